From an optimization exercise on the open Yosys and OpenROAD flow, aimed at small area; shortcuts taken in it are not production practice. Function was checked by simulation only, so behaviour that the tests miss may differ from the original. The runs stand in the order in which they began. Some may have run side by side, so a run need not build on the results above it, and the first need not be the original design. Not every run is shown, and edits may drop behaviour that the tests do not exercise. Power is estimated from default activity; no workload was simulated.

===== flow/run.sh =====
#!/bin/bash
# synth_recipe.tcl (not shown) runs the flow's synth.tcl, then flattens the netlist and writes it again
# the make line also repeats each setting of config.mk as NAME=value (left out here)
make -C /OpenROAD-flow-scripts/flow DESIGN_CONFIG=/design/flow/config.mk WORK_HOME=/design/flow/orfs CLKGATE_MAP_FILE= SYNTH_SCRIPT=/design/flow/synth_recipe.tcl finish

===== flow/config.mk =====
export PLATFORM = sky130hd
export DESIGN_NAME = eth_icmp_top
export DESIGN_NICKNAME = eth_icmp_top
export VERILOG_FILES = /design/flow/design.v
export SDC_FILE = /design/flow/constraint.sdc
export NUM_CORES = 4
export LEC_CHECK = 0
export CAP_MARGIN = 20
export CORE_MARGIN = 2
export CORE_UTILIZATION = 40
export SLEW_MARGIN = 20

===== flow/design.v =====
module eth_icmp_top (
    input   wire            clk,
    input   wire            rst_n,
    input   wire    [4:0]   i_rx_5b,
    input   wire            i_sfp_los,
    output  reg     [4:0]   o_tx_5b
);
    localparam [47:0] MY_MAC = 48'h123456789ABC;
    localparam DLY = 75;             
    reg     [3:0]   r_prev;          
    reg     [2:0]   r_pos;           
    reg             r_in_frame;
    reg     [6:0]   r_rc;            
    reg             r_match;
    wire    [8:0]   w_bits = {r_prev, i_rx_5b};
    reg     [4:0]   w_grp;
    always @(*) begin
        case (r_pos)
            3'd0:    w_grp = w_bits[8:4];
            3'd1:    w_grp = w_bits[7:3];
            3'd2:    w_grp = w_bits[6:2];
            3'd3:    w_grp = w_bits[5:1];
            default: w_grp = w_bits[4:0];
        endcase
    end
    wire    [3:0]   w_nib;
    assign w_nib[0] = w_grp[0];
    assign w_nib[1] = w_grp[2] & ~(w_grp[4] & w_grp[3] & w_grp[1] & ~w_grp[0]);
    assign w_nib[2] = (~w_grp[4] & w_grp[3] & w_grp[2] & w_grp[1]) |
                      ( w_grp[4] & w_grp[3] & w_grp[2] & ~w_grp[1]) |
                      ( w_grp[3] & ~w_grp[2] & w_grp[1]);
    assign w_nib[3] = ( w_grp[4] & ~w_grp[3] & w_grp[2] & w_grp[1]) |
                      ( w_grp[4] & w_grp[3] & w_grp[2] & ~w_grp[1]) |
                      ( w_grp[4] & ~w_grp[2] & w_grp[1]);
    reg             w_chk;
    reg     [3:0]   w_exp;
    always @(*) begin
        w_chk = 1'b1;
        case (r_rc)
            7'd16: w_exp = MY_MAC[43:40];
            7'd17: w_exp = MY_MAC[47:44];
            7'd18: w_exp = MY_MAC[35:32];
            7'd19: w_exp = MY_MAC[39:36];
            7'd20: w_exp = MY_MAC[27:24];
            7'd21: w_exp = MY_MAC[31:28];
            7'd22: w_exp = MY_MAC[19:16];
            7'd23: w_exp = MY_MAC[23:20];
            7'd24: w_exp = MY_MAC[11: 8];
            7'd25: w_exp = MY_MAC[15:12];
            7'd26: w_exp = MY_MAC[ 3: 0];
            7'd27: w_exp = MY_MAC[ 7: 4];
            7'd40: w_exp = 4'h8;         
            7'd41: w_exp = 4'h0;
            7'd42: w_exp = 4'h0;
            7'd43: w_exp = 4'h0;
            7'd62: w_exp = 4'h1;         
            7'd63: w_exp = 4'h0;
            7'd84: w_exp = 4'h8;         
            default: begin w_exp = 4'h0; w_chk = 1'b0; end
        endcase
    end
    always @(posedge clk) begin
        r_prev <= i_rx_5b[3:0];
        if (~r_in_frame) begin
            r_pos   <= ~i_rx_5b[4] ? 3'd2 :
                       ~i_rx_5b[3] ? 3'd3 :
                       ~i_rx_5b[2] ? 3'd4 :
                       ~i_rx_5b[1] ? 3'd0 : 3'd1;
            r_rc    <= {6'd0, ~(i_rx_5b[4] & i_rx_5b[3] & i_rx_5b[2])};
            r_match <= 1'b1;
        end else begin
            if (r_rc != 7'd127) r_rc <= r_rc + 7'd1;
            if (w_chk & (w_nib != w_exp)) r_match <= 1'b0;
        end
    end
    always @(posedge clk or negedge rst_n) begin
        if (~rst_n) begin
            r_in_frame <= 1'b0;
        end else begin
            if (~r_in_frame) r_in_frame <= ~&i_rx_5b;
            else if (&w_grp) r_in_frame <= 1'b0;     
        end
    end
    wire w_accept = r_in_frame & (r_rc == 7'd85) & r_match & (w_grp == 5'b11110);
    reg     [3:0]   r_dl    [1:DLY];
    wire            w_hold;          
    integer i;
    always @(posedge clk) begin
        r_dl[1] <= w_nib;
        for (i = 2; i <= DLY - 8; i = i + 1)
            r_dl[i] <= r_dl[i - 1];
        for (i = DLY - 7; i <= DLY; i = i + 1)
            if (~w_hold) r_dl[i] <= r_dl[i - 1];
    end
    reg             r_tx;
    reg     [6:0]   r_tc;
    reg     [10:0]  r_bc;            
    reg             r_cy;
    reg             r_end;           
    reg             r_f;             
    reg     [3:0]   r_a;             
    reg     [31:0]  r_crc;
    assign w_hold = (r_tc >= 7'd57) & (r_tc <= 7'd64);
    wire    [3:0]   w_dl  = r_dl[DLY];
    wire    [3:0]   w_d62 = r_dl[DLY - 13];
    wire            w_tail = ((r_tc >= 7'd41) & (r_bc < 11'd5)) | r_end;
    wire            w_data = r_tx & (r_tc >= 7'd5) & ~w_tail;
    reg     [3:0]   w_tx_nib;
    always @(*) begin
        case (r_tc)
            7'd5, 7'd6, 7'd7, 7'd8, 7'd9, 7'd10,
            7'd11, 7'd12, 7'd13, 7'd14, 7'd15, 7'd16: w_tx_nib = r_dl[DLY - 12];
            7'd17: w_tx_nib = MY_MAC[43:40];
            7'd18: w_tx_nib = MY_MAC[47:44];
            7'd19: w_tx_nib = MY_MAC[35:32];
            7'd20: w_tx_nib = MY_MAC[39:36];
            7'd21: w_tx_nib = MY_MAC[27:24];
            7'd22: w_tx_nib = MY_MAC[31:28];
            7'd23: w_tx_nib = MY_MAC[19:16];
            7'd24: w_tx_nib = MY_MAC[23:20];
            7'd25: w_tx_nib = MY_MAC[11: 8];
            7'd26: w_tx_nib = MY_MAC[15:12];
            7'd27: w_tx_nib = MY_MAC[ 3: 0];
            7'd28: w_tx_nib = MY_MAC[ 7: 4];
            7'd57, 7'd58, 7'd59, 7'd60,
            7'd61, 7'd62, 7'd63, 7'd64: w_tx_nib = r_dl[DLY - 8];
            7'd73, 7'd74: w_tx_nib = 4'h0;                   
            7'd77: w_tx_nib = w_dl ^ 4'h8;                   
            7'd78: w_tx_nib = w_dl + {3'd0, r_cy};
            default: w_tx_nib = w_dl;
        endcase
    end
    wire            w_new_hi0 = (r_tc == 7'd24) ? (w_d62[2:0] == 3'd0) : (r_bc[10:8] == 3'd0);
    reg             w_glitch;
    reg     [3:0]   w_j;
    always @(*) begin
        w_glitch = 1'b0;
        w_j = 4'd0;
        case (r_tc)
            7'd24: begin w_glitch = (r_a <= 4'd3); w_j = 4'd7 - {r_a[2:0], 1'b0}; end
            7'd25: begin w_glitch = (r_a >= 4'd1) & (r_a <= 4'd4); w_j = 4'd8 - {r_a[2:0], 1'b0}; end
            7'd26: begin w_glitch = (w_d62 >= 4'd1) & (w_d62 <= 4'd4); w_j = 4'd9 - {w_d62[2:0], 1'b0}; end
            default: ;
        endcase
        w_glitch = w_glitch & r_f & w_new_hi0;
        if (~w_glitch) w_j = 4'd0;
    end
    reg     [31:0]  w_crc_nx;
    reg             w_fb;
    integer k;
    always @(*) begin
        w_crc_nx = r_crc;
        for (k = 0; k < 4; k = k + 1) begin
            w_fb = (w_crc_nx[31] ^ w_tx_nib[k] ^ (r_tc <= 7'd12)) & w_data;
            w_crc_nx = {w_crc_nx[30:0], 1'b0} ^ (32'h04C11DB7 & {32{w_fb}});
        end
    end
    reg     [3:0]   w_fcs;
    always @(*) begin
        case (w_j[2:0])
            3'd0: w_fcs = {r_crc[28], r_crc[29], r_crc[30], r_crc[31]};
            3'd1: w_fcs = {r_crc[24], r_crc[25], r_crc[26], r_crc[27]};
            3'd2: w_fcs = {r_crc[20], r_crc[21], r_crc[22], r_crc[23]};
            3'd3: w_fcs = {r_crc[16], r_crc[17], r_crc[18], r_crc[19]};
            3'd4: w_fcs = {r_crc[12], r_crc[13], r_crc[14], r_crc[15]};
            3'd5: w_fcs = {r_crc[ 8], r_crc[ 9], r_crc[10], r_crc[11]};
            3'd6: w_fcs = {r_crc[ 4], r_crc[ 5], r_crc[ 6], r_crc[ 7]};
            default: w_fcs = {r_crc[ 0], r_crc[ 1], r_crc[ 2], r_crc[ 3]};
        endcase
        w_fcs = ~w_fcs;
    end
    function [4:0] enc;
        input [3:0] n;
        case (n)
            4'h0: enc = 5'b11110;   4'h1: enc = 5'b01001;
            4'h2: enc = 5'b10100;   4'h3: enc = 5'b10101;
            4'h4: enc = 5'b01010;   4'h5: enc = 5'b01011;
            4'h6: enc = 5'b01110;   4'h7: enc = 5'b01111;
            4'h8: enc = 5'b10010;   4'h9: enc = 5'b10011;
            4'hA: enc = 5'b10110;   4'hB: enc = 5'b10111;
            4'hC: enc = 5'b11010;   4'hD: enc = 5'b11011;
            4'hE: enc = 5'b11100;   default: enc = 5'b11101;
        endcase
    endfunction
    wire            w_tr = r_end | (r_bc == 11'd0);
    always @(*) begin
        if (~r_tx)
            o_tx_5b = 5'b11111;                              
        else if (r_tc == 7'd0)
            o_tx_5b = 5'b11000;                              
        else if (r_tc == 7'd1)
            o_tx_5b = 5'b10001;                              
        else if (r_tc <= 7'd3)
            o_tx_5b = 5'b01011;                              
        else if (r_tc == 7'd4)
            o_tx_5b = 5'b11011;                              
        else if (~w_tail)
            o_tx_5b = enc(w_glitch ? w_fcs : w_tx_nib);
        else if (~w_tr)
            o_tx_5b = enc(w_fcs);
        else
            o_tx_5b = r_tc[0] ? 5'b01101 : 5'b00111;         
    end
    wire    [7:0]   w_len24 = r_bc[7:0] + 8'd24;
    always @(posedge clk) begin
        r_crc <= w_crc_nx;
        if (w_accept)
            r_tc[5:0] <= 6'd0;
        else
            r_tc[5:0] <= {r_tc[5:1] + {4'd0, r_tc[0] & ~&r_tc[6:1]}, ~r_tc[0]};
        if (r_tc == 7'd24) r_bc[10:8] <= w_d62[2:0];
        if (r_tc == 7'd26) r_bc[3:0]  <= w_d62;
        if (r_tc == 7'd27) r_bc[7:4]  <= w_d62;
        if (r_tc >= 7'd42 && ~r_tc[0]) r_bc <= r_bc - 11'd1;
        if (r_tc == 7'd28) r_a <= w_len24[3:0];
        if (r_tc == 7'd77) r_cy <= w_dl[3];
        if (w_accept)
            r_end <= 1'b0;
        else if (w_glitch & (w_j == 4'd7))
            r_end <= 1'b1;
    end
    always @(posedge clk or negedge rst_n) begin
        if (~rst_n) begin
            r_tc[6] <= 1'b1;
            r_f <= 1'b0;
        end else begin
            if (w_accept)
                r_tc[6] <= 1'b0;
            else
                r_tc[6] <= r_tc[6] | (&r_tc[5:0]);
            if (r_tc == 7'd28) r_f <= (w_len24[7:4] == 4'd1);
        end
    end
    always @(posedge clk or negedge rst_n) begin
        if (~rst_n)
            r_tx <= 1'b0;
        else if (w_accept)
            r_tx <= 1'b1;
        else if (w_tail & w_tr & ~r_tc[0])
            r_tx <= 1'b0;                                    
    end
endmodule

===== flow/constraint.sdc =====
create_clock -name core_clock -period 10.0 [get_ports {clk}]
set_input_delay 2.0000 -clock core_clock [delete_from_list [all_inputs] [get_ports {clk}]]
set_output_delay 2.0000 -clock core_clock [all_outputs]
set_load 0.01 [all_outputs]

==> flow_metrics.py, run 1 <==
metrics = {
    "floorplanning": {
        "pin_count": 13,
        "start_util_pct": 40.47,
        "num_rows": 62,
        "coreArea_sq_um": 28630,
        "die_area_sq_um": 30340,
        "dieHeight_microns": 174.2,
        "fp.dieW_microns": 174.2,
    },
    "worst_setup_path": {
        "required_ns": 8.00,
        "startpoint_type": "register",
        "worstPathArrival_ns": 5.60,
        "critical_path.max_stage_delay_ns": 0.78,
        "cp_cell_sequence": "nand2_1 > nor3_4 > nand2_1 > nor2_1 > mux2i_1 > ha_1 > nand2b_1 > and2_1 > o221ai_1 > o211a_1 > a211oi_2 > a211oi_2 > nor4b_1 > a211oi_1 > a211o_1 > clkdlybuf4s50_1",
        "cp_slowest_cell": "dfxtp_1",
        "setup.worst_path.end_class": "primary output",
        "r2r-start": "r_tc[2]$_SDFF_PP0_",
        "cp-startpoint": "r_tc[3]$_SDFF_PP0_",
        "crit_buf_inv": 1,
        "crit_family": "simple AND/OR/NAND/NOR gates",
        "cp_max_fo": 21,
        "worstSetupPathType": "reg -> out",
    },
    "logic_synthesis": {
        "seq_area_frac_synth_pct": 69.31,
        "synth-edff-count": 52,
        "netlist_instances": 892,
        "ys.flop_type": "dfxtp_1",
        "yosys_warnings": 2,
        "ys_ff_latch": 374,
        "async_flop_share_pct": 1.070,
        "synth_cell_types": 95,
        "synth_nets": 911,
        "avgSynthCellArea_sq_um": 12.99,
        "syn-cell-area_sq_um": 11580,
    },
    "sta": {
        "worst_slack_ns": 2.404,
        "finalMaxSlewViolations": 0,
        "setup_violations": 0,
        "tightest_slew_ns": 1.038,
        "skew_ns": 0.01123,
        "relSlewSlack_pct": 30.79,
        "fin_crit_sh_pct": 75.96,
        "fmax_mhz": 131.6,
        "fin_setup_tns_ns": 0,
        "hold_viol_final": 0,
        "rsz0062_at_grt": "false",
        "min_period_ns": 7.596,
    },
    "global_routing": {
        "grt_max_degree": 42,
        "grt_pass1_vias": 6114,
        "grt_overflow": 0,
        "antenna_found_initial": 0,
        "grt_usage_pct": 12.55,
        "grt_pass1_wl_microns": 31190,
    },
    "clock_tree": {
        "cts_tree": "done",
        "cts_buffer_depth": 3,
        "root_buffer": "clkbuf_16",
        "htreeDepth": 2,
        "clock_latency_ns": 0.52,
        "clk_pin_slew_ns": 0.06,
        "numCtsBuffers": 35,
        "post_cts_buffers": 0,
        "ctsHoldBuffers": 0,
        "cts_resized": 0,
        "cts_num_sinks": 374,
    },
    "finish": {
        "drive_gt1_share_pct": 11.15,
        "layout.nets": 928,
        "area_growth_pct": 13.92,
        "diodes": 0,
        "utilization_pct": 46.11,
        "fillers": 2584,
        "fin_cells": 1317,
    },
    "placement": {
        "place_worst_setup_slack_ns": 2.998,
        "numPortBuffers": 11,
        "gp_congestion": 0.8636,
        "dpl.cell_count": 1256,
        "hpwl_microns": 12000,
    },
    "power": {
        "total_power_mw": 3.420,
        "power.density_nw_per_um2": 259.1,
        "vdd.ir_drop.worst_v": 0.0001846,
        "p_leak_nw": 5.183,
    },
    "hold_path": {
        "min_from": "r_dl[50][2]$_DFF_P_",
        "min_path_type": "reg -> reg",
    },
    "routing": {
        "first_pass_iters": 4,
        "route.detailed.drc": 0,
        "antenna_left": 0,
        "vias_per_cell": 4.804,
        "drt_wl_total_microns": 18660,
        "routedWlPerCell_microns": 14.17,
        "first_iter_violations": 359,
        "via_count": 6327,
    },
    "outcome": {
        "status": "finished clean",
    },
    "flow_run": {
        "drv_cap": 0,
    },
}
[per-stage QoR]
step,hold slack [ns],area [sq um]
2_1_floorplan,0.3096,11580
3_3_place_gp,0.3109,12020
3_5_place_dp,0.3121,12020
4_1_cts,0.3250,13190
5_1_grt,0.3282,13200
6_report,0.3223,13200
[cells in the final DEF (no fill, tap or decap), drive strengths merged, types with 4 or more instances in the layout]
master / count
o21bai: 5
and2: 6
clkdlybuf4s50: 11
xor2: 19
nand2: 46
edfxtp: 52
a31oi: 10
xnor2: 40
inv: 21
nand3: 18
clkbuf: 45
o211ai: 4
nor3: 14
dfxtp: 318
a22oi: 4
mux2i: 12
or3: 4
and3: 11
a211oi: 8
or2: 12
mux2: 5
nor4: 5
nor2b: 7
nor3b: 5
nand2b: 7
clkinv: 9
nand4: 10
nor2: 63
nor4b: 4
o21ai: 34
mux4: 5
a221oi: 4
ha: 11
a21oi: 39
a2bb2oi: 6
[path summary, 6_finish.rpt]
| check | cells after the start | slack, ns | endpoint |
|---|---|---|---|
| setup reg to reg | 9 | 6.13 | r_crc[11]$_DFF_P_ |
| hold reg to reg | 0 | 0.32 | r_dl[51][2]$_DFF_P_ |
| setup / recovery | 16 | 2.40 | o_tx_5b[1] |
| min in group asynchronous | 1 | 1.75 | r_in_frame$_DFF_PN0_ |
| max in group asynchronous | 1 | 7.94 | r_tc[6]$_DFF_PN1_ |
| hold / removal | 0 | 0.32 | r_dl[51][2]$_DFF_P_ |
[cell usage after synthesis, drive strengths merged, types with 12 or more instances]
master    n  share of area (%)
buf      19                1.1
dfxtp   318                 55
a21oi    39                1.7
or2      12               0.65
mux2i    12                1.0
clkbuf   14               0.45
o21ai    34                1.5
nor2     63                2.1
nor3     14               0.75
inv      18               0.58
nand3    18               0.78
nand2    46                1.5
xnor2    40                3.2
edfxtp   52                 13
xor2     19                1.5
[logic make-up (layout without fill, tap and decap cells)]
kind of cell,Yosys count,after routing,share of synthesized area [%]
AND/OR/NAND/NOR,221,221,10.20
adder cells (fa/ha/maj),11,11,1.188
multiplexers,22,22,2.527
XOR/XNOR,61,61,5.044
buffers and inverters,51,92,2.117
flip-flops,374,374,69.31
AO/OA/AOI/OAI,152,152,9.623
[final cells by class]
| cell class | instances | area (sq um) | share of cell area (%) |
|---|---|---|---|
| Inverter | 18 | 67.56 | 0.5119 |
| Clock buffer | 45 | 983.4 | 7.452 |
| Sequential cell | 374 | 8029 | 60.84 |
| Multi-Input combinational cell | 467 | 3326 | 25.20 |
| Tap cell | 384 | 480.5 | 3.640 |
| Timing Repair Buffer | 13 | 125.1 | 0.9480 |
| Clock inverter | 16 | 186.4 | 1.413 |
[registers in the layout, summed over array words and instances, names as in the netlist]
signal	count
r_dl	300
r_bc	11
r_end	1
r_in_frame	1
r_tc	7
r_crc	32
r_f	1
r_match	1
r_tx	1
r_prev	4
r_a	4
r_rc	7
r_cy	1
r_pos	3
[per-layer routing]
metal  part of all wire (%)  up-vias  track usage [%]
met5                      0        -                0
met4                    2.2        0            4.832
met3                    5.0       37            2.997
met2                     42      116            18.75
met1                     51     3011            17.63
li1                       -     3163                -
[where the power goes]
group	leakage (nW)	switching (mW)	internal [mW]	total, mW
Combinational	1.37	0.205	0.143	0.348
Clock	0.571	0.547	0.757	1.30
Sequential	3.24	0.106	1.66	1.77
[worst register-to-register path, delay by kind of cell (launching register included)]
family / cells / cell delay [ns]
compound gates: 3 / 1.29
simple gates: 3 / 0.99
xor+xnor: 2 / 0.64
flops: 1 / 0.56
mux: 1 / 0.30
==> inputs of run 2 (changes only) <==
--- a/flow/config.mk
+++ b/flow/config.mk
@@ -5,7 +5,9 @@
 export SDC_FILE = /design/flow/constraint.sdc
 export NUM_CORES = 4
 export LEC_CHECK = 0
+export ABC_AREA = 1
 export CAP_MARGIN = 20
 export CORE_MARGIN = 2
 export CORE_UTILIZATION = 40
+export CTS_BUF_LIST = sky130_fd_sc_hd__clkbuf_4
 export SLEW_MARGIN = 20
==> flow_metrics.py, run 2 <==
metrics = {
    "outcome": {
        "status": "finished clean",
    },
    "worst_setup_path": {
        "r2r-start": "r_tc[3]$_SDFF_PP0_",
        "setup.worst_path.end_class": "primary output",
        "cp_max_fo": 12,
        "reg2reg_slack_ns": 6.48,
        "required_ns": 8.00,
        "rr_endpoint": "r_crc[10]$_DFF_P_",
        "worstSetupPathType": "reg -> out",
        "rr_worst_depth": 13,
        "startpoint_type": "register",
        "worstPathArrival_ns": 4.47,
    },
    "clock_tree": {
        "cts_num_sinks": 374,
        "clk_pin_slew_ns": 0.07,
        "root_buffer": "clkbuf_4",
        "clock_latency_ns": 0.68,
        "cts_resized": 0,
        "post_cts_buffers": 0,
        "cts_buffer_depth": 3,
        "ctsHoldBuffers": 0,
        "cts_tree": "done",
        "numCtsBuffers": 91,
        "htreeDepth": 3,
    },
    "routing": {
        "top_layer": "met4",
        "first_pass_iters": 5,
        "met1_length_microns": 9790,
        "route.detailed.drc": 0,
        "wl_met2_microns": 8770,
        "routedWlPerCell_microns": 12.29,
        "drt_wl_total_microns": 19880,
        "antenna_left": 0,
        "via_count": 7308,
        "vias_per_cell": 4.519,
        "wl_met3_microns": 896,
        "first_iter_violations": 405,
    },
    "finish": {
        "drive_gt1_share_pct": 17.86,
        "top_regs": "r_dl: 300 flops, r_crc: 32 flops, r_bc: 11 flops",
        "largest_register": "r_dl",
        "fillers": 2689,
        "area_growth_pct": 14.90,
        "utilization_pct": 46.92,
        "final_common_cell": "dfxtp_1",
        "largest_reg_flops": 300,
        "mostFrequentLayoutCells": "dfxtp_1, nand2_1, clkbuf_4, inv_1, nor2_1",
        "layout.nets": 1176,
    },
    "logic_synthesis": {
        "yosys-mux-area-fraction_pct": 0,
        "avgSynthCellArea_sq_um": 11.11,
        "synth_cell_types": 60,
        "yosys.area.top_type": "dfxtp_1",
        "synth_compound_area_share_pct": 5.195,
        "yosysMostFrequentCell": "dfxtp_1",
        "synth-edff-count": 52,
        "yosysTopAreaCellShare_pct": 54.17,
        "netlist_instances": 1058,
        "ys_ff_latch": 374,
        "synth_top_family_by_area": "simple AND/OR/NAND/NOR gates",
        "synthXorXnorAreaFrac_pct": 4.535,
        "ys.flop_type": "dfxtp_1",
        "async_flop_share_pct": 1.070,
        "synth-simple-area-share_pct": 16.83,
        "synth_nets": 1077,
        "syn-cell-area_sq_um": 11750,
        "yosys_warnings": 2,
        "synth_area_leaders": "dfxtp_1, edfxtp_1, nand2_1",
        "synth_fa_ha_area_share_pct": 1.171,
        "synth_commonest_cells": "dfxtp_1, nand2_1, inv_1, nor2_1, nand3_1",
        "seq_area_frac_synth_pct": 68.32,
    },
    "sta": {
        "rsz0062_at_grt": "false",
        "tightest_slew_ns": 1.094,
        "fin_crit_sh_pct": 64.67,
        "fin_setup_tns_ns": 0,
        "setup_violations": 0,
        "relSlewSlack_pct": 26.46,
        "fmax_mhz": 154.6,
        "hold_viol_final": 0,
        "min_period_ns": 6.467,
        "skew_ns": 0.03996,
        "finalMaxSlewViolations": 0,
    },
    "global_routing": {
        "antenna_found_initial": 1,
        "grt_max_degree": 16,
        "grt_overflow": 0,
        "grt_usage_pct": 13.47,
        "grt_pass1_wl_microns": 34170,
        "grt_pass1_vias": 7254,
    },
    "floorplanning": {
        "num_rows": 62,
        "coreArea_sq_um": 28780,
        "fp.dieW_microns": 175.4,
        "start_util_pct": 40.84,
        "pin_count": 13,
        "die_area_sq_um": 30770,
        "dieHeight_microns": 175.4,
    },
    "power": {
        "vdd.ir_drop.worst_v": 0.0001346,
        "power.density_nw_per_um2": 237.7,
        "p_leak_nw": 5.902,
    },
    "hold_path": {
        "min_from": "r_dl[8][2]$_DFF_P_",
        "whs_path_depth": 0,
        "min_path_type": "reg -> reg",
        "min_to": "r_dl[9][2]$_DFF_P_",
    },
    "flow_run": {
        "drv_cap": 0,
    },
    "placement": {
        "numPortBuffers": 11,
        "hpwl_microns": 13330,
        "gp_congestion": 0.8829,
    },
}
[run 2: cell types whose count changed after synthesis, sizes merged, moves of 11 or more]
| cell | delta |
|---|---|
| a21oi | -17 |
| inv | +89 |
| clkbuf | -13 |
| and3 | -11 |
| nor3 | +11 |
| xnor2 | -19 |
| nand3 | +44 |
| nor2 | +35 |
| mux2i | -12 |
| buf | -13 |
| o21ai | +11 |
| nand2 | +143 |
| xor2 | +17 |
[run 2: worst max-delay path by stage]
| stage | start | to | slack (ns) |
|---|---|---|---|
| global route | r_tc[3]$_SDFF_PP0_ | o_tx_5b[3] | 3.16 |
| CTS | r_tc[3]$_SDFF_PP0_ | o_tx_5b[3] | 3.47 |
| detailed placement | r_tc[3]$_SDFF_PP0_ | o_tx_5b[3] | 4.22 |
| finish | r_tc[3]$_SDFF_PP0_ | o_tx_5b[3] | 3.53 |
| floorplan | r_tc[2]$_SDFF_PP0_ | o_tx_5b[1] | 5.45 |
| global placement | r_tc[3]$_SDFF_PP0_ | o_tx_5b[3] | 4.24 |
[run 2: power by group]
part,switching (mW),internal (mW),total [mW]
Combinational,0.200,0.0968,0.296
Clock,0.575,0.640,1.22
Sequential,0.0657,1.63,1.70
Total,0.840,2.37,3.21
[run 2: logic make-up (layout without fill, tap and decap cells)]
kind of cell	count (synthesis)	count (layout)
adders and majority gates	11	11
and+or+nand+nor	405	405
AOI/OAI and AO/OA	96	96
xor gates and xnor gates	57	57
other	0	1
DFF	374	374
buffers and inverters	115	289
[run 2: metal layers]
metal,GRT usage (%),up-vias
li1,-,3718
met1,18.11,3399
met2,20.85,151
met3,3.680,40
met4,4.993,0
met5,0,-
[run 2: critical path, cell delays in order, from the launching register on]
cell             delay (ns)
dfxtp_1                0.56
nand2_4                0.13
nor2_4                 0.24
nand3_1                0.16
nand2_1                0.15
inv_1                  0.06
ha_1                   0.28
nand2_1                0.08
o21ai_4                0.17
inv_4                  0.14
nor2_2                 0.23
nand2_1                0.10
o21ai_0                0.18
nor2_1                 0.07
nand3_2                0.09
nand2_1                0.06
nand2_1                0.14
nand3_1                0.09
nand4_1                0.12
nand2_1                0.06
nand2_1                0.13
clkdlybuf4s50_1        0.57
[run 2: cell type report]
class | count | area [sq um] | area share [%]
Antenna cell | 1 | 2.502 | 0.01853
Clock buffer | 131 | 983.4 | 7.282
Clock inverter | 37 | 202.7 | 1.501
Inverter | 108 | 410.4 | 3.039
Multi-Input combinational cell | 569 | 3259 | 24.14
Sequential cell | 374 | 8029 | 59.46
Tap cell | 384 | 480.5 | 3.558
Timing Repair Buffer | 13 | 136.4 | 1.010
[run 2: per-stage QoR]
stage,hold WS [ns],instance area (sq um),setup slack (ns),power [mW],cells
CTS,0.2816,13500,3.474,3.264,1616
detailed placement,0.3121,12320,4.222,2.023,1448
floorplan,0.3096,11750,5.445,1.954,1058
global route,0.3035,13500,3.160,3.393,1617
finish,0.2982,13500,3.533,3.209,1617
global placement,0.3104,12290,4.239,2.018,1446
==> inputs of run 3 (changes only) <==
--- a/flow/config.mk
+++ b/flow/config.mk
@@ -9,5 +9,6 @@
 export CAP_MARGIN = 20
 export CORE_MARGIN = 2
 export CORE_UTILIZATION = 40
-export CTS_BUF_LIST = sky130_fd_sc_hd__clkbuf_4
+export CTS_BUF_LIST = sky130_fd_sc_hd__clkbuf_2 sky130_fd_sc_hd__clkbuf_4 sky130_fd_sc_hd__clkbuf_8
+export CTS_CLUSTER_SIZE = 30
 export SLEW_MARGIN = 20
==> flow_metrics.py, run 3 <==
metrics = {
    "global_routing": {
        "grt_max_degree": 16,
        "grt_usage_pct": 13.16,
        "grt_overflow": 0,
        "grt_pass1_vias": 6915,
        "grt_pass1_wl_microns": 33430,
        "antenna_found_initial": 0,
    },
    "hold_path": {
        "min_path_type": "reg -> reg",
        "whs_path_depth": 0,
    },
    "flow_run": {
        "drv_cap": 0,
    },
    "worst_setup_path": {
        "worstSetupPathType": "reg -> out",
        "worstPathArrival_ns": 4.36,
        "cp_cell_sequence": "nand2_4 > nor2_4 > nand3_1 > nand2_1 > inv_1 > ha_1 > nand2_1 > o21ai_4 > inv_4 > nor2_2 > nand2_1 > o21ai_0 > nor2_1 > nand3_2 > nand2_1 > nand2_1 > nand3_1 > nand4_1 > nand2_1 > nand2_1 > clkdlybuf4s50_1",
        "cp_max_fo": 12,
        "crit_buf_inv": 3,
        "cp_num_cells": 21,
        "rr_worst_depth": 13,
        "cp_slowest_cell": "dfxtp_1",
        "crit_family": "simple AND/OR/NAND/NOR gates",
        "crit_top_cell": "nand2_1",
        "critical_path.max_stage_delay_ns": 0.57,
        "required_ns": 8.00,
        "setup.worst_path.end_class": "primary output",
        "startpoint_type": "register",
    },
    "logic_synthesis": {
        "async_flop_share_pct": 1.070,
        "ys.flop_type": "dfxtp_1",
        "yosys_warnings": 2,
        "seq_area_frac_synth_pct": 68.32,
        "yosys.area.top_type": "dfxtp_1",
        "synth_area_leaders": "dfxtp_1, edfxtp_1, nand2_1",
        "syn-cell-area_sq_um": 11750,
        "yosysMostFrequentCell": "dfxtp_1",
        "netlist_instances": 1058,
        "synth_nets": 1077,
        "synth_commonest_cells": "dfxtp_1, nand2_1, inv_1, nor2_1, nand3_1",
        "yosysTopAreaCellShare_pct": 54.17,
        "synth_cell_types": 60,
        "ys_ff_latch": 374,
        "avgSynthCellArea_sq_um": 11.11,
        "synth-edff-count": 52,
    },
    "routing": {
        "first_pass_iters": 5,
        "antenna_left": 0,
        "via_count": 7083,
        "route.detailed.drc": 0,
        "drt_wl_total_microns": 19610,
        "vias_per_cell": 4.576,
        "first_iter_violations": 523,
        "routedWlPerCell_microns": 12.67,
    },
    "floorplanning": {
        "pin_count": 13,
        "num_rows": 62,
        "fp.dieW_microns": 175.4,
        "die_area_sq_um": 30770,
        "dieHeight_microns": 175.4,
        "start_util_pct": 40.84,
        "coreArea_sq_um": 28780,
    },
    "sta": {
        "setup_violations": 0,
        "hold_viol_final": 0,
        "fin_crit_sh_pct": 63.61,
        "skew_ns": 0.02443,
        "worst_slack_ns": 3.639,
        "tightest_slew_ns": 1.074,
        "fmax_mhz": 157.2,
        "min_period_ns": 6.361,
        "timing.hold.ws_ns": 0.3160,
        "relSlewSlack_pct": 27.82,
        "rsz0062_at_grt": "false",
        "finalMaxSlewViolations": 0,
        "fin_setup_tns_ns": 0,
    },
    "clock_tree": {
        "cts_num_sinks": 374,
        "ctsHoldBuffers": 0,
        "root_buffer": "clkbuf_8",
        "post_cts_buffers": 0,
        "cts_resized": 0,
        "cts_buffer_depth": 3,
        "htreeDepth": 2,
        "clock_latency_ns": 0.57,
        "clk_pin_slew_ns": 0.06,
        "cts_tree": "done",
        "numCtsBuffers": 55,
    },
    "finish": {
        "fin_cells": 1548,
        "ff_latch_area_sq_um": 8029,
        "layout.nets": 1140,
        "largest_reg_flops": 300,
        "mostFrequentLayoutCells": "dfxtp_1, nand2_1, inv_1, nor2_1, clkbuf_8",
        "multi_input_area_sq_um": 3259,
        "top_regs": "r_dl: 300 flops, r_crc: 32 flops, r_bc: 11 flops",
        "area_growth_pct": 15.47,
        "drive_gt1_share_pct": 15.29,
        "diodes": 0,
        "final_common_cell": "dfxtp_1",
        "largest_register": "r_dl",
        "fillers": 2635,
    },
    "power": {
        "power.density_nw_per_um2": 243.8,
        "vdd.ir_drop.worst_v": 0.0001096,
        "p_leak_nw": 5.870,
        "total_power_mw": 3.308,
    },
    "placement": {
        "place_worst_setup_slack_ns": 4.222,
        "numPortBuffers": 11,
        "hpwl_microns": 13330,
        "gp_congestion": 0.8829,
        "dpl.cell_count": 1448,
    },
    "outcome": {
        "status": "finished clean",
    },
}
==> run 3: cells by family (layout without fill, tap and decap cells) <==
logic type	Yosys count	in the layout	share of synthesized area (%)
AO/OA/AOI/OAI	96	96	5.196
adder cells (fa/ha/maj)	11	11	1.171
XOR/XNOR	57	57	4.535
buffers and inverters	115	221	3.950
AND/OR/NAND/NOR	405	405	16.83
flip-flops	374	374	68.32
==> run 3: worst paths after layout <==
path	startpoint	to	slack, ns
setup / recovery	r_tc[3]$_SDFF_PP0_	o_tx_5b[3]	3.64
hold / removal	r_dl[52][2]$_DFF_P_	r_dl[53][2]$_DFF_P_	0.32
setup reg to reg	r_tc[3]$_SDFF_PP0_	r_crc[10]$_DFF_P_	6.46
hold reg to reg	r_dl[52][2]$_DFF_P_	r_dl[53][2]$_DFF_P_	0.32
max in group asynchronous	rst_n	r_tc[6]$_DFF_PN1_	7.97
min in group asynchronous	rst_n	r_in_frame$_DFF_PN0_	1.72
==> run 3: metal layers <==
metal	GRT usage [%]	share of wire, %	up-vias
li1	-	-	3596
met1	18.49	50	3305
met2	20.14	43	145
met3	3.095	4.4	37
met4	4.167	1.8	0
met5	0	0	-
==> run 3: report_power, final <==
| part | switching (mW) | internal (mW) |
|---|---|---|
| clock network | 0.551 | 0.762 |
| registers | 0.0657 | 1.63 |
| logic | 0.200 | 0.0968 |
==> run 3: through the flow <==
step           util, %  cell area (sq um)
2_1_floorplan        -              11750
3_3_place_gp     42.70              12290
3_5_place_dp     42.79              12320
4_1_cts          47.15              13570
5_1_grt          47.15              13570
6_report         47.15              13570
==> run 3: cell type report <==
| cell class | instances | share of cell area [%] |
|---|---|---|
| inverter | 108 | 3.024 |
| sequential | 374 | 59.16 |
| multi-input combinational | 569 | 24.02 |
| tap | 384 | 3.540 |
| clock buffer | 81 | 7.800 |
| timing repair buffer | 13 | 1.005 |
| clock inverter | 19 | 1.448 |
==> inputs of run 4 (changes only) <==
==> flow/config.mk (replaced) <==
export PLATFORM = sky130hd
export DESIGN_NAME = eth_icmp_top
export DESIGN_NICKNAME = eth_icmp_top
export VERILOG_FILES = /design/flow/design.v
export SDC_FILE = /design/flow/constraint.sdc
export NUM_CORES = 4
export LEC_CHECK = 0
export CAP_MARGIN = 20
export CORE_MARGIN = 2
export CORE_UTILIZATION = 40
export CTS_BUF_LIST = sky130_fd_sc_hd__clkbuf_8
export CTS_CLUSTER_DIAMETER = 80
export CTS_CLUSTER_SIZE = 20
export SLEW_MARGIN = 20
==> flow_metrics.py, run 4 <==
metrics = {
    "outcome": {
        "status": "finished clean",
    },
    "hold_path": {
        "whs_path_depth": 0,
        "min_path_type": "reg -> reg",
    },
    "clock_tree": {
        "ctsHoldBuffers": 0,
        "clk_pin_slew_ns": 0.12,
        "clock_latency_ns": 0.56,
        "cts_num_sinks": 374,
        "cts_tree": "done",
        "numCtsBuffers": 22,
        "cts_resized": 0,
        "cts_buffer_depth": 3,
        "post_cts_buffers": 0,
        "htreeDepth": 1,
        "root_buffer": "clkbuf_8",
    },
    "worst_setup_path": {
        "cp_max_fo": 21,
        "startpoint_type": "register",
        "rr_worst_depth": 9,
        "worstPathArrival_ns": 5.64,
        "required_ns": 8.00,
        "worstSetupPathType": "reg -> out",
        "setup.worst_path.end_class": "primary output",
    },
    "sta": {
        "relSlewSlack_pct": 30.92,
        "setup_violations": 0,
        "min_period_ns": 7.639,
        "fmax_mhz": 130.9,
        "fin_setup_tns_ns": 0,
        "hold_viol_final": 0,
        "tightest_slew_ns": 1.036,
        "rsz0062_at_grt": "false",
        "fin_crit_sh_pct": 76.39,
        "skew_ns": 0.01763,
        "timing.hold.ws_ns": 0.3257,
        "finalMaxSlewViolations": 0,
    },
    "logic_synthesis": {
        "netlist_instances": 892,
        "yosys_warnings": 2,
        "yosysMostFrequentCell": "dfxtp_1",
        "ys_ff_latch": 374,
        "yosys.area.top_type": "dfxtp_1",
        "synth-edff-count": 52,
        "synth_commonest_cells": "dfxtp_1, nor2_1, edfxtp_1, nand2_1",
        "synth_area_leaders": "dfxtp_1, edfxtp_1, xnor2_1",
        "synth_nets": 911,
        "synth_cell_types": 95,
        "avgSynthCellArea_sq_um": 12.99,
        "async_flop_share_pct": 1.070,
        "seq_area_frac_synth_pct": 69.31,
        "yosysTopAreaCellShare_pct": 54.95,
        "ys.flop_type": "dfxtp_1",
        "syn-cell-area_sq_um": 11580,
    },
    "finish": {
        "largest_reg_flops": 300,
        "utilization_pct": 43.26,
        "top_regs": "r_dl: 300 flops, r_crc: 32 flops, r_bc: 11 flops",
        "final_common_cell": "dfxtp_1",
        "area_growth_pct": 6.880,
        "ff_latch_area_sq_um": 8029,
        "diodes": 0,
        "multi_input_area_sq_um": 3326,
        "layout.nets": 915,
        "fillers": 2657,
        "mostFrequentLayoutCells": "dfxtp_1, nor2_1, edfxtp_1, nand2_1",
        "drive_gt1_share_pct": 7.863,
        "largest_register": "r_dl",
    },
    "floorplanning": {
        "coreArea_sq_um": 28630,
        "pin_count": 13,
        "num_rows": 62,
        "die_area_sq_um": 30340,
        "dieHeight_microns": 174.2,
        "start_util_pct": 40.47,
        "fp.dieW_microns": 174.2,
    },
    "routing": {
        "wl_met2_microns": 7611,
        "top_layer": "met4",
        "first_pass_iters": 5,
        "vias_per_cell": 4.831,
        "antenna_left": 0,
        "wl_met3_microns": 724,
        "route.detailed.drc": 0,
        "first_iter_violations": 417,
        "met1_length_microns": 9401,
        "drt_wl_total_microns": 18110,
        "via_count": 6218,
        "routedWlPerCell_microns": 14.07,
    },
    "global_routing": {
        "grt_usage_pct": 12.19,
        "grt_overflow": 0,
        "grt_pass1_vias": 5891,
        "antenna_found_initial": 0,
        "grt_pass1_wl_microns": 30610,
        "grt_max_degree": 42,
    },
    "placement": {
        "numPortBuffers": 11,
        "gp_congestion": 0.8636,
        "hpwl_microns": 12000,
    },
    "power": {
        "p_leak_nw": 4.818,
        "power.density_nw_per_um2": 221.3,
        "vdd.ir_drop.worst_v": 0.0001240,
    },
    "flow_run": {
        "drv_cap": 0,
    },
}
## run 4: cell types whose count changed after synthesis, moves of 15 or more
| cell | before | now |
|---|---|---|
| a21oi_1 | 20 | 38 |
| nor2_1 | 85 | 61 |
| nand3_1 | 58 | 18 |
| xor2_1 | 35 | 18 |
| nand2_2 | 16 | 1 |
| nand2_1 | 164 | 45 |
| inv_1 | 95 | 18 |
| xnor2_1 | 19 | 38 |
## run 4: worst paths after layout
check	start	to	slack, ns
min in group asynchronous	rst_n	r_in_frame$_DFF_PN0_	1.70
worst min-delay path	r_dl[52][2]$_DFF_P_	r_dl[53][2]$_DFF_P_	0.33
worst max-delay path	r_tc[3]$_SDFF_PP0_	o_tx_5b[2]	2.36
max in group asynchronous	rst_n	r_tc[6]$_DFF_PN1_	8.00
worst min register to register	r_dl[52][2]$_DFF_P_	r_dl[53][2]$_DFF_P_	0.33
worst max register to register	r_tc[2]$_SDFF_PP0_	r_crc[11]$_DFF_P_	6.09
## run 4: worst max-delay path, stage by stage (launching register included)
cell,delay (ns)
dfxtp_1,0.81
nand2_1,0.27
nor3_4,0.42
nand2_1,0.16
nor2_1,0.24
mux2i_1,0.23
ha_1,0.37
nand2b_1,0.29
and2_1,0.28
o221ai_1,0.16
o211a_1,0.16
a211oi_2,0.34
a21oi_1,0.11
o311a_1,0.38
o31ai_1,0.27
clkdlybuf4s50_1,0.58
## run 4: metrics by stage
stage               total power, mW  cell area, sq um  instances  setup slack (ns)
global placement              2.138             12020       1256             3.048
CTS                           2.774             12370       1287             2.327
global route                  2.899             12380       1287             1.874
detailed placement            2.144             12020       1256             2.998
finish                        2.740             12380       1287             2.361
floorplan                     2.075             11580        892             4.093
## run 4: logic make-up after synthesis
group,count (synthesis),share of synthesized area [%]
AOI/OAI and AO/OA,152,9.623
xor gates and xnor gates,61,5.044
adders and majority gates,11,1.188
buffers and inverters,51,2.117
DFF,374,69.31
muxes,22,2.527
and+or+nand+nor,221,10.20
## run 4: metal layers
layer  up-vias  track usage, %
met1      2980           18.08
met2       110           18.17
met4         0           3.046
li1       3099               -
met5         -               0
met3        29           2.493
## run 4: where the power goes
part           leakage [nW]  internal [mW]  switching (mW)  total (mW)
Combinational          1.37          0.143           0.205       0.349
Clock                 0.206          0.208           0.418       0.626
Sequential             3.24           1.66           0.106        1.77
Total                  4.82           2.01           0.730        2.74
## run 4: layout make-up
class	count	area share, %
flip-flops and latches	374	64.84
multi-input cells	467	26.86
well taps	384	3.880
clock buffers	22	2.445
repair buffers	13	1.011
inverters	18	0.5457
clock inverters	9	0.4143
==> inputs of run 5 (changes only) <==
--- a/flow/config.mk
+++ b/flow/config.mk
@@ -8,7 +8,7 @@
 export CAP_MARGIN = 20
 export CORE_MARGIN = 2
 export CORE_UTILIZATION = 40
-export CTS_BUF_LIST = sky130_fd_sc_hd__clkbuf_8
-export CTS_CLUSTER_DIAMETER = 80
-export CTS_CLUSTER_SIZE = 20
+export CTS_BUF_LIST = sky130_fd_sc_hd__clkbuf_16
+export CTS_CLUSTER_DIAMETER = 100
+export CTS_CLUSTER_SIZE = 30
 export SLEW_MARGIN = 20
==> flow_metrics.py, run 5 <==
metrics = {
    "outcome": {
        "status": "finished clean",
    },
    "finish": {
        "layout.nets": 909,
        "fillers": 2643,
        "fin_cells": 1282,
        "final_common_cell": "dfxtp_1",
        "top_regs": "r_dl: 300 flops, r_crc: 32 flops, r_bc: 11 flops",
        "mostFrequentLayoutCells": "dfxtp_1, nor2_1, edfxtp_1, nand2_1",
        "drive_gt1_share_pct": 7.350,
        "largest_reg_flops": 300,
        "area_growth_pct": 7.852,
        "diodes": 0,
        "largest_register": "r_dl",
    },
    "hold_path": {
        "min_from": "r_dl[58][1]$_DFF_P_",
        "min_path_type": "reg -> reg",
        "min_to": "r_dl[59][1]$_DFF_P_",
        "whs_path_depth": 0,
    },
    "worst_setup_path": {
        "crit_buf_inv": 1,
        "cp_max_fo": 21,
        "required_ns": 8.00,
        "r2r-start": "r_tc[2]$_SDFF_PP0_",
        "reg2reg_slack_ns": 6.10,
        "setup.worst_path.end_class": "primary output",
        "crit_family": "simple AND/OR/NAND/NOR gates",
        "cp_cell_sequence": "nand2_1 > nor3_4 > nand2_1 > nor2_1 > mux2i_1 > ha_1 > nand2b_1 > and2_1 > o221ai_1 > o211a_1 > a211oi_2 > a21oi_1 > o311a_1 > o31ai_1 > clkdlybuf4s50_1",
        "rr_worst_depth": 9,
        "cp_slowest_cell": "dfxtp_1",
        "cp_num_cells": 15,
        "crit_top_cell": "nand2_1",
        "rr_endpoint": "r_crc[11]$_DFF_P_",
        "worstPathArrival_ns": 5.59,
        "worstSetupPathType": "reg -> out",
        "startpoint_type": "register",
        "critical_path.max_stage_delay_ns": 0.81,
    },
    "floorplanning": {
        "coreArea_sq_um": 28630,
        "fp.dieW_microns": 174.2,
        "dieHeight_microns": 174.2,
        "pin_count": 13,
        "num_rows": 62,
        "start_util_pct": 40.47,
        "die_area_sq_um": 30340,
    },
    "logic_synthesis": {
        "synth_fa_ha_area_share_pct": 1.188,
        "synth-simple-area-share_pct": 10.20,
        "avgSynthCellArea_sq_um": 12.99,
        "yosysTopAreaCellShare_pct": 54.95,
        "synth_nets": 911,
        "synth_compound_area_share_pct": 9.623,
        "netlist_instances": 892,
        "syn-cell-area_sq_um": 11580,
        "seq_area_frac_synth_pct": 69.31,
        "yosysMostFrequentCell": "dfxtp_1",
        "ys.flop_type": "dfxtp_1",
        "synth-edff-count": 52,
        "synth_area_leaders": "dfxtp_1, edfxtp_1, xnor2_1",
        "async_flop_share_pct": 1.070,
        "synth_commonest_cells": "dfxtp_1, nor2_1, edfxtp_1, nand2_1",
        "synth_top_family_by_area": "simple AND/OR/NAND/NOR gates",
        "ys_ff_latch": 374,
        "yosys.area.top_type": "dfxtp_1",
        "yosys_warnings": 2,
        "synthXorXnorAreaFrac_pct": 5.044,
        "yosys-mux-area-fraction_pct": 2.527,
        "synth_cell_types": 95,
    },
    "global_routing": {
        "grt_overflow": 0,
        "grt_max_degree": 42,
        "grt_pass1_vias": 5846,
        "grt_usage_pct": 12.11,
        "grt_pass1_wl_microns": 30440,
        "antenna_found_initial": 0,
    },
    "power": {
        "netSwitchingFraction_pct": 26.13,
        "p_int_mw": 2.105,
        "combPwrFrac_pct": 12.3,
        "power.density_nw_per_um2": 228.0,
        "vdd.ir_drop.worst_v": 0.0001623,
        "p_sw_uw": 744.4,
        "sequentialPowerShare_pct": 62.0,
        "power.clock.fraction_pct": 25.8,
        "p_leak_nw": 4.860,
        "total_power_mw": 2.849,
    },
    "placement": {
        "dpl.cell_count": 1256,
        "gp_congestion": 0.8636,
        "numPortBuffers": 11,
        "hpwl_microns": 12000,
    },
    "clock_tree": {
        "clk_pin_slew_ns": 0.11,
        "ctsHoldBuffers": 0,
        "post_cts_buffers": 0,
        "htreeDepth": 1,
        "cts_tree": "done",
        "cts_resized": 0,
        "cts_buffer_depth": 3,
        "numCtsBuffers": 16,
        "clock_latency_ns": 0.51,
        "root_buffer": "clkbuf_16",
        "cts_num_sinks": 374,
    },
    "sta": {
        "finalMaxSlewViolations": 0,
        "tightest_slew_ns": 1.043,
        "fin_crit_sh_pct": 75.87,
        "hold_viol_final": 0,
        "skew_ns": 0.009868,
        "fin_setup_tns_ns": 0,
        "relSlewSlack_pct": 30.49,
        "fmax_mhz": 131.8,
        "min_period_ns": 7.587,
        "setup_violations": 0,
        "rsz0062_at_grt": "false",
    },
    "routing": {
        "first_pass_iters": 6,
        "vias_per_cell": 4.810,
        "routedWlPerCell_microns": 14.13,
        "route.detailed.drc": 0,
        "antenna_left": 0,
        "via_count": 6166,
        "first_iter_violations": 410,
        "drt_wl_total_microns": 18120,
    },
    "flow_run": {
        "drv_cap": 0,
    },
}
run 5: cell counts after synthesis:
No cell type changed its count.
run 5: worst max-delay path by stage:
stage               slack (ns)          to                from
floorplan                 4.09  o_tx_5b[1]  r_tc[1]$_SDFF_PP0_
global placement          3.05  o_tx_5b[2]  r_tc[3]$_SDFF_PP0_
detailed placement        3.00  o_tx_5b[2]  r_tc[3]$_SDFF_PP0_
CTS                       2.39  o_tx_5b[2]  r_tc[3]$_SDFF_PP0_
global route              1.92  o_tx_5b[1]  r_tc[3]$_SDFF_PP0_
finish                    2.41  o_tx_5b[2]  r_tc[3]$_SDFF_PP0_
run 5: layout make-up:
cell class,count,area (sq um),share of cell area (%)
Multi-Input combinational cell,467,3326,26.62
Sequential cell,374,8029,64.26
Clock inverter,10,66.31,0.5307
Clock buffer,16,400.4,3.204
Inverter,18,67.56,0.5408
Timing Repair Buffer,13,125.1,1.001
Tap cell,384,480.5,3.845
run 5: cells by family after synthesis:
family / Yosys count
compound gates: 152
xor+xnor: 61
fa+ha+maj: 11
buf+inv: 51
flops: 374
mux: 22
simple gates: 221
run 5: metal layers:
layer	vias to the layer above	part of all wire, %	track usage, %
met3	29	4.2	2.318
met1	2940	52	17.85
li1	3091	-	-
met4	0	2.3	3.256
met2	106	42	18.19
met5	-	0	0
run 5: power groups by stage:
stage | Combinational (mW) | Sequential [mW] | Clock, mW
floorplan | 0.349 | 1.73 | 0
global placement | 0.342 | 1.80 | 0
detailed placement | 0.346 | 1.80 | 0
CTS | 0.348 | 1.77 | 0.763
global route | 0.393 | 1.79 | 0.818
finish | 0.349 | 1.77 | 0.734
run 5: stage by stage:
| step | setup WS, ns | cell area, sq um | hold slack (ns) | util (%) |
|---|---|---|---|---|
| after floorplan | 4.093 | 11580 | 0.3096 | - |
| after global placement | 3.048 | 12020 | 0.3109 | 41.99 |
| after detailed placement | 2.998 | 12020 | 0.3121 | 41.99 |
| after CTS | 2.393 | 12490 | 0.3315 | 43.62 |
| after global routing | 1.925 | 12490 | 0.3394 | 43.65 |
| final | 2.413 | 12490 | 0.3277 | 43.65 |
==> inputs of run 6 (changes only) <==
--- a/flow/config.mk
+++ b/flow/config.mk
@@ -8,7 +8,7 @@
 export CAP_MARGIN = 20
 export CORE_MARGIN = 2
 export CORE_UTILIZATION = 40
-export CTS_BUF_LIST = sky130_fd_sc_hd__clkbuf_16
-export CTS_CLUSTER_DIAMETER = 100
-export CTS_CLUSTER_SIZE = 30
+export CTS_BUF_LIST = sky130_fd_sc_hd__clkbuf_8
+export CTS_CLUSTER_DIAMETER = 64
+export CTS_CLUSTER_SIZE = 16
 export SLEW_MARGIN = 20
==> flow_metrics.py, run 6 <==
metrics = {
    "finish": {
        "area_growth_pct": 7.603,
        "drive_gt1_share_pct": 8.434,
        "largest_reg_flops": 300,
        "largest_register": "r_dl",
        "diodes": 0,
        "fin_cells": 1297,
        "utilization_pct": 43.55,
        "mostFrequentLayoutCells": "dfxtp_1, nor2_1, edfxtp_1, nand2_1",
        "final_common_cell": "dfxtp_1",
        "top_regs": "r_dl: 300 flops, r_crc: 32 flops, r_bc: 11 flops",
        "final_cell_area_sq_um": 12470,
        "layout.nets": 920,
    },
    "logic_synthesis": {
        "synth_commonest_cells": "dfxtp_1, nor2_1, edfxtp_1, nand2_1",
        "yosys.area.top_type": "dfxtp_1",
        "syn-cell-area_sq_um": 11580,
        "ys_ff_latch": 374,
        "ys.flop_type": "dfxtp_1",
        "synth_area_leaders": "dfxtp_1, edfxtp_1, xnor2_1",
        "yosysMostFrequentCell": "dfxtp_1",
        "async_flop_share_pct": 1.070,
        "netlist_instances": 892,
        "yosys_warnings": 2,
        "yosysTopAreaCellShare_pct": 54.95,
        "avgSynthCellArea_sq_um": 12.99,
        "seq_area_frac_synth_pct": 69.31,
        "synth_cell_types": 95,
        "synth_nets": 911,
        "synth-edff-count": 52,
    },
    "clock_tree": {
        "cts_tree": "done",
        "clock_latency_ns": 0.58,
        "root_buffer": "clkbuf_8",
        "ctsHoldBuffers": 0,
        "cts_resized": 0,
        "htreeDepth": 1,
        "clk_pin_slew_ns": 0.11,
        "cts_num_sinks": 374,
        "numCtsBuffers": 27,
        "cts_buffer_depth": 3,
        "post_cts_buffers": 0,
    },
    "sta": {
        "finalMaxSlewViolations": 0,
        "fmax_mhz": 130.5,
        "timing.hold.ws_ns": 0.3224,
        "relSlewSlack_pct": 29.32,
        "setup_violations": 0,
        "tightest_slew_ns": 1.060,
        "fin_setup_tns_ns": 0,
        "hold_viol_final": 0,
        "rsz0062_at_grt": "false",
        "worst_slack_ns": 2.335,
        "fin_crit_sh_pct": 76.65,
        "skew_ns": 0.01310,
        "min_period_ns": 7.665,
    },
    "power": {
        "netSwitchingFraction_pct": 26.63,
        "power.density_nw_per_um2": 224.7,
        "vdd.ir_drop.worst_v": 0.0001385,
        "power.clock.fraction_pct": 24.5,
        "combPwrFrac_pct": 12.5,
        "sequentialPowerShare_pct": 63.0,
        "p_leak_nw": 4.878,
        "p_int_mw": 2.055,
        "p_sw_uw": 746.0,
        "total_power_mw": 2.801,
    },
    "floorplanning": {
        "start_util_pct": 40.47,
        "pin_count": 13,
        "num_rows": 62,
        "die_area_sq_um": 30340,
        "dieHeight_microns": 174.2,
        "fp.dieW_microns": 174.2,
        "coreArea_sq_um": 28630,
    },
    "worst_setup_path": {
        "setup.worst_path.end_class": "primary output",
        "startpoint_type": "register",
        "crit_buf_inv": 1,
        "required_ns": 8.00,
        "worstSetupPathType": "reg -> out",
        "worstPathArrival_ns": 5.67,
        "crit_family": "simple AND/OR/NAND/NOR gates",
        "cp_cell_sequence": "nand2_1 > nor3_4 > nand2_1 > nor2_1 > mux2i_1 > ha_1 > nand2b_1 > and2_1 > o221ai_1 > o211a_1 > a211oi_2 > a21oi_1 > o311a_1 > o31ai_1 > clkdlybuf4s50_1",
        "critical_path.max_stage_delay_ns": 0.81,
        "cp_slowest_cell": "dfxtp_1",
        "cp_max_fo": 21,
        "crit_top_cell": "nand2_1",
        "reg2reg_slack_ns": 6.10,
    },
    "global_routing": {
        "grt_usage_pct": 12.28,
        "antenna_found_initial": 0,
        "grt-busiest-layer": "met2",
        "grt_pass1_wl_microns": 30850,
        "grt_max_degree": 42,
        "grt_overflow": 0,
        "grt_use_met2_pct": 18.24,
        "grtUsageMet3_pct": 2.559,
        "met1_usage_pct": 18.13,
        "grt_pass1_vias": 5965,
    },
    "routing": {
        "vias_per_cell": 4.812,
        "antenna_left": 0,
        "first_pass_iters": 5,
        "drt_wl_total_microns": 18330,
        "routedWlPerCell_microns": 14.14,
        "first_iter_violations": 410,
        "route.detailed.drc": 0,
        "via_count": 6241,
    },
    "outcome": {
        "status": "finished clean",
    },
    "placement": {
        "gp_congestion": 0.8636,
        "hpwl_microns": 12000,
        "dpl.cell_count": 1256,
        "place_worst_setup_slack_ns": 2.998,
        "numPortBuffers": 11,
        "placed_cell_area_sq_um": 12020,
    },
    "flow_run": {
        "drv_cap": 0,
    },
    "hold_path": {
        "min_path_type": "reg -> reg",
    },
}
[run 6: final timing paths]
kind / cells after the start / end / start
setup / recovery: 15 / o_tx_5b[2] / r_tc[3]$_SDFF_PP0_
hold / removal: 0 / r_dl[65][2]$_DFF_P_ / r_dl[64][2]$_DFF_P_
setup reg to reg: 9 / r_crc[11]$_DFF_P_ / r_tc[2]$_SDFF_PP0_
hold reg to reg: 0 / r_dl[65][2]$_DFF_P_ / r_dl[64][2]$_DFF_P_
max in group asynchronous: 1 / r_tc[6]$_DFF_PN1_ / rst_n
min in group asynchronous: 1 / r_f$_DFFE_PN0P_ / rst_n
[run 6: layout make-up]
class	count	area, sq um
clock buffers	27	371.6
clock inverters	14	66.31
fillers	2651	16160
inverters	18	67.56
multi-input cells	467	3326
flip-flops and latches	374	8029
well taps	384	480.5
repair buffers	13	125.1
[run 6: power groups by stage]
stage / registers [mW] / clock network, mW / logic, mW
3_3_place_gp: 1.80 / 0 / 0.342
5_1_grt: 1.79 / 0.785 / 0.392
6_report: 1.77 / 0.687 / 0.349
2_1_floorplan: 1.73 / 0 / 0.349
3_5_place_dp: 1.80 / 0 / 0.346
4_1_cts: 1.77 / 0.725 / 0.348
[run 6: cell families after synthesis]
family	Yosys count	synth area share, %
xor gates and xnor gates	61	5.044
AOI/OAI and AO/OA	152	9.623
adders and majority gates	11	1.188
DFF	374	69.31
muxes	22	2.527
and+or+nand+nor	221	10.20
buffers and inverters	51	2.117
[run 6: metal layers]
layer  up-vias  part of all wire (%)
li1       3114                     -
met1      2954                    51
met2       143                    42
met3        30                   4.9
met4         0                   2.3
met5         -                     0
==> inputs of run 7 (changes only) <==
--- a/flow/config.mk
+++ b/flow/config.mk
@@ -8,7 +8,7 @@
 export CAP_MARGIN = 20
 export CORE_MARGIN = 2
 export CORE_UTILIZATION = 40
-export CTS_BUF_LIST = sky130_fd_sc_hd__clkbuf_8
-export CTS_CLUSTER_DIAMETER = 64
-export CTS_CLUSTER_SIZE = 16
+export CTS_BUF_LIST = sky130_fd_sc_hd__clkbuf_16
+export CTS_CLUSTER_DIAMETER = 110
+export CTS_CLUSTER_SIZE = 36
 export SLEW_MARGIN = 20
==> flow_metrics.py, run 7 <==
metrics = {
    "floorplanning": {
        "coreArea_sq_um": 28630,
        "fp.dieW_microns": 174.2,
        "start_util_pct": 40.47,
        "num_rows": 62,
        "dieHeight_microns": 174.2,
        "pin_count": 13,
        "die_area_sq_um": 30340,
    },
    "finish": {
        "layout.nets": 907,
        "largest_register": "r_dl",
        "multi_input_area_sq_um": 3326,
        "final_common_cell": "dfxtp_1",
        "mostFrequentLayoutCells": "dfxtp_1, nor2_1, edfxtp_1, nand2_1",
        "fillers": 2651,
        "drive_gt1_share_pct": 7.271,
        "area_growth_pct": 7.441,
        "diodes": 0,
        "fin_cells": 1278,
        "largest_reg_flops": 300,
        "ff_latch_area_sq_um": 8029,
        "top_regs": "r_dl: 300 flops, r_crc: 32 flops, r_bc: 11 flops",
        "utilization_pct": 43.48,
    },
    "routing": {
        "antenna_left": 0,
        "vias_per_cell": 4.822,
        "first_pass_iters": 5,
        "via_count": 6163,
        "first_iter_violations": 370,
        "drt_wl_total_microns": 18070,
        "route.detailed.drc": 0,
        "routedWlPerCell_microns": 14.14,
    },
    "worst_setup_path": {
        "rr_endpoint": "r_crc[11]$_DFF_P_",
        "startpoint_type": "register",
        "crit_top_cell": "nand2_1",
        "cp_max_fo": 21,
        "crit_buf_inv": 1,
        "worstSetupPathType": "reg -> out",
        "worstPathArrival_ns": 5.59,
        "reg2reg_slack_ns": 6.11,
        "crit_family": "simple AND/OR/NAND/NOR gates",
        "critical_path.max_stage_delay_ns": 0.81,
        "required_ns": 8.00,
        "cp-startpoint": "r_tc[3]$_SDFF_PP0_",
        "r2r-start": "r_tc[2]$_SDFF_PP0_",
        "rr_worst_depth": 9,
        "cp_cell_sequence": "nand2_1 > nor3_4 > nand2_1 > nor2_1 > mux2i_1 > ha_1 > nand2b_1 > and2_1 > o221ai_1 > o211a_1 > a211oi_2 > a21oi_1 > o311a_1 > o31ai_1 > clkdlybuf4s50_1",
        "cp_slowest_cell": "dfxtp_1",
        "setup.worst_path.end_class": "primary output",
    },
    "placement": {
        "hpwl_microns": 12000,
        "numPortBuffers": 11,
        "gp_congestion": 0.8636,
        "dpl.cell_count": 1256,
    },
    "clock_tree": {
        "cts_buffer_depth": 3,
        "post_cts_buffers": 0,
        "root_buffer": "clkbuf_16",
        "cts_num_sinks": 374,
        "clock_latency_ns": 0.51,
        "ctsHoldBuffers": 0,
        "cts_tree": "done",
        "cts_resized": 0,
        "numCtsBuffers": 14,
        "htreeDepth": 1,
        "clk_pin_slew_ns": 0.12,
    },
    "sta": {
        "hold_viol_final": 0,
        "relSlewSlack_pct": 30.34,
        "fin_crit_sh_pct": 75.87,
        "fmax_mhz": 131.8,
        "finalMaxSlewViolations": 0,
        "rsz0062_at_grt": "false",
        "tightest_slew_ns": 1.045,
        "skew_ns": 0.02137,
        "setup_violations": 0,
        "min_period_ns": 7.587,
        "fin_setup_tns_ns": 0,
    },
    "hold_path": {
        "min_path_type": "reg -> reg",
        "min_to": "r_dl[32][1]$_DFF_P_",
        "min_from": "r_dl[31][1]$_DFF_P_",
        "whs_path_depth": 0,
    },
    "logic_synthesis": {
        "synth_commonest_cells": "dfxtp_1, nor2_1, edfxtp_1, nand2_1",
        "yosysMostFrequentCell": "dfxtp_1",
        "ys_ff_latch": 374,
        "yosys_warnings": 2,
        "ys.flop_type": "dfxtp_1",
        "yosys.area.top_type": "dfxtp_1",
        "netlist_instances": 892,
        "synth_nets": 911,
        "yosysTopAreaCellShare_pct": 54.95,
        "synth_cell_types": 95,
        "synth-edff-count": 52,
        "syn-cell-area_sq_um": 11580,
        "synth_area_leaders": "dfxtp_1, edfxtp_1, xnor2_1",
        "async_flop_share_pct": 1.070,
        "seq_area_frac_synth_pct": 69.31,
        "avgSynthCellArea_sq_um": 12.99,
    },
    "global_routing": {
        "antenna_found_initial": 0,
        "grt_pass1_wl_microns": 30290,
        "grt_pass1_vias": 5838,
        "grt_usage_pct": 12.09,
        "grt_max_degree": 42,
        "grt_overflow": 0,
    },
    "power": {
        "vdd.ir_drop.worst_v": 0.0001550,
        "p_leak_nw": 4.829,
        "total_power_mw": 2.815,
        "power.density_nw_per_um2": 226.1,
    },
    "flow_run": {
        "drv_cap": 0,
    },
    "outcome": {
        "status": "finished clean",
    },
}
==> run 7: cell count changes in the layout (fill, tap and decap cells not counted), sizes merged <==
cell	previous run	this run
clkbuf	27	15
inv	30	23
clkinv	2	1
clkinvlp	0	1
==> run 7: final cells by class <==
class | count | area share, %
sequential | 374 | 64.51
multi-input combinational | 467 | 26.72
tap | 384 | 3.860
clock buffer | 15 | 3.016
timing repair buffer | 13 | 1.005
inverter | 18 | 0.5428
clock inverter | 7 | 0.3518
==> run 7: power by group <==
group | total [mW] | switching [mW] | internal, mW
Sequential | 1.76 | 0.105 | 1.66
Clock | 0.701 | 0.420 | 0.281
Combinational | 0.348 | 0.205 | 0.143
==> run 7: per-stage QoR <==
step           cell area, sq um  hold WS, ns  setup WS, ns
2_1_floorplan             11580       0.3096         4.093
3_3_place_gp              12020       0.3109         3.048
3_5_place_dp              12020       0.3121         2.998
4_1_cts                   12440       0.3305         2.386
5_1_grt                   12450       0.3412         1.933
6_report                  12450       0.3213         2.413
==> run 7: per-layer routing <==
layer | up-vias | routed length [microns] | GRT usage [%]
met3 | 27 | 655 | 2.187
met2 | 87 | 7612 | 18.07
li1 | 3088 | - | -
met5 | - | 0 | 0
met1 | 2961 | 9358 | 17.78
met4 | 0 | 448 | 3.746
==> run 7: kinds of logic after synthesis <==
| kind of cell | share of synthesized area, % |
|---|---|
| simple gates | 10.20 |
| compound gates | 9.623 |
| mux | 2.527 |
| xor+xnor | 5.044 |
| fa+ha+maj | 1.188 |
| flops | 69.31 |
| buf+inv | 2.117 |
==> run 7: worst max-delay path by stage <==
stage / end / slack, ns / depth (start not counted)
2_1_floorplan: o_tx_5b[1] / 4.09 / 18
3_3_place_gp: o_tx_5b[2] / 3.05 / 15
3_5_place_dp: o_tx_5b[2] / 3.00 / 15
4_1_cts: o_tx_5b[2] / 2.39 / 15
5_1_grt: o_tx_5b[1] / 1.93 / 16
6_report: o_tx_5b[2] / 2.41 / 15
==> inputs of run 8 (changes only) <==
--- a/flow/design.v
+++ b/flow/design.v
@@ -83,26 +83,23 @@
     end
     wire w_accept = r_in_frame & (r_rc == 7'd85) & r_match & (w_grp == 5'b11110);
     reg     [3:0]   r_dl    [1:DLY];
-    wire            w_hold;          
+    wire            w_rot;           
     integer i;
     always @(posedge clk) begin
         r_dl[1] <= w_nib;
-        for (i = 2; i <= DLY - 8; i = i + 1)
+        for (i = 2; i <= DLY; i = i + 1)
             r_dl[i] <= r_dl[i - 1];
-        for (i = DLY - 7; i <= DLY; i = i + 1)
-            if (~w_hold) r_dl[i] <= r_dl[i - 1];
+        if (w_rot) r_dl[DLY - 7] <= r_dl[DLY];
     end
     reg             r_tx;
     reg     [6:0]   r_tc;
     reg     [10:0]  r_bc;            
     reg             r_cy;
     reg             r_end;           
-    reg             r_f;             
-    reg     [3:0]   r_a;             
+    reg     [2:0]   r_pl;            
     reg     [31:0]  r_crc;
-    assign w_hold = (r_tc >= 7'd57) & (r_tc <= 7'd64);
+    assign w_rot = (r_tc >= 7'd57) & (r_tc <= 7'd64);
     wire    [3:0]   w_dl  = r_dl[DLY];
-    wire    [3:0]   w_d62 = r_dl[DLY - 13];
     wire            w_tail = ((r_tc >= 7'd41) & (r_bc < 11'd5)) | r_end;
     wire            w_data = r_tx & (r_tc >= 7'd5) & ~w_tail;
     reg     [3:0]   w_tx_nib;
@@ -130,21 +127,18 @@
             default: w_tx_nib = w_dl;
         endcase
     end
-    wire            w_new_hi0 = (r_tc == 7'd24) ? (w_d62[2:0] == 3'd0) : (r_bc[10:8] == 3'd0);
-    reg             w_glitch;
-    reg     [3:0]   w_j;
-    always @(*) begin
-        w_glitch = 1'b0;
-        w_j = 4'd0;
-        case (r_tc)
-            7'd24: begin w_glitch = (r_a <= 4'd3); w_j = 4'd7 - {r_a[2:0], 1'b0}; end
-            7'd25: begin w_glitch = (r_a >= 4'd1) & (r_a <= 4'd4); w_j = 4'd8 - {r_a[2:0], 1'b0}; end
-            7'd26: begin w_glitch = (w_d62 >= 4'd1) & (w_d62 <= 4'd4); w_j = 4'd9 - {w_d62[2:0], 1'b0}; end
-            default: ;
-        endcase
-        w_glitch = w_glitch & r_f & w_new_hi0;
-        if (~w_glitch) w_j = 4'd0;
-    end
+    reg     [3:0]   w_x;
+    always @(*) begin
+        case (r_tc[1:0])
+            2'd0:    w_x = {1'b0, r_pl};             
+            2'd1:    w_x = {1'b0, r_pl} - 4'd1;      
+            default: w_x = r_bc[3:0];                
+        endcase
+    end
+    wire            w_glitch = (r_tc >= 7'd24) & (r_tc <= 7'd26) & (r_pl != 3'd0) &
+                               (w_x != 4'd0) & (w_x <= 4'd4) & (r_bc[10:8] == 3'd0);
+    wire    [1:0]   w_jh = 2'd0 - w_x[1:0];
+    wire    [2:0]   w_j = w_glitch ? {w_jh, ~r_tc[0]} : 3'd0;
     reg     [31:0]  w_crc_nx;
     reg             w_fb;
     integer k;
@@ -157,7 +151,7 @@
     end
     reg     [3:0]   w_fcs;
     always @(*) begin
-        case (w_j[2:0])
+        case (w_j)
             3'd0: w_fcs = {r_crc[28], r_crc[29], r_crc[30], r_crc[31]};
             3'd1: w_fcs = {r_crc[24], r_crc[25], r_crc[26], r_crc[27]};
             3'd2: w_fcs = {r_crc[20], r_crc[21], r_crc[22], r_crc[23]};
@@ -194,12 +188,10 @@
             o_tx_5b = 5'b01011;                              
         else if (r_tc == 7'd4)
             o_tx_5b = 5'b11011;                              
-        else if (~w_tail)
-            o_tx_5b = enc(w_glitch ? w_fcs : w_tx_nib);
-        else if (~w_tr)
-            o_tx_5b = enc(w_fcs);
+        else if (w_tail & w_tr)
+            o_tx_5b = r_tc[0] ? 5'b01101 : 5'b00111;         
         else
-            o_tx_5b = r_tc[0] ? 5'b01101 : 5'b00111;         
+            o_tx_5b = enc((w_tail | w_glitch) ? w_fcs : w_tx_nib);
     end
     wire    [7:0]   w_len24 = r_bc[7:0] + 8'd24;
     always @(posedge clk) begin
@@ -208,27 +200,28 @@
             r_tc[5:0] <= 6'd0;
         else
             r_tc[5:0] <= {r_tc[5:1] + {4'd0, r_tc[0] & ~&r_tc[6:1]}, ~r_tc[0]};
-        if (r_tc == 7'd24) r_bc[10:8] <= w_d62[2:0];
-        if (r_tc == 7'd26) r_bc[3:0]  <= w_d62;
-        if (r_tc == 7'd27) r_bc[7:4]  <= w_d62;
-        if (r_tc >= 7'd42 && ~r_tc[0]) r_bc <= r_bc - 11'd1;
-        if (r_tc == 7'd28) r_a <= w_len24[3:0];
-        if (r_tc == 7'd77) r_cy <= w_dl[3];
+        if (r_tc == 7'd23)
+            r_bc <= {r_dl[DLY - 14][2:0], r_dl[DLY - 17], r_dl[DLY - 16]};
+        else
+            r_bc <= r_bc - {10'd0, r_tc >= 7'd42 && ~r_tc[0]};
+        r_cy <= w_dl[3];
         if (w_accept)
             r_end <= 1'b0;
-        else if (w_glitch & (w_j == 4'd7))
+        else if (w_glitch & (w_j == 3'd7))
             r_end <= 1'b1;
     end
     always @(posedge clk or negedge rst_n) begin
         if (~rst_n) begin
             r_tc[6] <= 1'b1;
-            r_f <= 1'b0;
+            r_pl <= 3'd0;
         end else begin
             if (w_accept)
                 r_tc[6] <= 1'b0;
             else
                 r_tc[6] <= r_tc[6] | (&r_tc[5:0]);
-            if (r_tc == 7'd28) r_f <= (w_len24[7:4] == 4'd1);
+            if (r_tc == 7'd28)
+                r_pl <= (w_len24[7:4] != 4'd1) ? 3'd0 :
+                        (w_len24[3:0] <= 4'd4) ? w_len24[2:0] + 3'd1 : 3'd6;
         end
     end
     always @(posedge clk or negedge rst_n) begin
--- a/flow/config.mk
+++ b/flow/config.mk
@@ -8,7 +8,7 @@
 export CAP_MARGIN = 20
 export CORE_MARGIN = 2
 export CORE_UTILIZATION = 40
-export CTS_BUF_LIST = sky130_fd_sc_hd__clkbuf_16
-export CTS_CLUSTER_DIAMETER = 110
-export CTS_CLUSTER_SIZE = 36
+export CTS_BUF_LIST = sky130_fd_sc_hd__clkbuf_8
+export CTS_CLUSTER_DIAMETER = 70
+export CTS_CLUSTER_SIZE = 18
 export SLEW_MARGIN = 20
==> flow_metrics.py, run 8 <==
metrics = {
    "clock_tree": {
        "cts_tree": "done",
        "cts_num_sinks": 372,
        "post_cts_buffers": 0,
        "cts_resized": 0,
        "htreeDepth": 1,
        "root_buffer": "clkbuf_8",
        "clk_pin_slew_ns": 0.12,
        "ctsHoldBuffers": 0,
        "clock_latency_ns": 0.56,
        "cts_buffer_depth": 3,
        "numCtsBuffers": 24,
    },
    "worst_setup_path": {
        "cp-startpoint": "r_pl[0]$_DFFE_PN0P_",
        "r2r-start": "r_tc[0]$_SDFF_PP0_",
        "critical_path.max_stage_delay_ns": 0.68,
        "crit_buf_inv": 2,
        "crit_family": "compound AO/OA/AOI/OAI gates",
        "required_ns": 8.00,
        "cp_cell_sequence": "inv_1 > ha_1 > mux2_2 > nor2_1 > a21oi_1 > ha_1 > mux2_2 > a22oi_1 > o22ai_1 > o22a_1 > a21oi_1 > o2bb2ai_1 > nor2b_1 > a221o_1 > o21a_1 > clkdlybuf4s50_1",
        "setup.worst_path.end_class": "primary output",
        "startpoint_type": "register",
        "cp_slowest_cell": "ha_1",
        "worstSetupPathType": "reg -> out",
        "cp_max_fo": 17,
        "worstPathArrival_ns": 4.81,
    },
    "finish": {
        "final_cell_area_sq_um": 11530,
        "top_regs": "r_dl: 300 flops, r_crc: 32 flops, r_bc: 11 flops",
        "layout.nets": 872,
        "largest_register": "r_dl",
        "diodes": 0,
        "area_growth_pct": 8.016,
        "fillers": 2475,
        "largest_reg_flops": 300,
        "mostFrequentLayoutCells": "dfxtp_1, nand2_1, xnor2_1, nor2_1, o21ai_0",
        "drive_gt1_share_pct": 7.629,
        "final_common_cell": "dfxtp_1",
    },
    "hold_path": {
        "min_from": "r_dl[8][0]$_DFF_P_",
        "min_path_type": "reg -> reg",
    },
    "logic_synthesis": {
        "synth_nets": 856,
        "synth_commonest_cells": "dfxtp_1, nand2_1, xnor2_1, nor2_1, o21ai_0",
        "yosys_warnings": 2,
        "yosysMostFrequentCell": "dfxtp_1",
        "synth-edff-count": 4,
        "synth_cell_types": 74,
        "synth_area_leaders": "dfxtp_1, xnor2_1, ha_1",
        "ys_ff_latch": 372,
        "seq_area_frac_synth_pct": 70.42,
        "async_flop_share_pct": 1.613,
        "yosysTopAreaCellShare_pct": 67.88,
        "avgSynthCellArea_sq_um": 12.83,
        "ys.flop_type": "dfxtp_1",
        "syn-cell-area_sq_um": 10680,
        "netlist_instances": 832,
        "yosys.area.top_type": "dfxtp_1",
    },
    "global_routing": {
        "grt_pass1_vias": 5422,
        "antenna_found_initial": 0,
        "grt_usage_pct": 11.45,
        "grt_max_degree": 34,
        "grt_overflow": 0,
        "grt_pass1_wl_microns": 26820,
    },
    "floorplanning": {
        "dieHeight_microns": 167.4,
        "coreArea_sq_um": 26130,
        "num_rows": 59,
        "pin_count": 13,
        "start_util_pct": 40.86,
        "fp.dieW_microns": 167.4,
        "die_area_sq_um": 28010,
    },
    "placement": {
        "hpwl_microns": 10150,
        "place_worst_setup_slack_ns": 3.816,
        "placed_cell_area_sq_um": 11120,
        "gp_congestion": 0.8449,
        "numPortBuffers": 11,
    },
    "power": {
        "p_sw_uw": 594.3,
        "p_leak_nw": 4.496,
        "p_int_mw": 1.924,
        "combPwrFrac_pct": 8.1,
        "netSwitchingFraction_pct": 23.60,
        "vdd.ir_drop.worst_v": 0.0001593,
        "sequentialPowerShare_pct": 65.3,
        "power.density_nw_per_um2": 218.4,
        "power.clock.fraction_pct": 26.6,
    },
    "sta": {
        "fin_crit_sh_pct": 68.11,
        "skew_ns": 0.01703,
        "relSlewSlack_pct": 45.30,
        "fmax_mhz": 146.8,
        "finalMaxSlewViolations": 0,
        "fin_setup_tns_ns": 0,
        "rsz0062_at_grt": "false",
        "setup_violations": 0,
        "worst_slack_ns": 3.189,
        "hold_viol_final": 0,
        "min_period_ns": 6.811,
        "tightest_slew_ns": 0.8091,
    },
    "routing": {
        "first_iter_violations": 375,
        "drt_wl_total_microns": 15680,
        "via_count": 5621,
        "antenna_left": 0,
        "first_pass_iters": 15,
        "routedWlPerCell_microns": 13.21,
        "route.detailed.drc": 0,
        "vias_per_cell": 4.735,
    },
    "outcome": {
        "status": "finished clean",
    },
    "flow_run": {
        "drv_cap": 0,
    },
}
run 8: final timing paths:
path,cells past startpoint,slack [ns],endpoint
max,16,3.19,o_tx_5b[4]
min,0,0.32,r_dl[9][0]$_DFF_P_
max reg2reg,9,6.41,r_crc[25]$_DFF_P_
min reg2reg,0,0.32,r_dl[9][0]$_DFF_P_
max in group asynchronous,1,7.94,r_tc[6]$_DFF_PN1_
min in group asynchronous,1,1.73,r_in_frame$_DFF_PN0_
run 8: cells by family (layout without fill, tap and decap cells):
kind of cell             Yosys count  in the layout  synth area share, %
multiplexers                      27             27                3.457
AO/OA/AOI/OAI                    123            123                8.086
AND/OR/NAND/NOR                  185            185                9.083
XOR/XNOR                          64             64                5.320
buffers and inverters             45             65                1.758
adder cells (fa/ha/maj)           16             16                1.875
flip-flops                       372            372                70.42
run 8: routing by layer:
metal	global-route usage, %	vias to the layer above	part of all wire, %
met2	17.73	88	43
met3	2.411	22	4.7
met5	0	-	0
li1	-	2839	-
met4	2.760	0	1.6
met1	16.47	2672	51
run 8: worst register-to-register path: stages, from the launching register on:
cell and delay [ns]:
dfxtp_1 0.43, buf_4 0.30, or3_1 0.42, mux2i_4 0.29, nor4b_4 0.58, mux2i_1 0.51, xnor2_1 0.21, and2_1 0.26
xnor2_1 0.33, xor2_1 0.20
run 8: area by class of cell:
cell class | instances | area, sq um | share of cell area, %
well taps | 335 | 419.2 | 3.635
multi-input cells | 415 | 2982 | 25.85
flip-flops and latches | 372 | 7518 | 65.19
clock buffers | 25 | 344.1 | 2.984
repair buffers | 14 | 132.6 | 1.150
clock inverters | 5 | 57.56 | 0.4991
inverters | 21 | 78.83 | 0.6835
run 8: through the flow:
step	hold WS [ns]	std cells	util (%)	total power [mW]
6_report	0.3241	1187	44.13	2.518
5_1_grt	0.3339	1187	44.13	2.649
4_1_cts	0.3289	1187	44.11	2.553
3_5_place_dp	0.3121	1157	42.57	1.879
3_3_place_gp	0.3101	1157	42.57	1.876
2_1_floorplan	0.3096	832	-	1.829
run 8: power groups by stage:
stage,Combinational (mW),Clock [mW],Sequential (mW)
detailed placement,0.204,0,1.68
global placement,0.201,0,1.67
global route,0.232,0.759,1.66
CTS,0.204,0.705,1.64
finish,0.205,0.670,1.64
floorplan,0.192,0,1.64
==> inputs of run 9 (changes only) <==
==> flow/design.v (replaced) <==
module eth_icmp_top (
    input   wire            clk,
    input   wire            rst_n,
    input   wire    [4:0]   i_rx_5b,
    input   wire            i_sfp_los,
    output  reg     [4:0]   o_tx_5b
);
    localparam [47:0] MY_MAC = 48'h123456789ABC;
    localparam DLY = 75;             
    reg     [3:0]   r_prev;          
    reg     [2:0]   r_pos;           
    reg             r_in_frame;
    reg     [7:0]   r_cnt;           
    reg             r_match;
    wire    [8:0]   w_bits = {r_prev, i_rx_5b};
    reg     [4:0]   w_grp;
    always @(*) begin
        case (r_pos)
            3'd0:    w_grp = w_bits[8:4];
            3'd1:    w_grp = w_bits[7:3];
            3'd2:    w_grp = w_bits[6:2];
            3'd3:    w_grp = w_bits[5:1];
            default: w_grp = w_bits[4:0];
        endcase
    end
    wire    [3:0]   w_nib;
    assign w_nib[0] = w_grp[0];
    assign w_nib[1] = w_grp[2] & ~(w_grp[4] & w_grp[3] & w_grp[1] & ~w_grp[0]);
    assign w_nib[2] = (~w_grp[4] & w_grp[3] & w_grp[2] & w_grp[1]) |
                      ( w_grp[4] & w_grp[3] & w_grp[2] & ~w_grp[1]) |
                      ( w_grp[3] & ~w_grp[2] & w_grp[1]);
    assign w_nib[3] = ( w_grp[4] & ~w_grp[3] & w_grp[2] & w_grp[1]) |
                      ( w_grp[4] & w_grp[3] & w_grp[2] & ~w_grp[1]) |
                      ( w_grp[4] & ~w_grp[2] & w_grp[1]);
    reg             w_chk;
    reg     [3:0]   w_exp;
    always @(*) begin
        w_chk = 1'b1;
        case (r_cnt)
            8'd16: w_exp = MY_MAC[43:40];
            8'd17: w_exp = MY_MAC[47:44];
            8'd18: w_exp = MY_MAC[35:32];
            8'd19: w_exp = MY_MAC[39:36];
            8'd20: w_exp = MY_MAC[27:24];
            8'd21: w_exp = MY_MAC[31:28];
            8'd22: w_exp = MY_MAC[19:16];
            8'd23: w_exp = MY_MAC[23:20];
            8'd24: w_exp = MY_MAC[11: 8];
            8'd25: w_exp = MY_MAC[15:12];
            8'd26: w_exp = MY_MAC[ 3: 0];
            8'd27: w_exp = MY_MAC[ 7: 4];
            8'd40: w_exp = 4'h8;         
            8'd41: w_exp = 4'h0;
            8'd42: w_exp = 4'h0;
            8'd43: w_exp = 4'h0;
            8'd62: w_exp = 4'h1;         
            8'd63: w_exp = 4'h0;
            8'd84: w_exp = 4'h8;         
            8'd85: w_exp = 4'h0;
            default: begin w_exp = 4'h0; w_chk = 1'b0; end
        endcase
    end
    wire w_sof = ~r_in_frame & ~&i_rx_5b;
    always @(posedge clk) begin
        r_prev <= i_rx_5b[3:0];
        if (w_sof)
            r_cnt <= {7'd0, ~(i_rx_5b[4] & i_rx_5b[3] & i_rx_5b[2])};
        else if (r_cnt != 8'd255)
            r_cnt <= r_cnt + 8'd1;
        if (~r_in_frame) begin
            r_pos   <= ~i_rx_5b[4] ? 3'd2 :
                       ~i_rx_5b[3] ? 3'd3 :
                       ~i_rx_5b[2] ? 3'd4 :
                       ~i_rx_5b[1] ? 3'd0 : 3'd1;
            r_match <= 1'b1;
        end else if (w_chk & (w_nib != w_exp)) begin
            r_match <= 1'b0;         
        end
    end
    always @(posedge clk or negedge rst_n) begin
        if (~rst_n) begin
            r_in_frame <= 1'b0;
        end else begin
            if (~r_in_frame) r_in_frame <= ~&i_rx_5b;
            else if (&w_grp) r_in_frame <= 1'b0;     
        end
    end
    wire w_accept = r_in_frame & (r_cnt == 8'd85) & r_match & (w_grp == 5'b11110);
    reg     [3:0]   r_dl    [1:DLY];
    wire            w_rot;           
    integer i;
    always @(posedge clk) begin
        r_dl[1] <= w_nib;
        for (i = 2; i <= DLY; i = i + 1)
            r_dl[i] <= r_dl[i - 1];
        if (w_rot) r_dl[DLY - 7] <= r_dl[DLY];
    end
    reg             r_tx;
    reg             r_odd;           
    reg     [10:0]  r_bc;            
    reg             r_cy;
    reg             r_end;           
    reg     [2:0]   r_pl;            
    reg     [31:0]  r_crc;
    assign w_rot = (r_cnt >= 8'd143) & (r_cnt <= 8'd150);
    wire    [3:0]   w_dl  = r_dl[DLY];
    wire            w_hdr = (r_cnt >= 8'd86) & (r_cnt <= 8'd126);       
    wire            w_tail = (~w_hdr & (r_bc < 11'd5)) | r_end;
    wire            w_data = r_tx & (r_cnt >= 8'd91 | r_cnt < 8'd86) & ~w_tail;
    reg     [3:0]   w_tx_nib;
    always @(*) begin
        case (r_cnt)
            8'd91, 8'd92, 8'd93, 8'd94, 8'd95, 8'd96,
            8'd97, 8'd98, 8'd99, 8'd100, 8'd101, 8'd102: w_tx_nib = r_dl[DLY - 12];
            8'd103: w_tx_nib = MY_MAC[43:40];
            8'd104: w_tx_nib = MY_MAC[47:44];
            8'd105: w_tx_nib = MY_MAC[35:32];
            8'd106: w_tx_nib = MY_MAC[39:36];
            8'd107: w_tx_nib = MY_MAC[27:24];
            8'd108: w_tx_nib = MY_MAC[31:28];
            8'd109: w_tx_nib = MY_MAC[19:16];
            8'd110: w_tx_nib = MY_MAC[23:20];
            8'd111: w_tx_nib = MY_MAC[11: 8];
            8'd112: w_tx_nib = MY_MAC[15:12];
            8'd113: w_tx_nib = MY_MAC[ 3: 0];
            8'd114: w_tx_nib = MY_MAC[ 7: 4];
            8'd143, 8'd144, 8'd145, 8'd146,
            8'd147, 8'd148, 8'd149, 8'd150: w_tx_nib = r_dl[DLY - 8];
            8'd159, 8'd160: w_tx_nib = 4'h0;                 
            8'd163: w_tx_nib = w_dl ^ 4'h8;                  
            8'd164: w_tx_nib = w_dl + {3'd0, r_cy};
            default: w_tx_nib = w_dl;
        endcase
    end
    reg     [3:0]   w_x;
    always @(*) begin
        case (r_cnt[1:0])
            2'd2:    w_x = {1'b0, r_pl};             
            2'd3:    w_x = {1'b0, r_pl} - 4'd1;      
            default: w_x = r_bc[3:0];                
        endcase
    end
    wire            w_glitch = (r_cnt >= 8'd110) & (r_cnt <= 8'd112) & (r_pl != 3'd0) &
                               (w_x != 4'd0) & (w_x <= 4'd4) & (r_bc[10:8] == 3'd0);
    wire    [1:0]   w_jh = 2'd0 - w_x[1:0];
    wire    [2:0]   w_j = w_glitch ? {w_jh, ~r_cnt[0]} : 3'd0;
    wire            w_inv = (r_cnt >= 8'd91) & (r_cnt <= 8'd98);
    reg     [31:0]  w_crc_nx;
    reg             w_fb;
    integer k;
    always @(*) begin
        w_crc_nx = r_crc;
        for (k = 0; k < 4; k = k + 1) begin
            w_fb = (w_crc_nx[31] ^ w_tx_nib[k] ^ w_inv) & w_data;
            w_crc_nx = {w_crc_nx[30:0], 1'b0} ^ (32'h04C11DB7 & {32{w_fb}});
        end
    end
    reg     [3:0]   w_fcs;
    always @(*) begin
        case (w_j)
            3'd0: w_fcs = {r_crc[28], r_crc[29], r_crc[30], r_crc[31]};
            3'd1: w_fcs = {r_crc[24], r_crc[25], r_crc[26], r_crc[27]};
            3'd2: w_fcs = {r_crc[20], r_crc[21], r_crc[22], r_crc[23]};
            3'd3: w_fcs = {r_crc[16], r_crc[17], r_crc[18], r_crc[19]};
            3'd4: w_fcs = {r_crc[12], r_crc[13], r_crc[14], r_crc[15]};
            3'd5: w_fcs = {r_crc[ 8], r_crc[ 9], r_crc[10], r_crc[11]};
            3'd6: w_fcs = {r_crc[ 4], r_crc[ 5], r_crc[ 6], r_crc[ 7]};
            default: w_fcs = {r_crc[ 0], r_crc[ 1], r_crc[ 2], r_crc[ 3]};
        endcase
        w_fcs = ~w_fcs;
    end
    function [4:0] enc;
        input [3:0] n;
        case (n)
            4'h0: enc = 5'b11110;   4'h1: enc = 5'b01001;
            4'h2: enc = 5'b10100;   4'h3: enc = 5'b10101;
            4'h4: enc = 5'b01010;   4'h5: enc = 5'b01011;
            4'h6: enc = 5'b01110;   4'h7: enc = 5'b01111;
            4'h8: enc = 5'b10010;   4'h9: enc = 5'b10011;
            4'hA: enc = 5'b10110;   4'hB: enc = 5'b10111;
            4'hC: enc = 5'b11010;   4'hD: enc = 5'b11011;
            4'hE: enc = 5'b11100;   default: enc = 5'b11101;
        endcase
    endfunction
    wire            w_tr = r_end | (r_bc == 11'd0);
    always @(*) begin
        if (~r_tx)
            o_tx_5b = 5'b11111;                              
        else if (r_cnt == 8'd86)
            o_tx_5b = 5'b11000;                              
        else if (r_cnt == 8'd87)
            o_tx_5b = 5'b10001;                              
        else if (r_cnt == 8'd88 || r_cnt == 8'd89)
            o_tx_5b = 5'b01011;                              
        else if (r_cnt == 8'd90)
            o_tx_5b = 5'b11011;                              
        else if (w_tail & w_tr)
            o_tx_5b = r_odd ? 5'b00111 : 5'b01101;           
        else
            o_tx_5b = enc((w_tail | w_glitch) ? w_fcs : w_tx_nib);
    end
    always @(posedge clk) begin
        r_crc <= w_crc_nx;
        r_odd <= w_accept | ~r_odd;
        if (r_cnt == 8'd109)
            r_bc <= {r_dl[DLY - 14][2:0], r_dl[DLY - 17], r_dl[DLY - 16]};
        else
            r_bc <= r_bc - {10'd0, ~w_hdr & r_odd};
        r_cy <= w_dl[3];
        if (w_sof)
            r_end <= 1'b0;
        else if (r_tx & w_glitch & (w_j == 3'd7))
            r_end <= 1'b1;
    end
    wire            w_f = (r_bc[7:3] == 5'd0) | (r_bc[7:3] == 5'd31);
    wire            w_h = (r_bc[7:3] == 5'd31) & (r_bc[2:0] <= 3'd4);
    always @(posedge clk or negedge rst_n) begin
        if (~rst_n)
            r_pl <= 3'd0;
        else if (r_in_frame & r_match & (r_cnt == 8'd113))
            r_pl <= ~w_f ? 3'd0 : w_h ? r_bc[2:0] + 3'd1 : 3'd6;
    end
    always @(posedge clk or negedge rst_n) begin
        if (~rst_n)
            r_tx <= 1'b0;
        else if (w_accept)
            r_tx <= 1'b1;
        else if (w_tail & w_tr & r_odd)
            r_tx <= 1'b0;                                    
    end
endmodule
==> flow_metrics.py, run 9 <==
metrics = {
    "outcome": {
        "status": "finished clean",
    },
    "placement": {
        "gp_congestion": 0.8913,
        "dpl.cell_count": 1165,
        "place_worst_setup_slack_ns": 2.392,
        "hpwl_microns": 11550,
        "numPortBuffers": 11,
    },
    "logic_synthesis": {
        "yosysMostFrequentCell": "dfxtp_1",
        "syn-cell-area_sq_um": 10760,
        "yosysTopAreaCellShare_pct": 66.63,
        "yosys_warnings": 2,
        "netlist_instances": 841,
        "synth-simple-area-share_pct": 9.480,
        "seq_area_frac_synth_pct": 68.91,
        "synth_area_leaders": "dfxtp_1, xnor2_1, nor2_1",
        "synth-edff-count": 4,
        "ys_ff_latch": 367,
        "synth_fa_ha_area_share_pct": 1.512,
        "yosys.area.top_type": "dfxtp_1",
        "async_flop_share_pct": 1.362,
        "synth_cell_types": 84,
        "synth_nets": 862,
        "yosys-mux-area-fraction_pct": 3.048,
        "ys.flop_type": "dfxtp_1",
        "synthXorXnorAreaFrac_pct": 5.956,
        "synth_compound_area_share_pct": 8.666,
        "avgSynthCellArea_sq_um": 12.79,
        "synth_top_family_by_area": "simple AND/OR/NAND/NOR gates",
        "synth_commonest_cells": "dfxtp_1, nor2_1, nand2_1, xnor2_1",
    },
    "hold_path": {
        "min_path_type": "reg -> reg",
        "whs_path_depth": 0,
        "min_from": "r_dl[5][3]$_DFF_P_",
        "min_to": "r_dl[6][3]$_DFF_P_",
    },
    "sta": {
        "worst_slack_ns": 1.700,
        "skew_ns": 0.03031,
        "fin_crit_sh_pct": 83.00,
        "fmax_mhz": 120.5,
        "relSlewSlack_pct": 36.22,
        "rsz0062_at_grt": "false",
        "setup_violations": 0,
        "fin_setup_tns_ns": 0,
        "finalMaxSlewViolations": 0,
        "tightest_slew_ns": 0.9554,
        "hold_viol_final": 0,
        "min_period_ns": 8.300,
    },
    "finish": {
        "fin_cells": 1199,
        "drive_gt1_share_pct": 7.692,
        "diodes": 0,
        "layout.nets": 872,
        "largest_register": "r_dl",
        "final_common_cell": "dfxtp_1",
        "top_regs": "r_dl: 300 flops, r_crc: 32 flops, r_bc: 11 flops",
        "mostFrequentLayoutCells": "dfxtp_1, nor2_1, nand2_1, clkbuf_8",
        "largest_reg_flops": 300,
        "utilization_pct": 43.30,
        "area_growth_pct": 7.270,
    },
    "power": {
        "p_leak_nw": 4.632,
        "combPwrFrac_pct": 15.1,
        "sequentialPowerShare_pct": 62.5,
        "power.density_nw_per_um2": 258.3,
        "vdd.ir_drop.worst_v": 0.0001944,
        "netSwitchingFraction_pct": 28.17,
        "p_sw_uw": 839.7,
        "total_power_mw": 2.981,
        "power.clock.fraction_pct": 22.4,
        "p_int_mw": 2.141,
    },
    "routing": {
        "vias_per_cell": 4.773,
        "routedWlPerCell_microns": 14.45,
        "route.detailed.drc": 0,
        "first_pass_iters": 5,
        "antenna_left": 0,
        "via_count": 5723,
        "drt_wl_total_microns": 17330,
        "first_iter_violations": 347,
    },
    "global_routing": {
        "grt_usage_pct": 12.30,
        "grt_overflow": 0,
        "grt_max_degree": 25,
        "antenna_found_initial": 0,
        "grt_pass1_wl_microns": 28480,
        "grt_pass1_vias": 5465,
    },
    "worst_setup_path": {
        "worstPathArrival_ns": 6.30,
        "r2r-start": "r_cnt[0]$_DFFE_PP_",
        "startpoint_type": "register",
        "setup.worst_path.end_class": "primary output",
        "rr_endpoint": "r_crc[13]$_DFF_P_",
        "cp_max_fo": 18,
        "required_ns": 8.00,
        "worstSetupPathType": "reg -> out",
        "reg2reg_slack_ns": 5.32,
        "rr_worst_depth": 10,
    },
    "floorplanning": {
        "num_rows": 60,
        "pin_count": 13,
        "start_util_pct": 40.36,
        "die_area_sq_um": 28220,
        "fp.dieW_microns": 168.0,
        "dieHeight_microns": 168.0,
        "coreArea_sq_um": 26650,
    },
    "clock_tree": {
        "post_cts_buffers": 0,
        "clk_pin_slew_ns": 0.10,
        "cts_buffer_depth": 3,
        "ctsHoldBuffers": 0,
        "cts_resized": 0,
        "cts_num_sinks": 367,
        "root_buffer": "clkbuf_8",
        "htreeDepth": 1,
        "numCtsBuffers": 25,
        "cts_tree": "done",
        "clock_latency_ns": 0.58,
    },
    "flow_run": {
        "drv_cap": 0,
    },
}
## run 9: changes by cell type after synthesis, moves of 5 or more
cell      previous run  this run
xnor2_1             47        25
a22oi_1              6         0
nor3_1              10        15
o21ai_0             35        24
a31oi_1              5        11
a211oi_1             2         8
nand3_1             14        21
xnor3_1              0         6
o22ai_1              1         9
nor2_1              44        50
buf_2               12         7
## run 9: metal layers
layer	global-route usage (%)	wire length, microns
met1	18.57	9123
met2	17.82	7033
met3	2.139	763
met4	4.045	407
met5	0	0
## run 9: per-stage QoR
stage          hold WS (ns)  cell area [sq um]
5_1_grt              0.3324              11540
3_3_place_gp         0.3104              11120
6_report             0.3192              11540
4_1_cts              0.3303              11540
3_5_place_dp         0.3121              11120
2_1_floorplan        0.3096              10760
## run 9: worst max path at each step
stage / cells after the start / slack [ns] / from / endpoint
2_1_floorplan: 17 / 4.42 / r_cnt[0]$_DFFE_PP_ / o_tx_5b[1]
3_3_place_gp: 15 / 2.36 / r_cnt[0]$_DFFE_PP_ / o_tx_5b[1]
3_5_place_dp: 14 / 2.39 / r_cnt[0]$_DFFE_PP_ / o_tx_5b[1]
4_1_cts: 15 / 1.70 / r_cnt[0]$_DFFE_PP_ / o_tx_5b[1]
5_1_grt: 15 / 1.14 / r_cnt[0]$_DFFE_PP_ / o_tx_5b[1]
6_report: 15 / 1.70 / r_cnt[0]$_DFFE_PP_ / o_tx_5b[1]
## run 9: power by group through the flow
stage	combinational (mW)	sequential [mW]	clock [mW]
CTS	0.444	1.87	0.702
detailed placement	0.442	1.90	0
global route	0.496	1.89	0.758
finish	0.451	1.86	0.667
floorplan	0.407	1.82	0
global placement	0.440	1.89	0
## run 9: layout make-up
type	instances	area (sq um)
Inverter	22	82.58
Clock inverter	8	58.81
Sequential cell	367	7412
Fill cell	2473	15110
Multi-Input combinational cell	423	3083
Timing Repair Buffer	12	117.6
Tap cell	341	426.7
Clock buffer	26	357.8
## run 9: logic make-up (layout without fill, tap and decap cells)
| family | after synthesis | after routing |
|---|---|---|
| flip-flops | 367 | 367 |
| AND/OR/NAND/NOR | 201 | 201 |
| AO/OA/AOI/OAI | 129 | 129 |
| XOR/XNOR | 56 | 56 |
| buffers and inverters | 51 | 68 |
| multiplexers | 24 | 24 |
| adder cells (fa/ha/maj) | 13 | 13 |
## run 9: critical path, stage by stage (launching register included)
cell and delay [ns]:
edfxtp_1 0.83, inv_1 0.36, ha_1 0.54, nor2_1 0.36, a221o_1 0.48, inv_1 0.36, ha_1 0.32, xnor2_1 0.13
or3_1 0.52, a2111oi_0 0.46, a211o_1 0.20, a22oi_2 0.12, nand3_1 0.11, o31ai_1 0.07, o311ai_1 0.25, clkdlybuf4s50_1 0.60
==> inputs of run 10 (changes only) <==
--- a/flow/design.v
+++ b/flow/design.v
@@ -104,8 +104,8 @@
     reg     [31:0]  r_crc;
     assign w_rot = (r_cnt >= 8'd143) & (r_cnt <= 8'd150);
     wire    [3:0]   w_dl  = r_dl[DLY];
-    wire            w_hdr = (r_cnt >= 8'd86) & (r_cnt <= 8'd126);       
-    wire            w_tail = (~w_hdr & (r_bc < 11'd5)) | r_end;
+    wire            w_hdr = (r_cnt >= 8'd86) & (r_cnt <= 8'd132);       
+    wire            w_tail = (~w_hdr & (r_bc[10:3] == 8'd0)) | r_end;
     wire            w_data = r_tx & (r_cnt >= 8'd91 | r_cnt < 8'd86) & ~w_tail;
     reg     [3:0]   w_tx_nib;
     always @(*) begin
@@ -144,15 +144,14 @@
                                (w_x != 4'd0) & (w_x <= 4'd4) & (r_bc[10:8] == 3'd0);
     wire    [1:0]   w_jh = 2'd0 - w_x[1:0];
     wire    [2:0]   w_j = w_glitch ? {w_jh, ~r_cnt[0]} : 3'd0;
-    wire            w_inv = (r_cnt >= 8'd91) & (r_cnt <= 8'd98);
     reg     [31:0]  w_crc_nx;
     reg             w_fb;
     integer k;
     always @(*) begin
         w_crc_nx = r_crc;
         for (k = 0; k < 4; k = k + 1) begin
-            w_fb = (w_crc_nx[31] ^ w_tx_nib[k] ^ w_inv) & w_data;
-            w_crc_nx = {w_crc_nx[30:0], 1'b0} ^ (32'h04C11DB7 & {32{w_fb}});
+            w_fb = (w_crc_nx[31] ^ w_tx_nib[k]) & w_data;
+            w_crc_nx = {w_crc_nx[30:0], ~w_data} ^ (32'h04C11DB7 & {32{w_fb}});
         end
     end
     reg     [3:0]   w_fcs;
@@ -182,7 +181,7 @@
             4'hE: enc = 5'b11100;   default: enc = 5'b11101;
         endcase
     endfunction
-    wire            w_tr = r_end | (r_bc == 11'd0);
+    wire            w_tr = r_end | ~r_bc[2];     
     always @(*) begin
         if (~r_tx)
             o_tx_5b = 5'b11111;                              
==> flow_metrics.py, run 10 <==
metrics = {
    "outcome": {
        "status": "finished clean",
    },
    "routing": {
        "first_iter_violations": 430,
        "vias_per_cell": 4.855,
        "route.detailed.drc": 0,
        "drt_wl_total_microns": 17220,
        "routedWlPerCell_microns": 14.46,
        "antenna_left": 0,
        "via_count": 5782,
        "first_pass_iters": 5,
    },
    "clock_tree": {
        "post_cts_buffers": 0,
        "cts_buffer_depth": 3,
        "root_buffer": "clkbuf_8",
        "cts_resized": 0,
        "numCtsBuffers": 24,
        "ctsHoldBuffers": 0,
        "cts_tree": "done",
        "cts_num_sinks": 367,
        "clock_latency_ns": 0.58,
        "clk_pin_slew_ns": 0.12,
        "htreeDepth": 1,
    },
    "worst_setup_path": {
        "cp_max_fo": 25,
        "startpoint_type": "register",
        "worstPathArrival_ns": 6.02,
        "setup.worst_path.end_class": "primary output",
        "required_ns": 8.00,
        "worstSetupPathType": "reg -> out",
    },
    "logic_synthesis": {
        "seq_area_frac_synth_pct": 70.01,
        "syn-cell-area_sq_um": 10590,
        "avgSynthCellArea_sq_um": 12.56,
        "yosys.area.top_type": "dfxtp_1",
        "synth_area_leaders": "dfxtp_1, xnor2_1, xor2_1",
        "netlist_instances": 843,
        "async_flop_share_pct": 1.362,
        "synth-edff-count": 4,
        "yosys_warnings": 2,
        "yosysTopAreaCellShare_pct": 67.69,
        "ys_ff_latch": 367,
        "yosysMostFrequentCell": "dfxtp_1",
        "synth_cell_types": 74,
        "ys.flop_type": "dfxtp_1",
        "synth_nets": 864,
        "synth_commonest_cells": "dfxtp_1, nand2_1, nor2_1, o21ai_0, xnor2_1",
    },
    "floorplanning": {
        "coreArea_sq_um": 26060,
        "dieHeight_microns": 166.7,
        "pin_count": 13,
        "die_area_sq_um": 27790,
        "num_rows": 59,
        "fp.dieW_microns": 166.7,
        "start_util_pct": 40.63,
    },
    "sta": {
        "skew_ns": 0.01671,
        "min_period_ns": 8.023,
        "finalMaxSlewViolations": 0,
        "rsz0062_at_grt": "false",
        "relSlewSlack_pct": 31.25,
        "fmax_mhz": 124.6,
        "fin_crit_sh_pct": 80.23,
        "hold_viol_final": 0,
        "fin_setup_tns_ns": 0,
        "setup_violations": 0,
        "tightest_slew_ns": 1.030,
    },
    "finish": {
        "drive_gt1_share_pct": 6.075,
        "diodes": 0,
        "largest_reg_flops": 300,
        "top_regs": "r_dl: 300 flops, r_crc: 32 flops, r_bc: 11 flops",
        "mostFrequentLayoutCells": "dfxtp_1, nand2_1, nor2_1, o21ai_0, xnor2_1",
        "area_growth_pct": 7.457,
        "final_cell_area_sq_um": 11380,
        "largest_register": "r_dl",
        "final_common_cell": "dfxtp_1",
        "layout.nets": 872,
    },
    "global_routing": {
        "antenna_found_initial": 0,
        "grt_pass1_wl_microns": 28570,
        "grt_overflow": 0,
        "grt_usage_pct": 12.40,
        "grt_max_degree": 35,
        "grt_pass1_vias": 5505,
    },
    "placement": {
        "numPortBuffers": 11,
        "placed_cell_area_sq_um": 11000,
        "gp_congestion": 0.8506,
        "hpwl_microns": 11080,
    },
    "power": {
        "power.density_nw_per_um2": 296.1,
        "p_leak_nw": 4.498,
        "total_power_mw": 3.369,
        "vdd.ir_drop.worst_v": 0.0001372,
    },
    "hold_path": {
        "min_path_type": "reg -> reg",
    },
    "flow_run": {
        "drv_cap": 0,
    },
}
## run 10: cell types whose count changed after synthesis, sizes merged, moves of 5 or more
cell,previous run,this run
nor2,52,38
o21ai,25,38
a21oi,26,20
a221o,7,1
nand2b,5,11
o22ai,10,4
xnor3,6,0
a31oi,11,6
clkbuf,13,18
mux2i,12,17
nand4,4,9
xnor2,27,32
## run 10: critical path, cell delays in order (launching register included)
cell and delay (ns):
edfxtp_1 0.91, inv_1 0.24, ha_1 0.47, nor2_1 0.44, a221oi_2 0.10, buf_4 0.23, ha_1 0.78, inv_1 0.18
a311oi_1 0.49, o22a_1 0.20, a2bb2oi_1 0.39, nor3_1 0.11, o21a_1 0.13, o211ai_1 0.17, clkdlybuf4s50_1 0.56
## run 10: final timing paths
path | start | to | slack (ns) | depth (start not counted)
setup / recovery | r_cnt[0]$_DFFE_PP_ | o_tx_5b[3] | 1.98 | 14
setup reg to reg | r_cnt[0]$_DFFE_PP_ | r_crc[4]$_DFF_P_ | 4.72 | 11
hold / removal | r_dl[2][0]$_DFF_P_ | r_dl[3][0]$_DFF_P_ | 0.32 | 0
min in group asynchronous | rst_n | r_in_frame$_DFF_PN0_ | 1.69 | 1
hold reg to reg | r_dl[2][0]$_DFF_P_ | r_dl[3][0]$_DFF_P_ | 0.32 | 0
max in group asynchronous | rst_n | r_tx$_DFFE_PN0P_ | 8.02 | 1
## run 10: stage by stage
step	util (%)	std cells	setup WS, ns	hold slack, ns
final	43.66	1191	1.977	0.3228
after global routing	43.66	1191	1.522	0.3285
after CTS	43.66	1191	1.934	0.3183
after floorplan	-	843	3.633	0.3096
after detailed placement	42.22	1160	2.643	0.3121
after global placement	42.22	1160	2.626	0.3105
## run 10: layer usage
layer  share of wire (%)  vias up  global-route usage [%]
li1                    -     2897                       -
met1                  51     2743                   18.30
met2                  41      107                   17.71
met3                 5.0       35                   2.971
met4                 3.2        0                   4.348
met5                   0        -                       0
## run 10: cell type report
class	count	area [sq um]
clock buffer	24	330.3
clock inverter	7	45.04
fill	2417	14680
inverter	23	86.33
multi-input combinational	421	2952
sequential	367	7412
tap	335	419.2
timing repair buffer	14	132.6
## run 10: kinds of logic (layout without fill, tap and decap cells)
| group | after synthesis | count (layout) | share of synthesized area (%) |
|---|---|---|---|
| mux | 28 | 28 | 3.309 |
| fa+ha+maj | 13 | 13 | 1.536 |
| simple gates | 191 | 191 | 9.407 |
| xor+xnor | 56 | 56 | 4.857 |
| flops | 367 | 367 | 70.01 |
| compound gates | 133 | 133 | 8.721 |
| buf+inv | 55 | 68 | 2.163 |
## run 10: where the power goes
part / internal, mW / total [mW] / switching, mW / leakage, nW
Combinational: 0.309 / 0.727 / 0.417 / 1.22
Clock: 0.224 / 0.646 / 0.422 / 0.209
Sequential: 1.81 / 2.00 / 0.190 / 3.07
==> inputs of run 11 (changes only) <==
==> flow/flow/run.sh (new file) <==
#!/bin/bash
# Standard layout, with two changes: the port buffers are buf_1 cells, and
# clock tree synthesis uses clkbuf_8 clusters without dummy loads.
set -euo pipefail
export BUFFER_PORTS_ARGS="-buffer_cell sky130_fd_sc_hd__buf_1"
export CTS_ARGS="-sink_clustering_enable -repair_clock_nets -sink_clustering_size 18 -sink_clustering_max_diameter 70 -buf_list sky130_fd_sc_hd__clkbuf_8 -dont_use_dummy_load"
bash standard.sh > standard.log 2>&1
==> flow/standard.sh (new file) <==
#!/bin/bash
# synth_recipe.tcl (not shown) runs the flow's synth.tcl, then flattens the netlist and writes it again
# the make line also repeats each setting of config.mk as NAME=value (left out here)
make -C /OpenROAD-flow-scripts/flow DESIGN_CONFIG=/design/flow/config.mk WORK_HOME=/design/flow/orfs CLKGATE_MAP_FILE= SYNTH_SCRIPT=/design/flow/synth_recipe.tcl "${@:-finish}"
removed: flow/run.sh
==> flow_metrics.py, run 11 <==
metrics = {
    "worst_setup_path": {
        "worstSetupPathType": "reg -> out",
        "required_ns": 8.00,
        "r2r-start": "r_cnt[0]$_DFFE_PP_",
        "critical_path.max_stage_delay_ns": 0.93,
        "startpoint_type": "register",
        "worstPathArrival_ns": 5.84,
        "cp_slowest_cell": "edfxtp_1",
        "rr_worst_depth": 11,
        "crit_top_cell": "ha_1",
        "setup.worst_path.end_class": "primary output",
        "cp_cell_sequence": "ha_1 > nor2_1 > a221oi_2 > buf_4 > ha_1 > inv_1 > a311oi_1 > o22a_1 > a2bb2oi_1 > nor3_1 > o21a_1 > o211ai_1 > buf_1",
        "cp_max_fo": 26,
        "cp-startpoint": "r_cnt[0]$_DFFE_PP_",
    },
    "sta": {
        "timing.hold.ws_ns": 0.3105,
        "setup_violations": 0,
        "min_period_ns": 7.839,
        "tightest_slew_ns": 1.039,
        "worst_slack_ns": 2.161,
        "fin_setup_tns_ns": 0,
        "skew_ns": 0.04753,
        "fmax_mhz": 127.6,
        "hold_viol_final": 0,
        "rsz0062_at_grt": "false",
        "relSlewSlack_pct": 30.66,
        "finalMaxSlewViolations": 0,
        "fin_crit_sh_pct": 78.39,
    },
    "logic_synthesis": {
        "yosysMostFrequentCell": "dfxtp_1",
        "yosys.area.top_type": "dfxtp_1",
        "yosys_warnings": 2,
        "synth_cell_types": 74,
        "synth_nets": 864,
        "async_flop_share_pct": 1.362,
        "synth_commonest_cells": "dfxtp_1, nand2_1, nor2_1, o21ai_0, xnor2_1",
        "syn-cell-area_sq_um": 10590,
        "ys_ff_latch": 367,
        "seq_area_frac_synth_pct": 70.01,
        "ys.flop_type": "dfxtp_1",
        "avgSynthCellArea_sq_um": 12.56,
        "synth-edff-count": 4,
        "netlist_instances": 843,
        "yosysTopAreaCellShare_pct": 67.69,
        "synth_area_leaders": "dfxtp_1, xnor2_1, xor2_1",
    },
    "clock_tree": {
        "cts_buffer_depth": 3,
        "numCtsBuffers": 24,
        "cts_num_sinks": 367,
        "root_buffer": "clkbuf_8",
        "cts_resized": 0,
        "post_cts_buffers": 0,
        "htreeDepth": 1,
        "clk_pin_slew_ns": 0.11,
        "ctsHoldBuffers": 0,
        "cts_tree": "done",
        "clock_latency_ns": 0.56,
    },
    "finish": {
        "largest_reg_flops": 300,
        "drive_gt1_share_pct": 5.660,
        "final_common_cell": "dfxtp_1",
        "diodes": 0,
        "top_regs": "r_dl: 300 flops, r_crc: 32 flops, r_bc: 11 flops",
        "area_growth_pct": 6.311,
        "mostFrequentLayoutCells": "dfxtp_1, nand2_1, nor2_1, o21ai_0, xnor2_1",
        "largest_register": "r_dl",
        "multi_input_area_sq_um": 2952,
        "layout.nets": 871,
        "fillers": 2421,
        "ff_latch_area_sq_um": 7412,
        "fin_cells": 1183,
    },
    "power": {
        "p_leak_nw": 4.424,
        "vdd.ir_drop.worst_v": 0.0001427,
        "total_power_mw": 3.342,
        "power.density_nw_per_um2": 296.9,
    },
    "floorplanning": {
        "coreArea_sq_um": 26060,
        "pin_count": 13,
        "start_util_pct": 40.63,
        "num_rows": 59,
        "fp.dieW_microns": 166.7,
        "die_area_sq_um": 27790,
        "dieHeight_microns": 166.7,
    },
    "routing": {
        "drt_wl_total_microns": 17410,
        "antenna_left": 0,
        "vias_per_cell": 4.885,
        "first_pass_iters": 5,
        "route.detailed.drc": 0,
        "routedWlPerCell_microns": 14.71,
        "via_count": 5779,
        "first_iter_violations": 429,
    },
    "placement": {
        "dpl.cell_count": 1159,
        "place_worst_setup_slack_ns": 2.758,
        "hpwl_microns": 11340,
        "gp_congestion": 0.8763,
        "numPortBuffers": 11,
    },
    "hold_path": {
        "min_from": "r_dl[51][2]$_DFF_P_",
        "whs_path_depth": 0,
        "min_path_type": "reg -> reg",
    },
    "flow_run": {
        "drv_cap": 0,
    },
    "global_routing": {
        "grt_max_degree": 35,
        "grt_pass1_vias": 5508,
        "antenna_found_initial": 0,
        "grt_pass1_wl_microns": 29040,
        "grt_usage_pct": 12.61,
        "grt_overflow": 0,
    },
    "outcome": {
        "status": "finished clean",
    },
}
-- run 11: cell count changes in the layout (fill, tap and decap cells not counted) --
cell / change
buf_1: +11
buf_4: -1
clkdlybuf4s50_1: -11
clkinv_2: -1
clkinv_8: -1
inv_1: -4
inv_6: -1
-- run 11: cell families (layout without fill, tap and decap cells) --
logic type,Yosys count,in the layout,synth area share (%)
AOI/OAI and AO/OA,133,133,8.721
xor gates and xnor gates,56,56,4.857
adders and majority gates,13,13,1.536
buffers and inverters,55,60,2.163
DFF,367,367,70.01
muxes,28,28,3.309
and+or+nand+nor,191,191,9.407
-- run 11: path summary, 6_finish.rpt --
check | endpoint | slack [ns]
min in group asynchronous | r_in_frame$_DFF_PN0_ | 1.34
max | o_tx_5b[3] | 2.16
max in group asynchronous | r_tx$_DFFE_PN0P_ | 8.33
min | r_dl[52][2]$_DFF_P_ | 0.31
min reg2reg | r_dl[52][2]$_DFF_P_ | 0.31
max reg2reg | r_crc[4]$_DFF_P_ | 4.81
-- run 11: worst max-delay path, delay by kind of cell (launching register included) --
family,cells,cell delay [ns]
compound gates,6,1.79
buf+inv,3,0.63
flops,1,0.93
simple gates,2,0.42
fa+ha+maj,2,1.52
-- run 11: cell type report --
type | count | area share (%)
flip-flops and latches | 367 | 65.85
multi-input cells | 421 | 26.22
well taps | 335 | 3.724
clock buffers | 24 | 2.935
inverters | 23 | 0.7670
repair buffers | 13 | 0.5002
-- run 11: report_power, final --
| part | switching (mW) | internal [mW] | total (mW) |
|---|---|---|---|
| Clock | 0.405 | 0.216 | 0.621 |
| Sequential | 0.189 | 1.81 | 2.00 |
| Combinational | 0.420 | 0.306 | 0.725 |
-- run 11: through the flow --
stage	util (%)	cell area [sq um]
after floorplan	-	10590
after global placement	41.93	10930
after detailed placement	41.93	10930
after CTS	43.19	11260
after global routing	43.19	11260
final	43.19	11260
-- run 11: routing by layer --
metal | share of wire (%) | global-route usage (%)
met2 | 40 | 17.73
met3 | 5.8 | 2.733
met1 | 52 | 19.09
met4 | 2.6 | 4.273
met5 | 0 | 0
==> inputs of run 12 (changes only) <==
==> flow/flow/run.sh (replaced) <==
#!/bin/bash
# Own layout flow: the standard flow with three changes.
#  1. After the standard synthesis, the combinational logic between the
#     registers is mapped again by ABC with an area-oriented script
#     (deepsyn + area mapping).  The registers, their names and their cells
#     are left exactly as the standard synthesis made them.
#  2. The port buffers are buf_1 cells.
#  3. Clock tree synthesis uses clkbuf_8 clusters without dummy loads.
# Each tool's output goes to a log file of its own in this folder.
set -euo pipefail
RES=orfs/results/${FLOW_PLATFORM}/eth_icmp_top/base
LIB=${FLOW_HOME}/platforms/${FLOW_PLATFORM}/lib/sky130_fd_sc_hd__tt_025C_1v80.lib
YOSYS=${FLOW_HOME}/../tools/install/yosys/bin/yosys

bash standard.sh synth > standard_synth.log 2>&1
cp $RES/1_2_yosys.v standard_1_2_yosys.v

cat > remap.ys <<EOY
read_liberty -ignore_miss_func $LIB
read_verilog standard_1_2_yosys.v
hierarchy -top $FLOW_TOP
blackbox sky130_fd_sc_hd__df* sky130_fd_sc_hd__edf* sky130_fd_sc_hd__sdf*
flatten
opt_clean -purge
tee -o remap_stat_before.txt stat -liberty $LIB
abc -liberty $LIB -dont_use sky130_fd_sc_hd__lpflow_bleeder_1 -dont_use sky130_fd_sc_hd__lpflow_clkbufkapwr_1 -dont_use sky130_fd_sc_hd__lpflow_clkbufkapwr_16 -dont_use sky130_fd_sc_hd__lpflow_clkbufkapwr_2 -dont_use sky130_fd_sc_hd__lpflow_clkbufkapwr_4 -dont_use sky130_fd_sc_hd__lpflow_clkbufkapwr_8 -dont_use sky130_fd_sc_hd__lpflow_clkinvkapwr_1 -dont_use sky130_fd_sc_hd__lpflow_clkinvkapwr_16 -dont_use sky130_fd_sc_hd__lpflow_clkinvkapwr_2 -dont_use sky130_fd_sc_hd__lpflow_clkinvkapwr_4 -dont_use sky130_fd_sc_hd__lpflow_clkinvkapwr_8 -dont_use sky130_fd_sc_hd__lpflow_decapkapwr_12 -dont_use sky130_fd_sc_hd__lpflow_decapkapwr_3 -dont_use sky130_fd_sc_hd__lpflow_decapkapwr_4 -dont_use sky130_fd_sc_hd__lpflow_decapkapwr_6 -dont_use sky130_fd_sc_hd__lpflow_decapkapwr_8 -dont_use sky130_fd_sc_hd__lpflow_inputiso0n_1 -dont_use sky130_fd_sc_hd__lpflow_inputiso0p_1 -dont_use sky130_fd_sc_hd__lpflow_inputiso1n_1 -dont_use sky130_fd_sc_hd__lpflow_inputiso1p_1 -dont_use sky130_fd_sc_hd__lpflow_inputisolatch_1 -dont_use sky130_fd_sc_hd__lpflow_isobufsrc_1 -dont_use sky130_fd_sc_hd__lpflow_isobufsrc_16 -dont_use sky130_fd_sc_hd__lpflow_isobufsrc_2 -dont_use sky130_fd_sc_hd__lpflow_isobufsrc_4 -dont_use sky130_fd_sc_hd__lpflow_isobufsrc_8 -dont_use sky130_fd_sc_hd__lpflow_isobufsrckapwr_16 -dont_use sky130_fd_sc_hd__lpflow_lsbuf_lh_hl_isowell_tap_1 -dont_use sky130_fd_sc_hd__lpflow_lsbuf_lh_hl_isowell_tap_2 -dont_use sky130_fd_sc_hd__lpflow_lsbuf_lh_hl_isowell_tap_4 -dont_use sky130_fd_sc_hd__lpflow_lsbuf_lh_isowell_4 -dont_use sky130_fd_sc_hd__lpflow_lsbuf_lh_isowell_tap_1 -dont_use sky130_fd_sc_hd__lpflow_lsbuf_lh_isowell_tap_2 -dont_use sky130_fd_sc_hd__lpflow_lsbuf_lh_isowell_tap_4 -dont_use sky130_fd_sc_hd__probe_p_8 -dont_use sky130_fd_sc_hd__probec_p_8  -dont_use sky130_fd_sc_hd__probe_p_8 -dont_use sky130_fd_sc_hd__probec_p_8 -script +strash;&get,-n;&deepsyn,-T,60;&put;dc2;&get,-n;&dch,-f;&nf,-a,-R,1000;&put
splitnets
opt_clean -purge
hilomap -singleton -hicell sky130_fd_sc_hd__conb_1 HI -locell sky130_fd_sc_hd__conb_1 LO
insbuf -buf sky130_fd_sc_hd__buf_4 A X
opt_clean -purge
rename -hide w:*\$func\$*
tee -o remap_check.txt check
tee -o remap_stat.txt stat -liberty $LIB
write_verilog -noattr -nohex -nodec remap.v
EOY
$YOSYS -s remap.ys > remap.log 2>&1
cp remap.v $RES/1_2_yosys.v
rm -f $RES/1_synth.odb $RES/1_synth.sdc

export BUFFER_PORTS_ARGS="-buffer_cell sky130_fd_sc_hd__buf_1"
export CTS_ARGS="-sink_clustering_enable -repair_clock_nets -sink_clustering_size 18 -sink_clustering_max_diameter 70 -buf_list sky130_fd_sc_hd__clkbuf_8 -dont_use_dummy_load"
bash standard.sh > standard.log 2>&1
==> flow_metrics.py, run 12 <==
metrics = {
    "worst_setup_path": {
        "rr_worst_depth": 14,
        "setup.worst_path.end_class": "primary output",
        "cp_cell_sequence": "and3_1 > and2_0 > nor2_1 > nor3b_1 > a31oi_1 > nor2_1 > a222oi_1 > o31ai_1 > a21oi_1 > o221ai_1 > xor2_1 > nand2_1 > a21oi_1 > and2_0 > o221ai_1 > buf_1",
        "worstSetupPathType": "reg -> out",
        "cp_max_fo": 19,
        "required_ns": 8.00,
        "cp_slowest_cell": "edfxtp_1",
        "startpoint_type": "register",
        "reg2reg_slack_ns": 5.58,
        "worstPathArrival_ns": 4.69,
        "critical_path.max_stage_delay_ns": 0.69,
    },
    "power": {
        "vdd.ir_drop.worst_v": 0.0001778,
        "power.density_nw_per_um2": 261.7,
        "p_leak_nw": 3.944,
    },
    "routing": {
        "first_pass_iters": 5,
        "route.detailed.drc": 0,
        "drt_wl_total_microns": 14510,
        "vias_per_cell": 4.608,
        "routedWlPerCell_microns": 13.25,
        "antenna_left": 0,
        "first_iter_violations": 355,
        "via_count": 5046,
    },
    "sta": {
        "relSlewSlack_pct": 40.66,
        "fin_crit_sh_pct": 66.86,
        "fin_setup_tns_ns": 0,
        "min_period_ns": 6.686,
        "skew_ns": 0.01784,
        "setup_violations": 0,
        "hold_viol_final": 0,
        "worst_slack_ns": 3.314,
        "timing.hold.ws_ns": 0.3160,
        "finalMaxSlewViolations": 0,
        "rsz0062_at_grt": "false",
        "tightest_slew_ns": 0.8809,
        "fmax_mhz": 149.6,
    },
    "floorplanning": {
        "num_rows": 56,
        "start_util_pct": 40.73,
        "dieHeight_microns": 158.4,
        "die_area_sq_um": 25080,
        "fp.dieW_microns": 158.4,
        "coreArea_sq_um": 23400,
        "pin_count": 13,
    },
    "finish": {
        "largest_reg_flops": 300,
        "fin_cells": 1095,
        "diodes": 0,
        "mostFrequentLayoutCells": "dfxtp_1, nand2_1, nor2_1, a21oi_1, o21ai_0",
        "drive_gt1_share_pct": 3.093,
        "top_regs": "r_dl: 300 flops, r_crc: 32 flops, r_bc: 11 flops",
        "area_growth_pct": 8.085,
        "utilization_pct": 44.03,
        "final_common_cell": "dfxtp_1",
        "largest_register": "r_dl",
        "layout.nets": 786,
    },
    "outcome": {
        "status": "finished clean",
    },
    "clock_tree": {
        "clock_latency_ns": 0.54,
        "cts_buffer_depth": 3,
        "cts_tree": "done",
        "cts_resized": 0,
        "post_cts_buffers": 0,
        "htreeDepth": 1,
        "ctsHoldBuffers": 0,
        "numCtsBuffers": 24,
        "clk_pin_slew_ns": 0.10,
        "root_buffer": "clkbuf_8",
        "cts_num_sinks": 367,
    },
    "placement": {
        "dpl.cell_count": 1071,
        "place_worst_setup_slack_ns": 3.998,
        "gp_congestion": 0.8871,
        "hpwl_microns": 9508,
        "numPortBuffers": 11,
    },
    "global_routing": {
        "grt_max_degree": 20,
        "grt_usage_pct": 11.71,
        "antenna_found_initial": 0,
        "grt_pass1_wl_microns": 23470,
        "grt_overflow": 0,
        "grt_pass1_vias": 4625,
    },
    "logic_synthesis": {
        "synth_nets": 749,
        "netlist_instances": 741,
        "yosys_warnings": 2,
        "syn-cell-area_sq_um": 9533,
        "avgSynthCellArea_sq_um": 12.86,
    },
    "hold_path": {
        "whs_path_depth": 0,
        "min_path_type": "reg -> reg",
    },
    "flow_run": {
        "drv_cap": 0,
    },
}
[run 12: final cells by class]
| type | instances | area, sq um |
|---|---|---|
| sequential | 367 | 7412 |
| timing repair buffer | 11 | 41.29 |
| clock buffer | 24 | 330.3 |
| inverter | 11 | 41.29 |
| multi-input combinational | 363 | 2079 |
| tap | 319 | 399.1 |
| fill | 2204 | 13100 |
[run 12: final timing paths]
| check | startpoint | end |
|---|---|---|
| min in group asynchronous | rst_n | r_pl[0]$_DFFE_PN0P_ |
| max in group asynchronous | rst_n | r_pl[1]$_DFFE_PN0P_ |
| min | r_dl[47][0]$_DFF_P_ | r_dl[48][0]$_DFF_P_ |
| max reg2reg | r_cnt[0]$_DFFE_PP_ | r_crc[8]$_DFF_P_ |
| min reg2reg | r_dl[47][0]$_DFF_P_ | r_dl[48][0]$_DFF_P_ |
| max | r_cnt[0]$_DFFE_PP_ | o_tx_5b[3] |
[run 12: routing by layer]
layer	part of all wire [%]	wire length, microns	global-route usage (%)	vias up
met5	0	0	0	-
met4	2.8	410	3.647	0
met3	4.6	666	2.123	27
met2	38	5570	16.17	100
met1	54	7861	18.36	2341
li1	-	-	-	2578
[run 12: metrics by stage]
step | area (sq um) | total power, mW
6_report | 10300 | 2.697
5_1_grt | 10300 | 2.837
4_1_cts | 10300 | 2.730
3_5_place_dp | 9973 | 2.111
3_3_place_gp | 9973 | 2.105
2_1_floorplan | 9533 | 2.012
[run 12: power breakdown]
group	internal (mW)	leakage (nW)	switching (mW)	total, mW
Sequential	1.75	3.06	0.131	1.88
Clock	0.216	0.173	0.399	0.616
Combinational	0.0745	0.710	0.130	0.205
Total	2.04	3.94	0.660	2.70
[run 12: worst max-delay path: cells and delay by family, from the launching register on]
kind                   cells  cell delay [ns]
flip-flops                 1             0.69
AND/OR/NAND/NOR            7             1.49
AO/OA/AOI/OAI              7             1.59
buffers and inverters      1             0.19
XOR/XNOR                   1             0.18
==> inputs of run 13 (changes only) <==
--- a/flow/design.v
+++ b/flow/design.v
@@ -11,7 +11,6 @@
     reg     [2:0]   r_pos;           
     reg             r_in_frame;
     reg     [7:0]   r_cnt;           
-    reg             r_match;
     wire    [8:0]   w_bits = {r_prev, i_rx_5b};
     reg     [4:0]   w_grp;
     always @(*) begin
@@ -32,34 +31,6 @@
     assign w_nib[3] = ( w_grp[4] & ~w_grp[3] & w_grp[2] & w_grp[1]) |
                       ( w_grp[4] & w_grp[3] & w_grp[2] & ~w_grp[1]) |
                       ( w_grp[4] & ~w_grp[2] & w_grp[1]);
-    reg             w_chk;
-    reg     [3:0]   w_exp;
-    always @(*) begin
-        w_chk = 1'b1;
-        case (r_cnt)
-            8'd16: w_exp = MY_MAC[43:40];
-            8'd17: w_exp = MY_MAC[47:44];
-            8'd18: w_exp = MY_MAC[35:32];
-            8'd19: w_exp = MY_MAC[39:36];
-            8'd20: w_exp = MY_MAC[27:24];
-            8'd21: w_exp = MY_MAC[31:28];
-            8'd22: w_exp = MY_MAC[19:16];
-            8'd23: w_exp = MY_MAC[23:20];
-            8'd24: w_exp = MY_MAC[11: 8];
-            8'd25: w_exp = MY_MAC[15:12];
-            8'd26: w_exp = MY_MAC[ 3: 0];
-            8'd27: w_exp = MY_MAC[ 7: 4];
-            8'd40: w_exp = 4'h8;         
-            8'd41: w_exp = 4'h0;
-            8'd42: w_exp = 4'h0;
-            8'd43: w_exp = 4'h0;
-            8'd62: w_exp = 4'h1;         
-            8'd63: w_exp = 4'h0;
-            8'd84: w_exp = 4'h8;         
-            8'd85: w_exp = 4'h0;
-            default: begin w_exp = 4'h0; w_chk = 1'b0; end
-        endcase
-    end
     wire w_sof = ~r_in_frame & ~&i_rx_5b;
     always @(posedge clk) begin
         r_prev <= i_rx_5b[3:0];
@@ -67,15 +38,11 @@
             r_cnt <= {7'd0, ~(i_rx_5b[4] & i_rx_5b[3] & i_rx_5b[2])};
         else if (r_cnt != 8'd255)
             r_cnt <= r_cnt + 8'd1;
-        if (~r_in_frame) begin
+        if (~r_in_frame)
             r_pos   <= ~i_rx_5b[4] ? 3'd2 :
                        ~i_rx_5b[3] ? 3'd3 :
                        ~i_rx_5b[2] ? 3'd4 :
                        ~i_rx_5b[1] ? 3'd0 : 3'd1;
-            r_match <= 1'b1;
-        end else if (w_chk & (w_nib != w_exp)) begin
-            r_match <= 1'b0;         
-        end
     end
     always @(posedge clk or negedge rst_n) begin
         if (~rst_n) begin
@@ -85,16 +52,33 @@
             else if (&w_grp) r_in_frame <= 1'b0;     
         end
     end
-    wire w_accept = r_in_frame & (r_cnt == 8'd85) & r_match & (w_grp == 5'b11110);
     reg     [3:0]   r_dl    [1:DLY];
-    wire            w_rot;           
+    wire            w_rot_mac;       
+    wire            w_rot_ip;        
     integer i;
     always @(posedge clk) begin
         r_dl[1] <= w_nib;
         for (i = 2; i <= DLY; i = i + 1)
             r_dl[i] <= r_dl[i - 1];
-        if (w_rot) r_dl[DLY - 7] <= r_dl[DLY];
-    end
+        if (w_rot_mac) r_dl[DLY - 11] <= r_dl[DLY];
+        if (w_rot_ip)  r_dl[DLY - 7]  <= r_dl[DLY];
+    end
+    function [3:0] mac_nib;              
+        input integer n;
+        mac_nib = MY_MAC[(47 - 8 * (n / 2) - 4 * (1 - n % 2)) -: 4];
+    endfunction
+    reg             w_match;
+    integer m;
+    always @(*) begin
+        w_match = 1'b1;
+        for (m = 0; m < 12; m = m + 1)
+            w_match = w_match & (r_dl[69 - m] == mac_nib(m));
+        w_match = w_match & (r_dl[45] == 4'h8) & (r_dl[44] == 4'h0) &   
+                  (r_dl[43] == 4'h0) & (r_dl[42] == 4'h0) &
+                  (r_dl[23] == 4'h1) & (r_dl[22] == 4'h0) &              
+                  (r_dl[1] == 4'h8) & (w_grp == 5'b11110);               
+    end
+    wire w_accept = r_in_frame & (r_cnt == 8'd85) & w_match;
     reg             r_tx;
     reg             r_odd;           
     reg     [10:0]  r_bc;            
@@ -102,7 +86,8 @@
     reg             r_end;           
     reg     [2:0]   r_pl;            
     reg     [31:0]  r_crc;
-    assign w_rot = (r_cnt >= 8'd143) & (r_cnt <= 8'd150);
+    assign w_rot_mac = (r_cnt >= 8'd91) & (r_cnt <= 8'd102);
+    assign w_rot_ip  = (r_cnt >= 8'd143) & (r_cnt <= 8'd150);
     wire    [3:0]   w_dl  = r_dl[DLY];
     wire            w_hdr = (r_cnt >= 8'd86) & (r_cnt <= 8'd132);       
     wire            w_tail = (~w_hdr & (r_bc[10:3] == 8'd0)) | r_end;
@@ -112,21 +97,9 @@
         case (r_cnt)
             8'd91, 8'd92, 8'd93, 8'd94, 8'd95, 8'd96,
             8'd97, 8'd98, 8'd99, 8'd100, 8'd101, 8'd102: w_tx_nib = r_dl[DLY - 12];
-            8'd103: w_tx_nib = MY_MAC[43:40];
-            8'd104: w_tx_nib = MY_MAC[47:44];
-            8'd105: w_tx_nib = MY_MAC[35:32];
-            8'd106: w_tx_nib = MY_MAC[39:36];
-            8'd107: w_tx_nib = MY_MAC[27:24];
-            8'd108: w_tx_nib = MY_MAC[31:28];
-            8'd109: w_tx_nib = MY_MAC[19:16];
-            8'd110: w_tx_nib = MY_MAC[23:20];
-            8'd111: w_tx_nib = MY_MAC[11: 8];
-            8'd112: w_tx_nib = MY_MAC[15:12];
-            8'd113: w_tx_nib = MY_MAC[ 3: 0];
-            8'd114: w_tx_nib = MY_MAC[ 7: 4];
             8'd143, 8'd144, 8'd145, 8'd146,
             8'd147, 8'd148, 8'd149, 8'd150: w_tx_nib = r_dl[DLY - 8];
-            8'd159, 8'd160: w_tx_nib = 4'h0;                 
+            8'd159: w_tx_nib = w_dl ^ 4'h8;                  
             8'd163: w_tx_nib = w_dl ^ 4'h8;                  
             8'd164: w_tx_nib = w_dl + {3'd0, r_cy};
             default: w_tx_nib = w_dl;
@@ -216,7 +189,7 @@
     always @(posedge clk or negedge rst_n) begin
         if (~rst_n)
             r_pl <= 3'd0;
-        else if (r_in_frame & r_match & (r_cnt == 8'd113))
+        else if (r_in_frame & (r_tx | r_end) & (r_cnt == 8'd113))
             r_pl <= ~w_f ? 3'd0 : w_h ? r_bc[2:0] + 3'd1 : 3'd6;
     end
     always @(posedge clk or negedge rst_n) begin
==> flow_metrics.py, run 13 <==
metrics = {
    "routing": {
        "drt_wl_total_microns": 15700,
        "vias_per_cell": 4.690,
        "routedWlPerCell_microns": 14.37,
        "antenna_left": 0,
        "first_iter_violations": 271,
        "route.detailed.drc": 0,
        "first_pass_iters": 5,
        "via_count": 5126,
    },
    "sta": {
        "finalMaxSlewViolations": 0,
        "hold_viol_final": 0,
        "fin_crit_sh_pct": 66.85,
        "setup_violations": 0,
        "fin_setup_tns_ns": 0,
        "tightest_slew_ns": 0.9976,
        "skew_ns": 0.07867,
        "rsz0062_at_grt": "false",
        "min_period_ns": 6.685,
        "relSlewSlack_pct": 32.79,
        "fmax_mhz": 149.6,
    },
    "finish": {
        "largest_register": "r_dl",
        "diodes": 0,
        "area_growth_pct": 8.037,
        "fin_cells": 1093,
        "drive_gt1_share_pct": 3.101,
        "mostFrequentLayoutCells": "dfxtp_1, nand2_1, nor2_1, o21ai_0, xnor2_1",
        "final_common_cell": "dfxtp_1",
        "largest_reg_flops": 300,
        "layout.nets": 784,
        "top_regs": "r_dl: 300 flops, r_crc: 32 flops, r_bc: 11 flops",
    },
    "floorplanning": {
        "dieHeight_microns": 158.8,
        "coreArea_sq_um": 23470,
        "die_area_sq_um": 25230,
        "num_rows": 56,
        "fp.dieW_microns": 158.8,
        "start_util_pct": 40.85,
        "pin_count": 13,
    },
    "clock_tree": {
        "cts_buffer_depth": 3,
        "cts_resized": 0,
        "cts_num_sinks": 366,
        "numCtsBuffers": 24,
        "post_cts_buffers": 0,
        "clock_latency_ns": 0.59,
        "root_buffer": "clkbuf_8",
        "clk_pin_slew_ns": 0.11,
        "cts_tree": "done",
        "ctsHoldBuffers": 0,
        "htreeDepth": 1,
    },
    "power": {
        "p_leak_nw": 3.967,
        "power.density_nw_per_um2": 252.6,
        "vdd.ir_drop.worst_v": 0.0001520,
    },
    "global_routing": {
        "grt_pass1_vias": 4860,
        "grt_max_degree": 19,
        "antenna_found_initial": 0,
        "grt_pass1_wl_microns": 25700,
        "grt_usage_pct": 12.61,
        "grt_overflow": 0,
    },
    "logic_synthesis": {
        "avgSynthCellArea_sq_um": 12.98,
        "netlist_instances": 739,
        "yosys_warnings": 2,
        "synth_nets": 747,
        "syn-cell-area_sq_um": 9589,
    },
    "placement": {
        "dpl.cell_count": 1069,
        "gp_congestion": 0.8340,
        "numPortBuffers": 11,
        "hpwl_microns": 10470,
    },
    "worst_setup_path": {
        "reg2reg_slack_ns": 5.23,
        "required_ns": 8.00,
        "rr_worst_depth": 15,
        "startpoint_type": "register",
        "worstSetupPathType": "reg -> out",
        "cp_max_fo": 16,
        "cp-endpoint": "o_tx_5b[3]",
        "cp-startpoint": "r_cnt[1]$_SDFFE_PP0P_",
        "worstPathArrival_ns": 4.68,
        "r2r-start": "r_cnt[1]$_SDFFE_PP0P_",
        "rr_endpoint": "r_crc[8]$_DFF_P_",
        "setup.worst_path.end_class": "primary output",
    },
    "flow_run": {
        "drv_cap": 0,
    },
    "hold_path": {
        "min_from": "r_dl[37][0]$_DFF_P_",
        "min_path_type": "reg -> reg",
    },
    "outcome": {
        "status": "finished clean",
    },
}
[run 13: power breakdown]
part | switching (mW) | internal (mW) | total (mW)
combinational | 0.0937 | 0.0666 | 0.160
sequential | 0.122 | 1.71 | 1.84
clock | 0.404 | 0.216 | 0.621
total | 0.620 | 2.00 | 2.62
[run 13: stage by stage]
step	power [mW]	setup WS, ns	instance area, sq um	utilization [%]	hold slack [ns]
global placement	2.022	3.981	10030	42.73	0.3101
detailed placement	2.028	3.982	10030	42.73	0.3121
CTS	2.648	3.293	10360	44.14	0.2720
finish	2.617	3.315	10360	44.14	0.2740
global route	2.750	2.855	10360	44.14	0.2835
floorplan	1.946	4.709	9589	-	0.3096
[run 13: area by class of cell]
| type | instances | area [sq um] |
|---|---|---|
| Timing Repair Buffer | 11 | 41.29 |
| Multi-Input combinational cell | 358 | 2141 |
| Tap cell | 319 | 399.1 |
| Sequential cell | 366 | 7392 |
| Inverter | 15 | 56.30 |
| Clock buffer | 24 | 330.3 |
| Fill cell | 2175 | 13110 |
[run 13: worst min path at each step]
stage | end | slack (ns) | cells past startpoint
after CTS | r_dl[38][0]$_DFF_P_ | 0.27 | 0
after detailed placement | r_dl[10][2]$_DFF_P_ | 0.31 | 0
after global placement | r_dl[71][3]$_DFF_P_ | 0.31 | 0
after global routing | r_dl[38][0]$_DFF_P_ | 0.28 | 0
after floorplan | r_dl[10][0]$_DFF_P_ | 0.31 | 0
final | r_dl[38][0]$_DFF_P_ | 0.27 | 0
[run 13: per-layer routing]
metal / wire [microns] / part of all wire (%) / global-route usage [%] / up-vias
met5: 0 / 0 / 0 / -
met4: 487 / 3.1 / 4.879 / 0
met3: 554 / 3.5 / 2.220 / 35
met2: 6543 / 42 / 18.54 / 70
met1: 8116 / 52 / 18.42 / 2443
li1: - / - / - / 2578
[run 13: critical path: stages, from the launching register on]
cell	delay, ns
dfxtp_1	0.68
and2_0	0.35
nand3_1	0.18
xnor2_1	0.17
and3_1	0.30
or2_0	0.29
a21o_1	0.20
nand3_1	0.10
a21oi_1	0.07
a221o_1	0.26
a31oi_1	0.32
o22ai_1	0.13
nor2_1	0.16
nand2_1	0.11
a21o_1	0.18
nand2_1	0.08
nand2_1	0.06
a211oi_1	0.24
a31oi_1	0.07
buf_1	0.14
==> inputs of run 14 (changes only) <==
==> flow/flow/run.sh (replaced) <==
#!/bin/bash
# Own layout flow: the standard flow with three changes.
#  1. After the standard synthesis, the combinational logic between the
#     registers is mapped again by ABC with an area-oriented script
#     (deepsyn + area mapping), best of three seeds.  The registers, their names and their cells
#     are left exactly as the standard synthesis made them.
#  2. The port buffers are buf_1 cells.
#  3. Clock tree synthesis uses clkbuf_8 clusters without dummy loads.
# Each tool's output goes to a log file of its own in this folder.
set -euo pipefail
RES=orfs/results/${FLOW_PLATFORM}/eth_icmp_top/base
LIB=${FLOW_HOME}/platforms/${FLOW_PLATFORM}/lib/sky130_fd_sc_hd__tt_025C_1v80.lib
YOSYS=${FLOW_HOME}/../tools/install/yosys/bin/yosys

bash standard.sh synth > standard_synth.log 2>&1
cp $RES/1_2_yosys.v standard_1_2_yosys.v

cat > remap_before.ys <<EOY
read_liberty -lib $LIB
read_verilog standard_1_2_yosys.v
hierarchy -top $FLOW_TOP
tee -o remap_stat_before.txt stat -liberty $LIB
EOY
$YOSYS -s remap_before.ys > remap_before.log 2>&1

# three remaps with different deepsyn seeds run side by side; the smallest
# netlist is kept
for S in 1 2 3; do
cat > remap_$S.ys <<EOY
read_liberty -ignore_miss_func $LIB
read_verilog standard_1_2_yosys.v
hierarchy -top $FLOW_TOP
blackbox sky130_fd_sc_hd__df* sky130_fd_sc_hd__edf* sky130_fd_sc_hd__sdf*
flatten
opt_clean -purge
abc -liberty $LIB -dont_use sky130_fd_sc_hd__lpflow_bleeder_1 -dont_use sky130_fd_sc_hd__lpflow_clkbufkapwr_1 -dont_use sky130_fd_sc_hd__lpflow_clkbufkapwr_16 -dont_use sky130_fd_sc_hd__lpflow_clkbufkapwr_2 -dont_use sky130_fd_sc_hd__lpflow_clkbufkapwr_4 -dont_use sky130_fd_sc_hd__lpflow_clkbufkapwr_8 -dont_use sky130_fd_sc_hd__lpflow_clkinvkapwr_1 -dont_use sky130_fd_sc_hd__lpflow_clkinvkapwr_16 -dont_use sky130_fd_sc_hd__lpflow_clkinvkapwr_2 -dont_use sky130_fd_sc_hd__lpflow_clkinvkapwr_4 -dont_use sky130_fd_sc_hd__lpflow_clkinvkapwr_8 -dont_use sky130_fd_sc_hd__lpflow_decapkapwr_12 -dont_use sky130_fd_sc_hd__lpflow_decapkapwr_3 -dont_use sky130_fd_sc_hd__lpflow_decapkapwr_4 -dont_use sky130_fd_sc_hd__lpflow_decapkapwr_6 -dont_use sky130_fd_sc_hd__lpflow_decapkapwr_8 -dont_use sky130_fd_sc_hd__lpflow_inputiso0n_1 -dont_use sky130_fd_sc_hd__lpflow_inputiso0p_1 -dont_use sky130_fd_sc_hd__lpflow_inputiso1n_1 -dont_use sky130_fd_sc_hd__lpflow_inputiso1p_1 -dont_use sky130_fd_sc_hd__lpflow_inputisolatch_1 -dont_use sky130_fd_sc_hd__lpflow_isobufsrc_1 -dont_use sky130_fd_sc_hd__lpflow_isobufsrc_16 -dont_use sky130_fd_sc_hd__lpflow_isobufsrc_2 -dont_use sky130_fd_sc_hd__lpflow_isobufsrc_4 -dont_use sky130_fd_sc_hd__lpflow_isobufsrc_8 -dont_use sky130_fd_sc_hd__lpflow_isobufsrckapwr_16 -dont_use sky130_fd_sc_hd__lpflow_lsbuf_lh_hl_isowell_tap_1 -dont_use sky130_fd_sc_hd__lpflow_lsbuf_lh_hl_isowell_tap_2 -dont_use sky130_fd_sc_hd__lpflow_lsbuf_lh_hl_isowell_tap_4 -dont_use sky130_fd_sc_hd__lpflow_lsbuf_lh_isowell_4 -dont_use sky130_fd_sc_hd__lpflow_lsbuf_lh_isowell_tap_1 -dont_use sky130_fd_sc_hd__lpflow_lsbuf_lh_isowell_tap_2 -dont_use sky130_fd_sc_hd__lpflow_lsbuf_lh_isowell_tap_4 -dont_use sky130_fd_sc_hd__probe_p_8 -dont_use sky130_fd_sc_hd__probec_p_8  -dont_use sky130_fd_sc_hd__probe_p_8 -dont_use sky130_fd_sc_hd__probec_p_8 -script +strash;&get,-n;&deepsyn,-T,60,-S,$S;&put;dc2;&get,-n;&dch,-f;&nf,-a,-R,1000;&put
splitnets
opt_clean -purge
hilomap -singleton -hicell sky130_fd_sc_hd__conb_1 HI -locell sky130_fd_sc_hd__conb_1 LO
insbuf -buf sky130_fd_sc_hd__buf_4 A X
opt_clean -purge
rename -hide w:*\$func\$*
tee -o remap_check_$S.txt check
tee -o remap_stat_$S.txt stat -liberty $LIB
write_verilog -noattr -nohex -nodec remap_$S.v
EOY
$YOSYS -s remap_$S.ys > remap_$S.log 2>&1 &
done
wait
# a remap that lost logic (far smaller than the standard netlist) is not used
STD=$(grep 'Chip area' remap_stat_before.txt | awk '{print $NF}')
BEST=$(for S in 1 2 3; do
         A=$(grep 'Chip area' remap_stat_$S.txt 2>/dev/null | awk '{print $NF}')
         if [[ -n "$A" && -s remap_$S.v ]] && awk -v a="$A" -v s="$STD" 'BEGIN{exit !(a > 0.85*s)}'; then echo "$A $S"; fi
       done | sort -g | head -1 | awk '{print $2}')
[[ -n "$BEST" ]]
echo "remap seed $BEST kept (standard $STD)" > remap_choice.txt
cp remap_$BEST.v remap.v
cp remap.v $RES/1_2_yosys.v
rm -f $RES/1_synth.odb $RES/1_synth.sdc

export BUFFER_PORTS_ARGS="-buffer_cell sky130_fd_sc_hd__buf_1"
export CTS_ARGS="-sink_clustering_enable -repair_clock_nets -sink_clustering_size 18 -sink_clustering_max_diameter 70 -buf_list sky130_fd_sc_hd__clkbuf_8 -dont_use_dummy_load"
bash standard.sh > standard.log 2>&1
==> flow_metrics.py, run 14 <==
metrics = {
    "flow_run": {
        "drv_cap": 0,
    },
    "worst_setup_path": {
        "cp_cell_sequence": "nand2_1 > o21ai_0 > nor2_1 > and3_1 > a31oi_1 > nand3_1 > xor2_1 > nor2_1 > nor2_1 > a21oi_1 > a21oi_1 > a221o_1 > nor2_1 > a221oi_1 > nor2_1 > a21oi_1 > nor2b_1 > o32a_1 > buf_1",
        "cp_num_cells": 19,
        "rr_worst_depth": 15,
        "startpoint_type": "register",
        "setup.worst_path.end_class": "primary output",
        "cp_slowest_cell": "dfxtp_1",
        "worstPathArrival_ns": 5.18,
        "worstSetupPathType": "reg -> out",
        "critical_path.max_stage_delay_ns": 0.64,
        "crit_top_cell": "nor2_1",
        "crit_buf_inv": 1,
        "cp_max_fo": 14,
        "crit_family": "simple AND/OR/NAND/NOR gates",
        "required_ns": 8.00,
    },
    "global_routing": {
        "grt_pass1_wl_microns": 25340,
        "grt_pass1_vias": 4761,
        "grt_overflow": 0,
        "grt_max_degree": 19,
        "antenna_found_initial": 1,
        "grt_usage_pct": 12.93,
    },
    "finish": {
        "drive_gt1_share_pct": 3.303,
        "top_regs": "r_dl: 300 flops, r_crc: 32 flops, r_bc: 11 flops",
        "utilization_pct": 44.00,
        "largest_reg_flops": 300,
        "final_common_cell": "dfxtp_1",
        "diodes": 0,
        "largest_register": "r_dl",
        "mostFrequentLayoutCells": "dfxtp_1, nor2_1, nand2_1, a21oi_1, o21ai_0",
        "fillers": 2181,
        "area_growth_pct": 8.176,
        "layout.nets": 767,
    },
    "floorplanning": {
        "fp.dieW_microns": 158.3,
        "die_area_sq_um": 25050,
        "coreArea_sq_um": 23400,
        "dieHeight_microns": 158.3,
        "start_util_pct": 40.68,
        "num_rows": 56,
        "pin_count": 13,
    },
    "power": {
        "vdd.ir_drop.worst_v": 0.0001679,
        "power.density_nw_per_um2": 257.1,
        "p_leak_nw": 3.935,
    },
    "routing": {
        "antenna_left": 0,
        "first_pass_iters": 5,
        "first_iter_violations": 283,
        "route.detailed.drc": 0,
        "drt_wl_total_microns": 15550,
        "vias_per_cell": 4.667,
        "via_count": 5022,
        "routedWlPerCell_microns": 14.45,
    },
    "clock_tree": {
        "cts_buffer_depth": 3,
        "cts_num_sinks": 366,
        "numCtsBuffers": 24,
        "clock_latency_ns": 0.58,
        "cts_tree": "done",
        "clk_pin_slew_ns": 0.11,
        "cts_resized": 0,
        "ctsHoldBuffers": 0,
        "root_buffer": "clkbuf_8",
        "htreeDepth": 1,
        "post_cts_buffers": 0,
    },
    "placement": {
        "gp_congestion": 0.8368,
        "hpwl_microns": 10690,
        "numPortBuffers": 11,
    },
    "sta": {
        "rsz0062_at_grt": "false",
        "fin_crit_sh_pct": 71.79,
        "skew_ns": 0.07312,
        "fin_setup_tns_ns": 0,
        "tightest_slew_ns": 0.7243,
        "relSlewSlack_pct": 51.20,
        "hold_viol_final": 0,
        "setup_violations": 0,
        "fmax_mhz": 139.3,
        "min_period_ns": 7.179,
        "finalMaxSlewViolations": 0,
    },
    "logic_synthesis": {
        "avgSynthCellArea_sq_um": 13.18,
        "netlist_instances": 722,
        "yosys_warnings": 2,
        "syn-cell-area_sq_um": 9519,
        "synth_nets": 730,
    },
    "outcome": {
        "status": "finished clean",
    },
    "hold_path": {
        "min_path_type": "reg -> reg",
        "whs_path_depth": 0,
    },
}
run 14: changes by cell type in the layout (fill, tap and decap cells not counted), sizes merged, moves of 5 or more:
cell,before,now
nand2,57,44
o22ai,9,3
a21oi,16,27
a31oi,5,10
xnor2,28,21
mux2,5,10
xor2,8,19
nand3,15,9
run 14: final timing paths:
| path | slack [ns] | startpoint | end |
|---|---|---|---|
| setup / recovery | 2.82 | r_cnt[1]$_SDFFE_PP0P_ | o_tx_5b[4] |
| hold / removal | 0.29 | r_dl[40][2]$_DFF_P_ | r_dl[41][2]$_DFF_P_ |
| setup reg to reg | 5.15 | r_cnt[1]$_SDFFE_PP0P_ | r_crc[11]$_DFF_P_ |
| hold reg to reg | 0.29 | r_dl[40][2]$_DFF_P_ | r_dl[41][2]$_DFF_P_ |
| max in group asynchronous | 8.38 | rst_n | r_tx$_DFFE_PN0P_ |
| min in group asynchronous | 1.29 | rst_n | r_in_frame$_DFF_PN0_ |
run 14: routing by layer:
metal	part of all wire (%)	GRT usage [%]	vias up
met5	0	0	-
met4	2.3	3.818	0
met3	5.3	2.967	28
met2	42	19.03	101
met1	51	19.00	2373
li1	-	-	2520
run 14: through the flow:
step / worst slack [ns] / total power [mW] / hold slack (ns) / cells / cell area [sq um]
after global placement: 3.597 / 2.058 / 0.3096 / 1052 / 9960
after detailed placement: 3.528 / 2.066 / 0.3121 / 1052 / 9960
final: 2.821 / 2.647 / 0.2892 / 1076 / 10300
after global routing: 2.320 / 2.792 / 0.2947 / 1076 / 10300
after floorplan: 4.401 / 1.975 / 0.3096 / 722 / 9519
after CTS: 2.840 / 2.682 / 0.2822 / 1076 / 10290
run 14: cell type report:
cell class                      instances  area (sq um)  area share, %
Sequential cell                       366          7392          71.79
Multi-Input combinational cell        341          2078          20.18
Tap cell                              319         399.1          3.876
Clock buffer                           24         330.3          3.208
Inverter                               15         56.30         0.5468
Timing Repair Buffer                   11         41.29         0.4010
run 14: report_power, final:
part           total (mW)  leakage (nW)  switching (mW)  internal (mW)
Sequential           1.87          3.05           0.133           1.74
Clock               0.612         0.173           0.396          0.216
Combinational       0.166         0.708          0.0989         0.0674
Total                2.65          3.94           0.628           2.02
==> inputs of run 15 (changes only) <==
--- a/flow/flow/run.sh
+++ b/flow/flow/run.sh
@@ -60,5 +60,5 @@
 rm -f $RES/1_synth.odb $RES/1_synth.sdc
 
 export BUFFER_PORTS_ARGS="-buffer_cell sky130_fd_sc_hd__buf_1"
-export CTS_ARGS="-sink_clustering_enable -repair_clock_nets -sink_clustering_size 18 -sink_clustering_max_diameter 70 -buf_list sky130_fd_sc_hd__clkbuf_8 -dont_use_dummy_load"
+export CTS_ARGS="-sink_clustering_enable -repair_clock_nets -sink_clustering_size 22 -sink_clustering_max_diameter 60 -buf_list sky130_fd_sc_hd__clkbuf_8 -dont_use_dummy_load"
 bash standard.sh > standard.log 2>&1
==> flow_metrics.py, run 15 <==
metrics = {
    "sta": {
        "fmax_mhz": 156.6,
        "tightest_slew_ns": 0.8277,
        "min_period_ns": 6.386,
        "fin_crit_sh_pct": 63.86,
        "timing.hold.ws_ns": 0.3092,
        "fin_setup_tns_ns": 0,
        "hold_viol_final": 0,
        "skew_ns": 0.03997,
        "relSlewSlack_pct": 44.62,
        "setup_violations": 0,
        "finalMaxSlewViolations": 0,
        "rsz0062_at_grt": "false",
    },
    "routing": {
        "via_count": 5029,
        "first_iter_violations": 345,
        "antenna_left": 0,
        "routedWlPerCell_microns": 14.36,
        "route.detailed.drc": 0,
        "first_pass_iters": 4,
        "drt_wl_total_microns": 15490,
        "vias_per_cell": 4.661,
    },
    "worst_setup_path": {
        "worstPathArrival_ns": 4.39,
        "setup.worst_path.end_class": "primary output",
        "cp_cell_sequence": "and2_0 > nand2_1 > xnor2_1 > nand2_1 > nor2_1 > a22oi_1 > o21ai_0 > a21oi_1 > a222oi_1 > o211ai_1 > o22ai_1 > nor2_1 > o21ai_0 > nand2_1 > nor3_1 > nor2_1 > buf_1",
        "r2r-start": "r_cnt[1]$_SDFFE_PP0P_",
        "cp_max_fo": 14,
        "startpoint_type": "register",
        "cp_slowest_cell": "dfxtp_1",
        "rr_worst_depth": 13,
        "critical_path.max_stage_delay_ns": 0.63,
        "worstSetupPathType": "reg -> out",
        "rr_endpoint": "r_crc[7]$_DFF_P_",
        "crit_family": "simple AND/OR/NAND/NOR gates",
        "crit_buf_inv": 1,
        "required_ns": 8.00,
        "reg2reg_slack_ns": 5.74,
    },
    "logic_synthesis": {
        "avgSynthCellArea_sq_um": 13.12,
        "yosys_warnings": 2,
        "syn-cell-area_sq_um": 9538,
        "synth_nets": 735,
        "netlist_instances": 727,
    },
    "global_routing": {
        "grt_max_degree": 23,
        "grt_overflow": 0,
        "grt_pass1_vias": 4834,
        "grt_pass1_wl_microns": 24870,
        "grt_usage_pct": 12.65,
        "antenna_found_initial": 0,
    },
    "placement": {
        "numPortBuffers": 11,
        "hpwl_microns": 10830,
        "gp_congestion": 0.8052,
    },
    "clock_tree": {
        "numCtsBuffers": 21,
        "clk_pin_slew_ns": 0.12,
        "cts_resized": 0,
        "cts_buffer_depth": 3,
        "ctsHoldBuffers": 0,
        "htreeDepth": 1,
        "post_cts_buffers": 0,
        "root_buffer": "clkbuf_8",
        "clock_latency_ns": 0.53,
        "cts_num_sinks": 366,
        "cts_tree": "done",
    },
    "finish": {
        "diodes": 0,
        "area_growth_pct": 7.727,
        "ff_latch_area_sq_um": 7392,
        "multi_input_area_sq_um": 2093,
        "largest_reg_flops": 300,
        "largest_register": "r_dl",
        "layout.nets": 770,
        "final_common_cell": "dfxtp_1",
        "mostFrequentLayoutCells": "dfxtp_1, nor2_1, nand2_1, o21ai_0, a21oi_1",
        "fillers": 2179,
        "top_regs": "r_dl: 300 flops, r_crc: 32 flops, r_bc: 11 flops",
        "drive_gt1_share_pct": 2.895,
    },
    "floorplanning": {
        "dieHeight_microns": 158.4,
        "coreArea_sq_um": 23470,
        "start_util_pct": 40.63,
        "fp.dieW_microns": 158.4,
        "pin_count": 13,
        "die_area_sq_um": 25100,
        "num_rows": 56,
    },
    "power": {
        "power.density_nw_per_um2": 249.9,
        "p_leak_nw": 3.894,
        "vdd.ir_drop.worst_v": 0.0001380,
    },
    "hold_path": {
        "min_from": "r_dl[55][1]$_DFF_P_",
        "min_path_type": "reg -> reg",
        "min_to": "r_dl[56][1]$_DFF_P_",
        "whs_path_depth": 0,
    },
    "flow_run": {
        "drv_cap": 0,
    },
    "outcome": {
        "status": "finished clean",
    },
}
==> run 15: metal layers <==
layer	global-route usage [%]	wire length, microns
met1	17.19	7663
met2	20.41	6875
met3	2.395	516
met4	4.161	437
met5	0	0
==> run 15: worst max-delay path by stage <==
stage                             to                  start  cells past startpoint
after global routing      o_tx_5b[4]  r_cnt[1]$_SDFFE_PP0P_                     17
after floorplan           o_tx_5b[1]  r_cnt[1]$_SDFFE_PP0P_                     15
after CTS                 o_tx_5b[4]  r_cnt[1]$_SDFFE_PP0P_                     17
after detailed placement  o_tx_5b[4]  r_cnt[1]$_SDFFE_PP0P_                     17
final                     o_tx_5b[4]  r_cnt[1]$_SDFFE_PP0P_                     17
after global placement    o_tx_5b[4]  r_cnt[1]$_SDFFE_PP0P_                     17
==> run 15: worst reg2reg max path, cell delays in order, from the launching register on <==
cell and delay [ns]:
dfxtp_1 0.63, and2_0 0.32, nand2_1 0.13, xnor2_1 0.22
nand2_1 0.07, nor2_1 0.57, or2_0 0.26, a21oi_1 0.08
o21a_1 0.12, a221oi_1 0.50, xnor2_1 0.27, xor2_1 0.24
mux2i_1 0.55, xnor2_1 0.19
==> run 15: layout make-up <==
class | instances | area share (%)
clock buffers | 21 | 2.813
multi-input cells | 347 | 20.37
inverters | 14 | 0.5114
well taps | 319 | 3.885
flip-flops and latches | 366 | 71.94
repair buffers | 12 | 0.4749
==> run 15: power by group <==
part,total [mW],leakage (nW),internal [mW],switching [mW]
Clock,0.585,0.151,0.191,0.394
Combinational,0.163,0.695,0.0646,0.0988
Sequential,1.82,3.05,1.69,0.124
Total,2.57,3.89,1.95,0.617
==> run 15: through the flow <==
step	std cells	worst slack (ns)	util, %	total power, mW	instance area (sq um)
after floorplan	727	4.971	-	1.927	9538
after global placement	1058	4.199	42.54	2.009	9986
after detailed placement	1058	4.196	42.54	2.016	9986
after CTS	1079	3.603	43.77	2.595	10270
after global routing	1079	2.971	43.77	2.692	10270
final	1079	3.614	43.77	2.568	10270
==> inputs of run 16 (changes only) <==
--- a/flow/design.v
+++ b/flow/design.v
@@ -63,21 +63,29 @@
         if (w_rot_mac) r_dl[DLY - 11] <= r_dl[DLY];
         if (w_rot_ip)  r_dl[DLY - 7]  <= r_dl[DLY];
     end
-    function [3:0] mac_nib;              
-        input integer n;
-        mac_nib = MY_MAC[(47 - 8 * (n / 2) - 4 * (1 - n % 2)) -: 4];
-    endfunction
-    reg             w_match;
-    integer m;
-    always @(*) begin
-        w_match = 1'b1;
-        for (m = 0; m < 12; m = m + 1)
-            w_match = w_match & (r_dl[69 - m] == mac_nib(m));
-        w_match = w_match & (r_dl[45] == 4'h8) & (r_dl[44] == 4'h0) &   
-                  (r_dl[43] == 4'h0) & (r_dl[42] == 4'h0) &
-                  (r_dl[23] == 4'h1) & (r_dl[22] == 4'h0) &              
-                  (r_dl[1] == 4'h8) & (w_grp == 5'b11110);               
-    end
+    reg             w_chk;
+    reg     [3:0]   w_exp;
+    always @(*) begin
+        w_chk = 1'b1;
+        w_exp = 4'h0;
+        if (r_cnt[7:4] == 4'd1 && r_cnt[3:0] <= 4'd11)
+            w_exp = {r_cnt[3:1] + {2'd0, ~r_cnt[0]}, r_cnt[0]};
+        else case (r_cnt)
+            8'd40: w_exp = 4'h8;         
+            8'd41, 8'd42, 8'd43: ;
+            8'd62: w_exp = 4'h1;         
+            8'd63: ;
+            8'd84: w_exp = 4'h8;         
+            default: w_chk = 1'b0;
+        endcase
+    end
+    reg             r_match;
+    always @(posedge clk)
+        if (~r_in_frame)
+            r_match <= 1'b1;
+        else if (w_chk & (w_nib != w_exp))
+            r_match <= 1'b0;
+    wire            w_match = r_match & (w_grp == 5'b11110);
     wire w_accept = r_in_frame & (r_cnt == 8'd85) & w_match;
     reg             r_tx;
     reg             r_odd;           
@@ -105,18 +113,20 @@
             default: w_tx_nib = w_dl;
         endcase
     end
-    reg     [3:0]   w_x;
-    always @(*) begin
-        case (r_cnt[1:0])
-            2'd2:    w_x = {1'b0, r_pl};             
-            2'd3:    w_x = {1'b0, r_pl} - 4'd1;      
-            default: w_x = r_bc[3:0];                
-        endcase
-    end
-    wire            w_glitch = (r_cnt >= 8'd110) & (r_cnt <= 8'd112) & (r_pl != 3'd0) &
-                               (w_x != 4'd0) & (w_x <= 4'd4) & (r_bc[10:8] == 3'd0);
-    wire    [1:0]   w_jh = 2'd0 - w_x[1:0];
-    wire    [2:0]   w_j = w_glitch ? {w_jh, ~r_cnt[0]} : 3'd0;
+    wire            w_n19 = (r_cnt == 8'd110);
+    wire            w_n20 = (r_cnt == 8'd111);
+    wire            w_n21 = (r_cnt == 8'd112) & (r_pl != 3'd0);
+    wire    [7:0]   w_sel;               
+    assign w_sel[7] = (w_n19 & (r_pl == 3'd1)) | (w_n21 & (r_bc[3:0] == 4'd1));
+    assign w_sel[5] = (w_n19 & (r_pl == 3'd2)) | (w_n21 & (r_bc[3:0] == 4'd2));
+    assign w_sel[3] = (w_n19 & (r_pl == 3'd3)) | (w_n21 & (r_bc[3:0] == 4'd3));
+    assign w_sel[1] = (w_n19 & (r_pl == 3'd4)) | (w_n21 & (r_bc[3:0] == 4'd4));
+    assign w_sel[6] = w_n20 & (r_pl == 3'd2);
+    assign w_sel[4] = w_n20 & (r_pl == 3'd3);
+    assign w_sel[2] = w_n20 & (r_pl == 3'd4);
+    assign w_sel[0] = w_n20 & (r_pl == 3'd5);
+    wire            w_glitch = (|w_sel) & (r_bc[10:8] == 3'd0);
+    wire            w_cut = w_sel[7] & (r_bc[10:8] == 3'd0);
     reg     [31:0]  w_crc_nx;
     reg             w_fb;
     integer k;
@@ -128,17 +138,12 @@
         end
     end
     reg     [3:0]   w_fcs;
-    always @(*) begin
-        case (w_j)
-            3'd0: w_fcs = {r_crc[28], r_crc[29], r_crc[30], r_crc[31]};
-            3'd1: w_fcs = {r_crc[24], r_crc[25], r_crc[26], r_crc[27]};
-            3'd2: w_fcs = {r_crc[20], r_crc[21], r_crc[22], r_crc[23]};
-            3'd3: w_fcs = {r_crc[16], r_crc[17], r_crc[18], r_crc[19]};
-            3'd4: w_fcs = {r_crc[12], r_crc[13], r_crc[14], r_crc[15]};
-            3'd5: w_fcs = {r_crc[ 8], r_crc[ 9], r_crc[10], r_crc[11]};
-            3'd6: w_fcs = {r_crc[ 4], r_crc[ 5], r_crc[ 6], r_crc[ 7]};
-            default: w_fcs = {r_crc[ 0], r_crc[ 1], r_crc[ 2], r_crc[ 3]};
-        endcase
+    integer q;
+    always @(*) begin
+        w_fcs = {r_crc[28], r_crc[29], r_crc[30], r_crc[31]} & {4{~w_glitch}};
+        for (q = 0; q < 8; q = q + 1)
+            if (w_sel[q] & w_glitch)
+                w_fcs = w_fcs | {r_crc[28 - 4*q], r_crc[29 - 4*q], r_crc[30 - 4*q], r_crc[31 - 4*q]};
         w_fcs = ~w_fcs;
     end
     function [4:0] enc;
@@ -181,7 +186,7 @@
         r_cy <= w_dl[3];
         if (w_sof)
             r_end <= 1'b0;
-        else if (r_tx & w_glitch & (w_j == 3'd7))
+        else if (r_tx & w_cut)
             r_end <= 1'b1;
     end
     wire            w_f = (r_bc[7:3] == 5'd0) | (r_bc[7:3] == 5'd31);
--- a/flow/flow/run.sh
+++ b/flow/flow/run.sh
@@ -60,5 +60,5 @@
 rm -f $RES/1_synth.odb $RES/1_synth.sdc
 
 export BUFFER_PORTS_ARGS="-buffer_cell sky130_fd_sc_hd__buf_1"
-export CTS_ARGS="-sink_clustering_enable -repair_clock_nets -sink_clustering_size 22 -sink_clustering_max_diameter 60 -buf_list sky130_fd_sc_hd__clkbuf_8 -dont_use_dummy_load"
+export CTS_ARGS="-sink_clustering_enable -repair_clock_nets -sink_clustering_size 18 -sink_clustering_max_diameter 70 -buf_list sky130_fd_sc_hd__clkbuf_8 -dont_use_dummy_load"
 bash standard.sh > standard.log 2>&1
==> flow_metrics.py, run 16 <==
metrics = {
    "outcome": {
        "status": "finished clean",
    },
    "sta": {
        "tightest_slew_ns": 0.8670,
        "setup_violations": 0,
        "skew_ns": 0.06255,
        "fin_setup_tns_ns": 0,
        "finalMaxSlewViolations": 0,
        "fin_crit_sh_pct": 66.43,
        "min_period_ns": 6.643,
        "fmax_mhz": 150.5,
        "rsz0062_at_grt": "false",
        "relSlewSlack_pct": 42.02,
        "hold_viol_final": 0,
    },
    "clock_tree": {
        "clk_pin_slew_ns": 0.10,
        "htreeDepth": 1,
        "cts_num_sinks": 367,
        "clock_latency_ns": 0.55,
        "ctsHoldBuffers": 0,
        "cts_tree": "done",
        "cts_buffer_depth": 3,
        "post_cts_buffers": 0,
        "cts_resized": 0,
        "numCtsBuffers": 25,
        "root_buffer": "clkbuf_8",
    },
    "hold_path": {
        "min_path_type": "reg -> reg",
        "min_to": "r_dl[16][3]$_DFF_P_",
        "min_from": "r_dl[15][3]$_DFF_P_",
        "whs_path_depth": 0,
    },
    "worst_setup_path": {
        "setup.worst_path.end_class": "primary output",
        "rr_endpoint": "r_crc[8]$_DFF_P_",
        "rr_worst_depth": 15,
        "reg2reg_slack_ns": 5.50,
        "r2r-start": "r_cnt[0]$_DFFE_PP_",
        "worstPathArrival_ns": 4.64,
        "startpoint_type": "register",
        "worstSetupPathType": "reg -> out",
        "cp_max_fo": 8,
        "required_ns": 8.00,
    },
    "floorplanning": {
        "coreArea_sq_um": 23400,
        "start_util_pct": 40.52,
        "fp.dieW_microns": 158.0,
        "num_rows": 56,
        "die_area_sq_um": 24950,
        "dieHeight_microns": 158.0,
        "pin_count": 13,
    },
    "flow_run": {
        "drv_cap": 0,
    },
    "finish": {
        "area_growth_pct": 8.272,
        "diodes": 0,
        "final_common_cell": "dfxtp_1",
        "largest_register": "r_dl",
        "layout.nets": 760,
        "top_regs": "r_dl: 300 flops, r_crc: 32 flops, r_bc: 11 flops",
        "final_cell_area_sq_um": 10270,
        "utilization_pct": 43.87,
        "fin_cells": 1069,
        "drive_gt1_share_pct": 3.333,
        "largest_reg_flops": 300,
        "mostFrequentLayoutCells": "dfxtp_1, nor2_1, nand2_1, a21oi_1, clkbuf_8",
        "fillers": 2233,
    },
    "global_routing": {
        "grt_max_degree": 19,
        "grt_pass1_vias": 4717,
        "grt_usage_pct": 11.71,
        "grt_overflow": 0,
        "grt_pass1_wl_microns": 23380,
        "antenna_found_initial": 0,
    },
    "routing": {
        "first_pass_iters": 7,
        "via_count": 4970,
        "antenna_left": 0,
        "wl_met2_microns": 5471,
        "vias_per_cell": 4.649,
        "route.detailed.drc": 0,
        "first_iter_violations": 392,
        "routedWlPerCell_microns": 13.19,
        "top_layer": "met4",
        "met1_length_microns": 7630,
        "wl_met3_microns": 677,
        "drt_wl_total_microns": 14100,
    },
    "logic_synthesis": {
        "netlist_instances": 714,
        "syn-cell-area_sq_um": 9483,
        "yosys_warnings": 2,
        "synth_nets": 722,
        "avgSynthCellArea_sq_um": 13.28,
    },
    "placement": {
        "hpwl_microns": 9280,
        "gp_congestion": 0.8378,
        "placed_cell_area_sq_um": 9923,
        "dpl.cell_count": 1044,
        "numPortBuffers": 11,
    },
    "power": {
        "total_power_mw": 2.723,
        "p_leak_nw": 3.975,
        "vdd.ir_drop.worst_v": 0.0001957,
        "power.density_nw_per_um2": 265.2,
    },
}
## run 16: per-layer routing
metal	global-route usage, %	vias up
met4	3.689	0
met2	16.17	100
met5	0	-
met3	2.382	29
li1	-	2493
met1	18.20	2348
## run 16: worst max path at each step
| stage | start | endpoint | slack [ns] | cells past startpoint |
|---|---|---|---|---|
| floorplan | r_cnt[0]$_DFFE_PP_ | o_tx_5b[1] | 4.95 | 15 |
| global placement | r_cnt[0]$_DFFE_PP_ | o_tx_5b[1] | 4.05 | 17 |
| detailed placement | r_cnt[0]$_DFFE_PP_ | o_tx_5b[1] | 3.91 | 17 |
| CTS | r_cnt[0]$_DFFE_PP_ | o_tx_5b[1] | 3.30 | 17 |
| global route | r_cnt[0]$_DFFE_PP_ | o_tx_5b[1] | 3.01 | 17 |
| finish | r_cnt[0]$_DFFE_PP_ | o_tx_5b[1] | 3.36 | 17 |
## run 16: final cells by class
class,count,area [sq um],share of cell area [%]
clock buffers,25,344.1,3.351
inverters,19,71.32,0.6946
multi-input cells,328,1999,19.47
flip-flops and latches,367,7412,72.19
well taps,319,399.1,3.887
repair buffers,11,41.29,0.4021
## run 16: power by group
| part | total, mW | internal [mW] | switching, mW |
|---|---|---|---|
| Combinational | 0.208 | 0.0804 | 0.127 |
| Sequential | 1.89 | 1.77 | 0.121 |
| Clock | 0.625 | 0.225 | 0.400 |
| Total | 2.72 | 2.07 | 0.648 |
## run 16: worst max-delay path, cell delays in order (launching register included)
cell and delay (ns):
edfxtp_1 0.55, clkinv_1 0.22, nand2_1 0.12, a211oi_1 0.31, a21oi_1 0.11, nor3b_1 0.49
and4_1 0.36, and3_1 0.21, a31oi_1 0.06, xnor2_1 0.16, a21oi_1 0.32, a21oi_1 0.18
or2_0 0.26, o21ai_0 0.24, o21bai_1 0.17, a32o_1 0.15, nand2_1 0.07, buf_1 0.15
## run 16: stage by stage
step	hold WS, ns	worst slack, ns
floorplan	0.3096	4.946
global placement	0.3101	4.047
detailed placement	0.3121	3.908
CTS	0.2531	3.302
global route	0.2613	3.008
finish	0.2514	3.357
==> inputs of run 17 (changes only) <==
--- a/flow/flow/run.sh
+++ b/flow/flow/run.sh
@@ -60,5 +60,5 @@
 rm -f $RES/1_synth.odb $RES/1_synth.sdc
 
 export BUFFER_PORTS_ARGS="-buffer_cell sky130_fd_sc_hd__buf_1"
-export CTS_ARGS="-sink_clustering_enable -repair_clock_nets -sink_clustering_size 18 -sink_clustering_max_diameter 70 -buf_list sky130_fd_sc_hd__clkbuf_8 -dont_use_dummy_load"
+export CTS_ARGS="-sink_clustering_enable -repair_clock_nets -sink_clustering_size 20 -sink_clustering_max_diameter 60 -buf_list sky130_fd_sc_hd__clkbuf_8 -dont_use_dummy_load"
 bash standard.sh > standard.log 2>&1
==> flow_metrics.py, run 17 <==
metrics = {
    "clock_tree": {
        "numCtsBuffers": 23,
        "clk_pin_slew_ns": 0.11,
        "ctsHoldBuffers": 0,
        "post_cts_buffers": 0,
        "cts_buffer_depth": 3,
        "clock_latency_ns": 0.56,
        "htreeDepth": 1,
        "cts_num_sinks": 367,
        "root_buffer": "clkbuf_8",
        "cts_tree": "done",
        "cts_resized": 0,
    },
    "power": {
        "power.clock.fraction_pct": 22.4,
        "p_sw_uw": 644.1,
        "p_int_mw": 2.058,
        "netSwitchingFraction_pct": 23.84,
        "total_power_mw": 2.702,
        "p_leak_nw": 3.960,
        "vdd.ir_drop.worst_v": 0.0001329,
        "combPwrFrac_pct": 7.7,
        "sequentialPowerShare_pct": 69.9,
        "power.density_nw_per_um2": 263.8,
    },
    "logic_synthesis": {
        "avgSynthCellArea_sq_um": 13.28,
        "netlist_instances": 714,
        "synth_nets": 722,
        "yosys_warnings": 2,
        "syn-cell-area_sq_um": 9483,
    },
    "routing": {
        "via_count": 4905,
        "antenna_left": 0,
        "vias_per_cell": 4.597,
        "route.detailed.drc": 0,
        "routedWlPerCell_microns": 13.20,
        "drt_wl_total_microns": 14090,
        "first_iter_violations": 367,
        "first_pass_iters": 5,
    },
    "worst_setup_path": {
        "setup.worst_path.end_class": "primary output",
        "worstSetupPathType": "reg -> out",
        "worstPathArrival_ns": 4.61,
        "cp_max_fo": 8,
        "critical_path.max_stage_delay_ns": 0.55,
        "crit_family": "compound AO/OA/AOI/OAI gates",
        "cp_cell_sequence": "clkinv_1 > nand2_1 > a211oi_1 > a21oi_1 > nor3b_1 > and4_1 > and3_1 > a31oi_1 > xnor2_1 > a21oi_1 > a21oi_1 > or2_0 > o21ai_0 > o21bai_1 > a32o_1 > nand2_1 > buf_1",
        "required_ns": 8.00,
        "crit_top_cell": "a21oi_1",
        "startpoint_type": "register",
        "crit_buf_inv": 2,
        "cp_slowest_cell": "edfxtp_1",
    },
    "sta": {
        "fmax_mhz": 151.2,
        "min_period_ns": 6.614,
        "relSlewSlack_pct": 41.97,
        "tightest_slew_ns": 0.8678,
        "timing.hold.ws_ns": 0.3005,
        "finalMaxSlewViolations": 0,
        "skew_ns": 0.05506,
        "fin_setup_tns_ns": 0,
        "hold_viol_final": 0,
        "fin_crit_sh_pct": 66.14,
        "setup_violations": 0,
        "rsz0062_at_grt": "false",
        "worst_slack_ns": 3.386,
    },
    "floorplanning": {
        "coreArea_sq_um": 23400,
        "dieHeight_microns": 158.0,
        "die_area_sq_um": 24950,
        "num_rows": 56,
        "start_util_pct": 40.52,
        "pin_count": 13,
        "fp.dieW_microns": 158.0,
    },
    "finish": {
        "final_common_cell": "dfxtp_1",
        "largest_register": "r_dl",
        "largest_reg_flops": 300,
        "utilization_pct": 43.76,
        "top_regs": "r_dl: 300 flops, r_crc: 32 flops, r_bc: 11 flops",
        "final_cell_area_sq_um": 10240,
        "area_growth_pct": 7.982,
        "diodes": 0,
        "drive_gt1_share_pct": 3.075,
        "layout.nets": 758,
        "fin_cells": 1067,
        "mostFrequentLayoutCells": "dfxtp_1, nor2_1, nand2_1, a21oi_1, clkbuf_8",
    },
    "outcome": {
        "status": "finished clean",
    },
    "placement": {
        "gp_congestion": 0.8378,
        "hpwl_microns": 9280,
        "placed_cell_area_sq_um": 9923,
        "numPortBuffers": 11,
        "dpl.cell_count": 1044,
        "place_worst_setup_slack_ns": 3.908,
    },
    "global_routing": {
        "grt_max_degree": 21,
        "grt_usage_pct": 11.68,
        "grt_pass1_wl_microns": 23400,
        "grt_pass1_vias": 4662,
        "grt_overflow": 0,
        "antenna_found_initial": 0,
    },
    "hold_path": {
        "min_path_type": "reg -> reg",
    },
    "flow_run": {
        "drv_cap": 0,
    },
}
## run 17: area by class of cell
cell class	count	area, sq um
Fill cell	2223	13160
Sequential cell	367	7412
Multi-Input combinational cell	328	1999
Tap cell	319	399.1
Clock buffer	23	316.6
Inverter	19	71.32
Timing Repair Buffer	11	41.29
## run 17: final timing paths
check,startpoint,to,slack (ns),cells after the start
max in group asynchronous,rst_n,r_in_frame$_DFF_PN0_,8.43,1
min reg2reg,r_dl[53][3]$_DFF_P_,r_dl[54][3]$_DFF_P_,0.30,0
max,r_cnt[0]$_DFFE_PP_,o_tx_5b[1],3.39,17
min,r_dl[53][3]$_DFF_P_,r_dl[54][3]$_DFF_P_,0.30,0
min in group asynchronous,rst_n,r_pl[2]$_DFFE_PN0P_,1.30,1
max reg2reg,r_cnt[0]$_DFFE_PP_,r_crc[11]$_DFF_P_,5.55,15
## run 17: power by group through the flow
stage	registers (mW)	logic, mW	clock network [mW]
floorplan	1.88	0.161	0
global placement	1.92	0.205	0
detailed placement	1.92	0.207	0
CTS	1.90	0.208	0.633
global route	1.93	0.239	0.687
finish	1.89	0.208	0.604
## run 17: layer usage
| layer | GRT usage (%) | part of all wire [%] | vias up |
|---|---|---|---|
| li1 | - | - | 2495 |
| met1 | 18.42 | 54 | 2292 |
| met2 | 16.00 | 39 | 91 |
| met3 | 2.409 | 5.0 | 27 |
| met5 | 0 | 0 | - |
| met4 | 3.303 | 1.7 | 0 |
==> inputs of run 18 (changes only) <==
--- a/flow/flow/run.sh
+++ b/flow/flow/run.sh
@@ -5,7 +5,7 @@
 #     (deepsyn + area mapping), best of three seeds.  The registers, their names and their cells
 #     are left exactly as the standard synthesis made them.
 #  2. The port buffers are buf_1 cells.
-#  3. Clock tree synthesis uses clkbuf_8 clusters without dummy loads.
+#  3. Clock tree synthesis uses clkbuf_8 clusters of up to 20 sinks, without dummy loads.
 # Each tool's output goes to a log file of its own in this folder.
 set -euo pipefail
 RES=orfs/results/${FLOW_PLATFORM}/eth_icmp_top/base
==> flow_metrics.py, run 18 <==
metrics = {
    "outcome": {
        "status": "finished clean",
    },
    "finish": {
        "layout.nets": 758,
        "multi_input_area_sq_um": 1999,
        "drive_gt1_share_pct": 3.075,
        "area_growth_pct": 7.982,
        "largest_reg_flops": 300,
        "final_cell_area_sq_um": 10240,
        "diodes": 0,
        "ff_latch_area_sq_um": 7412,
        "final_common_cell": "dfxtp_1",
        "largest_register": "r_dl",
        "top_regs": "r_dl: 300 flops, r_crc: 32 flops, r_bc: 11 flops",
        "mostFrequentLayoutCells": "dfxtp_1, nor2_1, nand2_1, a21oi_1, clkbuf_8",
        "fillers": 2223,
    },
    "sta": {
        "setup_violations": 0,
        "fmax_mhz": 151.2,
        "worst_slack_ns": 3.386,
        "fin_crit_sh_pct": 66.14,
        "min_period_ns": 6.614,
        "skew_ns": 0.05506,
        "relSlewSlack_pct": 41.97,
        "tightest_slew_ns": 0.8678,
        "hold_viol_final": 0,
        "timing.hold.ws_ns": 0.3005,
        "finalMaxSlewViolations": 0,
        "rsz0062_at_grt": "false",
        "fin_setup_tns_ns": 0,
    },
    "logic_synthesis": {
        "avgSynthCellArea_sq_um": 13.28,
        "netlist_instances": 714,
        "syn-cell-area_sq_um": 9483,
        "synth_nets": 722,
        "yosys_warnings": 2,
    },
    "routing": {
        "vias_per_cell": 4.597,
        "antenna_left": 0,
        "route.detailed.drc": 0,
        "first_pass_iters": 5,
        "first_iter_violations": 367,
        "via_count": 4905,
        "routedWlPerCell_microns": 13.20,
        "drt_wl_total_microns": 14090,
    },
    "floorplanning": {
        "dieHeight_microns": 158.0,
        "die_area_sq_um": 24950,
        "fp.dieW_microns": 158.0,
        "coreArea_sq_um": 23400,
        "pin_count": 13,
        "num_rows": 56,
        "start_util_pct": 40.52,
    },
    "power": {
        "total_power_mw": 2.702,
        "power.density_nw_per_um2": 263.8,
        "vdd.ir_drop.worst_v": 0.0001329,
        "p_leak_nw": 3.960,
    },
    "placement": {
        "place_worst_setup_slack_ns": 3.908,
        "hpwl_microns": 9280,
        "gp_congestion": 0.8378,
        "numPortBuffers": 11,
        "placed_cell_area_sq_um": 9923,
    },
    "clock_tree": {
        "cts_buffer_depth": 3,
        "cts_resized": 0,
        "post_cts_buffers": 0,
        "numCtsBuffers": 23,
        "cts_num_sinks": 367,
        "htreeDepth": 1,
        "root_buffer": "clkbuf_8",
        "cts_tree": "done",
        "clk_pin_slew_ns": 0.11,
        "clock_latency_ns": 0.56,
        "ctsHoldBuffers": 0,
    },
    "global_routing": {
        "grt_overflow": 0,
        "grt_max_degree": 21,
        "grt_pass1_wl_microns": 23400,
        "grt_pass1_vias": 4662,
        "grt_usage_pct": 11.68,
        "antenna_found_initial": 0,
    },
    "worst_setup_path": {
        "required_ns": 8.00,
        "setup.worst_path.end_class": "primary output",
        "startpoint_type": "register",
        "worstSetupPathType": "reg -> out",
        "cp_max_fo": 8,
        "worstPathArrival_ns": 4.61,
    },
    "flow_run": {
        "drv_cap": 0,
    },
    "hold_path": {
        "min_path_type": "reg -> reg",
    },
}
## run 18: area by class of cell
| cell class | instances | area share, % |
|---|---|---|
| multi-input combinational | 328 | 19.53 |
| inverter | 19 | 0.6965 |
| tap | 319 | 3.898 |
| sequential | 367 | 72.39 |
| clock buffer | 23 | 3.091 |
| timing repair buffer | 11 | 0.4032 |
## run 18: power by group
group / total (mW) / leakage [nW] / internal [mW] / switching (mW)
sequential: 1.89 / 3.07 / 1.77 / 0.120
combinational: 0.208 / 0.730 / 0.0804 / 0.128
clock: 0.604 / 0.165 / 0.208 / 0.396
## run 18: worst max-delay path, cell delays in order (launching register included)
cell      delay, ns
edfxtp_1       0.55
clkinv_1       0.22
nand2_1        0.12
a211oi_1       0.30
a21oi_1        0.11
nor3b_1        0.49
and4_1         0.36
and3_1         0.21
a31oi_1        0.06
xnor2_1        0.16
a21oi_1        0.31
a21oi_1        0.18
or2_0          0.26
o21ai_0        0.24
o21bai_1       0.17
a32o_1         0.15
nand2_1        0.07
buf_1          0.14
## run 18: through the flow
stage	cells	utilization, %
after floorplan	714	-
after global placement	1044	42.40
after global routing	1067	43.76
final	1067	43.76
after CTS	1067	43.76
after detailed placement	1044	42.40
## run 18: final timing paths
path	start	to	slack, ns	cells after the start
max in group asynchronous	rst_n	r_in_frame$_DFF_PN0_	8.43	1
worst max-delay path	r_cnt[0]$_DFFE_PP_	o_tx_5b[1]	3.39	17
worst max register to register	r_cnt[0]$_DFFE_PP_	r_crc[11]$_DFF_P_	5.55	15
worst min-delay path	r_dl[53][3]$_DFF_P_	r_dl[54][3]$_DFF_P_	0.30	0
min in group asynchronous	rst_n	r_pl[2]$_DFFE_PN0P_	1.30	1
worst min register to register	r_dl[53][3]$_DFF_P_	r_dl[54][3]$_DFF_P_	0.30	0
## run 18: routing by layer
metal / up-vias / global-route usage (%) / wire length, microns
met3: 27 / 2.409 / 702
li1: 2495 / - / -
met1: 2292 / 18.42 / 7663
met4: 0 / 3.303 / 238
met5: - / 0 / 0
met2: 91 / 16.00 / 5481
==> inputs of run 19 (changes only) <==
--- a/flow/flow/run.sh
+++ b/flow/flow/run.sh
@@ -5,7 +5,7 @@
 #     (deepsyn + area mapping), best of three seeds.  The registers, their names and their cells
 #     are left exactly as the standard synthesis made them.
 #  2. The port buffers are buf_1 cells.
-#  3. Clock tree synthesis uses clkbuf_8 clusters of up to 20 sinks, without dummy loads.
+#  3. Clock tree synthesis uses clkbuf_8 clusters of up to 24 sinks, without dummy loads.
 # Each tool's output goes to a log file of its own in this folder.
 set -euo pipefail
 RES=orfs/results/${FLOW_PLATFORM}/eth_icmp_top/base
@@ -60,5 +60,5 @@
 rm -f $RES/1_synth.odb $RES/1_synth.sdc
 
 export BUFFER_PORTS_ARGS="-buffer_cell sky130_fd_sc_hd__buf_1"
-export CTS_ARGS="-sink_clustering_enable -repair_clock_nets -sink_clustering_size 20 -sink_clustering_max_diameter 60 -buf_list sky130_fd_sc_hd__clkbuf_8 -dont_use_dummy_load"
+export CTS_ARGS="-sink_clustering_enable -repair_clock_nets -sink_clustering_size 24 -sink_clustering_max_diameter 45 -buf_list sky130_fd_sc_hd__clkbuf_8 -dont_use_dummy_load"
 bash standard.sh > standard.log 2>&1
==> flow_metrics.py, run 19 <==
metrics = {
    "outcome": {
        "status": "finished clean",
    },
    "floorplanning": {
        "dieHeight_microns": 158.0,
        "pin_count": 13,
        "coreArea_sq_um": 23400,
        "fp.dieW_microns": 158.0,
        "num_rows": 56,
        "die_area_sq_um": 24950,
        "start_util_pct": 40.52,
    },
    "clock_tree": {
        "root_buffer": "clkbuf_8",
        "cts_num_sinks": 367,
        "clk_pin_slew_ns": 0.12,
        "ctsHoldBuffers": 0,
        "post_cts_buffers": 0,
        "htreeDepth": 1,
        "cts_buffer_depth": 3,
        "numCtsBuffers": 31,
        "clock_latency_ns": 0.60,
        "cts_tree": "done",
        "cts_resized": 0,
    },
    "finish": {
        "largest_register": "r_dl",
        "final_cell_area_sq_um": 10350,
        "mostFrequentLayoutCells": "dfxtp_1, nor2_1, nand2_1, a21oi_1, clkbuf_8",
        "drive_gt1_share_pct": 4.101,
        "area_growth_pct": 9.143,
        "top_regs": "r_dl: 300 flops, r_crc: 32 flops, r_bc: 11 flops",
        "diodes": 0,
        "fillers": 2226,
        "largest_reg_flops": 300,
        "utilization_pct": 44.23,
        "final_common_cell": "dfxtp_1",
        "layout.nets": 766,
    },
    "sta": {
        "hold_viol_final": 0,
        "min_period_ns": 6.653,
        "finalMaxSlewViolations": 0,
        "skew_ns": 0.05344,
        "rsz0062_at_grt": "false",
        "fin_setup_tns_ns": 0,
        "fmax_mhz": 150.3,
        "tightest_slew_ns": 0.8644,
        "fin_crit_sh_pct": 66.53,
        "setup_violations": 0,
        "relSlewSlack_pct": 42.20,
    },
    "global_routing": {
        "grt_overflow": 0,
        "grt_pass1_vias": 4751,
        "grt_pass1_wl_microns": 23560,
        "grt_max_degree": 25,
        "grt_usage_pct": 11.79,
        "antenna_found_initial": 0,
    },
    "placement": {
        "placed_cell_area_sq_um": 9923,
        "gp_congestion": 0.8378,
        "hpwl_microns": 9280,
        "numPortBuffers": 11,
    },
    "logic_synthesis": {
        "yosys_warnings": 2,
        "syn-cell-area_sq_um": 9483,
        "synth_nets": 722,
        "netlist_instances": 714,
        "avgSynthCellArea_sq_um": 13.28,
    },
    "routing": {
        "via_count": 4992,
        "drt_wl_total_microns": 14190,
        "vias_per_cell": 4.644,
        "routedWlPerCell_microns": 13.20,
        "route.detailed.drc": 0,
        "antenna_left": 0,
        "first_iter_violations": 414,
        "first_pass_iters": 5,
    },
    "power": {
        "power.clock.fraction_pct": 24.6,
        "p_leak_nw": 4.018,
        "total_power_mw": 2.785,
        "combPwrFrac_pct": 7.5,
        "power.density_nw_per_um2": 269.1,
        "vdd.ir_drop.worst_v": 0.0001421,
        "sequentialPowerShare_pct": 67.9,
        "netSwitchingFraction_pct": 23.70,
        "p_sw_uw": 660.1,
        "p_int_mw": 2.125,
    },
    "flow_run": {
        "drv_cap": 0,
    },
    "worst_setup_path": {
        "cp_max_fo": 8,
        "worstSetupPathType": "reg -> out",
        "startpoint_type": "register",
        "required_ns": 8.00,
        "setup.worst_path.end_class": "primary output",
        "worstPathArrival_ns": 4.65,
    },
    "hold_path": {
        "min_path_type": "reg -> reg",
    },
}
==> run 19: area by class of cell <==
class / instances / area (sq um) / area share, %
Multi-Input combinational cell: 328 / 1999 / 19.32
Clock buffer: 31 / 426.7 / 4.122
Sequential cell: 367 / 7412 / 71.62
Tap cell: 319 / 399.1 / 3.856
Inverter: 19 / 71.32 / 0.6891
Timing Repair Buffer: 11 / 41.29 / 0.3989
==> run 19: final timing paths <==
kind / startpoint / end / slack, ns / cells after the start
hold / removal: r_dl[35][0]$_DFF_P_ / r_dl[36][0]$_DFF_P_ / 0.27 / 0
hold reg to reg: r_dl[35][0]$_DFF_P_ / r_dl[36][0]$_DFF_P_ / 0.27 / 0
min in group asynchronous: rst_n / r_pl[2]$_DFFE_PN0P_ / 1.31 / 1
setup reg to reg: r_cnt[0]$_DFFE_PP_ / r_crc[8]$_DFF_P_ / 5.53 / 15
setup / recovery: r_cnt[0]$_DFFE_PP_ / o_tx_5b[1] / 3.35 / 17
max in group asynchronous: rst_n / r_in_frame$_DFF_PN0_ / 8.44 / 1
==> run 19: metrics by stage <==
| stage | cells | hold slack [ns] | worst slack, ns |
|---|---|---|---|
| finish | 1075 | 0.2721 | 3.347 |
| global route | 1075 | 0.2680 | 2.986 |
| CTS | 1075 | 0.2694 | 3.275 |
| detailed placement | 1044 | 0.3121 | 3.908 |
| global placement | 1044 | 0.3101 | 4.047 |
| floorplan | 714 | 0.3096 | 4.946 |
==> run 19: power by group through the flow <==
| stage | Sequential [mW] | Clock [mW] | Combinational (mW) |
|---|---|---|---|
| floorplan | 1.88 | 0 | 0.161 |
| global route | 1.93 | 0.774 | 0.239 |
| CTS | 1.90 | 0.718 | 0.208 |
| detailed placement | 1.92 | 0 | 0.207 |
| global placement | 1.92 | 0 | 0.205 |
| finish | 1.89 | 0.686 | 0.208 |
==> run 19: worst max-delay path, stage by stage, from the launching register on <==
cell,delay [ns]
edfxtp_1,0.55
clkinv_1,0.22
nand2_1,0.12
a211oi_1,0.31
a21oi_1,0.11
nor3b_1,0.48
and4_1,0.36
and3_1,0.21
a31oi_1,0.06
xnor2_1,0.15
a21oi_1,0.31
a21oi_1,0.17
or2_0,0.25
o21ai_0,0.24
o21bai_1,0.17
a32o_1,0.15
nand2_1,0.07
buf_1,0.14
==> run 19: metal layers <==
metal,up-vias,global-route usage (%),share of wire (%)
li1,2508,-,-
met1,2332,18.22,54
met2,122,16.15,38
met3,30,2.655,5.8
met4,0,3.904,2.1
met5,-,0,0
==> inputs of run 20 (changes only) <==
--- a/flow/flow/run.sh
+++ b/flow/flow/run.sh
@@ -5,7 +5,7 @@
 #     (deepsyn + area mapping), best of three seeds.  The registers, their names and their cells
 #     are left exactly as the standard synthesis made them.
 #  2. The port buffers are buf_1 cells.
-#  3. Clock tree synthesis uses clkbuf_8 clusters of up to 24 sinks, without dummy loads.
+#  3. Clock tree synthesis uses clkbuf_8 clusters of up to 22 sinks, without dummy loads.
 # Each tool's output goes to a log file of its own in this folder.
 set -euo pipefail
 RES=orfs/results/${FLOW_PLATFORM}/eth_icmp_top/base
@@ -60,5 +60,5 @@
 rm -f $RES/1_synth.odb $RES/1_synth.sdc
 
 export BUFFER_PORTS_ARGS="-buffer_cell sky130_fd_sc_hd__buf_1"
-export CTS_ARGS="-sink_clustering_enable -repair_clock_nets -sink_clustering_size 24 -sink_clustering_max_diameter 45 -buf_list sky130_fd_sc_hd__clkbuf_8 -dont_use_dummy_load"
+export CTS_ARGS="-sink_clustering_enable -repair_clock_nets -sink_clustering_size 22 -sink_clustering_max_diameter 50 -buf_list sky130_fd_sc_hd__clkbuf_8 -dont_use_dummy_load"
 bash standard.sh > standard.log 2>&1
--- a/flow/config.mk
+++ b/flow/config.mk
@@ -7,7 +7,7 @@
 export LEC_CHECK = 0
 export CAP_MARGIN = 20
 export CORE_MARGIN = 2
-export CORE_UTILIZATION = 40
+export CORE_UTILIZATION = 65
 export CTS_BUF_LIST = sky130_fd_sc_hd__clkbuf_8
 export CTS_CLUSTER_DIAMETER = 70
 export CTS_CLUSTER_SIZE = 18
==> flow_metrics.py, run 20 <==
metrics = {
    "sta": {
        "relSlewSlack_pct": 34.02,
        "rsz0062_at_grt": "false",
        "fmax_mhz": 151.4,
        "tightest_slew_ns": 0.9866,
        "worst_slack_ns": 3.397,
        "min_period_ns": 6.603,
        "fin_setup_tns_ns": 0,
        "hold_viol_final": 0,
        "setup_violations": 0,
        "finalMaxSlewViolations": 0,
        "skew_ns": 0.06578,
        "fin_crit_sh_pct": 66.03,
    },
    "logic_synthesis": {
        "yosys_warnings": 2,
        "avgSynthCellArea_sq_um": 13.28,
        "netlist_instances": 714,
        "synth_nets": 722,
        "syn-cell-area_sq_um": 9483,
    },
    "clock_tree": {
        "ctsHoldBuffers": 0,
        "post_cts_buffers": 0,
        "cts_buffer_depth": 3,
        "cts_resized": 0,
        "clock_latency_ns": 0.55,
        "clk_pin_slew_ns": 0.12,
        "htreeDepth": 1,
        "numCtsBuffers": 25,
        "cts_num_sinks": 367,
        "cts_tree": "done",
        "root_buffer": "clkbuf_8",
    },
    "power": {
        "p_leak_nw": 3.975,
        "vdd.ir_drop.worst_v": 0.0002010,
        "power.density_nw_per_um2": 269.2,
    },
    "finish": {
        "layout.nets": 760,
        "area_growth_pct": 6.491,
        "multi_input_area_sq_um": 1999,
        "diodes": 0,
        "largest_reg_flops": 300,
        "drive_gt1_share_pct": 3.333,
        "top_regs": "r_dl: 300 flops, r_crc: 32 flops, r_bc: 11 flops",
        "largest_register": "r_dl",
        "fillers": 988,
        "mostFrequentLayoutCells": "dfxtp_1, nor2_1, nand2_1, a21oi_1, clkbuf_8",
        "final_common_cell": "dfxtp_1",
        "ff_latch_area_sq_um": 7412,
    },
    "worst_setup_path": {
        "setup.worst_path.end_class": "primary output",
        "cp-startpoint": "r_cnt[0]$_DFFE_PP_",
        "r2r-start": "r_cnt[0]$_DFFE_PP_",
        "reg2reg_slack_ns": 5.52,
        "required_ns": 8.00,
        "worstPathArrival_ns": 4.60,
        "rr_worst_depth": 15,
        "rr_endpoint": "r_crc[11]$_DFF_P_",
        "startpoint_type": "register",
        "worstSetupPathType": "reg -> out",
        "cp-endpoint": "o_tx_5b[1]",
        "cp_max_fo": 8,
    },
    "floorplanning": {
        "fp.dieW_microns": 124.8,
        "start_util_pct": 66.00,
        "num_rows": 44,
        "coreArea_sq_um": 14370,
        "pin_count": 13,
        "die_area_sq_um": 15570,
        "dieHeight_microns": 124.8,
    },
    "routing": {
        "via_count": 5025,
        "antenna_left": 0,
        "first_iter_violations": 566,
        "routedWlPerCell_microns": 15.68,
        "vias_per_cell": 5.380,
        "first_pass_iters": 5,
        "drt_wl_total_microns": 14650,
        "route.detailed.drc": 0,
    },
    "global_routing": {
        "grt_usage_pct": 19.30,
        "grt_pass1_vias": 4998,
        "antenna_found_initial": 0,
        "grt_overflow": 0,
        "grt_max_degree": 23,
        "grt_pass1_wl_microns": 24600,
    },
    "placement": {
        "numPortBuffers": 11,
        "hpwl_microns": 9615,
        "gp_congestion": 0.8962,
        "place_worst_setup_slack_ns": 3.974,
    },
    "flow_run": {
        "drv_cap": 0,
    },
    "outcome": {
        "status": "finished clean",
    },
    "hold_path": {
        "min_path_type": "reg -> reg",
        "whs_path_depth": 0,
    },
}
[run 20: where the power goes]
part | switching, mW | internal (mW)
clock network | 0.390 | 0.225
registers | 0.126 | 1.77
logic | 0.127 | 0.0804
total | 0.643 | 2.08
[run 20: layer usage]
layer,part of all wire [%],routed length [microns],up-vias,GRT usage (%)
met5,0,0,-,0
met4,2.3,335,0,5.618
met3,4.9,714,30,3.522
met2,44,6417,135,29.38
met1,49,7181,2359,28.56
li1,-,-,2501,-
[run 20: per-stage QoR]
step / util (%) / hold slack [ns] / std cells / total power [mW] / area [sq um]
floorplan: - / 0.3096 / 714 / 2.039 / 9483
global placement: 67.89 / 0.3102 / 909 / 2.118 / 9754
global route: 70.28 / 0.2865 / 934 / 2.847 / 10100
finish: 70.28 / 0.2775 / 934 / 2.719 / 10100
detailed placement: 67.89 / 0.3121 / 909 / 2.132 / 9754
CTS: 70.28 / 0.2816 / 934 / 2.743 / 10100
[run 20: worst min-delay path by stage]
stage,start,endpoint
floorplan,r_dl[9][0]$_DFF_P_,r_dl[10][0]$_DFF_P_
global placement,r_dl[68][1]$_DFF_P_,r_dl[69][1]$_DFF_P_
detailed placement,r_dl[41][2]$_DFF_P_,r_dl[42][2]$_DFF_P_
CTS,r_dl[46][0]$_DFF_P_,r_dl[47][0]$_DFF_P_
global route,r_dl[46][0]$_DFF_P_,r_dl[47][0]$_DFF_P_
finish,r_dl[39][0]$_DFF_P_,r_dl[40][0]$_DFF_P_
[run 20: final cells by class]
| cell class | instances | share of cell area [%] |
|---|---|---|
| clock buffer | 25 | 3.407 |
| multi-input combinational | 328 | 19.80 |
| timing repair buffer | 11 | 0.4089 |
| sequential | 367 | 73.40 |
| inverter | 19 | 0.7062 |
| tap | 184 | 2.280 |
[run 20: critical path, cell delays in order, from the launching register on]
cell and delay [ns]:
edfxtp_1 0.55, clkinv_1 0.23, nand2_1 0.12, a211oi_1 0.30, a21oi_1 0.11, nor3b_1 0.53
and4_1 0.36, and3_1 0.23, nor2_1 0.06, a221oi_1 0.42, a21oi_1 0.22, or2_0 0.28
o21ai_0 0.21, o21bai_1 0.15, a32o_1 0.14, nand2_1 0.06, buf_1 0.14

## re-timing with driven ports
The results above use ideal ports. As a check the final layouts listed here were re-extracted and re-timed, cells and wires unchanged. Step 1, drivers: a clkbuf_16 drives clk and a buf_2 each remaining input, both assumed. Step 2, shift: input delay + t, output delay - t, t = (earliest + latest rising clock arrival at the registers) / 2. This alone moves slack from input paths to output paths. a / b / c = ideal ports / drivers / drivers and shift; a / b = the first two.
run | shift t [ns] | slack for setup (ns) | hold WS [ns] | latest minus earliest clock arrival (ns)
run 1 | 0.563 | 2.404 / 2.360 / 2.923 | 0.322 / 0.322 / 0.322 | 0.016 / 0.016
run 2 | 0.706 | 3.533 / 3.490 / 4.196 | 0.298 / 0.298 / 0.298 | 0.043 / 0.043
run 3 | 0.609 | 3.639 / 3.593 / 4.202 | 0.316 / 0.316 / 0.316 | 0.037 / 0.036
run 4 | 0.589 | 2.361 / 2.322 / 2.912 | 0.326 / 0.326 / 0.326 | 0.018 / 0.017
run 5 | 0.550 | 2.413 / 2.370 / 2.920 | 0.328 / 0.328 / 0.328 | 0.012 / 0.013
run 6 | 0.609 | 2.335 / 2.296 / 2.906 | 0.322 / 0.322 / 0.322 | 0.020 / 0.021
run 7 | 0.546 | 2.413 / 2.370 / 2.916 | 0.321 / 0.321 / 0.321 | 0.023 / 0.023
run 8 | 0.593 | 3.189 / 3.150 / 3.743 | 0.324 / 0.324 / 0.324 | 0.018 / 0.019
run 9 | 0.610 | 1.700 / 1.653 / 2.263 | 0.319 / 0.319 / 0.319 | 0.031 / 0.030
run 10 | 0.613 | 1.977 / 1.938 / 2.551 | 0.323 / 0.323 / 0.323 | 0.021 / 0.022
run 11 | 0.581 | 2.161 / 2.119 / 2.700 | 0.310 / 0.310 / 0.310 | 0.050 / 0.050
run 12 | 0.574 | 3.314 / 3.275 / 3.849 | 0.316 / 0.316 / 0.316 | 0.023 / 0.022
run 13 | 0.597 | 3.315 / 3.273 / 3.870 | 0.274 / 0.274 / 0.274 | 0.080 / 0.080
run 14 | 0.585 | 2.821 / 2.781 / 3.365 | 0.289 / 0.289 / 0.289 | 0.074 / 0.075
run 15 | 0.552 | 3.614 / 3.579 / 4.131 | 0.309 / 0.309 / 0.309 | 0.044 / 0.044
run 16 | 0.565 | 3.357 / 3.313 / 3.877 | 0.251 / 0.251 / 0.251 | 0.063 / 0.063
run 17 | 0.570 | 3.386 / 3.345 / 3.914 | 0.300 / 0.300 / 0.300 | 0.057 / 0.057
run 18 | 0.570 | 3.386 / 3.345 / 3.914 | 0.300 / 0.300 / 0.300 | 0.057 / 0.057
run 19 | 0.602 | 3.347 / 3.303 / 3.904 | 0.272 / 0.272 / 0.272 | 0.081 / 0.081
run 20 | 0.562 | 3.397 / 3.358 / 3.920 | 0.278 / 0.278 / 0.278 | 0.066 / 0.066
After both steps setup and hold are still met in every run listed.
